Background: an optimization exercise with open tools, aiming at small area and a short achievable clock period. Do not read the settings as production practice.
RTL that was checked went through simulation tests only; none was proved equivalent to the original.
Order is by start time. A run may have started before the one above it ended, and the first run may already hold edits.
Not every run is shown, and edits may drop behaviour that the tests do not exercise.
The RTL of run 4 was laid out without a check of its function.

==> flow/design.v <==
module macc_417
  #(parameter A_WIDTH = 32,
    parameter B_WIDTH = 32
  )
  (
    input clk,
    input rst,
    input [A_WIDTH-1:0] a,
    input [B_WIDTH-1:0] b,
    input accumulate_enable,
    output [A_WIDTH+B_WIDTH-1:0] result,
    output overflow
  );
  parameter R_WIDTH = A_WIDTH+B_WIDTH;
  wire [A_WIDTH-1:0]a_input = accumulate_enable?a:{A_WIDTH{1'b0}};
  wire [B_WIDTH-1:0]b_input = accumulate_enable?b:{B_WIDTH{1'b0}};  
  reg [R_WIDTH-1:0] accumulator;
  always@(posedge clk or posedge rst)begin
    if (rst) accumulator <= {R_WIDTH{1'b0}};
    else if (accumulate_enable) accumulator <= result;
  end
  wire [A_WIDTH:1][R_WIDTH:0] interconnects;
  generate
    genvar i;
    for (i = 1; i< A_WIDTH; i++) begin:mult
      wire [B_WIDTH-1+i:0] adder_a;
      if (i==1) assign adder_a =  a_input[A_WIDTH-1]?b:{B_WIDTH{1'b0}};
      else assign adder_a =  interconnects[i];
      ripple_adder #(B_WIDTH+i+1,B_WIDTH)ra1(
        {adder_a[B_WIDTH-1+i:0],1'b0},
        a_input[A_WIDTH-1-i]? b_input :{B_WIDTH{1'b0}},
        interconnects[i+1][B_WIDTH+i+1:0]);
    end
  endgenerate
  wire [R_WIDTH-1:0]multiply_result = interconnects[A_WIDTH][R_WIDTH-1:0];
  ripple_adder #(R_WIDTH,R_WIDTH) ra_final(multiply_result, accumulator, {overflow,result});
endmodule
module ripple_adder
  #(parameter A_WIDTH = 64,
    parameter B_WIDTH = 64,
    parameter RESULT_INCL_CARRY = 1
  )
  (
    input [A_WIDTH-1:0] a,
    input [B_WIDTH-1:0] b,
    output [A_WIDTH-1+RESULT_INCL_CARRY:0] result
  );
  wire [A_WIDTH:1] carry; 
  generate 
    genvar i;
    for (i = 0; i<A_WIDTH; i=i+1) begin:adder
      if (i == 0) begin
        half_adder ha0(
          a[i],
          b[i],
          result[i],
          carry[i+1]
        );
      end
      else if (i<B_WIDTH)begin
        full_adder fa1(
          a[i],
          b[i],
          carry[i],
          result[i],
          carry[i+1]
        );
      end else begin
        half_adder ha1(
          a[i],
          carry[i],
          result[i],
          carry[i+1]
        );
      end      
    end
  endgenerate
  if (RESULT_INCL_CARRY) assign result[A_WIDTH] = carry[A_WIDTH];
endmodule
module full_adder
(
  input a,
  input b,
  input carry_in,
  output sum,
  output carry
);
  wire partial_sum, carry_1, carry_2;
  half_adder ha1(a, b, partial_sum, carry_1);
  half_adder ha2(partial_sum, carry_in, sum, carry_2);
  assign carry = carry_1 | carry_2;
endmodule
module half_adder
(
  input a,
  input b,
  output sum,
  output carry
);
  assign sum = a ^ b;
  assign carry = a & b;
endmodule
==> flow/run.sh <==
#!/bin/bash
# synth_recipe.tcl (not shown) runs the flow's synth.tcl, then flattens the netlist and writes it again
# the make line also repeats each setting of config.mk as NAME=value (left out here)
make -C /OpenROAD-flow-scripts/flow DESIGN_CONFIG=/design/flow/config.mk WORK_HOME=/design/flow/orfs CLKGATE_MAP_FILE= SYNTH_SCRIPT=/design/flow/synth_recipe.tcl finish
==> flow/config.mk <==
export PLATFORM = sky130hd
export DESIGN_NAME = macc_417
export DESIGN_NICKNAME = macc_417
export VERILOG_FILES = /design/flow/design.v
export SDC_FILE = /design/flow/constraint.sdc
export NUM_CORES = 4
export LEC_CHECK = 0
export CAP_MARGIN = 20
export CORE_MARGIN = 2
export CORE_UTILIZATION = 40
export SLEW_MARGIN = 20
==> flow/constraint.sdc <==
create_clock -name core_clock -period 55.0 [get_ports {clk}]
set_input_delay 11.0000 -clock core_clock [delete_from_list [all_inputs] [get_ports {clk}]]
set_output_delay 11.0000 -clock core_clock [all_outputs]
set_load 0.01 [all_outputs]
==> results.yml, run 1 <==
run_status:
  outcome: "complete, no violations"
floorplan:
  design.die.area_sq_um: 97700
  chipHeight_um: 313
  die_width_um: 313
  floorplan.initialDensity: 0.402
  design.core.area_sq_um: 94700
  placement_rows: 113
  num_io_pins: 132
final_layout:
  max_ffs_per_register: 64
  design_area_sq_um: 40000
  layout_commonest_cell: "fa_1"
  drive_above_1_share: 0.0237
  most_frequent_cells_in_the_layout: "994 x fa_1, 904 x and3_1, 526 x ha_1"
  final_nets: 4878
  largest_registers: "accumulator (64)"
  largest_register: "accumulator"
  finished_core_util: 0.422
  final.fill_count: 9185
  syn_to_final_growth_pct: 5.03
synth:
  yosys-mux-area-fraction: 0.00348
  syn-cell-area_sq_um: 38100
  ys_top_cells_by_area: "fa_1 52%, ha_1 17%, and3_1 15%, dfrtp_1 4.2%, inv_1 3.4%"
  sequential_area_share_after_synthesis: 0.0420
  average_instance_area_after_synthesis_sq_um: 11.0
  synth_simple_gate_area_share: 0.168
  syn_inst: 3474
  synth_compound_gate_area_share: 0.00670
  yosys.area.top_type: "fa_1"
  yosys.area_share.xor_xnor: 0.00726
  post-synth-top-area-fraction: 0.522
  ys.warnings.count: 1
  synth.lib_cells_used.distinct: 20
  number_of_storage_elements_in_the_synthesis_netlist: 64
  synth_top_family_by_area: "adder cells"
  synth_adder_area_share: 0.695
global_route:
  grt_start_max_net_pins: 127
  grt_first_pass_wirelength_um: 142000
  antenna_found_initial: 2
  grt-ovfl-total: 0
  grt_pass1_vias: 26998
  gr-usage-all-layers: 0.175
drt:
  detailedRoute.firstPassIterationCount: 5
  postRouteWirelength_um: 80400
  detailedRoute.firstIterationViolations: 1266
  detailed_route_wire_length_per_cell_um: 17.6
  drc: 0
  detail_route.vias_per_cell: 5.31
  vias_after_detailed_routing: 24216
  detail-route-antenna-nets: 0
clock_tree:
  tritoncts: "done"
  cts.repair_timing.setup_buffer_count: 0
  numClockSinks: 64
  cts_made_buffers: 9
  ctsHtreeMaxLevel: 3
  worst_skew_pair.late_latency_ns: 0.36
  path_clk_slew_ns: 0.06
  ctsResizeCount: 0
  maximum_buffer_depth_of_the_clock_tree: 2
  post_cts_hold_buffer_count: 0
  clockRootBuffer: "clkbuf_16"
setup_path:
  required_ns: 44.00
  r2r_start: "accumulator[0]"
  timing.critical_path.fanout_max: 32
  cp_common_cell: "fa_1"
  worst_path_largest_cell_delay_ns: 1.00
  critPathKind: "in2out"
  timing.rr.end: "accumulator[63]"
  reg2reg_depth: 67
  cp-end-kind: "primary output"
  crit_arrival_ns: 42.17
  critPathSlowestCell: "clkdlybuf4s50_1"
  regToRegSetupSlack_ns: 26.72
  critPathLaunchType: "input port"
job:
  timing.max_cap.violations: 0
timing:
  timing.setup.tns_ns: 0
  report.final.hold_viol_count: 0
  fin_hold_ws_ns: 0.520
  final.period_utilization: 0.967
  report.final.slew_viol_count: 0
  setup_viol_count_final: 0
  max_slew_margin: 0.252
  tightest_slew_ns: 1.12
  max_freq_mhz: 18.8
  rsz_0062_raised_after_global_routing: "false"
  post_layout_min_period_ns: 53.17
  fin_worst_skew_ns: 0.00496
worst_hold_path:
  hold_path_end: "accumulator[0]"
  min_delay_path_depth: 1
  worst_hold_path_type: "reg2reg"
  worstHoldStart: "accumulator[0]"
place:
  port-buffer-count: 131
  finalWeightedCongestion: 0.797
  place_area_sq_um: 39700
  dpl.hpwl_um: 68700
[critical path, delay by kind of cell]
kind	cells	cell delay, ns
adder cells (fa/ha/maj)	64	28.89
AND/OR/NAND/NOR	1	0.46
buffers and inverters	6	1.76
[metal layers]
metal	global-route usage	share of wire	up-vias	wire [um]
li1	-	-	10914	-
met1	0.264	0.48	13014	38400
met2	0.286	0.49	269	39100
met3	0.0156	0.030	19	2440
met4	0.0156	0.0052	0	420
met5	0	0	-	0
[worst max-delay path by stage]
stage	from	endpoint	slack [ns]	cells after the start
finish	a[27]	result[63]	1.83	71
global route	b[1]	result[63]	0.74	71
CTS	b[1]	result[63]	1.53	71
detailed placement	b[1]	result[63]	1.67	71
global placement	b[1]	result[63]	1.74	71
floorplan	accumulate_enable	result[63]	3.93	74
[logic make-up (layout without fill, tap and decap cells)]
group | after synthesis | in the layout
AO/OA/AOI/OAI | 51 | 51
adder cells (fa/ha/maj) | 1520 | 1520
buffers and inverters | 722 | 544
flip-flops | 64 | 64
multiplexers | 13 | 13
other | 0 | 2
XOR/XNOR | 26 | 26
AND/OR/NAND/NOR | 1078 | 1078
[synth_stat cells]
library cell  count
mux2_2            2
and3_1          904
xnor2_2           1
fa_1            994
mux2i_1          11
a21oi_1          51
dfrtp_1          64
xor2_1            1
nor2_1           51
ha_1            526
clkbuf_1        299
xnor2_1          21
buf_1             8
and2_1            3
nand2_1          62
inv_1           346
buf_2             5
buf_4            64
nand3_1          58
xnor3_1           3
[cell type report]
| type | instances | area [sq um] | share of cell area |
|---|---|---|---|
| Multi-Input combinational cell | 2688 | 33500 | 0.838 |
| Timing Repair Buffer | 182 | 1680 | 0.0419 |
| Sequential cell | 64 | 1600 | 0.0400 |
| Tap cell | 1265 | 1580 | 0.0396 |
| Inverter | 346 | 1300 | 0.0325 |
| Clock buffer | 10 | 239 | 0.00597 |
| Clock inverter | 6 | 68.8 | 0.00172 |
| Antenna cell | 2 | 5.00 | 0.000125 |
[per-stage QoR]
| stage | setup WS [ns] | cells |
|---|---|---|
| 2_1_floorplan | 3.93 | 3474 |
| 3_3_place_gp | 1.74 | 4544 |
| 3_5_place_dp | 1.67 | 4544 |
| 4_1_cts | 1.53 | 4560 |
| 5_1_grt | 0.739 | 4563 |
| 6_report | 1.83 | 4563 |
Power of run 1 is not shown: default switching activity piles up to over one toggle a cycle in this logic, so the estimate is an artifact.
## Run 2: large edit since run 1, in outline
flow/design.v: 102 -> 1247 lines; modules unchanged: 0
  macc_417: edited, 37 -> 1207 lines, shown in part
  pp_row: new, 3 lines
  fa: new, 4 lines
  han: new, 4 lines
  xnor_g: new, 3 lines
  or_g: new, 3 lines
  final_adder: new, 23 lines
  removed: ripple_adder, full_adder, half_adder
==> module macc_417, changes in run 2, first 46 of 1220 lines <==
@@ -11,27 +11,1197 @@
     output [A_WIDTH+B_WIDTH-1:0] result,
     output overflow
   );
-  parameter R_WIDTH = A_WIDTH+B_WIDTH;
-  wire [A_WIDTH-1:0]a_input = accumulate_enable?a:{A_WIDTH{1'b0}};
-  wire [B_WIDTH-1:0]b_input = accumulate_enable?b:{B_WIDTH{1'b0}};  
-  reg [R_WIDTH-1:0] accumulator;
-  always@(posedge clk or posedge rst)begin
-    if (rst) accumulator <= {R_WIDTH{1'b0}};
-    else if (accumulate_enable) accumulator <= result;
+  reg [63:0] accumulator;
+  always @(posedge clk or posedge rst) begin
+    if (rst) accumulator <= 64'd0;
+    else accumulator <= result;
   end
-  wire [A_WIDTH:1][R_WIDTH:0] interconnects;
-  generate
-    genvar i;
-    for (i = 1; i< A_WIDTH; i++) begin:mult
-      wire [B_WIDTH-1+i:0] adder_a;
-      if (i==1) assign adder_a =  a_input[A_WIDTH-1]?b:{B_WIDTH{1'b0}};
-      else assign adder_a =  interconnects[i];
-      ripple_adder #(B_WIDTH+i+1,B_WIDTH)ra1(
-        {adder_a[B_WIDTH-1+i:0],1'b0},
-        a_input[A_WIDTH-1-i]? b_input :{B_WIDTH{1'b0}},
-        interconnects[i+1][B_WIDTH+i+1:0]);
-    end
-  endgenerate
-  wire [R_WIDTH-1:0]multiply_result = interconnects[A_WIDTH][R_WIDTH-1:0];
-  ripple_adder #(R_WIDTH,R_WIDTH) ra_final(multiply_result, accumulator, {overflow,result});
+  wire [31:0] ag = a & {32{accumulate_enable}};
+  wire [63:0] accn = ~accumulator;
+  wire [31:0] ppn0;
+  pp_row u_pp0 (.ai(ag[0]), .b(b), .ppn(ppn0));
+  wire [31:0] ppn1;
+  pp_row u_pp1 (.ai(ag[1]), .b(b), .ppn(ppn1));
+  wire [31:0] ppn2;
+  pp_row u_pp2 (.ai(ag[2]), .b(b), .ppn(ppn2));
+  wire [31:0] ppn3;
+  pp_row u_pp3 (.ai(ag[3]), .b(b), .ppn(ppn3));
+  wire [31:0] ppn4;
+  pp_row u_pp4 (.ai(ag[4]), .b(b), .ppn(ppn4));
+  wire [31:0] ppn5;
+  pp_row u_pp5 (.ai(ag[5]), .b(b), .ppn(ppn5));
+  wire [31:0] ppn6;
==> module pp_row as of run 2 <==
module pp_row (input ai, input [31:0] b, output [31:0] ppn);
  assign ppn = ~(b & {32{ai}});
endmodule
==> module fa as of run 2 <==
module fa (input a, input b, input ci, output s, output co);
  assign s = a ^ b ^ ci;
  assign co = (a & b) | (a & ci) | (b & ci);
endmodule
==> module han as of run 2 <==
module han (input a, input b, output s, output co);
  xnor_g u_s (.a(a), .b(b), .y(s));
  or_g u_c (.a(a), .b(b), .y(co));
endmodule
==> module xnor_g as of run 2 <==
module xnor_g (input a, input b, output y);
  assign y = ~(a ^ b);
endmodule
==> module or_g as of run 2 <==
module or_g (input a, input b, output y);
  assign y = a | b;
endmodule
==> module final_adder as of run 2 <==
module final_adder (input [64:0] xn, input [64:0] yn, output [64:0] s);
  wire [64:0] p0 = xn ^ yn;
  wire [64:0] g [0:7];
  wire [64:0] p [0:7];
  assign g[0] = {xn[64:1] & yn[64:1], xn[0] | yn[0]};
  assign p[0] = p0;
  genvar l, i;
  generate
    for (l = 0; l < 7; l = l + 1) begin : g_lvl
      for (i = 0; i < 65; i = i + 1) begin : g_bit
        if (((i >> l) & 1) && (i >= (1 << l))) begin : g_op
          localparam integer J = ((i >> l) << l) - 1;
          assign g[l+1][i] = g[l][i] | (p[l][i] & g[l][J]);
          assign p[l+1][i] = p[l][i] & p[l][J];
        end else begin : g_pass
          assign g[l+1][i] = g[l][i];
          assign p[l+1][i] = p[l][i];
        end
      end
    end
  endgenerate
  assign s = ~(p0 ^ {g[7][63:0], 1'b1});
endmodule
--- a/flow/config.mk
+++ b/flow/config.mk
@@ -9,3 +9,5 @@
 export CORE_MARGIN = 2
 export CORE_UTILIZATION = 40
 export SLEW_MARGIN = 20
+export SYNTH_HIERARCHICAL = 1
+export SYNTH_MINIMUM_KEEP_SIZE = 0
==> run 2 against run 1 <==
Against the previous run: clock skew grew 0.0083 ns; largest cell class unchanged; global-route usage up 11 points; fmax rose by 69%; utilization rose by 1.0 points; wire length is 29% higher.
==> results.yml, run 2 <==
global_route:
  grt-ovfl-total: 0
  grt_pass1_vias: 25340
  antenna_found_initial: 2
  grt_first_pass_wirelength_um: 156000
  grt_start_max_net_pins: 34
  gr-usage-all-layers: 0.284
timing:
  report.final.hold_viol_count: 0
  timing.setup.tns_ns: 0
  fin_worst_skew_ns: 0.0133
  report.final.slew_viol_count: 0
  post_layout_min_period_ns: 31.43
  final.period_utilization: 0.571
  setup_viol_count_final: 0
  max_freq_mhz: 31.8
  tightest_slew_ns: 0.962
  final.setup.worst_slack_ns: 23.57
  rsz_0062_raised_after_global_routing: "false"
  max_slew_margin: 0.358
synth:
  number_of_storage_elements_in_the_synthesis_netlist: 64
  syn-cell-area_sq_um: 29300
  synth.lib_cells_used.distinct: 48
  yosys.area.top_type: "fa_1"
  average_instance_area_after_synthesis_sq_um: 11.1
  post-synth-top-area-fraction: 0.659
  synth.cells.most_frequent: "1034 x nand2_1, 966 x fa_1, 96 x buf_6"
  synth_edf_count: 0
  sequential_area_share_after_synthesis: 0.0546
  syn_inst: 2636
  ys_top_cells_by_area: "fa_1 66%, nand2_1 13%, dfrtp_1 5.5%, buf_6 3.7%, ha_1 2.7%"
  ys.warnings.count: 8
  synthArstFlopShare: 1.00
  yosys.cell_count.top_type: "nand2_1"
  postSynth.topFlopCell: "dfrtp_1"
final_layout:
  largest_register: "accumulator"
  design_area_sq_um: 31500
  most_frequent_cells_in_the_layout: "1034 x nand2_1, 966 x fa_1, 131 x clkdlybuf4s50_1"
  drive_above_1_share: 0.0474
  final-instance-count-excl-fill: 3700
  layout_commonest_cell: "nand2_1"
  syn_to_final_growth_pct: 7.28
  final_nets: 3831
  max_ffs_per_register: 64
  largest_registers: "accumulator (64)"
floorplan:
  floorplan.initialDensity: 0.403
  design.die.area_sq_um: 75600
  chipHeight_um: 275
  design.core.area_sq_um: 72800
  placement_rows: 99
  num_io_pins: 132
  die_width_um: 275
clock_tree:
  worst_skew_pair.late_latency_ns: 0.40
  ctsResizeCount: 0
  tritoncts: "done"
  path_clk_slew_ns: 0.06
  post_cts_hold_buffer_count: 0
  ctsHtreeMaxLevel: 3
  maximum_buffer_depth_of_the_clock_tree: 2
  cts.repair_timing.setup_buffer_count: 0
  cts_made_buffers: 9
  clockRootBuffer: "clkbuf_16"
  numClockSinks: 64
setup_path:
  critPathLaunchType: "input port"
  critPathSlowestCell: "and2_2"
  timing.critical_path.fanout_max: 32
  reg2reg_depth: 20
  critPathKind: "in2out"
  regToRegSetupSlack_ns: 47.47
  required_ns: 44.00
  cp_common_cell: "fa_1"
  timing.rr.end: "accumulator[53]"
  worst_path_largest_cell_delay_ns: 0.58
  crit_arrival_ns: 20.43
  r2r_start: "accumulator[28]"
  cp-end-kind: "primary output"
drt:
  detailed_route_wire_length_per_cell_um: 28.0
  detailedRoute.firstIterationViolations: 2563
  vias_after_detailed_routing: 21930
  detail-route-antenna-nets: 0
  detail_route.vias_per_cell: 5.93
  drc: 0
  detailedRoute.firstPassIterationCount: 7
  postRouteWirelength_um: 104000
worst_hold_path:
  hold_path_end: "accumulator[0]"
  worst_hold_path_type: "reg2reg"
  worstHoldStart: "accumulator[0]"
  min_delay_path_depth: 3
place:
  numPlacedInstances: 3683
  finalWeightedCongestion: 0.922
  dpl.hpwl_um: 69800
  port-buffer-count: 131
  place_area_sq_um: 31200
  pre_cts_slack_ns: 23.66
run_status:
  outcome: "complete, no violations"
job:
  timing.max_cap.violations: 0
[run 2: cell count changes after synthesis, moves of 33 or more]
cell / before / now
and3_1: 904 / 4
buf_4: 64 / 1
nand3_1: 58 / 11
clkbuf_1: 299 / 0
ha_1: 526 / 63
inv_1: 346 / 84
nor2_1: 51 / 15
nand2_1: 62 / 1034
or2_1: 0 / 33
buf_6: 0 / 96
[run 2: Yosys stat by module, one instance, submodules excluded, a selection]
module / cells / flops+latches / times used / cell area, sq um
pp_row: 35 / 0 / 32 / 154
final_adder: 327 / 0 / 1 / 2620
xnor_g: 1 / 0 / 32 / 8.76
or_g: 1 / 0 / 32 / 6.26
macc_417: 165 / 64 / 1 / 2100
fa: 1 / 0 / 960 / 20.0
[run 2: worst max-delay path by stage]
stage | end | cells past startpoint | startpoint
after detailed placement | result[53] | 24 | accumulate_enable
after floorplan | result[53] | 23 | accumulate_enable
after global placement | result[53] | 25 | accumulate_enable
final | result[53] | 25 | accumulate_enable
after CTS | result[53] | 24 | accumulate_enable
after global routing | result[63] | 24 | accumulate_enable
[run 2: cells by family (layout without fill, tap and decap cells)]
group                      count (synthesis)  count (layout)  share of synthesized area
and+or+nand+nor                         1169            1169                      0.160
buffers and inverters                    185             288                     0.0485
AOI/OAI and AO/OA                        106             106                     0.0263
adders and majority gates               1029            1029                      0.686
other                                      1               3                   0.000128
DFF                                       64              64                     0.0546
xor gates and xnor gates                  82              82                     0.0245
[run 2: critical path, delay by kind of cell]
| family | cells | cell delay (ns) |
|---|---|---|
| and+or+nand+nor | 2 | 0.71 |
| xor gates and xnor gates | 1 | 0.24 |
| adders and majority gates | 10 | 4.51 |
| buffers and inverters | 4 | 1.76 |
| AOI/OAI and AO/OA | 8 | 2.20 |
[run 2: cell type report]
class / instances / area, sq um
antenna: 1 / 2.50
sequential: 64 / 1600
inverter: 85 / 320
tap: 959 / 1200
timing repair buffer: 187 / 1730
clock buffer: 13 / 260
fill: 6856 / 41300
multi-input combinational: 2388 / 26300
clock inverter: 3 / 40.0
[run 2: layer usage]
layer / vias to the layer above / global-route usage / wire length, um
li1: 8208 / - / -
met1: 11477 / 0.362 / 37800
met2: 1870 / 0.443 / 47700
met3: 375 / 0.0889 / 13000
met4: 0 / 0.134 / 5070
met5: - / 0 / 0
[run 2: per-stage QoR]
step            util  hold slack, ns
6_report       0.432           0.564
5_1_grt        0.432           0.630
4_1_cts        0.432           0.571
3_5_place_dp   0.428           0.553
3_3_place_gp   0.428           0.546
2_1_floorplan      -           0.621
Power of run 2 is left out for the same reason.
==> run 3: changes to the inputs <==
==> flow/design.v (replaced) <==
module macc_417
  #(parameter A_WIDTH = 32,
    parameter B_WIDTH = 32
  )
  (
    input clk,
    input rst,
    input [A_WIDTH-1:0] a,
    input [B_WIDTH-1:0] b,
    input accumulate_enable,
    output [A_WIDTH+B_WIDTH-1:0] result,
    output overflow
  );
  reg [63:0] accumulator;
  always @(posedge clk or posedge rst) begin
    if (rst) accumulator <= 64'd0;
    else accumulator <= result;
  end
  wire [32:0] bx = {b, 1'b0};
  wire [15:0] one, two, neg, negn;
  genvar gi;
  generate
    for (gi = 0; gi < 16; gi = gi + 1) begin : g_enc
      booth_enc u_enc (.en(accumulate_enable), .y(bx[2*gi+2:2*gi]),
                       .one(one[gi]), .two(two[gi]), .neg(neg[gi]), .negn(negn[gi]));
    end
  endgenerate
  wire [31:0] pl;
  last_row u_last (.en(accumulate_enable), .y(b[31]), .a(a), .pl(pl));
  wire [32:0] pp0;
  booth_row u_row0 (.one(one[0]), .two(two[0]), .neg(neg[0]), .a(a), .pp(pp0));
  wire [32:0] pp1;
  booth_row u_row1 (.one(one[1]), .two(two[1]), .neg(neg[1]), .a(a), .pp(pp1));
  wire [32:0] pp2;
  booth_row u_row2 (.one(one[2]), .two(two[2]), .neg(neg[2]), .a(a), .pp(pp2));
  wire [32:0] pp3;
  booth_row u_row3 (.one(one[3]), .two(two[3]), .neg(neg[3]), .a(a), .pp(pp3));
  wire [32:0] pp4;
  booth_row u_row4 (.one(one[4]), .two(two[4]), .neg(neg[4]), .a(a), .pp(pp4));
  wire [32:0] pp5;
  booth_row u_row5 (.one(one[5]), .two(two[5]), .neg(neg[5]), .a(a), .pp(pp5));
  wire [32:0] pp6;
  booth_row u_row6 (.one(one[6]), .two(two[6]), .neg(neg[6]), .a(a), .pp(pp6));
  wire [32:0] pp7;
  booth_row u_row7 (.one(one[7]), .two(two[7]), .neg(neg[7]), .a(a), .pp(pp7));
  wire [32:0] pp8;
  booth_row u_row8 (.one(one[8]), .two(two[8]), .neg(neg[8]), .a(a), .pp(pp8));
  wire [32:0] pp9;
  booth_row u_row9 (.one(one[9]), .two(two[9]), .neg(neg[9]), .a(a), .pp(pp9));
  wire [32:0] pp10;
  booth_row u_row10 (.one(one[10]), .two(two[10]), .neg(neg[10]), .a(a), .pp(pp10));
  wire [32:0] pp11;
  booth_row u_row11 (.one(one[11]), .two(two[11]), .neg(neg[11]), .a(a), .pp(pp11));
  wire [32:0] pp12;
  booth_row u_row12 (.one(one[12]), .two(two[12]), .neg(neg[12]), .a(a), .pp(pp12));
  wire [32:0] pp13;
  booth_row u_row13 (.one(one[13]), .two(two[13]), .neg(neg[13]), .a(a), .pp(pp13));
  wire [32:0] pp14;
  booth_row u_row14 (.one(one[14]), .two(two[14]), .neg(neg[14]), .a(a), .pp(pp14));
  wire [32:0] pp15;
  booth_row u_row15 (.one(one[15]), .two(two[15]), .neg(neg[15]), .a(a), .pp(pp15));
  wire s0, c0, s1, c1, s2, c2, s3, c3, s4, c4, s5, c5, s6, c6, s7, c7;
  wire s8, c8, s9, c9, s10, c10, s11, c11, s12, c12, s13, c13, s14, c14, s15, c15;
  wire s16, c16, s17, c17, s18, c18, s19, c19, s20, c20, s21, c21, s22, c22, s23, c23;
  wire s24, c24, s25, c25, s26, c26, s27, c27, s28, c28, s29, c29, s30, c30, s31, c31;
  wire s32, c32, s33, c33, s34, c34, s35, c35, s36, c36, s37, c37, s38, c38, s39, c39;
  wire s40, c40, s41, c41, s42, c42, s43, c43, s44, c44, s45, c45, s46, c46, s47, c47;
  wire s48, c48, s49, c49, s50, c50, s51, c51, s52, c52, s53, c53, s54, c54, s55, c55;
  wire s56, c56, s57, c57, s58, c58, s59, c59, s60, c60, s61, c61, s62, c62, s63, c63;
  wire s64, c64, s65, c65, s66, c66, s67, c67, s68, c68, s69, c69, s70, c70, s71, c71;
  wire s72, c72, s73, c73, s74, c74, s75, c75, s76, c76, s77, c77, s78, c78, s79, c79;
  wire s80, c80, s81, c81, s82, c82, s83, c83, s84, c84, s85, c85, s86, c86, s87, c87;
  wire s88, c88, s89, c89, s90, c90, s91, c91, s92, c92, s93, c93, s94, c94, s95, c95;
  wire s96, c96, s97, c97, s98, c98, s99, c99, s100, c100, s101, c101, s102, c102, s103, c103;
  wire s104, c104, s105, c105, s106, c106, s107, c107, s108, c108, s109, c109, s110, c110, s111, c111;
  wire s112, c112, s113, c113, s114, c114, s115, c115, s116, c116, s117, c117, s118, c118, s119, c119;
  wire s120, c120, s121, c121, s122, c122, s123, c123, s124, c124, s125, c125, s126, c126, s127, c127;
  wire s128, c128, s129, c129, s130, c130, s131, c131, s132, c132, s133, c133, s134, c134, s135, c135;
  wire s136, c136, s137, c137, s138, c138, s139, c139, s140, c140, s141, c141, s142, c142, s143, c143;
  wire s144, c144, s145, c145, s146, c146, s147, c147, s148, c148, s149, c149, s150, c150, s151, c151;
  wire s152, c152, s153, c153, s154, c154, s155, c155, s156, c156, s157, c157, s158, c158, s159, c159;
  wire s160, c160, s161, c161, s162, c162, s163, c163, s164, c164, s165, c165, s166, c166, s167, c167;
  wire s168, c168, s169, c169, s170, c170, s171, c171, s172, c172, s173, c173, s174, c174, s175, c175;
  wire s176, c176, s177, c177, s178, c178, s179, c179, s180, c180, s181, c181, s182, c182, s183, c183;
  wire s184, c184, s185, c185, s186, c186, s187, c187, s188, c188, s189, c189, s190, c190, s191, c191;
  wire s192, c192, s193, c193, s194, c194, s195, c195, s196, c196, s197, c197, s198, c198, s199, c199;
  wire s200, c200, s201, c201, s202, c202, s203, c203, s204, c204, s205, c205, s206, c206, s207, c207;
  wire s208, c208, s209, c209, s210, c210, s211, c211, s212, c212, s213, c213, s214, c214, s215, c215;
  wire s216, c216, s217, c217, s218, c218, s219, c219, s220, c220, s221, c221, s222, c222, s223, c223;
  wire s224, c224, s225, c225, s226, c226, s227, c227, s228, c228, s229, c229, s230, c230, s231, c231;
  wire s232, c232, s233, c233, s234, c234, s235, c235, s236, c236, s237, c237, s238, c238, s239, c239;
  wire s240, c240, s241, c241, s242, c242, s243, c243, s244, c244, s245, c245, s246, c246, s247, c247;
  wire s248, c248, s249, c249, s250, c250, s251, c251, s252, c252, s253, c253, s254, c254, s255, c255;
  wire s256, c256, s257, c257, s258, c258, s259, c259, s260, c260, s261, c261, s262, c262, s263, c263;
  wire s264, c264, s265, c265, s266, c266, s267, c267, s268, c268, s269, c269, s270, c270, s271, c271;
  wire s272, c272, s273, c273, s274, c274, s275, c275, s276, c276, s277, c277, s278, c278, s279, c279;
  wire s280, c280, s281, c281, s282, c282, s283, c283, s284, c284, s285, c285, s286, c286, s287, c287;
  wire s288, c288, s289, c289, s290, c290, s291, c291, s292, c292, s293, c293, s294, c294, s295, c295;
  wire s296, c296, s297, c297, s298, c298, s299, c299, s300, c300, s301, c301, s302, c302, s303, c303;
  wire s304, c304, s305, c305, s306, c306, s307, c307, s308, c308, s309, c309, s310, c310, s311, c311;
  wire s312, c312, s313, c313, s314, c314, s315, c315, s316, c316, s317, c317, s318, c318, s319, c319;
  wire s320, c320, s321, c321, s322, c322, s323, c323, s324, c324, s325, c325, s326, c326, s327, c327;
  wire s328, c328, s329, c329, s330, c330, s331, c331, s332, c332, s333, c333, s334, c334, s335, c335;
  wire s336, c336, s337, c337, s338, c338, s339, c339, s340, c340, s341, c341, s342, c342, s343, c343;
  wire s344, c344, s345, c345, s346, c346, s347, c347, s348, c348, s349, c349, s350, c350, s351, c351;
  wire s352, c352, s353, c353, s354, c354, s355, c355, s356, c356, s357, c357, s358, c358, s359, c359;
  wire s360, c360, s361, c361, s362, c362, s363, c363, s364, c364, s365, c365, s366, c366, s367, c367;
  wire s368, c368, s369, c369, s370, c370, s371, c371, s372, c372, s373, c373, s374, c374, s375, c375;
  wire s376, c376, s377, c377, s378, c378, s379, c379, s380, c380, s381, c381, s382, c382, s383, c383;
  wire s384, c384, s385, c385, s386, c386, s387, c387, s388, c388, s389, c389, s390, c390, s391, c391;
  wire s392, c392, s393, c393, s394, c394, s395, c395, s396, c396, s397, c397, s398, c398, s399, c399;
  wire s400, c400, s401, c401, s402, c402, s403, c403, s404, c404, s405, c405, s406, c406, s407, c407;
  wire s408, c408, s409, c409, s410, c410, s411, c411, s412, c412, s413, c413, s414, c414, s415, c415;
  wire s416, c416, s417, c417, s418, c418, s419, c419, s420, c420, s421, c421, s422, c422, s423, c423;
  wire s424, c424, s425, c425, s426, c426, s427, c427, s428, c428, s429, c429, s430, c430, s431, c431;
  wire s432, c432, s433, c433, s434, c434, s435, c435, s436, c436, s437, c437, s438, c438, s439, c439;
  wire s440, c440, s441, c441, s442, c442, s443, c443, s444, c444, s445, c445, s446, c446, s447, c447;
  wire s448, c448, s449, c449, s450, c450, s451, c451, s452, c452, s453, c453, s454, c454, s455, c455;
  wire s456, c456, s457, c457, s458, c458, s459, c459, s460, c460, s461, c461, s462, c462, s463, c463;
  wire s464, c464, s465, c465, s466, c466, s467, c467, s468, c468, s469, c469, s470, c470, s471, c471;
  wire s472, c472, s473, c473, s474, c474, s475, c475, s476, c476, s477, c477, s478, c478, s479, c479;
  wire s480, c480, s481, c481, s482, c482, s483, c483, s484, c484, s485, c485, s486, c486, s487, c487;
  wire s488, c488, s489, c489, s490, c490, s491, c491, s492, c492, s493, c493, s494, c494, s495, c495;
  wire s496, c496, s497, c497, s498, c498, s499, c499, s500, c500, s501, c501, s502, c502, s503, c503;
  wire s504, c504, s505, c505, s506, c506, s507, c507, s508, c508, s509, c509, s510, c510, s511, c511;
  wire s512, c512, s513, c513, s514, c514, s515, c515, s516, c516, s517, c517, s518, c518, s519, c519;
  wire s520, c520, s521, c521, s522, c522, s523, c523, s524, c524, s525, c525, s526, c526, s527, c527;
  wire s528, c528, s529, c529, s530, c530, s531, c531, s532, c532, s533, c533, s534, c534, s535, c535;
  wire s536, c536, s537, c537, s538, c538, s539, c539, s540, c540, s541, c541, s542, c542, s543, c543;
  wire s544, c544, s545, c545, s546, c546, s547, c547, s548, c548, s549, c549, s550, c550, s551, c551;
  wire s552, c552, s553, c553, s554, c554, s555, c555, s556, c556, s557, c557, s558, c558, s559, c559;
  wire s560, c560, s561, c561, s562, c562, s563, c563, s564, c564, s565, c565, s566, c566, s567, c567;
  wire s568, c568, s569, c569, s570, c570, s571, c571, s572, c572, s573, c573, s574, c574, s575, c575;
  wire s576, c576, s577, c577, s578, c578, s579, c579, s580, c580, s581, c581, s582, c582, s583, c583;
  wire s584, c584, s585, c585, s586, c586, s587, c587, s588, c588, s589, c589, s590;
  ha u_ha0 (.a(accumulator[0]), .b(neg[0]), .s(s0), .co(c0));
  ha u_ha1 (.a(accumulator[1]), .b(c0), .s(s1), .co(c1));
  fa u_fa2 (.a(accumulator[2]), .b(neg[1]), .ci(pp0[2]), .s(s2), .co(c2));
  ha u_ha3 (.a(pp1[0]), .b(c1), .s(s3), .co(c3));
  fa u_fa4 (.a(accumulator[3]), .b(pp0[3]), .ci(pp1[1]), .s(s4), .co(c4));
  ha u_ha5 (.a(c3), .b(c2), .s(s5), .co(c5));
  fa u_fa6 (.a(accumulator[4]), .b(neg[2]), .ci(pp0[4]), .s(s6), .co(c6));
  fa u_fa7 (.a(pp1[2]), .b(pp2[0]), .ci(c4), .s(s7), .co(c7));
  ha u_ha8 (.a(s6), .b(c5), .s(s8), .co(c8));
  fa u_fa9 (.a(accumulator[5]), .b(pp0[5]), .ci(pp1[3]), .s(s9), .co(c9));
  fa u_fa10 (.a(pp2[1]), .b(c6), .ci(s9), .s(s10), .co(c10));
  ha u_ha11 (.a(c7), .b(s10), .s(s11), .co(c11));
  fa u_fa12 (.a(accumulator[6]), .b(neg[3]), .ci(pp0[6]), .s(s12), .co(c12));
  fa u_fa13 (.a(pp1[4]), .b(pp2[2]), .ci(pp3[0]), .s(s13), .co(c13));
  fa u_fa14 (.a(c9), .b(s12), .ci(s13), .s(s14), .co(c14));
  ha u_ha15 (.a(c10), .b(s14), .s(s15), .co(c15));
  fa u_fa16 (.a(accumulator[7]), .b(pp0[7]), .ci(pp1[5]), .s(s16), .co(c16));
  fa u_fa17 (.a(pp2[3]), .b(pp3[1]), .ci(c12), .s(s17), .co(c17));
  fa u_fa18 (.a(c13), .b(s16), .ci(c14), .s(s18), .co(c18));
  ha u_ha19 (.a(s17), .b(c15), .s(s19), .co(c19));
  fa u_fa20 (.a(accumulator[8]), .b(neg[4]), .ci(pp0[8]), .s(s20), .co(c20));
  fa u_fa21 (.a(pp1[6]), .b(pp2[4]), .ci(pp3[2]), .s(s21), .co(c21));
  fa u_fa22 (.a(pp4[0]), .b(c16), .ci(s20), .s(s22), .co(c22));
  fa u_fa23 (.a(s21), .b(c17), .ci(s22), .s(s23), .co(c23));
  ha u_ha24 (.a(c18), .b(s23), .s(s24), .co(c24));
  fa u_fa25 (.a(accumulator[9]), .b(pp0[9]), .ci(pp1[7]), .s(s25), .co(c25));
  fa u_fa26 (.a(pp2[5]), .b(pp3[3]), .ci(pp4[1]), .s(s26), .co(c26));
  fa u_fa27 (.a(c20), .b(c21), .ci(s25), .s(s27), .co(c27));
  fa u_fa28 (.a(s26), .b(c22), .ci(s27), .s(s28), .co(c28));
  ha u_ha29 (.a(c23), .b(s28), .s(s29), .co(c29));
  fa u_fa30 (.a(accumulator[10]), .b(neg[5]), .ci(pp0[10]), .s(s30), .co(c30));
  fa u_fa31 (.a(pp1[8]), .b(pp2[6]), .ci(pp3[4]), .s(s31), .co(c31));
  fa u_fa32 (.a(pp4[2]), .b(pp5[0]), .ci(c25), .s(s32), .co(c32));
  fa u_fa33 (.a(c26), .b(s30), .ci(s31), .s(s33), .co(c33));
  fa u_fa34 (.a(c27), .b(s32), .ci(s33), .s(s34), .co(c34));
  ha u_ha35 (.a(c28), .b(s34), .s(s35), .co(c35));
  fa u_fa36 (.a(accumulator[11]), .b(pp0[11]), .ci(pp1[9]), .s(s36), .co(c36));
  fa u_fa37 (.a(pp2[7]), .b(pp3[5]), .ci(pp4[3]), .s(s37), .co(c37));
  fa u_fa38 (.a(pp5[1]), .b(c30), .ci(c31), .s(s38), .co(c38));
  fa u_fa39 (.a(s36), .b(s37), .ci(c32), .s(s39), .co(c39));
  fa u_fa40 (.a(c33), .b(s38), .ci(s39), .s(s40), .co(c40));
  ha u_ha41 (.a(c34), .b(c35), .s(s41), .co(c41));
  fa u_fa42 (.a(accumulator[12]), .b(neg[6]), .ci(pp0[12]), .s(s42), .co(c42));
  fa u_fa43 (.a(pp1[10]), .b(pp2[8]), .ci(pp3[6]), .s(s43), .co(c43));
  fa u_fa44 (.a(pp4[4]), .b(pp5[2]), .ci(pp6[0]), .s(s44), .co(c44));
  fa u_fa45 (.a(c36), .b(c37), .ci(s42), .s(s45), .co(c45));
  fa u_fa46 (.a(s43), .b(s44), .ci(c38), .s(s46), .co(c46));
  fa u_fa47 (.a(s45), .b(c39), .ci(s46), .s(s47), .co(c47));
  ha u_ha48 (.a(c40), .b(s47), .s(s48), .co(c48));
  fa u_fa49 (.a(accumulator[13]), .b(pp0[13]), .ci(pp1[11]), .s(s49), .co(c49));
  fa u_fa50 (.a(pp2[9]), .b(pp3[7]), .ci(pp4[5]), .s(s50), .co(c50));
  fa u_fa51 (.a(pp5[3]), .b(pp6[1]), .ci(c42), .s(s51), .co(c51));
  fa u_fa52 (.a(c43), .b(c44), .ci(s49), .s(s52), .co(c52));
  fa u_fa53 (.a(s50), .b(c45), .ci(s51), .s(s53), .co(c53));
  fa u_fa54 (.a(s52), .b(c46), .ci(s53), .s(s54), .co(c54));
  ha u_ha55 (.a(c47), .b(s54), .s(s55), .co(c55));
  fa u_fa56 (.a(accumulator[14]), .b(neg[7]), .ci(pp0[14]), .s(s56), .co(c56));
  fa u_fa57 (.a(pp1[12]), .b(pp2[10]), .ci(pp3[8]), .s(s57), .co(c57));
  fa u_fa58 (.a(pp4[6]), .b(pp5[4]), .ci(pp6[2]), .s(s58), .co(c58));
  fa u_fa59 (.a(pp7[0]), .b(c49), .ci(c50), .s(s59), .co(c59));
  fa u_fa60 (.a(s56), .b(s57), .ci(s58), .s(s60), .co(c60));
  fa u_fa61 (.a(c51), .b(c52), .ci(s59), .s(s61), .co(c61));
  fa u_fa62 (.a(s60), .b(c53), .ci(s61), .s(s62), .co(c62));
  ha u_ha63 (.a(c54), .b(s62), .s(s63), .co(c63));
  fa u_fa64 (.a(accumulator[15]), .b(pp0[15]), .ci(pp1[13]), .s(s64), .co(c64));
  fa u_fa65 (.a(pp2[11]), .b(pp3[9]), .ci(pp4[7]), .s(s65), .co(c65));
  fa u_fa66 (.a(pp5[5]), .b(pp6[3]), .ci(pp7[1]), .s(s66), .co(c66));
  fa u_fa67 (.a(c56), .b(c57), .ci(c58), .s(s67), .co(c67));
  fa u_fa68 (.a(s64), .b(s65), .ci(s66), .s(s68), .co(c68));
  fa u_fa69 (.a(c59), .b(c60), .ci(s67), .s(s69), .co(c69));
  fa u_fa70 (.a(s68), .b(c61), .ci(s69), .s(s70), .co(c70));
  ha u_ha71 (.a(c62), .b(s70), .s(s71), .co(c71));
  fa u_fa72 (.a(accumulator[16]), .b(neg[8]), .ci(pp0[16]), .s(s72), .co(c72));
  fa u_fa73 (.a(pp1[14]), .b(pp2[12]), .ci(pp3[10]), .s(s73), .co(c73));
  fa u_fa74 (.a(pp4[8]), .b(pp5[6]), .ci(pp6[4]), .s(s74), .co(c74));
  fa u_fa75 (.a(pp7[2]), .b(pp8[0]), .ci(c64), .s(s75), .co(c75));
  fa u_fa76 (.a(c65), .b(c66), .ci(s72), .s(s76), .co(c76));
  fa u_fa77 (.a(s73), .b(s74), .ci(c67), .s(s77), .co(c77));
  fa u_fa78 (.a(c68), .b(s75), .ci(s76), .s(s78), .co(c78));
  fa u_fa79 (.a(s77), .b(c69), .ci(s78), .s(s79), .co(c79));
  ha u_ha80 (.a(c70), .b(s79), .s(s80), .co(c80));
  fa u_fa81 (.a(accumulator[17]), .b(pp0[17]), .ci(pp1[15]), .s(s81), .co(c81));
  fa u_fa82 (.a(pp2[13]), .b(pp3[11]), .ci(pp4[9]), .s(s82), .co(c82));
  fa u_fa83 (.a(pp5[7]), .b(pp6[5]), .ci(pp7[3]), .s(s83), .co(c83));
  fa u_fa84 (.a(pp8[1]), .b(c72), .ci(c73), .s(s84), .co(c84));
  fa u_fa85 (.a(c74), .b(s81), .ci(s82), .s(s85), .co(c85));
  fa u_fa86 (.a(s83), .b(c75), .ci(c76), .s(s86), .co(c86));
  fa u_fa87 (.a(s84), .b(s85), .ci(c77), .s(s87), .co(c87));
  fa u_fa88 (.a(s86), .b(c78), .ci(s87), .s(s88), .co(c88));
  ha u_ha89 (.a(c79), .b(c80), .s(s89), .co(c89));
  fa u_fa90 (.a(accumulator[18]), .b(neg[9]), .ci(pp0[18]), .s(s90), .co(c90));
  fa u_fa91 (.a(pp1[16]), .b(pp2[14]), .ci(pp3[12]), .s(s91), .co(c91));
  fa u_fa92 (.a(pp4[10]), .b(pp5[8]), .ci(pp6[6]), .s(s92), .co(c92));
  fa u_fa93 (.a(pp7[4]), .b(pp8[2]), .ci(pp9[0]), .s(s93), .co(c93));
  fa u_fa94 (.a(c81), .b(c82), .ci(c83), .s(s94), .co(c94));
  fa u_fa95 (.a(s90), .b(s91), .ci(s92), .s(s95), .co(c95));
  fa u_fa96 (.a(s93), .b(c84), .ci(c85), .s(s96), .co(c96));
  fa u_fa97 (.a(s94), .b(s95), .ci(c86), .s(s97), .co(c97));
  fa u_fa98 (.a(s96), .b(c87), .ci(s97), .s(s98), .co(c98));
  ha u_ha99 (.a(c88), .b(s98), .s(s99), .co(c99));
  fa u_fa100 (.a(accumulator[19]), .b(pp0[19]), .ci(pp1[17]), .s(s100), .co(c100));
  fa u_fa101 (.a(pp2[15]), .b(pp3[13]), .ci(pp4[11]), .s(s101), .co(c101));
  fa u_fa102 (.a(pp5[9]), .b(pp6[7]), .ci(pp7[5]), .s(s102), .co(c102));
  fa u_fa103 (.a(pp8[3]), .b(pp9[1]), .ci(c90), .s(s103), .co(c103));
  fa u_fa104 (.a(c91), .b(c92), .ci(c93), .s(s104), .co(c104));
  fa u_fa105 (.a(s100), .b(s101), .ci(s102), .s(s105), .co(c105));
  fa u_fa106 (.a(c94), .b(c95), .ci(s103), .s(s106), .co(c106));
  fa u_fa107 (.a(s104), .b(s105), .ci(c96), .s(s107), .co(c107));
  fa u_fa108 (.a(s106), .b(c97), .ci(s107), .s(s108), .co(c108));
  ha u_ha109 (.a(c98), .b(s108), .s(s109), .co(c109));
  fa u_fa110 (.a(accumulator[20]), .b(neg[10]), .ci(pp0[20]), .s(s110), .co(c110));
  fa u_fa111 (.a(pp1[18]), .b(pp2[16]), .ci(pp3[14]), .s(s111), .co(c111));
  fa u_fa112 (.a(pp4[12]), .b(pp5[10]), .ci(pp6[8]), .s(s112), .co(c112));
  fa u_fa113 (.a(pp7[6]), .b(pp8[4]), .ci(pp9[2]), .s(s113), .co(c113));
  fa u_fa114 (.a(pp10[0]), .b(c100), .ci(c101), .s(s114), .co(c114));
  fa u_fa115 (.a(c102), .b(s110), .ci(s111), .s(s115), .co(c115));
  fa u_fa116 (.a(s112), .b(s113), .ci(c103), .s(s116), .co(c116));
  fa u_fa117 (.a(c104), .b(c105), .ci(s114), .s(s117), .co(c117));
  fa u_fa118 (.a(s115), .b(s116), .ci(c106), .s(s118), .co(c118));
  fa u_fa119 (.a(s117), .b(c107), .ci(s118), .s(s119), .co(c119));
  ha u_ha120 (.a(c108), .b(s119), .s(s120), .co(c120));
  fa u_fa121 (.a(accumulator[21]), .b(pp0[21]), .ci(pp1[19]), .s(s121), .co(c121));
  fa u_fa122 (.a(pp2[17]), .b(pp3[15]), .ci(pp4[13]), .s(s122), .co(c122));
  fa u_fa123 (.a(pp5[11]), .b(pp6[9]), .ci(pp7[7]), .s(s123), .co(c123));
  fa u_fa124 (.a(pp8[5]), .b(pp9[3]), .ci(pp10[1]), .s(s124), .co(c124));
  fa u_fa125 (.a(c110), .b(c111), .ci(c112), .s(s125), .co(c125));
  fa u_fa126 (.a(c113), .b(s121), .ci(s122), .s(s126), .co(c126));
  fa u_fa127 (.a(s123), .b(s124), .ci(c114), .s(s127), .co(c127));
  fa u_fa128 (.a(c115), .b(s125), .ci(s126), .s(s128), .co(c128));
  fa u_fa129 (.a(c116), .b(s127), .ci(c117), .s(s129), .co(c129));
  fa u_fa130 (.a(s128), .b(c118), .ci(s129), .s(s130), .co(c130));
  ha u_ha131 (.a(c119), .b(s130), .s(s131), .co(c131));
  fa u_fa132 (.a(accumulator[22]), .b(neg[11]), .ci(pp0[22]), .s(s132), .co(c132));
  fa u_fa133 (.a(pp1[20]), .b(pp2[18]), .ci(pp3[16]), .s(s133), .co(c133));
  fa u_fa134 (.a(pp4[14]), .b(pp5[12]), .ci(pp6[10]), .s(s134), .co(c134));
  fa u_fa135 (.a(pp7[8]), .b(pp8[6]), .ci(pp9[4]), .s(s135), .co(c135));
  fa u_fa136 (.a(pp10[2]), .b(pp11[0]), .ci(c121), .s(s136), .co(c136));
  fa u_fa137 (.a(c122), .b(c123), .ci(c124), .s(s137), .co(c137));
  fa u_fa138 (.a(s132), .b(s133), .ci(s134), .s(s138), .co(c138));
  fa u_fa139 (.a(s135), .b(c125), .ci(c126), .s(s139), .co(c139));
  fa u_fa140 (.a(s136), .b(s137), .ci(s138), .s(s140), .co(c140));
  fa u_fa141 (.a(c127), .b(s139), .ci(c128), .s(s141), .co(c141));
  fa u_fa142 (.a(s140), .b(c129), .ci(s141), .s(s142), .co(c142));
  ha u_ha143 (.a(c130), .b(s142), .s(s143), .co(c143));
  fa u_fa144 (.a(accumulator[23]), .b(pp0[23]), .ci(pp1[21]), .s(s144), .co(c144));
  fa u_fa145 (.a(pp2[19]), .b(pp3[17]), .ci(pp4[15]), .s(s145), .co(c145));
  fa u_fa146 (.a(pp5[13]), .b(pp6[11]), .ci(pp7[9]), .s(s146), .co(c146));
  fa u_fa147 (.a(pp8[7]), .b(pp9[5]), .ci(pp10[3]), .s(s147), .co(c147));
  fa u_fa148 (.a(pp11[1]), .b(c132), .ci(c133), .s(s148), .co(c148));
  fa u_fa149 (.a(c134), .b(c135), .ci(s144), .s(s149), .co(c149));
  fa u_fa150 (.a(s145), .b(s146), .ci(s147), .s(s150), .co(c150));
  fa u_fa151 (.a(c136), .b(c137), .ci(c138), .s(s151), .co(c151));
  fa u_fa152 (.a(s148), .b(s149), .ci(s150), .s(s152), .co(c152));
  fa u_fa153 (.a(c139), .b(s151), .ci(c140), .s(s153), .co(c153));
  fa u_fa154 (.a(s152), .b(c141), .ci(s153), .s(s154), .co(c154));
  ha u_ha155 (.a(c142), .b(s154), .s(s155), .co(c155));
  fa u_fa156 (.a(accumulator[24]), .b(neg[12]), .ci(pp0[24]), .s(s156), .co(c156));
  fa u_fa157 (.a(pp1[22]), .b(pp2[20]), .ci(pp3[18]), .s(s157), .co(c157));
  fa u_fa158 (.a(pp4[16]), .b(pp5[14]), .ci(pp6[12]), .s(s158), .co(c158));
  fa u_fa159 (.a(pp7[10]), .b(pp8[8]), .ci(pp9[6]), .s(s159), .co(c159));
  fa u_fa160 (.a(pp10[4]), .b(pp11[2]), .ci(pp12[0]), .s(s160), .co(c160));
  fa u_fa161 (.a(c144), .b(c145), .ci(c146), .s(s161), .co(c161));
  fa u_fa162 (.a(c147), .b(s156), .ci(s157), .s(s162), .co(c162));
  fa u_fa163 (.a(s158), .b(s159), .ci(s160), .s(s163), .co(c163));
  fa u_fa164 (.a(c148), .b(c149), .ci(c150), .s(s164), .co(c164));
  fa u_fa165 (.a(s161), .b(s162), .ci(s163), .s(s165), .co(c165));
  fa u_fa166 (.a(c151), .b(s164), .ci(c152), .s(s166), .co(c166));
  fa u_fa167 (.a(s165), .b(c153), .ci(s166), .s(s167), .co(c167));
  ha u_ha168 (.a(c154), .b(s167), .s(s168), .co(c168));
  fa u_fa169 (.a(accumulator[25]), .b(pp0[25]), .ci(pp1[23]), .s(s169), .co(c169));
  fa u_fa170 (.a(pp2[21]), .b(pp3[19]), .ci(pp4[17]), .s(s170), .co(c170));
  fa u_fa171 (.a(pp5[15]), .b(pp6[13]), .ci(pp7[11]), .s(s171), .co(c171));
  fa u_fa172 (.a(pp8[9]), .b(pp9[7]), .ci(pp10[5]), .s(s172), .co(c172));
  fa u_fa173 (.a(pp11[3]), .b(pp12[1]), .ci(c156), .s(s173), .co(c173));
  fa u_fa174 (.a(c157), .b(c158), .ci(c159), .s(s174), .co(c174));
  fa u_fa175 (.a(c160), .b(s169), .ci(s170), .s(s175), .co(c175));
  fa u_fa176 (.a(s171), .b(s172), .ci(c161), .s(s176), .co(c176));
  fa u_fa177 (.a(c162), .b(c163), .ci(s173), .s(s177), .co(c177));
  fa u_fa178 (.a(s174), .b(s175), .ci(c164), .s(s178), .co(c178));
  fa u_fa179 (.a(s176), .b(c165), .ci(s177), .s(s179), .co(c179));
  fa u_fa180 (.a(c166), .b(s178), .ci(s179), .s(s180), .co(c180));
  ha u_ha181 (.a(c167), .b(s180), .s(s181), .co(c181));
  fa u_fa182 (.a(accumulator[26]), .b(neg[13]), .ci(pp0[26]), .s(s182), .co(c182));
  fa u_fa183 (.a(pp1[24]), .b(pp2[22]), .ci(pp3[20]), .s(s183), .co(c183));
  fa u_fa184 (.a(pp4[18]), .b(pp5[16]), .ci(pp6[14]), .s(s184), .co(c184));
  fa u_fa185 (.a(pp7[12]), .b(pp8[10]), .ci(pp9[8]), .s(s185), .co(c185));
  fa u_fa186 (.a(pp10[6]), .b(pp11[4]), .ci(pp12[2]), .s(s186), .co(c186));
  fa u_fa187 (.a(pp13[0]), .b(c169), .ci(c170), .s(s187), .co(c187));
  fa u_fa188 (.a(c171), .b(c172), .ci(s182), .s(s188), .co(c188));
  fa u_fa189 (.a(s183), .b(s184), .ci(s185), .s(s189), .co(c189));
  fa u_fa190 (.a(s186), .b(c173), .ci(c174), .s(s190), .co(c190));
  fa u_fa191 (.a(c175), .b(s187), .ci(s188), .s(s191), .co(c191));
  fa u_fa192 (.a(s189), .b(c176), .ci(s190), .s(s192), .co(c192));
  fa u_fa193 (.a(c177), .b(s191), .ci(c178), .s(s193), .co(c193));
  fa u_fa194 (.a(c179), .b(s192), .ci(s193), .s(s194), .co(c194));
  ha u_ha195 (.a(c180), .b(c181), .s(s195), .co(c195));
  fa u_fa196 (.a(accumulator[27]), .b(pp0[27]), .ci(pp1[25]), .s(s196), .co(c196));
  fa u_fa197 (.a(pp2[23]), .b(pp3[21]), .ci(pp4[19]), .s(s197), .co(c197));
  fa u_fa198 (.a(pp5[17]), .b(pp6[15]), .ci(pp7[13]), .s(s198), .co(c198));
  fa u_fa199 (.a(pp8[11]), .b(pp9[9]), .ci(pp10[7]), .s(s199), .co(c199));
  fa u_fa200 (.a(pp11[5]), .b(pp12[3]), .ci(pp13[1]), .s(s200), .co(c200));
  fa u_fa201 (.a(c182), .b(c183), .ci(c184), .s(s201), .co(c201));
  fa u_fa202 (.a(c185), .b(c186), .ci(s196), .s(s202), .co(c202));
  fa u_fa203 (.a(s197), .b(s198), .ci(s199), .s(s203), .co(c203));
  fa u_fa204 (.a(s200), .b(c187), .ci(c188), .s(s204), .co(c204));
  fa u_fa205 (.a(c189), .b(s201), .ci(s202), .s(s205), .co(c205));
  fa u_fa206 (.a(s203), .b(c190), .ci(s204), .s(s206), .co(c206));
  fa u_fa207 (.a(c191), .b(s205), .ci(c192), .s(s207), .co(c207));
  fa u_fa208 (.a(s206), .b(c193), .ci(s207), .s(s208), .co(c208));
  ha u_ha209 (.a(c194), .b(s208), .s(s209), .co(c209));
  fa u_fa210 (.a(accumulator[28]), .b(neg[14]), .ci(pp0[28]), .s(s210), .co(c210));
  fa u_fa211 (.a(pp1[26]), .b(pp2[24]), .ci(pp3[22]), .s(s211), .co(c211));
  fa u_fa212 (.a(pp4[20]), .b(pp5[18]), .ci(pp6[16]), .s(s212), .co(c212));
  fa u_fa213 (.a(pp7[14]), .b(pp8[12]), .ci(pp9[10]), .s(s213), .co(c213));
  fa u_fa214 (.a(pp10[8]), .b(pp11[6]), .ci(pp12[4]), .s(s214), .co(c214));
  fa u_fa215 (.a(pp13[2]), .b(pp14[0]), .ci(c196), .s(s215), .co(c215));
  fa u_fa216 (.a(c197), .b(c198), .ci(c199), .s(s216), .co(c216));
  fa u_fa217 (.a(c200), .b(s210), .ci(s211), .s(s217), .co(c217));
  fa u_fa218 (.a(s212), .b(s213), .ci(s214), .s(s218), .co(c218));
  fa u_fa219 (.a(c201), .b(c202), .ci(c203), .s(s219), .co(c219));
  fa u_fa220 (.a(s215), .b(s216), .ci(s217), .s(s220), .co(c220));
  fa u_fa221 (.a(s218), .b(c204), .ci(s219), .s(s221), .co(c221));
  fa u_fa222 (.a(c205), .b(s220), .ci(c206), .s(s222), .co(c222));
  fa u_fa223 (.a(s221), .b(c207), .ci(s222), .s(s223), .co(c223));
  ha u_ha224 (.a(c208), .b(s223), .s(s224), .co(c224));
  fa u_fa225 (.a(accumulator[29]), .b(pp0[29]), .ci(pp1[27]), .s(s225), .co(c225));
  fa u_fa226 (.a(pp2[25]), .b(pp3[23]), .ci(pp4[21]), .s(s226), .co(c226));
  fa u_fa227 (.a(pp5[19]), .b(pp6[17]), .ci(pp7[15]), .s(s227), .co(c227));
  fa u_fa228 (.a(pp8[13]), .b(pp9[11]), .ci(pp10[9]), .s(s228), .co(c228));
  fa u_fa229 (.a(pp11[7]), .b(pp12[5]), .ci(pp13[3]), .s(s229), .co(c229));
  fa u_fa230 (.a(pp14[1]), .b(c210), .ci(c211), .s(s230), .co(c230));
  fa u_fa231 (.a(c212), .b(c213), .ci(c214), .s(s231), .co(c231));
  fa u_fa232 (.a(s225), .b(s226), .ci(s227), .s(s232), .co(c232));
  fa u_fa233 (.a(s228), .b(s229), .ci(c215), .s(s233), .co(c233));
  fa u_fa234 (.a(c216), .b(c217), .ci(c218), .s(s234), .co(c234));
  fa u_fa235 (.a(s230), .b(s231), .ci(s232), .s(s235), .co(c235));
  fa u_fa236 (.a(c219), .b(s233), .ci(s234), .s(s236), .co(c236));
  fa u_fa237 (.a(c220), .b(s235), .ci(c221), .s(s237), .co(c237));
  fa u_fa238 (.a(s236), .b(c222), .ci(s237), .s(s238), .co(c238));
  ha u_ha239 (.a(c223), .b(s238), .s(s239), .co(c239));
  fa u_fa240 (.a(accumulator[30]), .b(neg[15]), .ci(pp0[30]), .s(s240), .co(c240));
  fa u_fa241 (.a(pp1[28]), .b(pp2[26]), .ci(pp3[24]), .s(s241), .co(c241));
  fa u_fa242 (.a(pp4[22]), .b(pp5[20]), .ci(pp6[18]), .s(s242), .co(c242));
  fa u_fa243 (.a(pp7[16]), .b(pp8[14]), .ci(pp9[12]), .s(s243), .co(c243));
  fa u_fa244 (.a(pp10[10]), .b(pp11[8]), .ci(pp12[6]), .s(s244), .co(c244));
  fa u_fa245 (.a(pp13[4]), .b(pp14[2]), .ci(pp15[0]), .s(s245), .co(c245));
  fa u_fa246 (.a(c225), .b(c226), .ci(c227), .s(s246), .co(c246));
  fa u_fa247 (.a(c228), .b(c229), .ci(s240), .s(s247), .co(c247));
  fa u_fa248 (.a(s241), .b(s242), .ci(s243), .s(s248), .co(c248));
  fa u_fa249 (.a(s244), .b(s245), .ci(c230), .s(s249), .co(c249));
  fa u_fa250 (.a(c231), .b(c232), .ci(s246), .s(s250), .co(c250));
  fa u_fa251 (.a(s247), .b(s248), .ci(c233), .s(s251), .co(c251));
  fa u_fa252 (.a(c234), .b(s249), .ci(c235), .s(s252), .co(c252));
  fa u_fa253 (.a(s250), .b(s251), .ci(c236), .s(s253), .co(c253));
  fa u_fa254 (.a(s252), .b(c237), .ci(s253), .s(s254), .co(c254));
  ha u_ha255 (.a(c238), .b(s254), .s(s255), .co(c255));
  fa u_fa256 (.a(accumulator[31]), .b(pp0[31]), .ci(pp1[29]), .s(s256), .co(c256));
  fa u_fa257 (.a(pp2[27]), .b(pp3[25]), .ci(pp4[23]), .s(s257), .co(c257));
  fa u_fa258 (.a(pp5[21]), .b(pp6[19]), .ci(pp7[17]), .s(s258), .co(c258));
  fa u_fa259 (.a(pp8[15]), .b(pp9[13]), .ci(pp10[11]), .s(s259), .co(c259));
  fa u_fa260 (.a(pp11[9]), .b(pp12[7]), .ci(pp13[5]), .s(s260), .co(c260));
  fa u_fa261 (.a(pp14[3]), .b(pp15[1]), .ci(c240), .s(s261), .co(c261));
  fa u_fa262 (.a(c241), .b(c242), .ci(c243), .s(s262), .co(c262));
  fa u_fa263 (.a(c244), .b(c245), .ci(s256), .s(s263), .co(c263));
  fa u_fa264 (.a(s257), .b(s258), .ci(s259), .s(s264), .co(c264));
  fa u_fa265 (.a(s260), .b(c246), .ci(c247), .s(s265), .co(c265));
  fa u_fa266 (.a(c248), .b(s261), .ci(s262), .s(s266), .co(c266));
  fa u_fa267 (.a(s263), .b(s264), .ci(c249), .s(s267), .co(c267));
  fa u_fa268 (.a(c250), .b(s265), .ci(s266), .s(s268), .co(c268));
  fa u_fa269 (.a(c251), .b(s267), .ci(c252), .s(s269), .co(c269));
  fa u_fa270 (.a(s268), .b(c253), .ci(s269), .s(s270), .co(c270));
  ha u_ha271 (.a(c254), .b(s270), .s(s271), .co(c271));
  fa u_fa272 (.a(accumulator[32]), .b(pp0[32]), .ci(pp1[30]), .s(s272), .co(c272));
  fa u_fa273 (.a(pp2[28]), .b(pp3[26]), .ci(pp4[24]), .s(s273), .co(c273));
  fa u_fa274 (.a(pp5[22]), .b(pp6[20]), .ci(pp7[18]), .s(s274), .co(c274));
  fa u_fa275 (.a(pp8[16]), .b(pp9[14]), .ci(pp10[12]), .s(s275), .co(c275));
  fa u_fa276 (.a(pp11[10]), .b(pp12[8]), .ci(pp13[6]), .s(s276), .co(c276));
  fa u_fa277 (.a(pp14[4]), .b(pp15[2]), .ci(pl[0]), .s(s277), .co(c277));
  fa u_fa278 (.a(c256), .b(c257), .ci(c258), .s(s278), .co(c278));
  fa u_fa279 (.a(c259), .b(c260), .ci(s272), .s(s279), .co(c279));
  fa u_fa280 (.a(s273), .b(s274), .ci(s275), .s(s280), .co(c280));
  fa u_fa281 (.a(s276), .b(s277), .ci(c261), .s(s281), .co(c281));
  fa u_fa282 (.a(c262), .b(c263), .ci(c264), .s(s282), .co(c282));
  fa u_fa283 (.a(s278), .b(s279), .ci(s280), .s(s283), .co(c283));
  fa u_fa284 (.a(c265), .b(s281), .ci(c266), .s(s284), .co(c284));
  fa u_fa285 (.a(s282), .b(s283), .ci(c267), .s(s285), .co(c285));
  fa u_fa286 (.a(c268), .b(s284), .ci(s285), .s(s286), .co(c286));
  fa u_fa287 (.a(c269), .b(s286), .ci(c270), .s(s287), .co(c287));
  fa1 u_fa288 (.a(accumulator[33]), .b(negn[0]), .s(s288), .co(c288));
  fa u_fa289 (.a(pp1[31]), .b(pp2[29]), .ci(pp3[27]), .s(s289), .co(c289));
  fa u_fa290 (.a(pp4[25]), .b(pp5[23]), .ci(pp6[21]), .s(s290), .co(c290));
  fa u_fa291 (.a(pp7[19]), .b(pp8[17]), .ci(pp9[15]), .s(s291), .co(c291));
  fa u_fa292 (.a(pp10[13]), .b(pp11[11]), .ci(pp12[9]), .s(s292), .co(c292));
  fa u_fa293 (.a(pp13[7]), .b(pp14[5]), .ci(pp15[3]), .s(s293), .co(c293));
  fa u_fa294 (.a(pl[1]), .b(s288), .ci(c272), .s(s294), .co(c294));
  fa u_fa295 (.a(c273), .b(c274), .ci(c275), .s(s295), .co(c295));
  fa u_fa296 (.a(c276), .b(c277), .ci(s289), .s(s296), .co(c296));
  fa u_fa297 (.a(s290), .b(s291), .ci(s292), .s(s297), .co(c297));
  fa u_fa298 (.a(s293), .b(c278), .ci(c279), .s(s298), .co(c298));
  fa u_fa299 (.a(c280), .b(s294), .ci(s295), .s(s299), .co(c299));
  fa u_fa300 (.a(s296), .b(s297), .ci(c281), .s(s300), .co(c300));
  fa u_fa301 (.a(c282), .b(s298), .ci(c283), .s(s301), .co(c301));
  fa u_fa302 (.a(s299), .b(c284), .ci(s300), .s(s302), .co(c302));
  fa u_fa303 (.a(s301), .b(c285), .ci(s302), .s(s303), .co(c303));
  ha u_ha304 (.a(c286), .b(s303), .s(s304), .co(c304));
  fa1 u_fa305 (.a(accumulator[34]), .b(pp1[32]), .s(s305), .co(c305));
  fa u_fa306 (.a(pp2[30]), .b(pp3[28]), .ci(pp4[26]), .s(s306), .co(c306));
  fa u_fa307 (.a(pp5[24]), .b(pp6[22]), .ci(pp7[20]), .s(s307), .co(c307));
  fa u_fa308 (.a(pp8[18]), .b(pp9[16]), .ci(pp10[14]), .s(s308), .co(c308));
  fa u_fa309 (.a(pp11[12]), .b(pp12[10]), .ci(pp13[8]), .s(s309), .co(c309));
  fa u_fa310 (.a(pp14[6]), .b(pp15[4]), .ci(pl[2]), .s(s310), .co(c310));
  fa u_fa311 (.a(c288), .b(c289), .ci(c290), .s(s311), .co(c311));
  fa u_fa312 (.a(c291), .b(c292), .ci(c293), .s(s312), .co(c312));
  fa u_fa313 (.a(s305), .b(s306), .ci(s307), .s(s313), .co(c313));
  fa u_fa314 (.a(s308), .b(s309), .ci(s310), .s(s314), .co(c314));
  fa u_fa315 (.a(c294), .b(c295), .ci(c296), .s(s315), .co(c315));
  fa u_fa316 (.a(c297), .b(s311), .ci(s312), .s(s316), .co(c316));
  fa u_fa317 (.a(s313), .b(s314), .ci(c298), .s(s317), .co(c317));
  fa u_fa318 (.a(c299), .b(s315), .ci(s316), .s(s318), .co(c318));
  fa u_fa319 (.a(c300), .b(c301), .ci(s317), .s(s319), .co(c319));
  fa u_fa320 (.a(s318), .b(c302), .ci(s319), .s(s320), .co(c320));
  ha u_ha321 (.a(c303), .b(s320), .s(s321), .co(c321));
  fa u_fa322 (.a(accumulator[35]), .b(negn[1]), .ci(pp2[31]), .s(s322), .co(c322));
  fa u_fa323 (.a(pp3[29]), .b(pp4[27]), .ci(pp5[25]), .s(s323), .co(c323));
  fa u_fa324 (.a(pp6[23]), .b(pp7[21]), .ci(pp8[19]), .s(s324), .co(c324));
  fa u_fa325 (.a(pp9[17]), .b(pp10[15]), .ci(pp11[13]), .s(s325), .co(c325));
  fa u_fa326 (.a(pp12[11]), .b(pp13[9]), .ci(pp14[7]), .s(s326), .co(c326));
  fa u_fa327 (.a(pp15[5]), .b(pl[3]), .ci(c305), .s(s327), .co(c327));
  fa u_fa328 (.a(c306), .b(c307), .ci(c308), .s(s328), .co(c328));
  fa u_fa329 (.a(c309), .b(c310), .ci(s322), .s(s329), .co(c329));
  fa u_fa330 (.a(s323), .b(s324), .ci(s325), .s(s330), .co(c330));
  fa u_fa331 (.a(s326), .b(c311), .ci(c312), .s(s331), .co(c331));
  fa u_fa332 (.a(c313), .b(c314), .ci(s327), .s(s332), .co(c332));
  fa u_fa333 (.a(s328), .b(s329), .ci(s330), .s(s333), .co(c333));
  fa u_fa334 (.a(c315), .b(s331), .ci(c316), .s(s334), .co(c334));
  fa u_fa335 (.a(s332), .b(s333), .ci(c317), .s(s335), .co(c335));
  fa u_fa336 (.a(c318), .b(s334), .ci(c319), .s(s336), .co(c336));
  fa u_fa337 (.a(s335), .b(c320), .ci(s336), .s(s337), .co(c337));
  fa1 u_fa338 (.a(accumulator[36]), .b(pp2[32]), .s(s338), .co(c338));
  fa u_fa339 (.a(pp3[30]), .b(pp4[28]), .ci(pp5[26]), .s(s339), .co(c339));
  fa u_fa340 (.a(pp6[24]), .b(pp7[22]), .ci(pp8[20]), .s(s340), .co(c340));
  fa u_fa341 (.a(pp9[18]), .b(pp10[16]), .ci(pp11[14]), .s(s341), .co(c341));
  fa u_fa342 (.a(pp12[12]), .b(pp13[10]), .ci(pp14[8]), .s(s342), .co(c342));
  fa u_fa343 (.a(pp15[6]), .b(pl[4]), .ci(c322), .s(s343), .co(c343));
  fa u_fa344 (.a(c323), .b(c324), .ci(c325), .s(s344), .co(c344));
  fa u_fa345 (.a(c326), .b(s338), .ci(s339), .s(s345), .co(c345));
  fa u_fa346 (.a(s340), .b(s341), .ci(s342), .s(s346), .co(c346));
  fa u_fa347 (.a(c327), .b(c328), .ci(c329), .s(s347), .co(c347));
  fa u_fa348 (.a(c330), .b(s343), .ci(s344), .s(s348), .co(c348));
  fa u_fa349 (.a(s345), .b(s346), .ci(c331), .s(s349), .co(c349));
  fa u_fa350 (.a(c332), .b(s347), .ci(c333), .s(s350), .co(c350));
  fa u_fa351 (.a(s348), .b(c334), .ci(s349), .s(s351), .co(c351));
  fa u_fa352 (.a(s350), .b(c335), .ci(s351), .s(s352), .co(c352));
  ha u_ha353 (.a(c336), .b(s352), .s(s353), .co(c353));
  fa u_fa354 (.a(accumulator[37]), .b(negn[2]), .ci(pp3[31]), .s(s354), .co(c354));
  fa u_fa355 (.a(pp4[29]), .b(pp5[27]), .ci(pp6[25]), .s(s355), .co(c355));
  fa u_fa356 (.a(pp7[23]), .b(pp8[21]), .ci(pp9[19]), .s(s356), .co(c356));
  fa u_fa357 (.a(pp10[17]), .b(pp11[15]), .ci(pp12[13]), .s(s357), .co(c357));
  fa u_fa358 (.a(pp13[11]), .b(pp14[9]), .ci(pp15[7]), .s(s358), .co(c358));
  fa u_fa359 (.a(pl[5]), .b(c338), .ci(c339), .s(s359), .co(c359));
  fa u_fa360 (.a(c340), .b(c341), .ci(c342), .s(s360), .co(c360));
  fa u_fa361 (.a(s354), .b(s355), .ci(s356), .s(s361), .co(c361));
  fa u_fa362 (.a(s357), .b(s358), .ci(c343), .s(s362), .co(c362));
  fa u_fa363 (.a(c344), .b(c345), .ci(c346), .s(s363), .co(c363));
  fa u_fa364 (.a(s359), .b(s360), .ci(s361), .s(s364), .co(c364));
  fa u_fa365 (.a(c347), .b(s362), .ci(c348), .s(s365), .co(c365));
  fa u_fa366 (.a(s363), .b(s364), .ci(c349), .s(s366), .co(c366));
  fa u_fa367 (.a(c350), .b(s365), .ci(c351), .s(s367), .co(c367));
  fa u_fa368 (.a(s366), .b(c352), .ci(s367), .s(s368), .co(c368));
  fa1 u_fa369 (.a(accumulator[38]), .b(pp3[32]), .s(s369), .co(c369));
  fa u_fa370 (.a(pp4[30]), .b(pp5[28]), .ci(pp6[26]), .s(s370), .co(c370));
  fa u_fa371 (.a(pp7[24]), .b(pp8[22]), .ci(pp9[20]), .s(s371), .co(c371));
  fa u_fa372 (.a(pp10[18]), .b(pp11[16]), .ci(pp12[14]), .s(s372), .co(c372));
  fa u_fa373 (.a(pp13[12]), .b(pp14[10]), .ci(pp15[8]), .s(s373), .co(c373));
  fa u_fa374 (.a(pl[6]), .b(c354), .ci(c355), .s(s374), .co(c374));
  fa u_fa375 (.a(c356), .b(c357), .ci(c358), .s(s375), .co(c375));
  fa u_fa376 (.a(s369), .b(s370), .ci(s371), .s(s376), .co(c376));
  fa u_fa377 (.a(s372), .b(s373), .ci(c359), .s(s377), .co(c377));
  fa u_fa378 (.a(c360), .b(c361), .ci(s374), .s(s378), .co(c378));
  fa u_fa379 (.a(s375), .b(s376), .ci(c362), .s(s379), .co(c379));
  fa u_fa380 (.a(c363), .b(s377), .ci(c364), .s(s380), .co(c380));
  fa u_fa381 (.a(s378), .b(c365), .ci(s379), .s(s381), .co(c381));
  fa u_fa382 (.a(s380), .b(c366), .ci(s381), .s(s382), .co(c382));
  ha u_ha383 (.a(c367), .b(s382), .s(s383), .co(c383));
  fa u_fa384 (.a(accumulator[39]), .b(negn[3]), .ci(pp4[31]), .s(s384), .co(c384));
  fa u_fa385 (.a(pp5[29]), .b(pp6[27]), .ci(pp7[25]), .s(s385), .co(c385));
  fa u_fa386 (.a(pp8[23]), .b(pp9[21]), .ci(pp10[19]), .s(s386), .co(c386));
  fa u_fa387 (.a(pp11[17]), .b(pp12[15]), .ci(pp13[13]), .s(s387), .co(c387));
  fa u_fa388 (.a(pp14[11]), .b(pp15[9]), .ci(pl[7]), .s(s388), .co(c388));
  fa u_fa389 (.a(c369), .b(c370), .ci(c371), .s(s389), .co(c389));
  fa u_fa390 (.a(c372), .b(c373), .ci(s384), .s(s390), .co(c390));
  fa u_fa391 (.a(s385), .b(s386), .ci(s387), .s(s391), .co(c391));
  fa u_fa392 (.a(s388), .b(c374), .ci(c375), .s(s392), .co(c392));
  fa u_fa393 (.a(c376), .b(s389), .ci(s390), .s(s393), .co(c393));
  fa u_fa394 (.a(s391), .b(c377), .ci(s392), .s(s394), .co(c394));
  fa u_fa395 (.a(c378), .b(s393), .ci(c379), .s(s395), .co(c395));
  fa u_fa396 (.a(c380), .b(s394), .ci(c381), .s(s396), .co(c396));
  fa u_fa397 (.a(s395), .b(c382), .ci(s396), .s(s397), .co(c397));
  fa1 u_fa398 (.a(accumulator[40]), .b(pp4[32]), .s(s398), .co(c398));
  fa u_fa399 (.a(pp5[30]), .b(pp6[28]), .ci(pp7[26]), .s(s399), .co(c399));
  fa u_fa400 (.a(pp8[24]), .b(pp9[22]), .ci(pp10[20]), .s(s400), .co(c400));
  fa u_fa401 (.a(pp11[18]), .b(pp12[16]), .ci(pp13[14]), .s(s401), .co(c401));
  fa u_fa402 (.a(pp14[12]), .b(pp15[10]), .ci(pl[8]), .s(s402), .co(c402));
  fa u_fa403 (.a(c384), .b(c385), .ci(c386), .s(s403), .co(c403));
  fa u_fa404 (.a(c387), .b(c388), .ci(s398), .s(s404), .co(c404));
  fa u_fa405 (.a(s399), .b(s400), .ci(s401), .s(s405), .co(c405));
  fa u_fa406 (.a(s402), .b(c389), .ci(c390), .s(s406), .co(c406));
  fa u_fa407 (.a(c391), .b(s403), .ci(s404), .s(s407), .co(c407));
  fa u_fa408 (.a(s405), .b(c392), .ci(s406), .s(s408), .co(c408));
  fa u_fa409 (.a(c393), .b(s407), .ci(c394), .s(s409), .co(c409));
  fa u_fa410 (.a(s408), .b(c395), .ci(s409), .s(s410), .co(c410));
  ha u_ha411 (.a(c396), .b(s410), .s(s411), .co(c411));
  fa u_fa412 (.a(accumulator[41]), .b(negn[4]), .ci(pp5[31]), .s(s412), .co(c412));
  fa u_fa413 (.a(pp6[29]), .b(pp7[27]), .ci(pp8[25]), .s(s413), .co(c413));
  fa u_fa414 (.a(pp9[23]), .b(pp10[21]), .ci(pp11[19]), .s(s414), .co(c414));
  fa u_fa415 (.a(pp12[17]), .b(pp13[15]), .ci(pp14[13]), .s(s415), .co(c415));
  fa u_fa416 (.a(pp15[11]), .b(pl[9]), .ci(c398), .s(s416), .co(c416));
  fa u_fa417 (.a(c399), .b(c400), .ci(c401), .s(s417), .co(c417));
  fa u_fa418 (.a(c402), .b(s412), .ci(s413), .s(s418), .co(c418));
  fa u_fa419 (.a(s414), .b(s415), .ci(c403), .s(s419), .co(c419));
  fa u_fa420 (.a(c404), .b(c405), .ci(s416), .s(s420), .co(c420));
  fa u_fa421 (.a(s417), .b(s418), .ci(c406), .s(s421), .co(c421));
  fa u_fa422 (.a(s419), .b(c407), .ci(s420), .s(s422), .co(c422));
  fa u_fa423 (.a(c408), .b(s421), .ci(s422), .s(s423), .co(c423));
  fa u_fa424 (.a(c409), .b(s423), .ci(c410), .s(s424), .co(c424));
  fa1 u_fa425 (.a(accumulator[42]), .b(pp5[32]), .s(s425), .co(c425));
  fa u_fa426 (.a(pp6[30]), .b(pp7[28]), .ci(pp8[26]), .s(s426), .co(c426));
  fa u_fa427 (.a(pp9[24]), .b(pp10[22]), .ci(pp11[20]), .s(s427), .co(c427));
  fa u_fa428 (.a(pp12[18]), .b(pp13[16]), .ci(pp14[14]), .s(s428), .co(c428));
  fa u_fa429 (.a(pp15[12]), .b(pl[10]), .ci(c412), .s(s429), .co(c429));
  fa u_fa430 (.a(c413), .b(c414), .ci(c415), .s(s430), .co(c430));
  fa u_fa431 (.a(s425), .b(s426), .ci(s427), .s(s431), .co(c431));
  fa u_fa432 (.a(s428), .b(c416), .ci(c417), .s(s432), .co(c432));
  fa u_fa433 (.a(c418), .b(s429), .ci(s430), .s(s433), .co(c433));
  fa u_fa434 (.a(s431), .b(c419), .ci(s432), .s(s434), .co(c434));
  fa u_fa435 (.a(c420), .b(s433), .ci(c421), .s(s435), .co(c435));
  fa u_fa436 (.a(c422), .b(s434), .ci(s435), .s(s436), .co(c436));
  ha u_ha437 (.a(c423), .b(s436), .s(s437), .co(c437));
  fa u_fa438 (.a(accumulator[43]), .b(negn[5]), .ci(pp6[31]), .s(s438), .co(c438));
  fa u_fa439 (.a(pp7[29]), .b(pp8[27]), .ci(pp9[25]), .s(s439), .co(c439));
  fa u_fa440 (.a(pp10[23]), .b(pp11[21]), .ci(pp12[19]), .s(s440), .co(c440));
  fa u_fa441 (.a(pp13[17]), .b(pp14[15]), .ci(pp15[13]), .s(s441), .co(c441));
  fa u_fa442 (.a(pl[11]), .b(c425), .ci(c426), .s(s442), .co(c442));
  fa u_fa443 (.a(c427), .b(c428), .ci(s438), .s(s443), .co(c443));
  fa u_fa444 (.a(s439), .b(s440), .ci(s441), .s(s444), .co(c444));
  fa u_fa445 (.a(c429), .b(c430), .ci(c431), .s(s445), .co(c445));
  fa u_fa446 (.a(s442), .b(s443), .ci(s444), .s(s446), .co(c446));
  fa u_fa447 (.a(c432), .b(c433), .ci(s445), .s(s447), .co(c447));
  fa u_fa448 (.a(s446), .b(c434), .ci(s447), .s(s448), .co(c448));
  fa u_fa449 (.a(c435), .b(s448), .ci(c436), .s(s449), .co(c449));
  fa1 u_fa450 (.a(accumulator[44]), .b(pp6[32]), .s(s450), .co(c450));
  fa u_fa451 (.a(pp7[30]), .b(pp8[28]), .ci(pp9[26]), .s(s451), .co(c451));
  fa u_fa452 (.a(pp10[24]), .b(pp11[22]), .ci(pp12[20]), .s(s452), .co(c452));
  fa u_fa453 (.a(pp13[18]), .b(pp14[16]), .ci(pp15[14]), .s(s453), .co(c453));
  fa u_fa454 (.a(pl[12]), .b(c438), .ci(c439), .s(s454), .co(c454));
  fa u_fa455 (.a(c440), .b(c441), .ci(s450), .s(s455), .co(c455));
  fa u_fa456 (.a(s451), .b(s452), .ci(s453), .s(s456), .co(c456));
  fa u_fa457 (.a(c442), .b(c443), .ci(c444), .s(s457), .co(c457));
  fa u_fa458 (.a(s454), .b(s455), .ci(s456), .s(s458), .co(c458));
  fa u_fa459 (.a(c445), .b(s457), .ci(c446), .s(s459), .co(c459));
  fa u_fa460 (.a(s458), .b(c447), .ci(s459), .s(s460), .co(c460));
  ha u_ha461 (.a(c448), .b(s460), .s(s461), .co(c461));
  fa u_fa462 (.a(accumulator[45]), .b(negn[6]), .ci(pp7[31]), .s(s462), .co(c462));
  fa u_fa463 (.a(pp8[29]), .b(pp9[27]), .ci(pp10[25]), .s(s463), .co(c463));
  fa u_fa464 (.a(pp11[23]), .b(pp12[21]), .ci(pp13[19]), .s(s464), .co(c464));
  fa u_fa465 (.a(pp14[17]), .b(pp15[15]), .ci(pl[13]), .s(s465), .co(c465));
  fa u_fa466 (.a(c450), .b(c451), .ci(c452), .s(s466), .co(c466));
  fa u_fa467 (.a(c453), .b(s462), .ci(s463), .s(s467), .co(c467));
  fa u_fa468 (.a(s464), .b(s465), .ci(c454), .s(s468), .co(c468));
  fa u_fa469 (.a(c455), .b(c456), .ci(s466), .s(s469), .co(c469));
  fa u_fa470 (.a(s467), .b(c457), .ci(s468), .s(s470), .co(c470));
  fa u_fa471 (.a(c458), .b(s469), .ci(c459), .s(s471), .co(c471));
  fa u_fa472 (.a(s470), .b(c460), .ci(s471), .s(s472), .co(c472));
  fa1 u_fa473 (.a(accumulator[46]), .b(pp7[32]), .s(s473), .co(c473));
  fa u_fa474 (.a(pp8[30]), .b(pp9[28]), .ci(pp10[26]), .s(s474), .co(c474));
  fa u_fa475 (.a(pp11[24]), .b(pp12[22]), .ci(pp13[20]), .s(s475), .co(c475));
  fa u_fa476 (.a(pp14[18]), .b(pp15[16]), .ci(pl[14]), .s(s476), .co(c476));
  fa u_fa477 (.a(c462), .b(c463), .ci(c464), .s(s477), .co(c477));
  fa u_fa478 (.a(c465), .b(s473), .ci(s474), .s(s478), .co(c478));
  fa u_fa479 (.a(s475), .b(s476), .ci(c466), .s(s479), .co(c479));
  fa u_fa480 (.a(c467), .b(s477), .ci(s478), .s(s480), .co(c480));
  fa u_fa481 (.a(c468), .b(s479), .ci(c469), .s(s481), .co(c481));
  fa u_fa482 (.a(s480), .b(c470), .ci(s481), .s(s482), .co(c482));
  ha u_ha483 (.a(c471), .b(s482), .s(s483), .co(c483));
  fa u_fa484 (.a(accumulator[47]), .b(negn[7]), .ci(pp8[31]), .s(s484), .co(c484));
  fa u_fa485 (.a(pp9[29]), .b(pp10[27]), .ci(pp11[25]), .s(s485), .co(c485));
  fa u_fa486 (.a(pp12[23]), .b(pp13[21]), .ci(pp14[19]), .s(s486), .co(c486));
  fa u_fa487 (.a(pp15[17]), .b(pl[15]), .ci(c473), .s(s487), .co(c487));
  fa u_fa488 (.a(c474), .b(c475), .ci(c476), .s(s488), .co(c488));
  fa u_fa489 (.a(s484), .b(s485), .ci(s486), .s(s489), .co(c489));
  fa u_fa490 (.a(c477), .b(c478), .ci(s487), .s(s490), .co(c490));
  fa u_fa491 (.a(s488), .b(s489), .ci(c479), .s(s491), .co(c491));
  fa u_fa492 (.a(c480), .b(s490), .ci(c481), .s(s492), .co(c492));
  fa u_fa493 (.a(s491), .b(c482), .ci(s492), .s(s493), .co(c493));
  fa1 u_fa494 (.a(accumulator[48]), .b(pp8[32]), .s(s494), .co(c494));
  fa u_fa495 (.a(pp9[30]), .b(pp10[28]), .ci(pp11[26]), .s(s495), .co(c495));
  fa u_fa496 (.a(pp12[24]), .b(pp13[22]), .ci(pp14[20]), .s(s496), .co(c496));
  fa u_fa497 (.a(pp15[18]), .b(pl[16]), .ci(c484), .s(s497), .co(c497));
  fa u_fa498 (.a(c485), .b(c486), .ci(s494), .s(s498), .co(c498));
  fa u_fa499 (.a(s495), .b(s496), .ci(c487), .s(s499), .co(c499));
  fa u_fa500 (.a(c488), .b(c489), .ci(s497), .s(s500), .co(c500));
  fa u_fa501 (.a(s498), .b(s499), .ci(c490), .s(s501), .co(c501));
  fa u_fa502 (.a(s500), .b(c491), .ci(s501), .s(s502), .co(c502));
  ha u_ha503 (.a(c492), .b(s502), .s(s503), .co(c503));
  fa u_fa504 (.a(accumulator[49]), .b(negn[8]), .ci(pp9[31]), .s(s504), .co(c504));
  fa u_fa505 (.a(pp10[29]), .b(pp11[27]), .ci(pp12[25]), .s(s505), .co(c505));
  fa u_fa506 (.a(pp13[23]), .b(pp14[21]), .ci(pp15[19]), .s(s506), .co(c506));
  fa u_fa507 (.a(pl[17]), .b(c494), .ci(c495), .s(s507), .co(c507));
  fa u_fa508 (.a(c496), .b(s504), .ci(s505), .s(s508), .co(c508));
  fa u_fa509 (.a(s506), .b(c497), .ci(c498), .s(s509), .co(c509));
  fa u_fa510 (.a(s507), .b(s508), .ci(c499), .s(s510), .co(c510));
  fa u_fa511 (.a(c500), .b(s509), .ci(c501), .s(s511), .co(c511));
  fa u_fa512 (.a(s510), .b(c502), .ci(s511), .s(s512), .co(c512));
  fa1 u_fa513 (.a(accumulator[50]), .b(pp9[32]), .s(s513), .co(c513));
  fa u_fa514 (.a(pp10[30]), .b(pp11[28]), .ci(pp12[26]), .s(s514), .co(c514));
  fa u_fa515 (.a(pp13[24]), .b(pp14[22]), .ci(pp15[20]), .s(s515), .co(c515));
  fa u_fa516 (.a(pl[18]), .b(c504), .ci(c505), .s(s516), .co(c516));
  fa u_fa517 (.a(c506), .b(s513), .ci(s514), .s(s517), .co(c517));
  fa u_fa518 (.a(s515), .b(c507), .ci(c508), .s(s518), .co(c518));
  fa u_fa519 (.a(s516), .b(s517), .ci(c509), .s(s519), .co(c519));
  fa u_fa520 (.a(s518), .b(c510), .ci(s519), .s(s520), .co(c520));
  ha u_ha521 (.a(c511), .b(s520), .s(s521), .co(c521));
  fa u_fa522 (.a(accumulator[51]), .b(negn[9]), .ci(pp10[31]), .s(s522), .co(c522));
  fa u_fa523 (.a(pp11[29]), .b(pp12[27]), .ci(pp13[25]), .s(s523), .co(c523));
  fa u_fa524 (.a(pp14[23]), .b(pp15[21]), .ci(pl[19]), .s(s524), .co(c524));
  fa u_fa525 (.a(c513), .b(c514), .ci(c515), .s(s525), .co(c525));
  fa u_fa526 (.a(s522), .b(s523), .ci(s524), .s(s526), .co(c526));
  fa u_fa527 (.a(c516), .b(c517), .ci(s525), .s(s527), .co(c527));
  fa u_fa528 (.a(s526), .b(c518), .ci(s527), .s(s528), .co(c528));
  fa u_fa529 (.a(c519), .b(s528), .ci(c520), .s(s529), .co(c529));
  fa1 u_fa530 (.a(accumulator[52]), .b(pp10[32]), .s(s530), .co(c530));
  fa u_fa531 (.a(pp11[30]), .b(pp12[28]), .ci(pp13[26]), .s(s531), .co(c531));
  fa u_fa532 (.a(pp14[24]), .b(pp15[22]), .ci(pl[20]), .s(s532), .co(c532));
  fa u_fa533 (.a(c522), .b(c523), .ci(c524), .s(s533), .co(c533));
  fa u_fa534 (.a(s530), .b(s531), .ci(s532), .s(s534), .co(c534));
  fa u_fa535 (.a(c525), .b(c526), .ci(s533), .s(s535), .co(c535));
  fa u_fa536 (.a(s534), .b(c527), .ci(s535), .s(s536), .co(c536));
  ha u_ha537 (.a(c528), .b(s536), .s(s537), .co(c537));
  fa u_fa538 (.a(accumulator[53]), .b(negn[10]), .ci(pp11[31]), .s(s538), .co(c538));
  fa u_fa539 (.a(pp12[29]), .b(pp13[27]), .ci(pp14[25]), .s(s539), .co(c539));
  fa u_fa540 (.a(pp15[23]), .b(pl[21]), .ci(c530), .s(s540), .co(c540));
  fa u_fa541 (.a(c531), .b(c532), .ci(s538), .s(s541), .co(c541));
  fa u_fa542 (.a(s539), .b(c533), .ci(c534), .s(s542), .co(c542));
  fa u_fa543 (.a(s540), .b(s541), .ci(c535), .s(s543), .co(c543));
  fa u_fa544 (.a(s542), .b(c536), .ci(s543), .s(s544), .co(c544));
  fa1 u_fa545 (.a(accumulator[54]), .b(pp11[32]), .s(s545), .co(c545));
  fa u_fa546 (.a(pp12[30]), .b(pp13[28]), .ci(pp14[26]), .s(s546), .co(c546));
  fa u_fa547 (.a(pp15[24]), .b(pl[22]), .ci(c538), .s(s547), .co(c547));
  fa u_fa548 (.a(c539), .b(s545), .ci(s546), .s(s548), .co(c548));
  fa u_fa549 (.a(c540), .b(c541), .ci(s547), .s(s549), .co(c549));
  fa u_fa550 (.a(s548), .b(c542), .ci(s549), .s(s550), .co(c550));
  ha u_ha551 (.a(c543), .b(s550), .s(s551), .co(c551));
  fa u_fa552 (.a(accumulator[55]), .b(negn[11]), .ci(pp12[31]), .s(s552), .co(c552));
  fa u_fa553 (.a(pp13[29]), .b(pp14[27]), .ci(pp15[25]), .s(s553), .co(c553));
  fa u_fa554 (.a(pl[23]), .b(c545), .ci(c546), .s(s554), .co(c554));
  fa u_fa555 (.a(s552), .b(s553), .ci(c547), .s(s555), .co(c555));
  fa u_fa556 (.a(c548), .b(s554), .ci(s555), .s(s556), .co(c556));
  fa u_fa557 (.a(c549), .b(c550), .ci(s556), .s(s557), .co(c557));
  fa1 u_fa558 (.a(accumulator[56]), .b(pp12[32]), .s(s558), .co(c558));
  fa u_fa559 (.a(pp13[30]), .b(pp14[28]), .ci(pp15[26]), .s(s559), .co(c559));
  fa u_fa560 (.a(pl[24]), .b(c552), .ci(c553), .s(s560), .co(c560));
  fa u_fa561 (.a(s558), .b(s559), .ci(c554), .s(s561), .co(c561));
  fa u_fa562 (.a(s560), .b(c555), .ci(s561), .s(s562), .co(c562));
  ha u_ha563 (.a(c556), .b(s562), .s(s563), .co(c563));
  fa u_fa564 (.a(accumulator[57]), .b(negn[12]), .ci(pp13[31]), .s(s564), .co(c564));
  fa u_fa565 (.a(pp14[29]), .b(pp15[27]), .ci(pl[25]), .s(s565), .co(c565));
  fa u_fa566 (.a(c558), .b(c559), .ci(s564), .s(s566), .co(c566));
  fa u_fa567 (.a(s565), .b(c560), .ci(s566), .s(s567), .co(c567));
  fa u_fa568 (.a(c561), .b(s567), .ci(c562), .s(s568), .co(c568));
  fa1 u_fa569 (.a(accumulator[58]), .b(pp13[32]), .s(s569), .co(c569));
  fa u_fa570 (.a(pp14[30]), .b(pp15[28]), .ci(pl[26]), .s(s570), .co(c570));
  fa u_fa571 (.a(c564), .b(c565), .ci(s569), .s(s571), .co(c571));
  fa u_fa572 (.a(s570), .b(c566), .ci(s571), .s(s572), .co(c572));
  ha u_ha573 (.a(c567), .b(s572), .s(s573), .co(c573));
  fa u_fa574 (.a(accumulator[59]), .b(negn[13]), .ci(pp14[31]), .s(s574), .co(c574));
  fa u_fa575 (.a(pp15[29]), .b(pl[27]), .ci(c569), .s(s575), .co(c575));
  fa u_fa576 (.a(c570), .b(s574), .ci(c571), .s(s576), .co(c576));
  fa u_fa577 (.a(s575), .b(s576), .ci(c572), .s(s577), .co(c577));
  fa1 u_fa578 (.a(accumulator[60]), .b(pp14[32]), .s(s578), .co(c578));
  fa u_fa579 (.a(pp15[30]), .b(pl[28]), .ci(c574), .s(s579), .co(c579));
  fa u_fa580 (.a(s578), .b(c575), .ci(s579), .s(s580), .co(c580));
  ha u_ha581 (.a(c576), .b(s580), .s(s581), .co(c581));
  fa u_fa582 (.a(accumulator[61]), .b(negn[14]), .ci(pp15[31]), .s(s582), .co(c582));
  fa u_fa583 (.a(pl[29]), .b(c578), .ci(s582), .s(s583), .co(c583));
  fa u_fa584 (.a(c579), .b(s583), .ci(c580), .s(s584), .co(c584));
  fa1 u_fa585 (.a(accumulator[62]), .b(pp15[32]), .s(s585), .co(c585));
  fa u_fa586 (.a(pl[30]), .b(c582), .ci(s585), .s(s586), .co(c586));
  ha u_ha587 (.a(c583), .b(s586), .s(s587), .co(c587));
  fa u_fa588 (.a(accumulator[63]), .b(negn[15]), .ci(pl[31]), .s(s588), .co(c588));
  fa u_fa589 (.a(c585), .b(s588), .ci(c586), .s(s589), .co(c589));
  assign s590 = ~c588;
  wire [64:0] x = {c589, c587, c584, c581, c577, c573, c568, c563, c557, c551, c544, c537, c529, c521, c512, c503, c493, c483, c472, c461, c449, c437, c424, c411, c397, c383, c368, c353, c337, c321, c304, c287, c271, c255, c239, c224, c209, c195, s194, c168, c155, c143, c131, c120, c109, c99, c89, s88, c71, c63, c55, c48, c41, s40, c29, c24, c19, s18, c11, c8, s7, s4, s2, pp0[1], pp0[0]};
  wire [64:0] y = {s590, s589, s587, s584, s581, s577, s573, s568, s563, s557, s551, s544, s537, s529, s521, s512, s503, s493, s483, s472, s461, s449, s437, s424, s411, s397, s383, s368, s353, s337, s321, s304, s287, s271, s255, s239, s224, s209, s195, s181, s168, s155, s143, s131, s120, s109, s99, s89, s80, s71, s63, s55, s48, s41, s35, s29, s24, s19, s15, s11, s8, s5, s3, s1, s0};
  wire [64:0] sum;
  final_adder u_add (.x(x), .y(y), .s(sum));
  assign result = sum[63:0];
  assign overflow = sum[64];
endmodule
module booth_enc (input en, input [2:0] y, output one, output two, output neg, output negn);
  assign one = en & (y[1] ^ y[0]);
  assign two = en & ((y[2] & ~y[1] & ~y[0]) | (~y[2] & y[1] & y[0]));
  assign neg = en & y[2];
  assign negn = ~neg;
endmodule
module booth_row (input one, input two, input neg, input [31:0] a, output [32:0] pp);
  wire [32:0] a0 = {1'b0, a};
  wire [32:0] a1 = {a, 1'b0};
  assign pp = ((a0 & {33{one}}) | (a1 & {33{two}})) ^ {33{neg}};
endmodule
module last_row (input en, input y, input [31:0] a, output [31:0] pl);
  wire e = en & y;
  assign pl = a & {32{e}};
endmodule
module fa (input a, input b, input ci, output s, output co);
  assign s = a ^ b ^ ci;
  assign co = (a & b) | (a & ci) | (b & ci);
endmodule
module ha (input a, input b, output s, output co);
  assign s = a ^ b;
  assign co = a & b;
endmodule
module fa1 (input a, input b, output s, output co);
  xnor_g u_s (.a(a), .b(b), .y(s));
  or_g u_c (.a(a), .b(b), .y(co));
endmodule
module xnor_g (input a, input b, output y);
  assign y = ~(a ^ b);
endmodule
module or_g (input a, input b, output y);
  assign y = a | b;
endmodule
module final_adder (input [64:0] x, input [64:0] y, output [64:0] s);
  wire [64:0] p0 = x ^ y;
  wire [64:0] g [0:7];
  wire [64:0] p [0:7];
  assign g[0] = x & y;
  assign p[0] = p0;
  genvar l, i;
  generate
    for (l = 0; l < 7; l = l + 1) begin : g_lvl
      for (i = 0; i < 65; i = i + 1) begin : g_bit
        if (((i >> l) & 1) && (i >= (1 << l))) begin : g_op
          localparam integer J = ((i >> l) << l) - 1;
          assign g[l+1][i] = g[l][i] | (p[l][i] & g[l][J]);
          assign p[l+1][i] = p[l][i] & p[l][J];
        end else begin : g_pass
          assign g[l+1][i] = g[l][i];
          assign p[l+1][i] = p[l][i];
        end
      end
    end
  endgenerate
  assign s = p0 ^ {g[7][63:0], 1'b0};
endmodule
==> run 3 against run 2 <==
Against the previous run: critical path type unchanged; sequential share of layout area is 0.55 points higher; clock skew is 0.00054 ns higher; wire length is 7.6% lower; highest routed layer unchanged; cell area is 9.8% lower; utilization is 0.73 points higher; critical path depth is 1 higher; final cell count is 12% lower; global-route usage is 0.59 points higher; hold slack better by 0.088 ns; fmax is 0.57% lower; still clean; die area is 11% lower.
==> results.yml, run 3 <==
timing:
  report.final.hold_viol_count: 0
  final.period_utilization: 0.575
  max_freq_mhz: 31.6
  tightest_slew_ns: 1.17
  post_layout_min_period_ns: 31.61
  rsz_0062_raised_after_global_routing: "false"
  max_slew_margin: 0.209
  fin_hold_ws_ns: 0.653
  fin_worst_skew_ns: 0.0138
  setup_viol_count_final: 0
  timing.setup.tns_ns: 0
  final.setup.worst_slack_ns: 23.39
  report.final.slew_viol_count: 0
setup_path:
  cp-end-kind: "primary output"
  timing.critical_path.fanout_max: 57
  required_ns: 44.00
  critPathKind: "in2out"
  crit_arrival_ns: 20.61
  critPathLaunchType: "input port"
synth:
  syn_inst: 2351
  ys_top_cells_by_area: "fa_1 41%, xnor2_1 19%, a22oi_1 14%, dfrtp_1 6.1%, ha_1 5.3%"
  synth.cells.most_frequent: "576 x xnor2_1, 532 x fa_1, 496 x a22oi_1"
  synthArstFlopShare: 1.00
  yosys.area.top_type: "fa_1"
  yosys.cell_count.top_type: "xnor2_1"
  synth.lib_cells_used.distinct: 57
  synth_edf_count: 0
  post-synth-top-area-fraction: 0.407
  syn-cell-area_sq_um: 26200
  average_instance_area_after_synthesis_sq_um: 11.1
  number_of_storage_elements_in_the_synthesis_netlist: 64
  synth_compound_gate_area_share: 0.174
  ys.warnings.count: 8
  postSynth.topFlopCell: "dfrtp_1"
  yosys.area_share.xor_xnor: 0.205
  synth_adder_area_share: 0.460
  yosys-mux-area-fraction: 0
  sequential_area_share_after_synthesis: 0.0612
  synth_top_family_by_area: "adder cells"
  synth_simple_gate_area_share: 0.0461
floorplan:
  design.die.area_sq_um: 67500
  num_io_pins: 132
  design.core.area_sq_um: 64600
  chipHeight_um: 260
  floorplan.initialDensity: 0.405
  placement_rows: 93
  die_width_um: 260
final_layout:
  syn_to_final_growth_pct: 8.51
  largest_register: "accumulator"
  layout_commonest_cell: "xnor2_1"
  drive_above_1_share: 0.0749
  most_frequent_cells_in_the_layout: "576 x xnor2_1, 532 x fa_1, 496 x a22oi_1"
  final_nets: 3109
  max_ffs_per_register: 64
  design_area_sq_um: 28400
  largest_registers: "accumulator (64)"
drt:
  vias_after_detailed_routing: 20958
  drc: 0
  detail-route-antenna-nets: 0
  detailedRoute.firstIterationViolations: 2669
  detailedRoute.firstPassIterationCount: 10
  detailed_route_wire_length_per_cell_um: 29.4
  postRouteWirelength_um: 95800
  detail_route.vias_per_cell: 6.43
global_route:
  grt_start_max_net_pins: 58
  antenna_found_initial: 1
  grt_pass1_vias: 23134
  grt_first_pass_wirelength_um: 146000
  gr-usage-all-layers: 0.290
  grt-ovfl-total: 0
clock_tree:
  clockRootBuffer: "clkbuf_16"
  path_clk_slew_ns: 0.07
  cts.repair_timing.setup_buffer_count: 0
  worst_skew_pair.late_latency_ns: 0.41
  ctsHtreeMaxLevel: 3
  numClockSinks: 64
  cts_made_buffers: 9
  ctsResizeCount: 0
  post_cts_hold_buffer_count: 0
  maximum_buffer_depth_of_the_clock_tree: 2
  tritoncts: "done"
place:
  finalWeightedCongestion: 0.915
  pre_cts_slack_ns: 23.57
  dpl.hpwl_um: 63500
  place_area_sq_um: 28000
  port-buffer-count: 131
worst_hold_path:
  worst_hold_path_type: "reg2reg"
job:
  timing.max_cap.violations: 0
run_status:
  outcome: "complete, no violations"
## run 3: changes by cell type after synthesis, sizes merged, moves of 21 or more
cell,previous run,this run
a22oi,0,496
nand2,1034,64
and3,4,35
fa,966,532
or2,40,19
buf,97,148
xnor2,53,576
inv,85,33
ha,63,111
## run 3: logic make-up (layout without fill, tap and decap cells)
family / after synthesis / count (layout)
buf+inv: 200 / 251
xor+xnor: 612 / 612
simple gates: 215 / 215
other cells: 1 / 4
flops: 64 / 64
fa+ha+maj: 643 / 643
compound gates: 616 / 616
## run 3: final timing paths
kind                                   start               to  slack (ns)  depth (start not counted)
max                        accumulate_enable       result[59]       23.39                         26
min                           accumulator[0]   accumulator[0]        0.65                          2
max reg2reg                  accumulator[31]  accumulator[59]       48.05                         18
min reg2reg                   accumulator[0]   accumulator[0]        0.65                          2
max in group asynchronous                rst  accumulator[52]       43.00                          3
min in group asynchronous                rst   accumulator[5]       10.96                          2
## run 3: per-module statistics from Yosys (local to each module, per instance), excerpt
module	cells inside	flip-flops and latches	area (sq um)	times used
or_g	1	0	6.26	16
booth_row	76	0	607	16
fa	1	0	20.0	526
xnor_g	1	0	8.76	16
final_adder	328	0	2560	1
macc_417	67	64	1610	1
booth_enc	6	0	40.0	16
## run 3: worst max-delay path, stage by stage
cell	delay (ns)
buf_2	0.48
buf_4	0.65
nand2_1	0.30
o31ai_4	0.23
buf_4	0.48
a22oi_1	0.19
xnor2_1	0.22
fa_1	0.50
fa_1	0.48
fa_1	0.46
fa_1	0.48
fa_1	0.50
fa_1	0.42
fa_1	0.48
ha_1	0.37
a21oi_1	0.14
o21ai_1	0.19
a21oi_1	0.27
o21ai_1	0.25
o211a_1	0.32
a221o_1	0.30
a31oi_1	0.57
nor2b_1	0.23
a31oi_1	0.26
xnor2_1	0.18
clkdlybuf4s50_1	0.58
## run 3: cell type report
cell class | instances | area (sq um)
Clock buffer | 9 | 225
Tap cell | 855 | 1070
Multi-Input combinational cell | 2089 | 23400
Sequential cell | 64 | 1600
Inverter | 33 | 125
Timing Repair Buffer | 202 | 1830
Fill cell | 6056 | 36200
Clock inverter | 7 | 144
Antenna cell | 1 | 2.50
## run 3: stage by stage
| step | instances | util |
|---|---|---|
| after detailed placement | 3243 | 0.434 |
| after global placement | 3243 | 0.434 |
| final | 3260 | 0.440 |
| after floorplan | 2353 | - |
| after global routing | 3259 | 0.440 |
| after CTS | 3259 | 0.440 |
## run 3: metal layers
layer / up-vias / routed length, um / track usage
met5: - / 0 / 0
met4: 0 / 4300 / 0.130
met3: 331 / 10800 / 0.0780
met2: 1509 / 44100 / 0.458
met1: 10754 / 36500 / 0.372
li1: 8364 / - / -
Power of run 3 is left out for the same reason.
==> run 4: changes to the inputs <==
--- a/flow/design.v
+++ b/flow/design.v
@@ -138,24 +138,24 @@
   fa u_fa2 (.a(accumulator[2]), .b(neg[1]), .ci(pp0[2]), .s(s2), .co(c2));
   ha u_ha3 (.a(pp1[0]), .b(c1), .s(s3), .co(c3));
   fa u_fa4 (.a(accumulator[3]), .b(pp0[3]), .ci(pp1[1]), .s(s4), .co(c4));
-  ha u_ha5 (.a(c3), .b(c2), .s(s5), .co(c5));
+  ha u_ha5 (.a(c2), .b(s4), .s(s5), .co(c5));
   fa u_fa6 (.a(accumulator[4]), .b(neg[2]), .ci(pp0[4]), .s(s6), .co(c6));
-  fa u_fa7 (.a(pp1[2]), .b(pp2[0]), .ci(c4), .s(s7), .co(c7));
-  ha u_ha8 (.a(s6), .b(c5), .s(s8), .co(c8));
+  fa u_fa7 (.a(pp1[2]), .b(pp2[0]), .ci(s6), .s(s7), .co(c7));
+  ha u_ha8 (.a(c4), .b(c5), .s(s8), .co(c8));
   fa u_fa9 (.a(accumulator[5]), .b(pp0[5]), .ci(pp1[3]), .s(s9), .co(c9));
   fa u_fa10 (.a(pp2[1]), .b(c6), .ci(s9), .s(s10), .co(c10));
   ha u_ha11 (.a(c7), .b(s10), .s(s11), .co(c11));
   fa u_fa12 (.a(accumulator[6]), .b(neg[3]), .ci(pp0[6]), .s(s12), .co(c12));
   fa u_fa13 (.a(pp1[4]), .b(pp2[2]), .ci(pp3[0]), .s(s13), .co(c13));
-  fa u_fa14 (.a(c9), .b(s12), .ci(s13), .s(s14), .co(c14));
+  fa u_fa14 (.a(s12), .b(c9), .ci(s13), .s(s14), .co(c14));
   ha u_ha15 (.a(c10), .b(s14), .s(s15), .co(c15));
   fa u_fa16 (.a(accumulator[7]), .b(pp0[7]), .ci(pp1[5]), .s(s16), .co(c16));
   fa u_fa17 (.a(pp2[3]), .b(pp3[1]), .ci(c12), .s(s17), .co(c17));
-  fa u_fa18 (.a(c13), .b(s16), .ci(c14), .s(s18), .co(c18));
-  ha u_ha19 (.a(s17), .b(c15), .s(s19), .co(c19));
+  fa u_fa18 (.a(c13), .b(s16), .ci(s17), .s(s18), .co(c18));
+  ha u_ha19 (.a(c14), .b(s18), .s(s19), .co(c19));
   fa u_fa20 (.a(accumulator[8]), .b(neg[4]), .ci(pp0[8]), .s(s20), .co(c20));
   fa u_fa21 (.a(pp1[6]), .b(pp2[4]), .ci(pp3[2]), .s(s21), .co(c21));
-  fa u_fa22 (.a(pp4[0]), .b(c16), .ci(s20), .s(s22), .co(c22));
+  fa u_fa22 (.a(pp4[0]), .b(s20), .ci(c16), .s(s22), .co(c22));
   fa u_fa23 (.a(s21), .b(c17), .ci(s22), .s(s23), .co(c23));
   ha u_ha24 (.a(c18), .b(s23), .s(s24), .co(c24));
   fa u_fa25 (.a(accumulator[9]), .b(pp0[9]), .ci(pp1[7]), .s(s25), .co(c25));
@@ -165,20 +165,20 @@
   ha u_ha29 (.a(c23), .b(s28), .s(s29), .co(c29));
   fa u_fa30 (.a(accumulator[10]), .b(neg[5]), .ci(pp0[10]), .s(s30), .co(c30));
   fa u_fa31 (.a(pp1[8]), .b(pp2[6]), .ci(pp3[4]), .s(s31), .co(c31));
-  fa u_fa32 (.a(pp4[2]), .b(pp5[0]), .ci(c25), .s(s32), .co(c32));
-  fa u_fa33 (.a(c26), .b(s30), .ci(s31), .s(s33), .co(c33));
-  fa u_fa34 (.a(c27), .b(s32), .ci(s33), .s(s34), .co(c34));
+  fa u_fa32 (.a(pp4[2]), .b(pp5[0]), .ci(s30), .s(s32), .co(c32));
+  fa u_fa33 (.a(c25), .b(c26), .ci(s31), .s(s33), .co(c33));
+  fa u_fa34 (.a(s32), .b(c27), .ci(s33), .s(s34), .co(c34));
   ha u_ha35 (.a(c28), .b(s34), .s(s35), .co(c35));
   fa u_fa36 (.a(accumulator[11]), .b(pp0[11]), .ci(pp1[9]), .s(s36), .co(c36));
   fa u_fa37 (.a(pp2[7]), .b(pp3[5]), .ci(pp4[3]), .s(s37), .co(c37));
   fa u_fa38 (.a(pp5[1]), .b(c30), .ci(c31), .s(s38), .co(c38));
   fa u_fa39 (.a(s36), .b(s37), .ci(c32), .s(s39), .co(c39));
-  fa u_fa40 (.a(c33), .b(s38), .ci(s39), .s(s40), .co(c40));
-  ha u_ha41 (.a(c34), .b(c35), .s(s41), .co(c41));
+  fa u_fa40 (.a(s38), .b(c33), .ci(s39), .s(s40), .co(c40));
+  ha u_ha41 (.a(c34), .b(s40), .s(s41), .co(c41));
   fa u_fa42 (.a(accumulator[12]), .b(neg[6]), .ci(pp0[12]), .s(s42), .co(c42));
   fa u_fa43 (.a(pp1[10]), .b(pp2[8]), .ci(pp3[6]), .s(s43), .co(c43));
   fa u_fa44 (.a(pp4[4]), .b(pp5[2]), .ci(pp6[0]), .s(s44), .co(c44));
-  fa u_fa45 (.a(c36), .b(c37), .ci(s42), .s(s45), .co(c45));
+  fa u_fa45 (.a(s42), .b(c36), .ci(c37), .s(s45), .co(c45));
   fa u_fa46 (.a(s43), .b(s44), .ci(c38), .s(s46), .co(c46));
   fa u_fa47 (.a(s45), .b(c39), .ci(s46), .s(s47), .co(c47));
   ha u_ha48 (.a(c40), .b(s47), .s(s48), .co(c48));
@@ -186,15 +186,15 @@
   fa u_fa50 (.a(pp2[9]), .b(pp3[7]), .ci(pp4[5]), .s(s50), .co(c50));
   fa u_fa51 (.a(pp5[3]), .b(pp6[1]), .ci(c42), .s(s51), .co(c51));
   fa u_fa52 (.a(c43), .b(c44), .ci(s49), .s(s52), .co(c52));
-  fa u_fa53 (.a(s50), .b(c45), .ci(s51), .s(s53), .co(c53));
+  fa u_fa53 (.a(s50), .b(s51), .ci(c45), .s(s53), .co(c53));
   fa u_fa54 (.a(s52), .b(c46), .ci(s53), .s(s54), .co(c54));
   ha u_ha55 (.a(c47), .b(s54), .s(s55), .co(c55));
   fa u_fa56 (.a(accumulator[14]), .b(neg[7]), .ci(pp0[14]), .s(s56), .co(c56));
   fa u_fa57 (.a(pp1[12]), .b(pp2[10]), .ci(pp3[8]), .s(s57), .co(c57));
   fa u_fa58 (.a(pp4[6]), .b(pp5[4]), .ci(pp6[2]), .s(s58), .co(c58));
-  fa u_fa59 (.a(pp7[0]), .b(c49), .ci(c50), .s(s59), .co(c59));
-  fa u_fa60 (.a(s56), .b(s57), .ci(s58), .s(s60), .co(c60));
-  fa u_fa61 (.a(c51), .b(c52), .ci(s59), .s(s61), .co(c61));
+  fa u_fa59 (.a(pp7[0]), .b(s56), .ci(c49), .s(s59), .co(c59));
+  fa u_fa60 (.a(c50), .b(s57), .ci(s58), .s(s60), .co(c60));
+  fa u_fa61 (.a(c51), .b(s59), .ci(c52), .s(s61), .co(c61));
   fa u_fa62 (.a(s60), .b(c53), .ci(s61), .s(s62), .co(c62));
   ha u_ha63 (.a(c54), .b(s62), .s(s63), .co(c63));
   fa u_fa64 (.a(accumulator[15]), .b(pp0[15]), .ci(pp1[13]), .s(s64), .co(c64));
@@ -208,10 +208,10 @@
   fa u_fa72 (.a(accumulator[16]), .b(neg[8]), .ci(pp0[16]), .s(s72), .co(c72));
   fa u_fa73 (.a(pp1[14]), .b(pp2[12]), .ci(pp3[10]), .s(s73), .co(c73));
   fa u_fa74 (.a(pp4[8]), .b(pp5[6]), .ci(pp6[4]), .s(s74), .co(c74));
-  fa u_fa75 (.a(pp7[2]), .b(pp8[0]), .ci(c64), .s(s75), .co(c75));
-  fa u_fa76 (.a(c65), .b(c66), .ci(s72), .s(s76), .co(c76));
-  fa u_fa77 (.a(s73), .b(s74), .ci(c67), .s(s77), .co(c77));
-  fa u_fa78 (.a(c68), .b(s75), .ci(s76), .s(s78), .co(c78));
+  fa u_fa75 (.a(pp7[2]), .b(pp8[0]), .ci(s72), .s(s75), .co(c75));
+  fa u_fa76 (.a(c64), .b(c65), .ci(c66), .s(s76), .co(c76));
+  fa u_fa77 (.a(s73), .b(s74), .ci(s75), .s(s77), .co(c77));
+  fa u_fa78 (.a(c67), .b(c68), .ci(s76), .s(s78), .co(c78));
   fa u_fa79 (.a(s77), .b(c69), .ci(s78), .s(s79), .co(c79));
   ha u_ha80 (.a(c70), .b(s79), .s(s80), .co(c80));
   fa u_fa81 (.a(accumulator[17]), .b(pp0[17]), .ci(pp1[15]), .s(s81), .co(c81));
@@ -219,16 +219,16 @@
   fa u_fa83 (.a(pp5[7]), .b(pp6[5]), .ci(pp7[3]), .s(s83), .co(c83));
   fa u_fa84 (.a(pp8[1]), .b(c72), .ci(c73), .s(s84), .co(c84));
   fa u_fa85 (.a(c74), .b(s81), .ci(s82), .s(s85), .co(c85));
-  fa u_fa86 (.a(s83), .b(c75), .ci(c76), .s(s86), .co(c86));
-  fa u_fa87 (.a(s84), .b(s85), .ci(c77), .s(s87), .co(c87));
+  fa u_fa86 (.a(s83), .b(c75), .ci(s84), .s(s86), .co(c86));
+  fa u_fa87 (.a(c76), .b(s85), .ci(c77), .s(s87), .co(c87));
   fa u_fa88 (.a(s86), .b(c78), .ci(s87), .s(s88), .co(c88));
-  ha u_ha89 (.a(c79), .b(c80), .s(s89), .co(c89));
+  ha u_ha89 (.a(c79), .b(s88), .s(s89), .co(c89));
   fa u_fa90 (.a(accumulator[18]), .b(neg[9]), .ci(pp0[18]), .s(s90), .co(c90));
   fa u_fa91 (.a(pp1[16]), .b(pp2[14]), .ci(pp3[12]), .s(s91), .co(c91));
   fa u_fa92 (.a(pp4[10]), .b(pp5[8]), .ci(pp6[6]), .s(s92), .co(c92));
   fa u_fa93 (.a(pp7[4]), .b(pp8[2]), .ci(pp9[0]), .s(s93), .co(c93));
-  fa u_fa94 (.a(c81), .b(c82), .ci(c83), .s(s94), .co(c94));
-  fa u_fa95 (.a(s90), .b(s91), .ci(s92), .s(s95), .co(c95));
+  fa u_fa94 (.a(s90), .b(c81), .ci(c82), .s(s94), .co(c94));
+  fa u_fa95 (.a(c83), .b(s91), .ci(s92), .s(s95), .co(c95));
   fa u_fa96 (.a(s93), .b(c84), .ci(c85), .s(s96), .co(c96));
   fa u_fa97 (.a(s94), .b(s95), .ci(c86), .s(s97), .co(c97));
   fa u_fa98 (.a(s96), .b(c87), .ci(s97), .s(s98), .co(c98));
@@ -239,7 +239,7 @@
   fa u_fa103 (.a(pp8[3]), .b(pp9[1]), .ci(c90), .s(s103), .co(c103));
   fa u_fa104 (.a(c91), .b(c92), .ci(c93), .s(s104), .co(c104));
   fa u_fa105 (.a(s100), .b(s101), .ci(s102), .s(s105), .co(c105));
-  fa u_fa106 (.a(c94), .b(c95), .ci(s103), .s(s106), .co(c106));
+  fa u_fa106 (.a(s103), .b(c94), .ci(c95), .s(s106), .co(c106));
   fa u_fa107 (.a(s104), .b(s105), .ci(c96), .s(s107), .co(c107));
   fa u_fa108 (.a(s106), .b(c97), .ci(s107), .s(s108), .co(c108));
   ha u_ha109 (.a(c98), .b(s108), .s(s109), .co(c109));
@@ -247,10 +247,10 @@
   fa u_fa111 (.a(pp1[18]), .b(pp2[16]), .ci(pp3[14]), .s(s111), .co(c111));
   fa u_fa112 (.a(pp4[12]), .b(pp5[10]), .ci(pp6[8]), .s(s112), .co(c112));
   fa u_fa113 (.a(pp7[6]), .b(pp8[4]), .ci(pp9[2]), .s(s113), .co(c113));
-  fa u_fa114 (.a(pp10[0]), .b(c100), .ci(c101), .s(s114), .co(c114));
-  fa u_fa115 (.a(c102), .b(s110), .ci(s111), .s(s115), .co(c115));
+  fa u_fa114 (.a(pp10[0]), .b(s110), .ci(c100), .s(s114), .co(c114));
+  fa u_fa115 (.a(c101), .b(c102), .ci(s111), .s(s115), .co(c115));
   fa u_fa116 (.a(s112), .b(s113), .ci(c103), .s(s116), .co(c116));
-  fa u_fa117 (.a(c104), .b(c105), .ci(s114), .s(s117), .co(c117));
+  fa u_fa117 (.a(s114), .b(c104), .ci(c105), .s(s117), .co(c117));
   fa u_fa118 (.a(s115), .b(s116), .ci(c106), .s(s118), .co(c118));
   fa u_fa119 (.a(s117), .b(c107), .ci(s118), .s(s119), .co(c119));
   ha u_ha120 (.a(c108), .b(s119), .s(s120), .co(c120));
@@ -269,11 +269,11 @@
   fa u_fa133 (.a(pp1[20]), .b(pp2[18]), .ci(pp3[16]), .s(s133), .co(c133));
   fa u_fa134 (.a(pp4[14]), .b(pp5[12]), .ci(pp6[10]), .s(s134), .co(c134));
   fa u_fa135 (.a(pp7[8]), .b(pp8[6]), .ci(pp9[4]), .s(s135), .co(c135));
-  fa u_fa136 (.a(pp10[2]), .b(pp11[0]), .ci(c121), .s(s136), .co(c136));
-  fa u_fa137 (.a(c122), .b(c123), .ci(c124), .s(s137), .co(c137));
-  fa u_fa138 (.a(s132), .b(s133), .ci(s134), .s(s138), .co(c138));
-  fa u_fa139 (.a(s135), .b(c125), .ci(c126), .s(s139), .co(c139));
-  fa u_fa140 (.a(s136), .b(s137), .ci(s138), .s(s140), .co(c140));
+  fa u_fa136 (.a(pp10[2]), .b(pp11[0]), .ci(s132), .s(s136), .co(c136));
+  fa u_fa137 (.a(c121), .b(c122), .ci(c123), .s(s137), .co(c137));
+  fa u_fa138 (.a(c124), .b(s133), .ci(s134), .s(s138), .co(c138));
+  fa u_fa139 (.a(s135), .b(s136), .ci(c125), .s(s139), .co(c139));
+  fa u_fa140 (.a(c126), .b(s137), .ci(s138), .s(s140), .co(c140));
   fa u_fa141 (.a(c127), .b(s139), .ci(c128), .s(s141), .co(c141));
   fa u_fa142 (.a(s140), .b(c129), .ci(s141), .s(s142), .co(c142));
   ha u_ha143 (.a(c130), .b(s142), .s(s143), .co(c143));
@@ -284,8 +284,8 @@
   fa u_fa148 (.a(pp11[1]), .b(c132), .ci(c133), .s(s148), .co(c148));
   fa u_fa149 (.a(c134), .b(c135), .ci(s144), .s(s149), .co(c149));
   fa u_fa150 (.a(s145), .b(s146), .ci(s147), .s(s150), .co(c150));
-  fa u_fa151 (.a(c136), .b(c137), .ci(c138), .s(s151), .co(c151));
-  fa u_fa152 (.a(s148), .b(s149), .ci(s150), .s(s152), .co(c152));
+  fa u_fa151 (.a(c136), .b(s148), .ci(c137), .s(s151), .co(c151));
+  fa u_fa152 (.a(c138), .b(s149), .ci(s150), .s(s152), .co(c152));
   fa u_fa153 (.a(c139), .b(s151), .ci(c140), .s(s153), .co(c153));
   fa u_fa154 (.a(s152), .b(c141), .ci(s153), .s(s154), .co(c154));
   ha u_ha155 (.a(c142), .b(s154), .s(s155), .co(c155));
@@ -294,12 +294,12 @@
   fa u_fa158 (.a(pp4[16]), .b(pp5[14]), .ci(pp6[12]), .s(s158), .co(c158));
   fa u_fa159 (.a(pp7[10]), .b(pp8[8]), .ci(pp9[6]), .s(s159), .co(c159));
   fa u_fa160 (.a(pp10[4]), .b(pp11[2]), .ci(pp12[0]), .s(s160), .co(c160));
-  fa u_fa161 (.a(c144), .b(c145), .ci(c146), .s(s161), .co(c161));
-  fa u_fa162 (.a(c147), .b(s156), .ci(s157), .s(s162), .co(c162));
+  fa u_fa161 (.a(s156), .b(c144), .ci(c145), .s(s161), .co(c161));
+  fa u_fa162 (.a(c146), .b(c147), .ci(s157), .s(s162), .co(c162));
   fa u_fa163 (.a(s158), .b(s159), .ci(s160), .s(s163), .co(c163));
   fa u_fa164 (.a(c148), .b(c149), .ci(c150), .s(s164), .co(c164));
   fa u_fa165 (.a(s161), .b(s162), .ci(s163), .s(s165), .co(c165));
-  fa u_fa166 (.a(c151), .b(s164), .ci(c152), .s(s166), .co(c166));
+  fa u_fa166 (.a(c151), .b(c152), .ci(s164), .s(s166), .co(c166));
   fa u_fa167 (.a(s165), .b(c153), .ci(s166), .s(s167), .co(c167));
   ha u_ha168 (.a(c154), .b(s167), .s(s168), .co(c168));
   fa u_fa169 (.a(accumulator[25]), .b(pp0[25]), .ci(pp1[23]), .s(s169), .co(c169));
@@ -309,26 +309,26 @@
   fa u_fa173 (.a(pp11[3]), .b(pp12[1]), .ci(c156), .s(s173), .co(c173));
   fa u_fa174 (.a(c157), .b(c158), .ci(c159), .s(s174), .co(c174));
   fa u_fa175 (.a(c160), .b(s169), .ci(s170), .s(s175), .co(c175));
-  fa u_fa176 (.a(s171), .b(s172), .ci(c161), .s(s176), .co(c176));
-  fa u_fa177 (.a(c162), .b(c163), .ci(s173), .s(s177), .co(c177));
-  fa u_fa178 (.a(s174), .b(s175), .ci(c164), .s(s178), .co(c178));
-  fa u_fa179 (.a(s176), .b(c165), .ci(s177), .s(s179), .co(c179));
-  fa u_fa180 (.a(c166), .b(s178), .ci(s179), .s(s180), .co(c180));
+  fa u_fa176 (.a(s171), .b(s172), .ci(s173), .s(s176), .co(c176));
+  fa u_fa177 (.a(c161), .b(c162), .ci(c163), .s(s177), .co(c177));
+  fa u_fa178 (.a(s174), .b(s175), .ci(s176), .s(s178), .co(c178));
+  fa u_fa179 (.a(c164), .b(c165), .ci(s177), .s(s179), .co(c179));
+  fa u_fa180 (.a(s178), .b(c166), .ci(s179), .s(s180), .co(c180));
   ha u_ha181 (.a(c167), .b(s180), .s(s181), .co(c181));
   fa u_fa182 (.a(accumulator[26]), .b(neg[13]), .ci(pp0[26]), .s(s182), .co(c182));
   fa u_fa183 (.a(pp1[24]), .b(pp2[22]), .ci(pp3[20]), .s(s183), .co(c183));
   fa u_fa184 (.a(pp4[18]), .b(pp5[16]), .ci(pp6[14]), .s(s184), .co(c184));
   fa u_fa185 (.a(pp7[12]), .b(pp8[10]), .ci(pp9[8]), .s(s185), .co(c185));
   fa u_fa186 (.a(pp10[6]), .b(pp11[4]), .ci(pp12[2]), .s(s186), .co(c186));
-  fa u_fa187 (.a(pp13[0]), .b(c169), .ci(c170), .s(s187), .co(c187));
-  fa u_fa188 (.a(c171), .b(c172), .ci(s182), .s(s188), .co(c188));
+  fa u_fa187 (.a(pp13[0]), .b(s182), .ci(c169), .s(s187), .co(c187));
+  fa u_fa188 (.a(c170), .b(c171), .ci(c172), .s(s188), .co(c188));
   fa u_fa189 (.a(s183), .b(s184), .ci(s185), .s(s189), .co(c189));
-  fa u_fa190 (.a(s186), .b(c173), .ci(c174), .s(s190), .co(c190));
-  fa u_fa191 (.a(c175), .b(s187), .ci(s188), .s(s191), .co(c191));
+  fa u_fa190 (.a(s186), .b(c173), .ci(s187), .s(s190), .co(c190));
+  fa u_fa191 (.a(c174), .b(c175), .ci(s188), .s(s191), .co(c191));
   fa u_fa192 (.a(s189), .b(c176), .ci(s190), .s(s192), .co(c192));
   fa u_fa193 (.a(c177), .b(s191), .ci(c178), .s(s193), .co(c193));
-  fa u_fa194 (.a(c179), .b(s192), .ci(s193), .s(s194), .co(c194));
-  ha u_ha195 (.a(c180), .b(c181), .s(s195), .co(c195));
+  fa u_fa194 (.a(s192), .b(c179), .ci(s193), .s(s194), .co(c194));
+  ha u_ha195 (.a(c180), .b(s194), .s(s195), .co(c195));
   fa u_fa196 (.a(accumulator[27]), .b(pp0[27]), .ci(pp1[25]), .s(s196), .co(c196));
   fa u_fa197 (.a(pp2[23]), .b(pp3[21]), .ci(pp4[19]), .s(s197), .co(c197));
   fa u_fa198 (.a(pp5[17]), .b(pp6[15]), .ci(pp7[13]), .s(s198), .co(c198));
@@ -348,14 +348,14 @@
   fa u_fa212 (.a(pp4[20]), .b(pp5[18]), .ci(pp6[16]), .s(s212), .co(c212));
   fa u_fa213 (.a(pp7[14]), .b(pp8[12]), .ci(pp9[10]), .s(s213), .co(c213));
   fa u_fa214 (.a(pp10[8]), .b(pp11[6]), .ci(pp12[4]), .s(s214), .co(c214));
-  fa u_fa215 (.a(pp13[2]), .b(pp14[0]), .ci(c196), .s(s215), .co(c215));
-  fa u_fa216 (.a(c197), .b(c198), .ci(c199), .s(s216), .co(c216));
-  fa u_fa217 (.a(c200), .b(s210), .ci(s211), .s(s217), .co(c217));
+  fa u_fa215 (.a(pp13[2]), .b(pp14[0]), .ci(s210), .s(s215), .co(c215));
+  fa u_fa216 (.a(c196), .b(c197), .ci(c198), .s(s216), .co(c216));
+  fa u_fa217 (.a(c199), .b(c200), .ci(s211), .s(s217), .co(c217));
   fa u_fa218 (.a(s212), .b(s213), .ci(s214), .s(s218), .co(c218));
-  fa u_fa219 (.a(c201), .b(c202), .ci(c203), .s(s219), .co(c219));
-  fa u_fa220 (.a(s215), .b(s216), .ci(s217), .s(s220), .co(c220));
-  fa u_fa221 (.a(s218), .b(c204), .ci(s219), .s(s221), .co(c221));
-  fa u_fa222 (.a(c205), .b(s220), .ci(c206), .s(s222), .co(c222));
+  fa u_fa219 (.a(s215), .b(c201), .ci(c202), .s(s219), .co(c219));
+  fa u_fa220 (.a(c203), .b(s216), .ci(s217), .s(s220), .co(c220));
+  fa u_fa221 (.a(s218), .b(c204), .ci(c205), .s(s221), .co(c221));
+  fa u_fa222 (.a(s219), .b(s220), .ci(c206), .s(s222), .co(c222));
   fa u_fa223 (.a(s221), .b(c207), .ci(s222), .s(s223), .co(c223));
   ha u_ha224 (.a(c208), .b(s223), .s(s224), .co(c224));
   fa u_fa225 (.a(accumulator[29]), .b(pp0[29]), .ci(pp1[27]), .s(s225), .co(c225));
@@ -367,10 +367,10 @@
   fa u_fa231 (.a(c212), .b(c213), .ci(c214), .s(s231), .co(c231));
   fa u_fa232 (.a(s225), .b(s226), .ci(s227), .s(s232), .co(c232));
   fa u_fa233 (.a(s228), .b(s229), .ci(c215), .s(s233), .co(c233));
-  fa u_fa234 (.a(c216), .b(c217), .ci(c218), .s(s234), .co(c234));
-  fa u_fa235 (.a(s230), .b(s231), .ci(s232), .s(s235), .co(c235));
-  fa u_fa236 (.a(c219), .b(s233), .ci(s234), .s(s236), .co(c236));
-  fa u_fa237 (.a(c220), .b(s235), .ci(c221), .s(s237), .co(c237));
+  fa u_fa234 (.a(s230), .b(c216), .ci(c217), .s(s234), .co(c234));
+  fa u_fa235 (.a(c218), .b(s231), .ci(s232), .s(s235), .co(c235));
+  fa u_fa236 (.a(s233), .b(c219), .ci(c220), .s(s236), .co(c236));
+  fa u_fa237 (.a(s234), .b(s235), .ci(c221), .s(s237), .co(c237));
   fa u_fa238 (.a(s236), .b(c222), .ci(s237), .s(s238), .co(c238));
   ha u_ha239 (.a(c223), .b(s238), .s(s239), .co(c239));
   fa u_fa240 (.a(accumulator[30]), .b(neg[15]), .ci(pp0[30]), .s(s240), .co(c240));
@@ -379,13 +379,13 @@
   fa u_fa243 (.a(pp7[16]), .b(pp8[14]), .ci(pp9[12]), .s(s243), .co(c243));
   fa u_fa244 (.a(pp10[10]), .b(pp11[8]), .ci(pp12[6]), .s(s244), .co(c244));
   fa u_fa245 (.a(pp13[4]), .b(pp14[2]), .ci(pp15[0]), .s(s245), .co(c245));
-  fa u_fa246 (.a(c225), .b(c226), .ci(c227), .s(s246), .co(c246));
-  fa u_fa247 (.a(c228), .b(c229), .ci(s240), .s(s247), .co(c247));
+  fa u_fa246 (.a(s240), .b(c225), .ci(c226), .s(s246), .co(c246));
+  fa u_fa247 (.a(c227), .b(c228), .ci(c229), .s(s247), .co(c247));
   fa u_fa248 (.a(s241), .b(s242), .ci(s243), .s(s248), .co(c248));
   fa u_fa249 (.a(s244), .b(s245), .ci(c230), .s(s249), .co(c249));
   fa u_fa250 (.a(c231), .b(c232), .ci(s246), .s(s250), .co(c250));
   fa u_fa251 (.a(s247), .b(s248), .ci(c233), .s(s251), .co(c251));
-  fa u_fa252 (.a(c234), .b(s249), .ci(c235), .s(s252), .co(c252));
+  fa u_fa252 (.a(s249), .b(c234), .ci(c235), .s(s252), .co(c252));
   fa u_fa253 (.a(s250), .b(s251), .ci(c236), .s(s253), .co(c253));
   fa u_fa254 (.a(s252), .b(c237), .ci(s253), .s(s254), .co(c254));
   ha u_ha255 (.a(c238), .b(s254), .s(s255), .co(c255));
@@ -398,10 +398,10 @@
   fa u_fa262 (.a(c241), .b(c242), .ci(c243), .s(s262), .co(c262));
   fa u_fa263 (.a(c244), .b(c245), .ci(s256), .s(s263), .co(c263));
   fa u_fa264 (.a(s257), .b(s258), .ci(s259), .s(s264), .co(c264));
-  fa u_fa265 (.a(s260), .b(c246), .ci(c247), .s(s265), .co(c265));
-  fa u_fa266 (.a(c248), .b(s261), .ci(s262), .s(s266), .co(c266));
+  fa u_fa265 (.a(s260), .b(s261), .ci(c246), .s(s265), .co(c265));
+  fa u_fa266 (.a(c247), .b(c248), .ci(s262), .s(s266), .co(c266));
   fa u_fa267 (.a(s263), .b(s264), .ci(c249), .s(s267), .co(c267));
-  fa u_fa268 (.a(c250), .b(s265), .ci(s266), .s(s268), .co(c268));
+  fa u_fa268 (.a(s265), .b(c250), .ci(s266), .s(s268), .co(c268));
   fa u_fa269 (.a(c251), .b(s267), .ci(c252), .s(s269), .co(c269));
   fa u_fa270 (.a(s268), .b(c253), .ci(s269), .s(s270), .co(c270));
   ha u_ha271 (.a(c254), .b(s270), .s(s271), .co(c271));
@@ -417,9 +417,9 @@
   fa u_fa281 (.a(s276), .b(s277), .ci(c261), .s(s281), .co(c281));
   fa u_fa282 (.a(c262), .b(c263), .ci(c264), .s(s282), .co(c282));
   fa u_fa283 (.a(s278), .b(s279), .ci(s280), .s(s283), .co(c283));
-  fa u_fa284 (.a(c265), .b(s281), .ci(c266), .s(s284), .co(c284));
+  fa u_fa284 (.a(s281), .b(c265), .ci(c266), .s(s284), .co(c284));
   fa u_fa285 (.a(s282), .b(s283), .ci(c267), .s(s285), .co(c285));
-  fa u_fa286 (.a(c268), .b(s284), .ci(s285), .s(s286), .co(c286));
+  fa u_fa286 (.a(s284), .b(c268), .ci(s285), .s(s286), .co(c286));
   fa u_fa287 (.a(c269), .b(s286), .ci(c270), .s(s287), .co(c287));
   fa1 u_fa288 (.a(accumulator[33]), .b(negn[0]), .s(s288), .co(c288));
   fa u_fa289 (.a(pp1[31]), .b(pp2[29]), .ci(pp3[27]), .s(s289), .co(c289));
@@ -431,11 +431,11 @@
   fa u_fa295 (.a(c273), .b(c274), .ci(c275), .s(s295), .co(c295));
   fa u_fa296 (.a(c276), .b(c277), .ci(s289), .s(s296), .co(c296));
   fa u_fa297 (.a(s290), .b(s291), .ci(s292), .s(s297), .co(c297));
-  fa u_fa298 (.a(s293), .b(c278), .ci(c279), .s(s298), .co(c298));
-  fa u_fa299 (.a(c280), .b(s294), .ci(s295), .s(s299), .co(c299));
+  fa u_fa298 (.a(s293), .b(s294), .ci(c278), .s(s298), .co(c298));
+  fa u_fa299 (.a(c279), .b(c280), .ci(s295), .s(s299), .co(c299));
   fa u_fa300 (.a(s296), .b(s297), .ci(c281), .s(s300), .co(c300));
-  fa u_fa301 (.a(c282), .b(s298), .ci(c283), .s(s301), .co(c301));
-  fa u_fa302 (.a(s299), .b(c284), .ci(s300), .s(s302), .co(c302));
+  fa u_fa301 (.a(s298), .b(c282), .ci(c283), .s(s301), .co(c301));
+  fa u_fa302 (.a(s299), .b(s300), .ci(c284), .s(s302), .co(c302));
   fa u_fa303 (.a(s301), .b(c285), .ci(s302), .s(s303), .co(c303));
   ha u_ha304 (.a(c286), .b(s303), .s(s304), .co(c304));
   fa1 u_fa305 (.a(accumulator[34]), .b(pp1[32]), .s(s305), .co(c305));
@@ -444,15 +444,15 @@
   fa u_fa308 (.a(pp8[18]), .b(pp9[16]), .ci(pp10[14]), .s(s308), .co(c308));
   fa u_fa309 (.a(pp11[12]), .b(pp12[10]), .ci(pp13[8]), .s(s309), .co(c309));
   fa u_fa310 (.a(pp14[6]), .b(pp15[4]), .ci(pl[2]), .s(s310), .co(c310));
-  fa u_fa311 (.a(c288), .b(c289), .ci(c290), .s(s311), .co(c311));
-  fa u_fa312 (.a(c291), .b(c292), .ci(c293), .s(s312), .co(c312));
-  fa u_fa313 (.a(s305), .b(s306), .ci(s307), .s(s313), .co(c313));
+  fa u_fa311 (.a(c288), .b(s305), .ci(c289), .s(s311), .co(c311));
+  fa u_fa312 (.a(c290), .b(c291), .ci(c292), .s(s312), .co(c312));
+  fa u_fa313 (.a(c293), .b(s306), .ci(s307), .s(s313), .co(c313));
   fa u_fa314 (.a(s308), .b(s309), .ci(s310), .s(s314), .co(c314));
-  fa u_fa315 (.a(c294), .b(c295), .ci(c296), .s(s315), .co(c315));
-  fa u_fa316 (.a(c297), .b(s311), .ci(s312), .s(s316), .co(c316));
+  fa u_fa315 (.a(c294), .b(s311), .ci(c295), .s(s315), .co(c315));
+  fa u_fa316 (.a(c296), .b(c297), .ci(s312), .s(s316), .co(c316));
   fa u_fa317 (.a(s313), .b(s314), .ci(c298), .s(s317), .co(c317));
-  fa u_fa318 (.a(c299), .b(s315), .ci(s316), .s(s318), .co(c318));
-  fa u_fa319 (.a(c300), .b(c301), .ci(s317), .s(s319), .co(c319));
+  fa u_fa318 (.a(s315), .b(c299), .ci(s316), .s(s318), .co(c318));
+  fa u_fa319 (.a(c300), .b(s317), .ci(c301), .s(s319), .co(c319));
   fa u_fa320 (.a(s318), .b(c302), .ci(s319), .s(s320), .co(c320));
   ha u_ha321 (.a(c303), .b(s320), .s(s321), .co(c321));
   fa u_fa322 (.a(accumulator[35]), .b(negn[1]), .ci(pp2[31]), .s(s322), .co(c322));
@@ -461,30 +461,30 @@
   fa u_fa325 (.a(pp9[17]), .b(pp10[15]), .ci(pp11[13]), .s(s325), .co(c325));
   fa u_fa326 (.a(pp12[11]), .b(pp13[9]), .ci(pp14[7]), .s(s326), .co(c326));
   fa u_fa327 (.a(pp15[5]), .b(pl[3]), .ci(c305), .s(s327), .co(c327));
-  fa u_fa328 (.a(c306), .b(c307), .ci(c308), .s(s328), .co(c328));
-  fa u_fa329 (.a(c309), .b(c310), .ci(s322), .s(s329), .co(c329));
+  fa u_fa328 (.a(s322), .b(c306), .ci(c307), .s(s328), .co(c328));
+  fa u_fa329 (.a(c308), .b(c309), .ci(c310), .s(s329), .co(c329));
   fa u_fa330 (.a(s323), .b(s324), .ci(s325), .s(s330), .co(c330));
-  fa u_fa331 (.a(s326), .b(c311), .ci(c312), .s(s331), .co(c331));
-  fa u_fa332 (.a(c313), .b(c314), .ci(s327), .s(s332), .co(c332));
+  fa u_fa331 (.a(s326), .b(s327), .ci(c311), .s(s331), .co(c331));
+  fa u_fa332 (.a(c312), .b(c313), .ci(c314), .s(s332), .co(c332));
   fa u_fa333 (.a(s328), .b(s329), .ci(s330), .s(s333), .co(c333));
-  fa u_fa334 (.a(c315), .b(s331), .ci(c316), .s(s334), .co(c334));
+  fa u_fa334 (.a(s331), .b(c315), .ci(c316), .s(s334), .co(c334));
   fa u_fa335 (.a(s332), .b(s333), .ci(c317), .s(s335), .co(c335));
-  fa u_fa336 (.a(c318), .b(s334), .ci(c319), .s(s336), .co(c336));
-  fa u_fa337 (.a(s335), .b(c320), .ci(s336), .s(s337), .co(c337));
+  fa u_fa336 (.a(s334), .b(c318), .ci(s335), .s(s336), .co(c336));
+  fa u_fa337 (.a(c319), .b(s336), .ci(c320), .s(s337), .co(c337));
   fa1 u_fa338 (.a(accumulator[36]), .b(pp2[32]), .s(s338), .co(c338));
   fa u_fa339 (.a(pp3[30]), .b(pp4[28]), .ci(pp5[26]), .s(s339), .co(c339));
   fa u_fa340 (.a(pp6[24]), .b(pp7[22]), .ci(pp8[20]), .s(s340), .co(c340));
   fa u_fa341 (.a(pp9[18]), .b(pp10[16]), .ci(pp11[14]), .s(s341), .co(c341));
   fa u_fa342 (.a(pp12[12]), .b(pp13[10]), .ci(pp14[8]), .s(s342), .co(c342));
   fa u_fa343 (.a(pp15[6]), .b(pl[4]), .ci(c322), .s(s343), .co(c343));
-  fa u_fa344 (.a(c323), .b(c324), .ci(c325), .s(s344), .co(c344));
-  fa u_fa345 (.a(c326), .b(s338), .ci(s339), .s(s345), .co(c345));
+  fa u_fa344 (.a(s338), .b(c323), .ci(c324), .s(s344), .co(c344));
+  fa u_fa345 (.a(c325), .b(c326), .ci(s339), .s(s345), .co(c345));
   fa u_fa346 (.a(s340), .b(s341), .ci(s342), .s(s346), .co(c346));
-  fa u_fa347 (.a(c327), .b(c328), .ci(c329), .s(s347), .co(c347));
-  fa u_fa348 (.a(c330), .b(s343), .ci(s344), .s(s348), .co(c348));
+  fa u_fa347 (.a(c327), .b(s343), .ci(c328), .s(s347), .co(c347));
+  fa u_fa348 (.a(c329), .b(c330), .ci(s344), .s(s348), .co(c348));
   fa u_fa349 (.a(s345), .b(s346), .ci(c331), .s(s349), .co(c349));
-  fa u_fa350 (.a(c332), .b(s347), .ci(c333), .s(s350), .co(c350));
-  fa u_fa351 (.a(s348), .b(c334), .ci(s349), .s(s351), .co(c351));
+  fa u_fa350 (.a(s347), .b(c332), .ci(c333), .s(s350), .co(c350));
+  fa u_fa351 (.a(s348), .b(s349), .ci(c334), .s(s351), .co(c351));
   fa u_fa352 (.a(s350), .b(c335), .ci(s351), .s(s352), .co(c352));
   ha u_ha353 (.a(c336), .b(s352), .s(s353), .co(c353));
   fa u_fa354 (.a(accumulator[37]), .b(negn[2]), .ci(pp3[31]), .s(s354), .co(c354));
@@ -492,29 +492,29 @@
   fa u_fa356 (.a(pp7[23]), .b(pp8[21]), .ci(pp9[19]), .s(s356), .co(c356));
   fa u_fa357 (.a(pp10[17]), .b(pp11[15]), .ci(pp12[13]), .s(s357), .co(c357));
   fa u_fa358 (.a(pp13[11]), .b(pp14[9]), .ci(pp15[7]), .s(s358), .co(c358));
-  fa u_fa359 (.a(pl[5]), .b(c338), .ci(c339), .s(s359), .co(c359));
-  fa u_fa360 (.a(c340), .b(c341), .ci(c342), .s(s360), .co(c360));
-  fa u_fa361 (.a(s354), .b(s355), .ci(s356), .s(s361), .co(c361));
+  fa u_fa359 (.a(pl[5]), .b(c338), .ci(s354), .s(s359), .co(c359));
+  fa u_fa360 (.a(c339), .b(c340), .ci(c341), .s(s360), .co(c360));
+  fa u_fa361 (.a(c342), .b(s355), .ci(s356), .s(s361), .co(c361));
   fa u_fa362 (.a(s357), .b(s358), .ci(c343), .s(s362), .co(c362));
-  fa u_fa363 (.a(c344), .b(c345), .ci(c346), .s(s363), .co(c363));
-  fa u_fa364 (.a(s359), .b(s360), .ci(s361), .s(s364), .co(c364));
-  fa u_fa365 (.a(c347), .b(s362), .ci(c348), .s(s365), .co(c365));
+  fa u_fa363 (.a(s359), .b(c344), .ci(c345), .s(s363), .co(c363));
+  fa u_fa364 (.a(c346), .b(s360), .ci(s361), .s(s364), .co(c364));
+  fa u_fa365 (.a(s362), .b(c347), .ci(c348), .s(s365), .co(c365));
   fa u_fa366 (.a(s363), .b(s364), .ci(c349), .s(s366), .co(c366));
-  fa u_fa367 (.a(c350), .b(s365), .ci(c351), .s(s367), .co(c367));
-  fa u_fa368 (.a(s366), .b(c352), .ci(s367), .s(s368), .co(c368));
+  fa u_fa367 (.a(s365), .b(c350), .ci(s366), .s(s367), .co(c367));
+  fa u_fa368 (.a(c351), .b(s367), .ci(c352), .s(s368), .co(c368));
   fa1 u_fa369 (.a(accumulator[38]), .b(pp3[32]), .s(s369), .co(c369));
   fa u_fa370 (.a(pp4[30]), .b(pp5[28]), .ci(pp6[26]), .s(s370), .co(c370));
   fa u_fa371 (.a(pp7[24]), .b(pp8[22]), .ci(pp9[20]), .s(s371), .co(c371));
   fa u_fa372 (.a(pp10[18]), .b(pp11[16]), .ci(pp12[14]), .s(s372), .co(c372));
   fa u_fa373 (.a(pp13[12]), .b(pp14[10]), .ci(pp15[8]), .s(s373), .co(c373));
-  fa u_fa374 (.a(pl[6]), .b(c354), .ci(c355), .s(s374), .co(c374));
-  fa u_fa375 (.a(c356), .b(c357), .ci(c358), .s(s375), .co(c375));
-  fa u_fa376 (.a(s369), .b(s370), .ci(s371), .s(s376), .co(c376));
+  fa u_fa374 (.a(pl[6]), .b(c354), .ci(s369), .s(s374), .co(c374));
+  fa u_fa375 (.a(c355), .b(c356), .ci(c357), .s(s375), .co(c375));
+  fa u_fa376 (.a(c358), .b(s370), .ci(s371), .s(s376), .co(c376));
   fa u_fa377 (.a(s372), .b(s373), .ci(c359), .s(s377), .co(c377));
-  fa u_fa378 (.a(c360), .b(c361), .ci(s374), .s(s378), .co(c378));
+  fa u_fa378 (.a(s374), .b(c360), .ci(c361), .s(s378), .co(c378));
   fa u_fa379 (.a(s375), .b(s376), .ci(c362), .s(s379), .co(c379));
-  fa u_fa380 (.a(c363), .b(s377), .ci(c364), .s(s380), .co(c380));
-  fa u_fa381 (.a(s378), .b(c365), .ci(s379), .s(s381), .co(c381));
+  fa u_fa380 (.a(s377), .b(c363), .ci(c364), .s(s380), .co(c380));
+  fa u_fa381 (.a(s378), .b(s379), .ci(c365), .s(s381), .co(c381));
   fa u_fa382 (.a(s380), .b(c366), .ci(s381), .s(s382), .co(c382));
   ha u_ha383 (.a(c367), .b(s382), .s(s383), .co(c383));
   fa u_fa384 (.a(accumulator[39]), .b(negn[3]), .ci(pp4[31]), .s(s384), .co(c384));
@@ -522,25 +522,25 @@
   fa u_fa386 (.a(pp8[23]), .b(pp9[21]), .ci(pp10[19]), .s(s386), .co(c386));
   fa u_fa387 (.a(pp11[17]), .b(pp12[15]), .ci(pp13[13]), .s(s387), .co(c387));
   fa u_fa388 (.a(pp14[11]), .b(pp15[9]), .ci(pl[7]), .s(s388), .co(c388));
-  fa u_fa389 (.a(c369), .b(c370), .ci(c371), .s(s389), .co(c389));
-  fa u_fa390 (.a(c372), .b(c373), .ci(s384), .s(s390), .co(c390));
+  fa u_fa389 (.a(c369), .b(s384), .ci(c370), .s(s389), .co(c389));
+  fa u_fa390 (.a(c371), .b(c372), .ci(c373), .s(s390), .co(c390));
   fa u_fa391 (.a(s385), .b(s386), .ci(s387), .s(s391), .co(c391));
-  fa u_fa392 (.a(s388), .b(c374), .ci(c375), .s(s392), .co(c392));
-  fa u_fa393 (.a(c376), .b(s389), .ci(s390), .s(s393), .co(c393));
+  fa u_fa392 (.a(s388), .b(c374), .ci(s389), .s(s392), .co(c392));
+  fa u_fa393 (.a(c375), .b(c376), .ci(s390), .s(s393), .co(c393));
   fa u_fa394 (.a(s391), .b(c377), .ci(s392), .s(s394), .co(c394));
   fa u_fa395 (.a(c378), .b(s393), .ci(c379), .s(s395), .co(c395));
-  fa u_fa396 (.a(c380), .b(s394), .ci(c381), .s(s396), .co(c396));
-  fa u_fa397 (.a(s395), .b(c382), .ci(s396), .s(s397), .co(c397));
+  fa u_fa396 (.a(s394), .b(c380), .ci(s395), .s(s396), .co(c396));
+  fa u_fa397 (.a(c381), .b(s396), .ci(c382), .s(s397), .co(c397));
   fa1 u_fa398 (.a(accumulator[40]), .b(pp4[32]), .s(s398), .co(c398));
   fa u_fa399 (.a(pp5[30]), .b(pp6[28]), .ci(pp7[26]), .s(s399), .co(c399));
   fa u_fa400 (.a(pp8[24]), .b(pp9[22]), .ci(pp10[20]), .s(s400), .co(c400));
   fa u_fa401 (.a(pp11[18]), .b(pp12[16]), .ci(pp13[14]), .s(s401), .co(c401));
   fa u_fa402 (.a(pp14[12]), .b(pp15[10]), .ci(pl[8]), .s(s402), .co(c402));
-  fa u_fa403 (.a(c384), .b(c385), .ci(c386), .s(s403), .co(c403));
-  fa u_fa404 (.a(c387), .b(c388), .ci(s398), .s(s404), .co(c404));
+  fa u_fa403 (.a(c384), .b(s398), .ci(c385), .s(s403), .co(c403));
+  fa u_fa404 (.a(c386), .b(c387), .ci(c388), .s(s404), .co(c404));
   fa u_fa405 (.a(s399), .b(s400), .ci(s401), .s(s405), .co(c405));
-  fa u_fa406 (.a(s402), .b(c389), .ci(c390), .s(s406), .co(c406));
-  fa u_fa407 (.a(c391), .b(s403), .ci(s404), .s(s407), .co(c407));
+  fa u_fa406 (.a(s402), .b(c389), .ci(s403), .s(s406), .co(c406));
+  fa u_fa407 (.a(c390), .b(c391), .ci(s404), .s(s407), .co(c407));
   fa u_fa408 (.a(s405), .b(c392), .ci(s406), .s(s408), .co(c408));
   fa u_fa409 (.a(c393), .b(s407), .ci(c394), .s(s409), .co(c409));
   fa u_fa410 (.a(s408), .b(c395), .ci(s409), .s(s410), .co(c410));
@@ -550,48 +550,48 @@
   fa u_fa414 (.a(pp9[23]), .b(pp10[21]), .ci(pp11[19]), .s(s414), .co(c414));
   fa u_fa415 (.a(pp12[17]), .b(pp13[15]), .ci(pp14[13]), .s(s415), .co(c415));
   fa u_fa416 (.a(pp15[11]), .b(pl[9]), .ci(c398), .s(s416), .co(c416));
-  fa u_fa417 (.a(c399), .b(c400), .ci(c401), .s(s417), .co(c417));
-  fa u_fa418 (.a(c402), .b(s412), .ci(s413), .s(s418), .co(c418));
-  fa u_fa419 (.a(s414), .b(s415), .ci(c403), .s(s419), .co(c419));
-  fa u_fa420 (.a(c404), .b(c405), .ci(s416), .s(s420), .co(c420));
-  fa u_fa421 (.a(s417), .b(s418), .ci(c406), .s(s421), .co(c421));
-  fa u_fa422 (.a(s419), .b(c407), .ci(s420), .s(s422), .co(c422));
-  fa u_fa423 (.a(c408), .b(s421), .ci(s422), .s(s423), .co(c423));
+  fa u_fa417 (.a(s412), .b(c399), .ci(c400), .s(s417), .co(c417));
+  fa u_fa418 (.a(c401), .b(c402), .ci(s413), .s(s418), .co(c418));
+  fa u_fa419 (.a(s414), .b(s415), .ci(s416), .s(s419), .co(c419));
+  fa u_fa420 (.a(c403), .b(c404), .ci(c405), .s(s420), .co(c420));
+  fa u_fa421 (.a(s417), .b(s418), .ci(s419), .s(s421), .co(c421));
+  fa u_fa422 (.a(c406), .b(c407), .ci(s420), .s(s422), .co(c422));
+  fa u_fa423 (.a(s421), .b(c408), .ci(s422), .s(s423), .co(c423));
   fa u_fa424 (.a(c409), .b(s423), .ci(c410), .s(s424), .co(c424));
   fa1 u_fa425 (.a(accumulator[42]), .b(pp5[32]), .s(s425), .co(c425));
   fa u_fa426 (.a(pp6[30]), .b(pp7[28]), .ci(pp8[26]), .s(s426), .co(c426));
   fa u_fa427 (.a(pp9[24]), .b(pp10[22]), .ci(pp11[20]), .s(s427), .co(c427));
   fa u_fa428 (.a(pp12[18]), .b(pp13[16]), .ci(pp14[14]), .s(s428), .co(c428));
   fa u_fa429 (.a(pp15[12]), .b(pl[10]), .ci(c412), .s(s429), .co(c429));
-  fa u_fa430 (.a(c413), .b(c414), .ci(c415), .s(s430), .co(c430));
-  fa u_fa431 (.a(s425), .b(s426), .ci(s427), .s(s431), .co(c431));
-  fa u_fa432 (.a(s428), .b(c416), .ci(c417), .s(s432), .co(c432));
-  fa u_fa433 (.a(c418), .b(s429), .ci(s430), .s(s433), .co(c433));
+  fa u_fa430 (.a(s425), .b(c413), .ci(c414), .s(s430), .co(c430));
+  fa u_fa431 (.a(c415), .b(s426), .ci(s427), .s(s431), .co(c431));
+  fa u_fa432 (.a(s428), .b(c416), .ci(s429), .s(s432), .co(c432));
+  fa u_fa433 (.a(c417), .b(c418), .ci(s430), .s(s433), .co(c433));
   fa u_fa434 (.a(s431), .b(c419), .ci(s432), .s(s434), .co(c434));
   fa u_fa435 (.a(c420), .b(s433), .ci(c421), .s(s435), .co(c435));
-  fa u_fa436 (.a(c422), .b(s434), .ci(s435), .s(s436), .co(c436));
+  fa u_fa436 (.a(s434), .b(c422), .ci(s435), .s(s436), .co(c436));
   ha u_ha437 (.a(c423), .b(s436), .s(s437), .co(c437));
   fa u_fa438 (.a(accumulator[43]), .b(negn[5]), .ci(pp6[31]), .s(s438), .co(c438));
   fa u_fa439 (.a(pp7[29]), .b(pp8[27]), .ci(pp9[25]), .s(s439), .co(c439));
   fa u_fa440 (.a(pp10[23]), .b(pp11[21]), .ci(pp12[19]), .s(s440), .co(c440));
   fa u_fa441 (.a(pp13[17]), .b(pp14[15]), .ci(pp15[13]), .s(s441), .co(c441));
-  fa u_fa442 (.a(pl[11]), .b(c425), .ci(c426), .s(s442), .co(c442));
-  fa u_fa443 (.a(c427), .b(c428), .ci(s438), .s(s443), .co(c443));
+  fa u_fa442 (.a(pl[11]), .b(c425), .ci(s438), .s(s442), .co(c442));
+  fa u_fa443 (.a(c426), .b(c427), .ci(c428), .s(s443), .co(c443));
   fa u_fa444 (.a(s439), .b(s440), .ci(s441), .s(s444), .co(c444));
-  fa u_fa445 (.a(c429), .b(c430), .ci(c431), .s(s445), .co(c445));
-  fa u_fa446 (.a(s442), .b(s443), .ci(s444), .s(s446), .co(c446));
-  fa u_fa447 (.a(c432), .b(c433), .ci(s445), .s(s447), .co(c447));
+  fa u_fa445 (.a(c429), .b(s442), .ci(c430), .s(s445), .co(c445));
+  fa u_fa446 (.a(c431), .b(s443), .ci(s444), .s(s446), .co(c446));
+  fa u_fa447 (.a(c432), .b(s445), .ci(c433), .s(s447), .co(c447));
   fa u_fa448 (.a(s446), .b(c434), .ci(s447), .s(s448), .co(c448));
   fa u_fa449 (.a(c435), .b(s448), .ci(c436), .s(s449), .co(c449));
   fa1 u_fa450 (.a(accumulator[44]), .b(pp6[32]), .s(s450), .co(c450));
   fa u_fa451 (.a(pp7[30]), .b(pp8[28]), .ci(pp9[26]), .s(s451), .co(c451));
   fa u_fa452 (.a(pp10[24]), .b(pp11[22]), .ci(pp12[20]), .s(s452), .co(c452));
   fa u_fa453 (.a(pp13[18]), .b(pp14[16]), .ci(pp15[14]), .s(s453), .co(c453));
-  fa u_fa454 (.a(pl[12]), .b(c438), .ci(c439), .s(s454), .co(c454));
-  fa u_fa455 (.a(c440), .b(c441), .ci(s450), .s(s455), .co(c455));
+  fa u_fa454 (.a(pl[12]), .b(c438), .ci(s450), .s(s454), .co(c454));
+  fa u_fa455 (.a(c439), .b(c440), .ci(c441), .s(s455), .co(c455));
   fa u_fa456 (.a(s451), .b(s452), .ci(s453), .s(s456), .co(c456));
-  fa u_fa457 (.a(c442), .b(c443), .ci(c444), .s(s457), .co(c457));
-  fa u_fa458 (.a(s454), .b(s455), .ci(s456), .s(s458), .co(c458));
+  fa u_fa457 (.a(c442), .b(s454), .ci(c443), .s(s457), .co(c457));
+  fa u_fa458 (.a(c444), .b(s455), .ci(s456), .s(s458), .co(c458));
   fa u_fa459 (.a(c445), .b(s457), .ci(c446), .s(s459), .co(c459));
   fa u_fa460 (.a(s458), .b(c447), .ci(s459), .s(s460), .co(c460));
   ha u_ha461 (.a(c448), .b(s460), .s(s461), .co(c461));
@@ -599,21 +599,21 @@
   fa u_fa463 (.a(pp8[29]), .b(pp9[27]), .ci(pp10[25]), .s(s463), .co(c463));
   fa u_fa464 (.a(pp11[23]), .b(pp12[21]), .ci(pp13[19]), .s(s464), .co(c464));
   fa u_fa465 (.a(pp14[17]), .b(pp15[15]), .ci(pl[13]), .s(s465), .co(c465));
-  fa u_fa466 (.a(c450), .b(c451), .ci(c452), .s(s466), .co(c466));
-  fa u_fa467 (.a(c453), .b(s462), .ci(s463), .s(s467), .co(c467));
+  fa u_fa466 (.a(c450), .b(s462), .ci(c451), .s(s466), .co(c466));
+  fa u_fa467 (.a(c452), .b(c453), .ci(s463), .s(s467), .co(c467));
   fa u_fa468 (.a(s464), .b(s465), .ci(c454), .s(s468), .co(c468));
-  fa u_fa469 (.a(c455), .b(c456), .ci(s466), .s(s469), .co(c469));
-  fa u_fa470 (.a(s467), .b(c457), .ci(s468), .s(s470), .co(c470));
-  fa u_fa471 (.a(c458), .b(s469), .ci(c459), .s(s471), .co(c471));
-  fa u_fa472 (.a(s470), .b(c460), .ci(s471), .s(s472), .co(c472));
+  fa u_fa469 (.a(s466), .b(c455), .ci(c456), .s(s469), .co(c469));
+  fa u_fa470 (.a(s467), .b(s468), .ci(c457), .s(s470), .co(c470));
+  fa u_fa471 (.a(c458), .b(s469), .ci(s470), .s(s471), .co(c471));
+  fa u_fa472 (.a(c459), .b(s471), .ci(c460), .s(s472), .co(c472));
   fa1 u_fa473 (.a(accumulator[46]), .b(pp7[32]), .s(s473), .co(c473));
   fa u_fa474 (.a(pp8[30]), .b(pp9[28]), .ci(pp10[26]), .s(s474), .co(c474));
   fa u_fa475 (.a(pp11[24]), .b(pp12[22]), .ci(pp13[20]), .s(s475), .co(c475));
   fa u_fa476 (.a(pp14[18]), .b(pp15[16]), .ci(pl[14]), .s(s476), .co(c476));
-  fa u_fa477 (.a(c462), .b(c463), .ci(c464), .s(s477), .co(c477));
-  fa u_fa478 (.a(c465), .b(s473), .ci(s474), .s(s478), .co(c478));
+  fa u_fa477 (.a(c462), .b(s473), .ci(c463), .s(s477), .co(c477));
+  fa u_fa478 (.a(c464), .b(c465), .ci(s474), .s(s478), .co(c478));
   fa u_fa479 (.a(s475), .b(s476), .ci(c466), .s(s479), .co(c479));
-  fa u_fa480 (.a(c467), .b(s477), .ci(s478), .s(s480), .co(c480));
+  fa u_fa480 (.a(s477), .b(c467), .ci(s478), .s(s480), .co(c480));
   fa u_fa481 (.a(c468), .b(s479), .ci(c469), .s(s481), .co(c481));
   fa u_fa482 (.a(s480), .b(c470), .ci(s481), .s(s482), .co(c482));
   ha u_ha483 (.a(c471), .b(s482), .s(s483), .co(c483));
@@ -621,96 +621,96 @@
   fa u_fa485 (.a(pp9[29]), .b(pp10[27]), .ci(pp11[25]), .s(s485), .co(c485));
   fa u_fa486 (.a(pp12[23]), .b(pp13[21]), .ci(pp14[19]), .s(s486), .co(c486));
   fa u_fa487 (.a(pp15[17]), .b(pl[15]), .ci(c473), .s(s487), .co(c487));
-  fa u_fa488 (.a(c474), .b(c475), .ci(c476), .s(s488), .co(c488));
-  fa u_fa489 (.a(s484), .b(s485), .ci(s486), .s(s489), .co(c489));
-  fa u_fa490 (.a(c477), .b(c478), .ci(s487), .s(s490), .co(c490));
+  fa u_fa488 (.a(s484), .b(c474), .ci(c475), .s(s488), .co(c488));
+  fa u_fa489 (.a(c476), .b(s485), .ci(s486), .s(s489), .co(c489));
+  fa u_fa490 (.a(s487), .b(c477), .ci(c478), .s(s490), .co(c490));
   fa u_fa491 (.a(s488), .b(s489), .ci(c479), .s(s491), .co(c491));
-  fa u_fa492 (.a(c480), .b(s490), .ci(c481), .s(s492), .co(c492));
-  fa u_fa493 (.a(s491), .b(c482), .ci(s492), .s(s493), .co(c493));
+  fa u_fa492 (.a(s490), .b(c480), .ci(s491), .s(s492), .co(c492));
+  fa u_fa493 (.a(c481), .b(s492), .ci(c482), .s(s493), .co(c493));
   fa1 u_fa494 (.a(accumulator[48]), .b(pp8[32]), .s(s494), .co(c494));
   fa u_fa495 (.a(pp9[30]), .b(pp10[28]), .ci(pp11[26]), .s(s495), .co(c495));
   fa u_fa496 (.a(pp12[24]), .b(pp13[22]), .ci(pp14[20]), .s(s496), .co(c496));
   fa u_fa497 (.a(pp15[18]), .b(pl[16]), .ci(c484), .s(s497), .co(c497));
-  fa u_fa498 (.a(c485), .b(c486), .ci(s494), .s(s498), .co(c498));
+  fa u_fa498 (.a(s494), .b(c485), .ci(c486), .s(s498), .co(c498));
   fa u_fa499 (.a(s495), .b(s496), .ci(c487), .s(s499), .co(c499));
-  fa u_fa500 (.a(c488), .b(c489), .ci(s497), .s(s500), .co(c500));
+  fa u_fa500 (.a(s497), .b(c488), .ci(c489), .s(s500), .co(c500));
   fa u_fa501 (.a(s498), .b(s499), .ci(c490), .s(s501), .co(c501));
   fa u_fa502 (.a(s500), .b(c491), .ci(s501), .s(s502), .co(c502));
   ha u_ha503 (.a(c492), .b(s502), .s(s503), .co(c503));
   fa u_fa504 (.a(accumulator[49]), .b(negn[8]), .ci(pp9[31]), .s(s504), .co(c504));
   fa u_fa505 (.a(pp10[29]), .b(pp11[27]), .ci(pp12[25]), .s(s505), .co(c505));
   fa u_fa506 (.a(pp13[23]), .b(pp14[21]), .ci(pp15[19]), .s(s506), .co(c506));
-  fa u_fa507 (.a(pl[17]), .b(c494), .ci(c495), .s(s507), .co(c507));
-  fa u_fa508 (.a(c496), .b(s504), .ci(s505), .s(s508), .co(c508));
-  fa u_fa509 (.a(s506), .b(c497), .ci(c498), .s(s509), .co(c509));
-  fa u_fa510 (.a(s507), .b(s508), .ci(c499), .s(s510), .co(c510));
-  fa u_fa511 (.a(c500), .b(s509), .ci(c501), .s(s511), .co(c511));
-  fa u_fa512 (.a(s510), .b(c502), .ci(s511), .s(s512), .co(c512));
+  fa u_fa507 (.a(pl[17]), .b(c494), .ci(s504), .s(s507), .co(c507));
+  fa u_fa508 (.a(c495), .b(c496), .ci(s505), .s(s508), .co(c508));
+  fa u_fa509 (.a(s506), .b(c497), .ci(s507), .s(s509), .co(c509));
+  fa u_fa510 (.a(c498), .b(s508), .ci(c499), .s(s510), .co(c510));
+  fa u_fa511 (.a(s509), .b(c500), .ci(s510), .s(s511), .co(c511));
+  fa u_fa512 (.a(c501), .b(s511), .ci(c502), .s(s512), .co(c512));
   fa1 u_fa513 (.a(accumulator[50]), .b(pp9[32]), .s(s513), .co(c513));
   fa u_fa514 (.a(pp10[30]), .b(pp11[28]), .ci(pp12[26]), .s(s514), .co(c514));
   fa u_fa515 (.a(pp13[24]), .b(pp14[22]), .ci(pp15[20]), .s(s515), .co(c515));
-  fa u_fa516 (.a(pl[18]), .b(c504), .ci(c505), .s(s516), .co(c516));
-  fa u_fa517 (.a(c506), .b(s513), .ci(s514), .s(s517), .co(c517));
-  fa u_fa518 (.a(s515), .b(c507), .ci(c508), .s(s518), .co(c518));
-  fa u_fa519 (.a(s516), .b(s517), .ci(c509), .s(s519), .co(c519));
+  fa u_fa516 (.a(pl[18]), .b(c504), .ci(s513), .s(s516), .co(c516));
+  fa u_fa517 (.a(c505), .b(c506), .ci(s514), .s(s517), .co(c517));
+  fa u_fa518 (.a(s515), .b(c507), .ci(s516), .s(s518), .co(c518));
+  fa u_fa519 (.a(c508), .b(s517), .ci(c509), .s(s519), .co(c519));
   fa u_fa520 (.a(s518), .b(c510), .ci(s519), .s(s520), .co(c520));
   ha u_ha521 (.a(c511), .b(s520), .s(s521), .co(c521));
   fa u_fa522 (.a(accumulator[51]), .b(negn[9]), .ci(pp10[31]), .s(s522), .co(c522));
   fa u_fa523 (.a(pp11[29]), .b(pp12[27]), .ci(pp13[25]), .s(s523), .co(c523));
   fa u_fa524 (.a(pp14[23]), .b(pp15[21]), .ci(pl[19]), .s(s524), .co(c524));
-  fa u_fa525 (.a(c513), .b(c514), .ci(c515), .s(s525), .co(c525));
-  fa u_fa526 (.a(s522), .b(s523), .ci(s524), .s(s526), .co(c526));
-  fa u_fa527 (.a(c516), .b(c517), .ci(s525), .s(s527), .co(c527));
+  fa u_fa525 (.a(c513), .b(s522), .ci(c514), .s(s525), .co(c525));
+  fa u_fa526 (.a(c515), .b(s523), .ci(s524), .s(s526), .co(c526));
+  fa u_fa527 (.a(c516), .b(s525), .ci(c517), .s(s527), .co(c527));
   fa u_fa528 (.a(s526), .b(c518), .ci(s527), .s(s528), .co(c528));
   fa u_fa529 (.a(c519), .b(s528), .ci(c520), .s(s529), .co(c529));
   fa1 u_fa530 (.a(accumulator[52]), .b(pp10[32]), .s(s530), .co(c530));
   fa u_fa531 (.a(pp11[30]), .b(pp12[28]), .ci(pp13[26]), .s(s531), .co(c531));
   fa u_fa532 (.a(pp14[24]), .b(pp15[22]), .ci(pl[20]), .s(s532), .co(c532));
-  fa u_fa533 (.a(c522), .b(c523), .ci(c524), .s(s533), .co(c533));
-  fa u_fa534 (.a(s530), .b(s531), .ci(s532), .s(s534), .co(c534));
-  fa u_fa535 (.a(c525), .b(c526), .ci(s533), .s(s535), .co(c535));
+  fa u_fa533 (.a(c522), .b(s530), .ci(c523), .s(s533), .co(c533));
+  fa u_fa534 (.a(c524), .b(s531), .ci(s532), .s(s534), .co(c534));
+  fa u_fa535 (.a(c525), .b(s533), .ci(c526), .s(s535), .co(c535));
   fa u_fa536 (.a(s534), .b(c527), .ci(s535), .s(s536), .co(c536));
   ha u_ha537 (.a(c528), .b(s536), .s(s537), .co(c537));
   fa u_fa538 (.a(accumulator[53]), .b(negn[10]), .ci(pp11[31]), .s(s538), .co(c538));
   fa u_fa539 (.a(pp12[29]), .b(pp13[27]), .ci(pp14[25]), .s(s539), .co(c539));
   fa u_fa540 (.a(pp15[23]), .b(pl[21]), .ci(c530), .s(s540), .co(c540));
-  fa u_fa541 (.a(c531), .b(c532), .ci(s538), .s(s541), .co(c541));
-  fa u_fa542 (.a(s539), .b(c533), .ci(c534), .s(s542), .co(c542));
-  fa u_fa543 (.a(s540), .b(s541), .ci(c535), .s(s543), .co(c543));
-  fa u_fa544 (.a(s542), .b(c536), .ci(s543), .s(s544), .co(c544));
+  fa u_fa541 (.a(s538), .b(c531), .ci(c532), .s(s541), .co(c541));
+  fa u_fa542 (.a(s539), .b(s540), .ci(c533), .s(s542), .co(c542));
+  fa u_fa543 (.a(c534), .b(s541), .ci(s542), .s(s543), .co(c543));
+  fa u_fa544 (.a(c535), .b(s543), .ci(c536), .s(s544), .co(c544));
   fa1 u_fa545 (.a(accumulator[54]), .b(pp11[32]), .s(s545), .co(c545));
   fa u_fa546 (.a(pp12[30]), .b(pp13[28]), .ci(pp14[26]), .s(s546), .co(c546));
   fa u_fa547 (.a(pp15[24]), .b(pl[22]), .ci(c538), .s(s547), .co(c547));
-  fa u_fa548 (.a(c539), .b(s545), .ci(s546), .s(s548), .co(c548));
-  fa u_fa549 (.a(c540), .b(c541), .ci(s547), .s(s549), .co(c549));
+  fa u_fa548 (.a(s545), .b(c539), .ci(s546), .s(s548), .co(c548));
+  fa u_fa549 (.a(c540), .b(s547), .ci(c541), .s(s549), .co(c549));
   fa u_fa550 (.a(s548), .b(c542), .ci(s549), .s(s550), .co(c550));
   ha u_ha551 (.a(c543), .b(s550), .s(s551), .co(c551));
   fa u_fa552 (.a(accumulator[55]), .b(negn[11]), .ci(pp12[31]), .s(s552), .co(c552));
   fa u_fa553 (.a(pp13[29]), .b(pp14[27]), .ci(pp15[25]), .s(s553), .co(c553));
-  fa u_fa554 (.a(pl[23]), .b(c545), .ci(c546), .s(s554), .co(c554));
-  fa u_fa555 (.a(s552), .b(s553), .ci(c547), .s(s555), .co(c555));
-  fa u_fa556 (.a(c548), .b(s554), .ci(s555), .s(s556), .co(c556));
-  fa u_fa557 (.a(c549), .b(c550), .ci(s556), .s(s557), .co(c557));
+  fa u_fa554 (.a(pl[23]), .b(c545), .ci(s552), .s(s554), .co(c554));
+  fa u_fa555 (.a(c546), .b(s553), .ci(c547), .s(s555), .co(c555));
+  fa u_fa556 (.a(s554), .b(c548), .ci(s555), .s(s556), .co(c556));
+  fa u_fa557 (.a(c549), .b(s556), .ci(c550), .s(s557), .co(c557));
   fa1 u_fa558 (.a(accumulator[56]), .b(pp12[32]), .s(s558), .co(c558));
   fa u_fa559 (.a(pp13[30]), .b(pp14[28]), .ci(pp15[26]), .s(s559), .co(c559));
-  fa u_fa560 (.a(pl[24]), .b(c552), .ci(c553), .s(s560), .co(c560));
-  fa u_fa561 (.a(s558), .b(s559), .ci(c554), .s(s561), .co(c561));
+  fa u_fa560 (.a(pl[24]), .b(c552), .ci(s558), .s(s560), .co(c560));
+  fa u_fa561 (.a(c553), .b(s559), .ci(c554), .s(s561), .co(c561));
   fa u_fa562 (.a(s560), .b(c555), .ci(s561), .s(s562), .co(c562));
   ha u_ha563 (.a(c556), .b(s562), .s(s563), .co(c563));
   fa u_fa564 (.a(accumulator[57]), .b(negn[12]), .ci(pp13[31]), .s(s564), .co(c564));
   fa u_fa565 (.a(pp14[29]), .b(pp15[27]), .ci(pl[25]), .s(s565), .co(c565));
-  fa u_fa566 (.a(c558), .b(c559), .ci(s564), .s(s566), .co(c566));
+  fa u_fa566 (.a(c558), .b(s564), .ci(c559), .s(s566), .co(c566));
   fa u_fa567 (.a(s565), .b(c560), .ci(s566), .s(s567), .co(c567));
   fa u_fa568 (.a(c561), .b(s567), .ci(c562), .s(s568), .co(c568));
   fa1 u_fa569 (.a(accumulator[58]), .b(pp13[32]), .s(s569), .co(c569));
   fa u_fa570 (.a(pp14[30]), .b(pp15[28]), .ci(pl[26]), .s(s570), .co(c570));
-  fa u_fa571 (.a(c564), .b(c565), .ci(s569), .s(s571), .co(c571));
+  fa u_fa571 (.a(c564), .b(s569), .ci(c565), .s(s571), .co(c571));
   fa u_fa572 (.a(s570), .b(c566), .ci(s571), .s(s572), .co(c572));
   ha u_ha573 (.a(c567), .b(s572), .s(s573), .co(c573));
   fa u_fa574 (.a(accumulator[59]), .b(negn[13]), .ci(pp14[31]), .s(s574), .co(c574));
   fa u_fa575 (.a(pp15[29]), .b(pl[27]), .ci(c569), .s(s575), .co(c575));
-  fa u_fa576 (.a(c570), .b(s574), .ci(c571), .s(s576), .co(c576));
-  fa u_fa577 (.a(s575), .b(s576), .ci(c572), .s(s577), .co(c577));
+  fa u_fa576 (.a(s574), .b(c570), .ci(s575), .s(s576), .co(c576));
+  fa u_fa577 (.a(c571), .b(s576), .ci(c572), .s(s577), .co(c577));
   fa1 u_fa578 (.a(accumulator[60]), .b(pp14[32]), .s(s578), .co(c578));
   fa u_fa579 (.a(pp15[30]), .b(pl[28]), .ci(c574), .s(s579), .co(c579));
   fa u_fa580 (.a(s578), .b(c575), .ci(s579), .s(s580), .co(c580));
@@ -724,7 +724,7 @@
   fa u_fa588 (.a(accumulator[63]), .b(negn[15]), .ci(pl[31]), .s(s588), .co(c588));
   fa u_fa589 (.a(c585), .b(s588), .ci(c586), .s(s589), .co(c589));
   assign s590 = ~c588;
-  wire [64:0] x = {c589, c587, c584, c581, c577, c573, c568, c563, c557, c551, c544, c537, c529, c521, c512, c503, c493, c483, c472, c461, c449, c437, c424, c411, c397, c383, c368, c353, c337, c321, c304, c287, c271, c255, c239, c224, c209, c195, s194, c168, c155, c143, c131, c120, c109, c99, c89, s88, c71, c63, c55, c48, c41, s40, c29, c24, c19, s18, c11, c8, s7, s4, s2, pp0[1], pp0[0]};
+  wire [64:0] x = {c589, c587, c584, c581, c577, c573, c568, c563, c557, c551, c544, c537, c529, c521, c512, c503, c493, c483, c472, c461, c449, c437, c424, c411, c397, c383, c368, c353, c337, c321, c304, c287, c271, c255, c239, c224, c209, c195, c181, c168, c155, c143, c131, c120, c109, c99, c89, c80, c71, c63, c55, c48, c41, c35, c29, c24, c19, c15, c11, c8, s7, c3, s2, pp0[1], pp0[0]};
   wire [64:0] y = {s590, s589, s587, s584, s581, s577, s573, s568, s563, s557, s551, s544, s537, s529, s521, s512, s503, s493, s483, s472, s461, s449, s437, s424, s411, s397, s383, s368, s353, s337, s321, s304, s287, s271, s255, s239, s224, s209, s195, s181, s168, s155, s143, s131, s120, s109, s99, s89, s80, s71, s63, s55, s48, s41, s35, s29, s24, s19, s15, s11, s8, s5, s3, s1, s0};
   wire [64:0] sum;
   final_adder u_add (.x(x), .y(y), .s(sum));
@@ -765,25 +765,622 @@
   assign y = a | b;
 endmodule
 module final_adder (input [64:0] x, input [64:0] y, output [64:0] s);
-  wire [64:0] p0 = x ^ y;
-  wire [64:0] g [0:7];
-  wire [64:0] p [0:7];
-  assign g[0] = x & y;
-  assign p[0] = p0;
-  genvar l, i;
-  generate
-    for (l = 0; l < 7; l = l + 1) begin : g_lvl
-      for (i = 0; i < 65; i = i + 1) begin : g_bit
-        if (((i >> l) & 1) && (i >= (1 << l))) begin : g_op
-          localparam integer J = ((i >> l) << l) - 1;
-          assign g[l+1][i] = g[l][i] | (p[l][i] & g[l][J]);
-          assign p[l+1][i] = p[l][i] & p[l][J];
-        end else begin : g_pass
-          assign g[l+1][i] = g[l][i];
-          assign p[l+1][i] = p[l][i];
-        end
-      end
-    end
-  endgenerate
-  assign s = p0 ^ {g[7][63:0], 1'b0};
+  wire [64:0] p0;
+  wire w1;
+  ha u_h0 (.a(x[0]), .b(y[0]), .s(p0[0]), .co(w1));
+  wire w2;
+  ha u_h1 (.a(x[1]), .b(y[1]), .s(p0[1]), .co(w2));
+  wire w3;
+  ha u_h2 (.a(x[2]), .b(y[2]), .s(p0[2]), .co(w3));
+  wire w4;
+  ha u_h3 (.a(x[3]), .b(y[3]), .s(p0[3]), .co(w4));
+  wire w5;
+  ha u_h4 (.a(x[4]), .b(y[4]), .s(p0[4]), .co(w5));
+  wire w6;
+  ha u_h5 (.a(x[5]), .b(y[5]), .s(p0[5]), .co(w6));
+  wire w7;
+  ha u_h6 (.a(x[6]), .b(y[6]), .s(p0[6]), .co(w7));
+  wire w8;
+  ha u_h7 (.a(x[7]), .b(y[7]), .s(p0[7]), .co(w8));
+  wire w9;
+  ha u_h8 (.a(x[8]), .b(y[8]), .s(p0[8]), .co(w9));
+  wire w10;
+  ha u_h9 (.a(x[9]), .b(y[9]), .s(p0[9]), .co(w10));
+  wire w11;
+  ha u_h10 (.a(x[10]), .b(y[10]), .s(p0[10]), .co(w11));
+  wire w12;
+  ha u_h11 (.a(x[11]), .b(y[11]), .s(p0[11]), .co(w12));
+  wire w13;
+  ha u_h12 (.a(x[12]), .b(y[12]), .s(p0[12]), .co(w13));
+  wire w14;
+  ha u_h13 (.a(x[13]), .b(y[13]), .s(p0[13]), .co(w14));
+  wire w15;
+  ha u_h14 (.a(x[14]), .b(y[14]), .s(p0[14]), .co(w15));
+  wire w16;
+  ha u_h15 (.a(x[15]), .b(y[15]), .s(p0[15]), .co(w16));
+  wire w17;
+  ha u_h16 (.a(x[16]), .b(y[16]), .s(p0[16]), .co(w17));
+  wire w18;
+  ha u_h17 (.a(x[17]), .b(y[17]), .s(p0[17]), .co(w18));
+  wire w19;
+  ha u_h18 (.a(x[18]), .b(y[18]), .s(p0[18]), .co(w19));
+  wire w20;
+  ha u_h19 (.a(x[19]), .b(y[19]), .s(p0[19]), .co(w20));
+  wire w21;
+  ha u_h20 (.a(x[20]), .b(y[20]), .s(p0[20]), .co(w21));
+  wire w22;
+  ha u_h21 (.a(x[21]), .b(y[21]), .s(p0[21]), .co(w22));
+  wire w23;
+  ha u_h22 (.a(x[22]), .b(y[22]), .s(p0[22]), .co(w23));
+  wire w24;
+  ha u_h23 (.a(x[23]), .b(y[23]), .s(p0[23]), .co(w24));
+  wire w25;
+  ha u_h24 (.a(x[24]), .b(y[24]), .s(p0[24]), .co(w25));
+  wire w26;
+  ha u_h25 (.a(x[25]), .b(y[25]), .s(p0[25]), .co(w26));
+  wire w27;
+  ha u_h26 (.a(x[26]), .b(y[26]), .s(p0[26]), .co(w27));
+  wire w28;
+  ha u_h27 (.a(x[27]), .b(y[27]), .s(p0[27]), .co(w28));
+  wire w29;
+  ha u_h28 (.a(x[28]), .b(y[28]), .s(p0[28]), .co(w29));
+  wire w30;
+  ha u_h29 (.a(x[29]), .b(y[29]), .s(p0[29]), .co(w30));
+  wire w31;
+  ha u_h30 (.a(x[30]), .b(y[30]), .s(p0[30]), .co(w31));
+  wire w32;
+  ha u_h31 (.a(x[31]), .b(y[31]), .s(p0[31]), .co(w32));
+  wire w33;
+  ha u_h32 (.a(x[32]), .b(y[32]), .s(p0[32]), .co(w33));
+  wire w34;
+  ha u_h33 (.a(x[33]), .b(y[33]), .s(p0[33]), .co(w34));
+  wire w35;
+  ha u_h34 (.a(x[34]), .b(y[34]), .s(p0[34]), .co(w35));
+  wire w36;
+  ha u_h35 (.a(x[35]), .b(y[35]), .s(p0[35]), .co(w36));
+  wire w37;
+  ha u_h36 (.a(x[36]), .b(y[36]), .s(p0[36]), .co(w37));
+  wire w38;
+  ha u_h37 (.a(x[37]), .b(y[37]), .s(p0[37]), .co(w38));
+  wire w39;
+  ha u_h38 (.a(x[38]), .b(y[38]), .s(p0[38]), .co(w39));
+  wire w40;
+  ha u_h39 (.a(x[39]), .b(y[39]), .s(p0[39]), .co(w40));
+  wire w41;
+  ha u_h40 (.a(x[40]), .b(y[40]), .s(p0[40]), .co(w41));
+  wire w42;
+  ha u_h41 (.a(x[41]), .b(y[41]), .s(p0[41]), .co(w42));
+  wire w43;
+  ha u_h42 (.a(x[42]), .b(y[42]), .s(p0[42]), .co(w43));
+  wire w44;
+  ha u_h43 (.a(x[43]), .b(y[43]), .s(p0[43]), .co(w44));
+  wire w45;
+  ha u_h44 (.a(x[44]), .b(y[44]), .s(p0[44]), .co(w45));
+  wire w46;
+  ha u_h45 (.a(x[45]), .b(y[45]), .s(p0[45]), .co(w46));
+  wire w47;
+  ha u_h46 (.a(x[46]), .b(y[46]), .s(p0[46]), .co(w47));
+  wire w48;
+  ha u_h47 (.a(x[47]), .b(y[47]), .s(p0[47]), .co(w48));
+  wire w49;
+  ha u_h48 (.a(x[48]), .b(y[48]), .s(p0[48]), .co(w49));
+  wire w50;
+  ha u_h49 (.a(x[49]), .b(y[49]), .s(p0[49]), .co(w50));
+  wire w51;
+  ha u_h50 (.a(x[50]), .b(y[50]), .s(p0[50]), .co(w51));
+  wire w52;
+  ha u_h51 (.a(x[51]), .b(y[51]), .s(p0[51]), .co(w52));
+  wire w53;
+  ha u_h52 (.a(x[52]), .b(y[52]), .s(p0[52]), .co(w53));
+  wire w54;
+  ha u_h53 (.a(x[53]), .b(y[53]), .s(p0[53]), .co(w54));
+  wire w55;
+  ha u_h54 (.a(x[54]), .b(y[54]), .s(p0[54]), .co(w55));
+  wire w56;
+  ha u_h55 (.a(x[55]), .b(y[55]), .s(p0[55]), .co(w56));
+  wire w57;
+  ha u_h56 (.a(x[56]), .b(y[56]), .s(p0[56]), .co(w57));
+  wire w58;
+  ha u_h57 (.a(x[57]), .b(y[57]), .s(p0[57]), .co(w58));
+  wire w59;
+  ha u_h58 (.a(x[58]), .b(y[58]), .s(p0[58]), .co(w59));
+  wire w60;
+  ha u_h59 (.a(x[59]), .b(y[59]), .s(p0[59]), .co(w60));
+  wire w61;
+  ha u_h60 (.a(x[60]), .b(y[60]), .s(p0[60]), .co(w61));
+  wire w62;
+  ha u_h61 (.a(x[61]), .b(y[61]), .s(p0[61]), .co(w62));
+  wire w63;
+  ha u_h62 (.a(x[62]), .b(y[62]), .s(p0[62]), .co(w63));
+  wire w64;
+  ha u_h63 (.a(x[63]), .b(y[63]), .s(p0[63]), .co(w64));
+  wire w65;
+  ha u_h64 (.a(x[64]), .b(y[64]), .s(p0[64]), .co(w65));
+  wire w66;
+  g_aoi21 u_n66 (.a1(p0[1]), .a2(w1), .b(w2), .y(w66));
+  wire w67;
+  g_aoi21 u_n67 (.a1(p0[3]), .a2(w3), .b(w4), .y(w67));
+  wire w68;
+  g_nand u_q68 (.a(p0[3]), .b(p0[2]), .y(w68));
+  wire w69;
+  g_aoi21 u_n69 (.a1(p0[5]), .a2(w5), .b(w6), .y(w69));
+  wire w70;
+  g_nand u_q70 (.a(p0[5]), .b(p0[4]), .y(w70));
+  wire w71;
+  g_aoi21 u_n71 (.a1(p0[7]), .a2(w7), .b(w8), .y(w71));
+  wire w72;
+  g_nand u_q72 (.a(p0[7]), .b(p0[6]), .y(w72));
+  wire w73;
+  g_aoi21 u_n73 (.a1(p0[9]), .a2(w9), .b(w10), .y(w73));
+  wire w74;
+  g_nand u_q74 (.a(p0[9]), .b(p0[8]), .y(w74));
+  wire w75;
+  g_aoi21 u_n75 (.a1(p0[11]), .a2(w11), .b(w12), .y(w75));
+  wire w76;
+  g_nand u_q76 (.a(p0[11]), .b(p0[10]), .y(w76));
+  wire w77;
+  g_aoi21 u_n77 (.a1(p0[13]), .a2(w13), .b(w14), .y(w77));
+  wire w78;
+  g_nand u_q78 (.a(p0[13]), .b(p0[12]), .y(w78));
+  wire w79;
+  g_aoi21 u_n79 (.a1(p0[15]), .a2(w15), .b(w16), .y(w79));
+  wire w80;
+  g_nand u_q80 (.a(p0[15]), .b(p0[14]), .y(w80));
+  wire w81;
+  g_aoi21 u_n81 (.a1(p0[17]), .a2(w17), .b(w18), .y(w81));
+  wire w82;
+  g_nand u_q82 (.a(p0[17]), .b(p0[16]), .y(w82));
+  wire w83;
+  g_aoi21 u_n83 (.a1(p0[19]), .a2(w19), .b(w20), .y(w83));
+  wire w84;
+  g_nand u_q84 (.a(p0[19]), .b(p0[18]), .y(w84));
+  wire w85;
+  g_aoi21 u_n85 (.a1(p0[21]), .a2(w21), .b(w22), .y(w85));
+  wire w86;
+  g_nand u_q86 (.a(p0[21]), .b(p0[20]), .y(w86));
+  wire w87;
+  g_aoi21 u_n87 (.a1(p0[23]), .a2(w23), .b(w24), .y(w87));
+  wire w88;
+  g_nand u_q88 (.a(p0[23]), .b(p0[22]), .y(w88));
+  wire w89;
+  g_aoi21 u_n89 (.a1(p0[25]), .a2(w25), .b(w26), .y(w89));
+  wire w90;
+  g_nand u_q90 (.a(p0[25]), .b(p0[24]), .y(w90));
+  wire w91;
+  g_aoi21 u_n91 (.a1(p0[27]), .a2(w27), .b(w28), .y(w91));
+  wire w92;
+  g_nand u_q92 (.a(p0[27]), .b(p0[26]), .y(w92));
+  wire w93;
+  g_aoi21 u_n93 (.a1(p0[29]), .a2(w29), .b(w30), .y(w93));
+  wire w94;
+  g_nand u_q94 (.a(p0[29]), .b(p0[28]), .y(w94));
+  wire w95;
+  g_aoi21 u_n95 (.a1(p0[31]), .a2(w31), .b(w32), .y(w95));
+  wire w96;
+  g_nand u_q96 (.a(p0[31]), .b(p0[30]), .y(w96));
+  wire w97;
+  g_aoi21 u_n97 (.a1(p0[33]), .a2(w33), .b(w34), .y(w97));
+  wire w98;
+  g_nand u_q98 (.a(p0[33]), .b(p0[32]), .y(w98));
+  wire w99;
+  g_aoi21 u_n99 (.a1(p0[35]), .a2(w35), .b(w36), .y(w99));
+  wire w100;
+  g_nand u_q100 (.a(p0[35]), .b(p0[34]), .y(w100));
+  wire w101;
+  g_aoi21 u_n101 (.a1(p0[37]), .a2(w37), .b(w38), .y(w101));
+  wire w102;
+  g_nand u_q102 (.a(p0[37]), .b(p0[36]), .y(w102));
+  wire w103;
+  g_aoi21 u_n103 (.a1(p0[39]), .a2(w39), .b(w40), .y(w103));
+  wire w104;
+  g_nand u_q104 (.a(p0[39]), .b(p0[38]), .y(w104));
+  wire w105;
+  g_aoi21 u_n105 (.a1(p0[41]), .a2(w41), .b(w42), .y(w105));
+  wire w106;
+  g_nand u_q106 (.a(p0[41]), .b(p0[40]), .y(w106));
+  wire w107;
+  g_aoi21 u_n107 (.a1(p0[43]), .a2(w43), .b(w44), .y(w107));
+  wire w108;
+  g_nand u_q108 (.a(p0[43]), .b(p0[42]), .y(w108));
+  wire w109;
+  g_aoi21 u_n109 (.a1(p0[45]), .a2(w45), .b(w46), .y(w109));
+  wire w110;
+  g_nand u_q110 (.a(p0[45]), .b(p0[44]), .y(w110));
+  wire w111;
+  g_aoi21 u_n111 (.a1(p0[47]), .a2(w47), .b(w48), .y(w111));
+  wire w112;
+  g_nand u_q112 (.a(p0[47]), .b(p0[46]), .y(w112));
+  wire w113;
+  g_aoi21 u_n113 (.a1(p0[49]), .a2(w49), .b(w50), .y(w113));
+  wire w114;
+  g_nand u_q114 (.a(p0[49]), .b(p0[48]), .y(w114));
+  wire w115;
+  g_aoi21 u_n115 (.a1(p0[51]), .a2(w51), .b(w52), .y(w115));
+  wire w116;
+  g_nand u_q116 (.a(p0[51]), .b(p0[50]), .y(w116));
+  wire w117;
+  g_aoi21 u_n117 (.a1(p0[53]), .a2(w53), .b(w54), .y(w117));
+  wire w118;
+  g_nand u_q118 (.a(p0[53]), .b(p0[52]), .y(w118));
+  wire w119;
+  g_aoi21 u_n119 (.a1(p0[55]), .a2(w55), .b(w56), .y(w119));
+  wire w120;
+  g_nand u_q120 (.a(p0[55]), .b(p0[54]), .y(w120));
+  wire w121;
+  g_aoi21 u_n121 (.a1(p0[57]), .a2(w57), .b(w58), .y(w121));
+  wire w122;
+  g_nand u_q122 (.a(p0[57]), .b(p0[56]), .y(w122));
+  wire w123;
+  g_aoi21 u_n123 (.a1(p0[59]), .a2(w59), .b(w60), .y(w123));
+  wire w124;
+  g_nand u_q124 (.a(p0[59]), .b(p0[58]), .y(w124));
+  wire w125;
+  g_aoi21 u_n125 (.a1(p0[61]), .a2(w61), .b(w62), .y(w125));
+  wire w126;
+  g_nand u_q126 (.a(p0[61]), .b(p0[60]), .y(w126));
+  wire w127;
+  g_aoi21 u_n127 (.a1(p0[63]), .a2(w63), .b(w64), .y(w127));
+  wire w128;
+  g_nand u_q128 (.a(p0[63]), .b(p0[62]), .y(w128));
+  wire w129;
+  g_oai21 u_n129 (.a1(w68), .a2(w66), .b(w67), .y(w129));
+  wire w130;
+  g_oai21 u_n130 (.a1(w72), .a2(w69), .b(w71), .y(w130));
+  wire w131;
+  g_nor u_q131 (.a(w72), .b(w70), .y(w131));
+  wire w132;
+  g_oai21 u_n132 (.a1(w76), .a2(w73), .b(w75), .y(w132));
+  wire w133;
+  g_nor u_q133 (.a(w76), .b(w74), .y(w133));
+  wire w134;
+  g_oai21 u_n134 (.a1(w80), .a2(w77), .b(w79), .y(w134));
+  wire w135;
+  g_nor u_q135 (.a(w80), .b(w78), .y(w135));
+  wire w136;
+  g_oai21 u_n136 (.a1(w84), .a2(w81), .b(w83), .y(w136));
+  wire w137;
+  g_nor u_q137 (.a(w84), .b(w82), .y(w137));
+  wire w138;
+  g_oai21 u_n138 (.a1(w88), .a2(w85), .b(w87), .y(w138));
+  wire w139;
+  g_nor u_q139 (.a(w88), .b(w86), .y(w139));
+  wire w140;
+  g_oai21 u_n140 (.a1(w92), .a2(w89), .b(w91), .y(w140));
+  wire w141;
+  g_nor u_q141 (.a(w92), .b(w90), .y(w141));
+  wire w142;
+  g_oai21 u_n142 (.a1(w96), .a2(w93), .b(w95), .y(w142));
+  wire w143;
+  g_nor u_q143 (.a(w96), .b(w94), .y(w143));
+  wire w144;
+  g_oai21 u_n144 (.a1(w100), .a2(w97), .b(w99), .y(w144));
+  wire w145;
+  g_nor u_q145 (.a(w100), .b(w98), .y(w145));
+  wire w146;
+  g_oai21 u_n146 (.a1(w104), .a2(w101), .b(w103), .y(w146));
+  wire w147;
+  g_nor u_q147 (.a(w104), .b(w102), .y(w147));
+  wire w148;
+  g_oai21 u_n148 (.a1(w108), .a2(w105), .b(w107), .y(w148));
+  wire w149;
+  g_nor u_q149 (.a(w108), .b(w106), .y(w149));
+  wire w150;
+  g_oai21 u_n150 (.a1(w112), .a2(w109), .b(w111), .y(w150));
+  wire w151;
+  g_nor u_q151 (.a(w112), .b(w110), .y(w151));
+  wire w152;
+  g_oai21 u_n152 (.a1(w116), .a2(w113), .b(w115), .y(w152));
+  wire w153;
+  g_nor u_q153 (.a(w116), .b(w114), .y(w153));
+  wire w154;
+  g_oai21 u_n154 (.a1(w120), .a2(w117), .b(w119), .y(w154));
+  wire w155;
+  g_nor u_q155 (.a(w120), .b(w118), .y(w155));
+  wire w156;
+  g_oai21 u_n156 (.a1(w124), .a2(w121), .b(w123), .y(w156));
+  wire w157;
+  g_nor u_q157 (.a(w124), .b(w122), .y(w157));
+  wire w158;
+  g_oai21 u_n158 (.a1(w128), .a2(w125), .b(w127), .y(w158));
+  wire w159;
+  g_nor u_q159 (.a(w128), .b(w126), .y(w159));
+  wire w160;
+  g_aoi21 u_n160 (.a1(w131), .a2(w129), .b(w130), .y(w160));
+  wire w161;
+  g_aoi21 u_n161 (.a1(w135), .a2(w132), .b(w134), .y(w161));
+  wire w162;
+  g_nand u_q162 (.a(w135), .b(w133), .y(w162));
+  wire w163;
+  g_aoi21 u_n163 (.a1(w139), .a2(w136), .b(w138), .y(w163));
+  wire w164;
+  g_nand u_q164 (.a(w139), .b(w137), .y(w164));
+  wire w165;
+  g_aoi21 u_n165 (.a1(w143), .a2(w140), .b(w142), .y(w165));
+  wire w166;
+  g_nand u_q166 (.a(w143), .b(w141), .y(w166));
+  wire w167;
+  g_aoi21 u_n167 (.a1(w147), .a2(w144), .b(w146), .y(w167));
+  wire w168;
+  g_nand u_q168 (.a(w147), .b(w145), .y(w168));
+  wire w169;
+  g_aoi21 u_n169 (.a1(w151), .a2(w148), .b(w150), .y(w169));
+  wire w170;
+  g_nand u_q170 (.a(w151), .b(w149), .y(w170));
+  wire w171;
+  g_aoi21 u_n171 (.a1(w155), .a2(w152), .b(w154), .y(w171));
+  wire w172;
+  g_nand u_q172 (.a(w155), .b(w153), .y(w172));
+  wire w173;
+  g_aoi21 u_n173 (.a1(w159), .a2(w156), .b(w158), .y(w173));
+  wire w174;
+  g_nand u_q174 (.a(w159), .b(w157), .y(w174));
+  wire w175;
+  g_oai21 u_n175 (.a1(w162), .a2(w160), .b(w161), .y(w175));
+  wire w176;
+  g_oai21 u_n176 (.a1(w166), .a2(w163), .b(w165), .y(w176));
+  wire w177;
+  g_nor u_q177 (.a(w166), .b(w164), .y(w177));
+  wire w178;
+  g_oai21 u_n178 (.a1(w170), .a2(w167), .b(w169), .y(w178));
+  wire w179;
+  g_nor u_q179 (.a(w170), .b(w168), .y(w179));
+  wire w180;
+  g_oai21 u_n180 (.a1(w174), .a2(w171), .b(w173), .y(w180));
+  wire w181;
+  g_nor u_q181 (.a(w174), .b(w172), .y(w181));
+  wire w182;
+  g_aoi21 u_n182 (.a1(w177), .a2(w175), .b(w176), .y(w182));
+  wire w183;
+  g_aoi21 u_n183 (.a1(w181), .a2(w178), .b(w180), .y(w183));
+  wire w184;
+  g_nand u_q184 (.a(w181), .b(w179), .y(w184));
+  wire w185;
+  g_oai21 u_n185 (.a1(w184), .a2(w182), .b(w183), .y(w185));
+  wire w186;
+  g_inv u_i186 (.a(w182), .y(w186));
+  wire w187;
+  g_aoi21 u_n187 (.a1(w179), .a2(w186), .b(w178), .y(w187));
+  wire w188;
+  g_inv u_i188 (.a(w175), .y(w188));
+  wire w189;
+  g_oai21 u_n189 (.a1(w164), .a2(w188), .b(w163), .y(w189));
+  wire w190;
+  g_oai21 u_n190 (.a1(w168), .a2(w182), .b(w167), .y(w190));
+  wire w191;
+  g_oai21 u_n191 (.a1(w172), .a2(w187), .b(w171), .y(w191));
+  wire w192;
+  g_inv u_i192 (.a(w160), .y(w192));
+  wire w193;
+  g_aoi21 u_n193 (.a1(w133), .a2(w192), .b(w132), .y(w193));
+  wire w194;
+  g_aoi21 u_n194 (.a1(w137), .a2(w175), .b(w136), .y(w194));
+  wire w195;
+  g_aoi21 u_n195 (.a1(w141), .a2(w189), .b(w140), .y(w195));
+  wire w196;
+  g_inv u_i196 (.a(w182), .y(w196));
+  wire w197;
+  g_aoi21 u_n197 (.a1(w145), .a2(w196), .b(w144), .y(w197));
+  wire w198;
+  g_aoi21 u_n198 (.a1(w149), .a2(w190), .b(w148), .y(w198));
+  wire w199;
+  g_inv u_i199 (.a(w187), .y(w199));
+  wire w200;
+  g_aoi21 u_n200 (.a1(w153), .a2(w199), .b(w152), .y(w200));
+  wire w201;
+  g_aoi21 u_n201 (.a1(w157), .a2(w191), .b(w156), .y(w201));
+  wire w202;
+  g_inv u_i202 (.a(w129), .y(w202));
+  wire w203;
+  g_oai21 u_n203 (.a1(w70), .a2(w202), .b(w69), .y(w203));
+  wire w204;
+  g_oai21 u_n204 (.a1(w74), .a2(w160), .b(w73), .y(w204));
+  wire w205;
+  g_oai21 u_n205 (.a1(w78), .a2(w193), .b(w77), .y(w205));
+  wire w206;
+  g_inv u_i206 (.a(w175), .y(w206));
+  wire w207;
+  g_oai21 u_n207 (.a1(w82), .a2(w206), .b(w81), .y(w207));
+  wire w208;
+  g_oai21 u_n208 (.a1(w86), .a2(w194), .b(w85), .y(w208));
+  wire w209;
+  g_inv u_i209 (.a(w189), .y(w209));
+  wire w210;
+  g_oai21 u_n210 (.a1(w90), .a2(w209), .b(w89), .y(w210));
+  wire w211;
+  g_oai21 u_n211 (.a1(w94), .a2(w195), .b(w93), .y(w211));
+  wire w212;
+  g_oai21 u_n212 (.a1(w98), .a2(w182), .b(w97), .y(w212));
+  wire w213;
+  g_oai21 u_n213 (.a1(w102), .a2(w197), .b(w101), .y(w213));
+  wire w214;
+  g_inv u_i214 (.a(w190), .y(w214));
+  wire w215;
+  g_oai21 u_n215 (.a1(w106), .a2(w214), .b(w105), .y(w215));
+  wire w216;
+  g_oai21 u_n216 (.a1(w110), .a2(w198), .b(w109), .y(w216));
+  wire w217;
+  g_oai21 u_n217 (.a1(w114), .a2(w187), .b(w113), .y(w217));
+  wire w218;
+  g_oai21 u_n218 (.a1(w118), .a2(w200), .b(w117), .y(w218));
+  wire w219;
+  g_inv u_i219 (.a(w191), .y(w219));
+  wire w220;
+  g_oai21 u_n220 (.a1(w122), .a2(w219), .b(w121), .y(w220));
+  wire w221;
+  g_oai21 u_n221 (.a1(w126), .a2(w201), .b(w125), .y(w221));
+  wire w222;
+  g_inv u_i222 (.a(w66), .y(w222));
+  wire w223;
+  g_aoi21 u_n223 (.a1(p0[2]), .a2(w222), .b(w3), .y(w223));
+  wire w224;
+  g_aoi21 u_n224 (.a1(p0[4]), .a2(w129), .b(w5), .y(w224));
+  wire w225;
+  g_aoi21 u_n225 (.a1(p0[6]), .a2(w203), .b(w7), .y(w225));
+  wire w226;
+  g_inv u_i226 (.a(w160), .y(w226));
+  wire w227;
+  g_aoi21 u_n227 (.a1(p0[8]), .a2(w226), .b(w9), .y(w227));
+  wire w228;
+  g_aoi21 u_n228 (.a1(p0[10]), .a2(w204), .b(w11), .y(w228));
+  wire w229;
+  g_inv u_i229 (.a(w193), .y(w229));
+  wire w230;
+  g_aoi21 u_n230 (.a1(p0[12]), .a2(w229), .b(w13), .y(w230));
+  wire w231;
+  g_aoi21 u_n231 (.a1(p0[14]), .a2(w205), .b(w15), .y(w231));
+  wire w232;
+  g_aoi21 u_n232 (.a1(p0[16]), .a2(w175), .b(w17), .y(w232));
+  wire w233;
+  g_aoi21 u_n233 (.a1(p0[18]), .a2(w207), .b(w19), .y(w233));
+  wire w234;
+  g_inv u_i234 (.a(w194), .y(w234));
+  wire w235;
+  g_aoi21 u_n235 (.a1(p0[20]), .a2(w234), .b(w21), .y(w235));
+  wire w236;
+  g_aoi21 u_n236 (.a1(p0[22]), .a2(w208), .b(w23), .y(w236));
+  wire w237;
+  g_aoi21 u_n237 (.a1(p0[24]), .a2(w189), .b(w25), .y(w237));
+  wire w238;
+  g_aoi21 u_n238 (.a1(p0[26]), .a2(w210), .b(w27), .y(w238));
+  wire w239;
+  g_inv u_i239 (.a(w195), .y(w239));
+  wire w240;
+  g_aoi21 u_n240 (.a1(p0[28]), .a2(w239), .b(w29), .y(w240));
+  wire w241;
+  g_aoi21 u_n241 (.a1(p0[30]), .a2(w211), .b(w31), .y(w241));
+  wire w242;
+  g_inv u_i242 (.a(w182), .y(w242));
+  wire w243;
+  g_aoi21 u_n243 (.a1(p0[32]), .a2(w242), .b(w33), .y(w243));
+  wire w244;
+  g_aoi21 u_n244 (.a1(p0[34]), .a2(w212), .b(w35), .y(w244));
+  wire w245;
+  g_inv u_i245 (.a(w197), .y(w245));
+  wire w246;
+  g_aoi21 u_n246 (.a1(p0[36]), .a2(w245), .b(w37), .y(w246));
+  wire w247;
+  g_aoi21 u_n247 (.a1(p0[38]), .a2(w213), .b(w39), .y(w247));
+  wire w248;
+  g_aoi21 u_n248 (.a1(p0[40]), .a2(w190), .b(w41), .y(w248));
+  wire w249;
+  g_aoi21 u_n249 (.a1(p0[42]), .a2(w215), .b(w43), .y(w249));
+  wire w250;
+  g_inv u_i250 (.a(w198), .y(w250));
+  wire w251;
+  g_aoi21 u_n251 (.a1(p0[44]), .a2(w250), .b(w45), .y(w251));
+  wire w252;
+  g_aoi21 u_n252 (.a1(p0[46]), .a2(w216), .b(w47), .y(w252));
+  wire w253;
+  g_inv u_i253 (.a(w187), .y(w253));
+  wire w254;
+  g_aoi21 u_n254 (.a1(p0[48]), .a2(w253), .b(w49), .y(w254));
+  wire w255;
+  g_aoi21 u_n255 (.a1(p0[50]), .a2(w217), .b(w51), .y(w255));
+  wire w256;
+  g_inv u_i256 (.a(w200), .y(w256));
+  wire w257;
+  g_aoi21 u_n257 (.a1(p0[52]), .a2(w256), .b(w53), .y(w257));
+  wire w258;
+  g_aoi21 u_n258 (.a1(p0[54]), .a2(w218), .b(w55), .y(w258));
+  wire w259;
+  g_aoi21 u_n259 (.a1(p0[56]), .a2(w191), .b(w57), .y(w259));
+  wire w260;
+  g_aoi21 u_n260 (.a1(p0[58]), .a2(w220), .b(w59), .y(w260));
+  wire w261;
+  g_inv u_i261 (.a(w201), .y(w261));
+  wire w262;
+  g_aoi21 u_n262 (.a1(p0[60]), .a2(w261), .b(w61), .y(w262));
+  wire w263;
+  g_aoi21 u_n263 (.a1(p0[62]), .a2(w221), .b(w63), .y(w263));
+  wire w264;
+  g_aoi21 u_n264 (.a1(p0[64]), .a2(w185), .b(w65), .y(w264));
+  assign s[0] = p0[0];
+  g_xor u_s1 (.a(p0[1]), .b(w1), .y(s[1]));
+  g_xnor u_s2 (.a(p0[2]), .b(w66), .y(s[2]));
+  g_xnor u_s3 (.a(p0[3]), .b(w223), .y(s[3]));
+  g_xor u_s4 (.a(p0[4]), .b(w129), .y(s[4]));
+  g_xnor u_s5 (.a(p0[5]), .b(w224), .y(s[5]));
+  g_xor u_s6 (.a(p0[6]), .b(w203), .y(s[6]));
+  g_xnor u_s7 (.a(p0[7]), .b(w225), .y(s[7]));
+  g_xnor u_s8 (.a(p0[8]), .b(w160), .y(s[8]));
+  g_xnor u_s9 (.a(p0[9]), .b(w227), .y(s[9]));
+  g_xor u_s10 (.a(p0[10]), .b(w204), .y(s[10]));
+  g_xnor u_s11 (.a(p0[11]), .b(w228), .y(s[11]));
+  g_xnor u_s12 (.a(p0[12]), .b(w193), .y(s[12]));
+  g_xnor u_s13 (.a(p0[13]), .b(w230), .y(s[13]));
+  g_xor u_s14 (.a(p0[14]), .b(w205), .y(s[14]));
+  g_xnor u_s15 (.a(p0[15]), .b(w231), .y(s[15]));
+  g_xor u_s16 (.a(p0[16]), .b(w175), .y(s[16]));
+  g_xnor u_s17 (.a(p0[17]), .b(w232), .y(s[17]));
+  g_xor u_s18 (.a(p0[18]), .b(w207), .y(s[18]));
+  g_xnor u_s19 (.a(p0[19]), .b(w233), .y(s[19]));
+  g_xnor u_s20 (.a(p0[20]), .b(w194), .y(s[20]));
+  g_xnor u_s21 (.a(p0[21]), .b(w235), .y(s[21]));
+  g_xor u_s22 (.a(p0[22]), .b(w208), .y(s[22]));
+  g_xnor u_s23 (.a(p0[23]), .b(w236), .y(s[23]));
+  g_xor u_s24 (.a(p0[24]), .b(w189), .y(s[24]));
+  g_xnor u_s25 (.a(p0[25]), .b(w237), .y(s[25]));
+  g_xor u_s26 (.a(p0[26]), .b(w210), .y(s[26]));
+  g_xnor u_s27 (.a(p0[27]), .b(w238), .y(s[27]));
+  g_xnor u_s28 (.a(p0[28]), .b(w195), .y(s[28]));
+  g_xnor u_s29 (.a(p0[29]), .b(w240), .y(s[29]));
+  g_xor u_s30 (.a(p0[30]), .b(w211), .y(s[30]));
+  g_xnor u_s31 (.a(p0[31]), .b(w241), .y(s[31]));
+  g_xnor u_s32 (.a(p0[32]), .b(w182), .y(s[32]));
+  g_xnor u_s33 (.a(p0[33]), .b(w243), .y(s[33]));
+  g_xor u_s34 (.a(p0[34]), .b(w212), .y(s[34]));
+  g_xnor u_s35 (.a(p0[35]), .b(w244), .y(s[35]));
+  g_xnor u_s36 (.a(p0[36]), .b(w197), .y(s[36]));
+  g_xnor u_s37 (.a(p0[37]), .b(w246), .y(s[37]));
+  g_xor u_s38 (.a(p0[38]), .b(w213), .y(s[38]));
+  g_xnor u_s39 (.a(p0[39]), .b(w247), .y(s[39]));
+  g_xor u_s40 (.a(p0[40]), .b(w190), .y(s[40]));
+  g_xnor u_s41 (.a(p0[41]), .b(w248), .y(s[41]));
+  g_xor u_s42 (.a(p0[42]), .b(w215), .y(s[42]));
+  g_xnor u_s43 (.a(p0[43]), .b(w249), .y(s[43]));
+  g_xnor u_s44 (.a(p0[44]), .b(w198), .y(s[44]));
+  g_xnor u_s45 (.a(p0[45]), .b(w251), .y(s[45]));
+  g_xor u_s46 (.a(p0[46]), .b(w216), .y(s[46]));
+  g_xnor u_s47 (.a(p0[47]), .b(w252), .y(s[47]));
+  g_xnor u_s48 (.a(p0[48]), .b(w187), .y(s[48]));
+  g_xnor u_s49 (.a(p0[49]), .b(w254), .y(s[49]));
+  g_xor u_s50 (.a(p0[50]), .b(w217), .y(s[50]));
+  g_xnor u_s51 (.a(p0[51]), .b(w255), .y(s[51]));
+  g_xnor u_s52 (.a(p0[52]), .b(w200), .y(s[52]));
+  g_xnor u_s53 (.a(p0[53]), .b(w257), .y(s[53]));
+  g_xor u_s54 (.a(p0[54]), .b(w218), .y(s[54]));
+  g_xnor u_s55 (.a(p0[55]), .b(w258), .y(s[55]));
+  g_xor u_s56 (.a(p0[56]), .b(w191), .y(s[56]));
+  g_xnor u_s57 (.a(p0[57]), .b(w259), .y(s[57]));
+  g_xor u_s58 (.a(p0[58]), .b(w220), .y(s[58]));
+  g_xnor u_s59 (.a(p0[59]), .b(w260), .y(s[59]));
+  g_xnor u_s60 (.a(p0[60]), .b(w201), .y(s[60]));
+  g_xnor u_s61 (.a(p0[61]), .b(w262), .y(s[61]));
+  g_xor u_s62 (.a(p0[62]), .b(w221), .y(s[62]));
+  g_xnor u_s63 (.a(p0[63]), .b(w263), .y(s[63]));
+  g_xor u_s64 (.a(p0[64]), .b(w185), .y(s[64]));
+endmodule
+module g_inv (input a, output y);
+  assign y = ~a;
+endmodule
+module g_nand (input a, input b, output y);
+  assign y = ~(a & b);
+endmodule
+module g_or (input a, input b, output y);
+  assign y = a | b;
+endmodule
+module g_nor (input a, input b, output y);
+  assign y = ~(a | b);
+endmodule
+module g_xor (input a, input b, output y);
+  assign y = a ^ b;
+endmodule
+module g_xnor (input a, input b, output y);
+  assign y = ~(a ^ b);
+endmodule
+module g_aoi21 (input a1, input a2, input b, output y);
+  assign y = ~((a1 & a2) | b);
+endmodule
+module g_oai21 (input a1, input a2, input b, output y);
+  assign y = ~((a1 | a2) & b);
 endmodule
==> flow/flow/run.sh (new file) <==
#!/bin/bash
# The standard layout (standard.sh: standard synthesis, then ORFS to
# finish), with one change: the buffers placed on the input and output ports
# are sky130_fd_sc_hd__buf_2 cells instead of the ones buffer_ports picks.
set -euo pipefail
export BUFFER_PORTS_ARGS="-buffer_cell sky130_fd_sc_hd__buf_2"
bash standard.sh > standard_flow.log 2>&1
==> flow/standard.sh (new file) <==
#!/bin/bash
# synth_recipe.tcl (not shown) runs the flow's synth.tcl, then flattens the netlist and writes it again
# the make line also repeats each setting of config.mk as NAME=value (left out here)
make -C /OpenROAD-flow-scripts/flow DESIGN_CONFIG=/design/flow/config.mk WORK_HOME=/design/flow/orfs CLKGATE_MAP_FILE= SYNTH_SCRIPT=/design/flow/synth_recipe.tcl "${@:-finish}"
removed: flow/run.sh
==> run 4 against run 3 <==
Against the previous run: synthesized area about the same; setup slack better by 0.87 ns; clock-buffer cell count up 2; hold slack barely moved; flip-flop and latch count is the same; register-to-register slack improved by 0.35 ns; highest routed layer is now met5.
==> results.yml, run 4 <==
run_status:
  outcome: "complete, no violations"
global_route:
  grt-ovfl-total: 0
  grt_start_max_net_pins: 65
  gr-usage-all-layers: 0.283
  antenna_found_initial: 2
  grt_pass1_vias: 22666
  grt_first_pass_wirelength_um: 143000
drt:
  postRouteWirelength_um: 94700
  detail_route.vias_per_cell: 6.44
  detailedRoute.firstIterationViolations: 2621
  detailed_route_wire_length_per_cell_um: 29.2
  drc: 0
  vias_after_detailed_routing: 20836
  detail-route-antenna-nets: 0
  detailedRoute.firstPassIterationCount: 6
synth:
  ys_top_cells_by_area: "fa_1 40%, xnor2_1 20%, a22oi_1 14%, dfrtp_1 6.1%, ha_1 5.4%"
  number_of_storage_elements_in_the_synthesis_netlist: 64
  ys.warnings.count: 7
  average_instance_area_after_synthesis_sq_um: 11.1
  sequential_area_share_after_synthesis: 0.0612
  synthArstFlopShare: 1.00
  syn-cell-area_sq_um: 26200
  yosys.area.top_type: "fa_1"
  postSynth.topFlopCell: "dfrtp_1"
  synth.lib_cells_used.distinct: 22
  synth_edf_count: 0
  post-synth-top-area-fraction: 0.402
  syn_inst: 2351
  yosys.cell_count.top_type: "xnor2_1"
  synth.cells.most_frequent: "586 x xnor2_1, 526 x fa_1, 496 x a22oi_1"
final_layout:
  largest_registers: "accumulator (64)"
  layout_commonest_cell: "xnor2_1"
  multiInputGateArea_sq_um: 23400
  final_nets: 3083
  syn_to_final_growth_pct: 5.10
  drive_above_1_share: 0.149
  largest_register: "accumulator"
  layout.area.seq_sq_um: 1600
  most_frequent_cells_in_the_layout: "586 x xnor2_1, 526 x fa_1, 496 x a22oi_1"
  num_antenna_cells: 0
  max_ffs_per_register: 64
  final.fill_count: 6081
clock_tree:
  worst_skew_pair.late_latency_ns: 0.40
  path_clk_slew_ns: 0.07
  cts_made_buffers: 9
  ctsResizeCount: 0
  maximum_buffer_depth_of_the_clock_tree: 2
  clockRootBuffer: "clkbuf_16"
  tritoncts: "done"
  ctsHtreeMaxLevel: 3
  cts.repair_timing.setup_buffer_count: 0
  numClockSinks: 64
  post_cts_hold_buffer_count: 0
floorplan:
  chipHeight_um: 260
  placement_rows: 93
  floorplan.initialDensity: 0.405
  die_width_um: 260
  num_io_pins: 132
  design.core.area_sq_um: 64600
  design.die.area_sq_um: 67500
timing:
  max_freq_mhz: 32.5
  setup_viol_count_final: 0
  final.period_utilization: 0.559
  report.final.slew_viol_count: 0
  report.final.hold_viol_count: 0
  timing.setup.tns_ns: 0
  max_slew_margin: 0.212
  tightest_slew_ns: 1.18
  rsz_0062_raised_after_global_routing: "false"
  fin_worst_skew_ns: 0.0179
  post_layout_min_period_ns: 30.74
setup_path:
  reg2reg_depth: 18
  cp-end-kind: "primary output"
  required_ns: 44.00
  critPathLaunchType: "input port"
  timing.critical_path.fanout_max: 61
  crit_arrival_ns: 19.74
  r2r_start: "accumulator[31]"
  regToRegSetupSlack_ns: 48.40
  critPathKind: "in2out"
  timing.rr.end: "accumulator[59]"
worst_hold_path:
  worst_hold_path_type: "reg2reg"
  min_delay_path_depth: 2
  hold_path_end: "accumulator[0]"
  worstHoldStart: "accumulator[0]"
place:
  dpl.hpwl_um: 61600
  port-buffer-count: 131
  finalWeightedCongestion: 0.902
job:
  timing.max_cap.violations: 0
## run 4: area by class of cell
type	count	area share
Timing Repair Buffer	180	0.0373
Sequential cell	64	0.0582
Multi-Input combinational cell	2083	0.850
Inverter	39	0.00541
Clock buffer	11	0.00882
Clock inverter	5	0.00150
Tap cell	855	0.0389
## run 4: per-layer routing
layer	wire length [um]	up-vias	GRT usage
li1	-	8241	-
met1	36800	10784	0.372
met2	43000	1525	0.435
met3	11100	284	0.0781
met4	3780	2	0.121
met5	8	-	0
## run 4: cell families after synthesis
logic type / after synthesis / share of synthesized area
AO/OA/AOI/OAI: 632 / 0.181
flip-flops: 64 / 0.0612
other: 1 / 0.000143
AND/OR/NAND/NOR: 185 / 0.0380
XOR/XNOR: 624 / 0.209
adder cells (fa/ha/maj): 639 / 0.456
buffers and inverters: 206 / 0.0544
## run 4: per-module statistics from Yosys (local to each module, per instance), a selection
module,area (sq um),flops+latches
g_nor,3.75,0
fa,20.0,0
final_adder,7.51,0
g_oai21,5.00,0
g_aoi21,8.76,0
g_xor,8.76,0
ha,12.5,0
booth_enc,40.0,0
booth_row,607,0
macc_417,1610,64
last_row,270,0
g_inv,3.75,0
g_nand,3.75,0
or_g,6.26,0
xnor_g,8.76,0
## run 4: stage by stage
stage	hold WS (ns)	setup slack, ns	util	instances	cell area (sq um)
floorplan	0.683	27.00	-	2353	26200
global placement	0.659	24.73	0.422	3221	27200
CTS	0.667	24.57	0.426	3237	27500
detailed placement	0.650	24.57	0.422	3221	27200
global route	0.670	24.11	0.426	3237	27500
finish	0.653	24.26	0.426	3237	27500
## run 4: worst max-delay path by stage
stage                            end  cells after the start         startpoint  slack (ns)
final                     result[59]                     24  accumulate_enable       24.26
after global placement    result[59]                     26  accumulate_enable       24.73
after global routing      result[59]                     24  accumulate_enable       24.11
after detailed placement  result[59]                     24  accumulate_enable       24.57
after CTS                 result[59]                     24  accumulate_enable       24.57
after floorplan           result[63]                     25  accumulate_enable       27.00
## run 4: worst max-delay path, stage by stage
cell     delay (ns)
buf_2          0.30
buf_4          0.62
nand2_1        0.32
inv_2          0.93
xnor2_1        0.26
fa_1           0.50
fa_1           0.50
fa_1           0.45
fa_1           0.44
fa_1           0.42
fa_1           0.42
fa_1           0.44
ha_1           0.38
nand2_1        0.09
nor2_1         0.39
nand2_1        0.23
nor2_1         0.30
a21oi_2        0.17
o21ai_1        0.54
inv_1          0.10
o21ai_1        0.25
a21oi_2        0.09
xnor2_1        0.28
buf_2          0.19
Power of run 4 is left out for the same reason.
==> run 5: changes to the inputs <==
--- a/flow/design.v
+++ b/flow/design.v
@@ -16,49 +16,50 @@
     if (rst) accumulator <= 64'd0;
     else accumulator <= result;
   end
+  wire [31:0] ag = a & {32{accumulate_enable}};
   wire [32:0] bx = {b, 1'b0};
   wire [15:0] one, two, neg, negn;
   genvar gi;
   generate
     for (gi = 0; gi < 16; gi = gi + 1) begin : g_enc
-      booth_enc u_enc (.en(accumulate_enable), .y(bx[2*gi+2:2*gi]),
+      booth_enc u_enc (.y(bx[2*gi+2:2*gi]),
                        .one(one[gi]), .two(two[gi]), .neg(neg[gi]), .negn(negn[gi]));
     end
   endgenerate
   wire [31:0] pl;
-  last_row u_last (.en(accumulate_enable), .y(b[31]), .a(a), .pl(pl));
+  last_row u_last (.y(b[31]), .a(ag), .pl(pl));
   wire [32:0] pp0;
-  booth_row u_row0 (.one(one[0]), .two(two[0]), .neg(neg[0]), .a(a), .pp(pp0));
+  booth_row u_row0 (.one(one[0]), .two(two[0]), .neg(neg[0]), .a(ag), .pp(pp0));
   wire [32:0] pp1;
-  booth_row u_row1 (.one(one[1]), .two(two[1]), .neg(neg[1]), .a(a), .pp(pp1));
+  booth_row u_row1 (.one(one[1]), .two(two[1]), .neg(neg[1]), .a(ag), .pp(pp1));
   wire [32:0] pp2;
-  booth_row u_row2 (.one(one[2]), .two(two[2]), .neg(neg[2]), .a(a), .pp(pp2));
+  booth_row u_row2 (.one(one[2]), .two(two[2]), .neg(neg[2]), .a(ag), .pp(pp2));
   wire [32:0] pp3;
-  booth_row u_row3 (.one(one[3]), .two(two[3]), .neg(neg[3]), .a(a), .pp(pp3));
+  booth_row u_row3 (.one(one[3]), .two(two[3]), .neg(neg[3]), .a(ag), .pp(pp3));
   wire [32:0] pp4;
-  booth_row u_row4 (.one(one[4]), .two(two[4]), .neg(neg[4]), .a(a), .pp(pp4));
+  booth_row u_row4 (.one(one[4]), .two(two[4]), .neg(neg[4]), .a(ag), .pp(pp4));
   wire [32:0] pp5;
-  booth_row u_row5 (.one(one[5]), .two(two[5]), .neg(neg[5]), .a(a), .pp(pp5));
+  booth_row u_row5 (.one(one[5]), .two(two[5]), .neg(neg[5]), .a(ag), .pp(pp5));
   wire [32:0] pp6;
-  booth_row u_row6 (.one(one[6]), .two(two[6]), .neg(neg[6]), .a(a), .pp(pp6));
+  booth_row u_row6 (.one(one[6]), .two(two[6]), .neg(neg[6]), .a(ag), .pp(pp6));
   wire [32:0] pp7;
-  booth_row u_row7 (.one(one[7]), .two(two[7]), .neg(neg[7]), .a(a), .pp(pp7));
+  booth_row u_row7 (.one(one[7]), .two(two[7]), .neg(neg[7]), .a(ag), .pp(pp7));
   wire [32:0] pp8;
-  booth_row u_row8 (.one(one[8]), .two(two[8]), .neg(neg[8]), .a(a), .pp(pp8));
+  booth_row u_row8 (.one(one[8]), .two(two[8]), .neg(neg[8]), .a(ag), .pp(pp8));
   wire [32:0] pp9;
-  booth_row u_row9 (.one(one[9]), .two(two[9]), .neg(neg[9]), .a(a), .pp(pp9));
+  booth_row u_row9 (.one(one[9]), .two(two[9]), .neg(neg[9]), .a(ag), .pp(pp9));
   wire [32:0] pp10;
-  booth_row u_row10 (.one(one[10]), .two(two[10]), .neg(neg[10]), .a(a), .pp(pp10));
+  booth_row u_row10 (.one(one[10]), .two(two[10]), .neg(neg[10]), .a(ag), .pp(pp10));
   wire [32:0] pp11;
-  booth_row u_row11 (.one(one[11]), .two(two[11]), .neg(neg[11]), .a(a), .pp(pp11));
+  booth_row u_row11 (.one(one[11]), .two(two[11]), .neg(neg[11]), .a(ag), .pp(pp11));
   wire [32:0] pp12;
-  booth_row u_row12 (.one(one[12]), .two(two[12]), .neg(neg[12]), .a(a), .pp(pp12));
+  booth_row u_row12 (.one(one[12]), .two(two[12]), .neg(neg[12]), .a(ag), .pp(pp12));
   wire [32:0] pp13;
-  booth_row u_row13 (.one(one[13]), .two(two[13]), .neg(neg[13]), .a(a), .pp(pp13));
+  booth_row u_row13 (.one(one[13]), .two(two[13]), .neg(neg[13]), .a(ag), .pp(pp13));
   wire [32:0] pp14;
-  booth_row u_row14 (.one(one[14]), .two(two[14]), .neg(neg[14]), .a(a), .pp(pp14));
+  booth_row u_row14 (.one(one[14]), .two(two[14]), .neg(neg[14]), .a(ag), .pp(pp14));
   wire [32:0] pp15;
-  booth_row u_row15 (.one(one[15]), .two(two[15]), .neg(neg[15]), .a(a), .pp(pp15));
+  booth_row u_row15 (.one(one[15]), .two(two[15]), .neg(neg[15]), .a(ag), .pp(pp15));
   wire s0, c0, s1, c1, s2, c2, s3, c3, s4, c4, s5, c5, s6, c6, s7, c7;
   wire s8, c8, s9, c9, s10, c10, s11, c11, s12, c12, s13, c13, s14, c14, s15, c15;
   wire s16, c16, s17, c17, s18, c18, s19, c19, s20, c20, s21, c21, s22, c22, s23, c23;
@@ -731,10 +732,10 @@
   assign result = sum[63:0];
   assign overflow = sum[64];
 endmodule
-module booth_enc (input en, input [2:0] y, output one, output two, output neg, output negn);
-  assign one = en & (y[1] ^ y[0]);
-  assign two = en & ((y[2] & ~y[1] & ~y[0]) | (~y[2] & y[1] & y[0]));
-  assign neg = en & y[2];
+module booth_enc (input [2:0] y, output one, output two, output neg, output negn);
+  assign one = y[1] ^ y[0];
+  assign two = (y[2] & ~y[1] & ~y[0]) | (~y[2] & y[1] & y[0]);
+  assign neg = y[2];
   assign negn = ~neg;
 endmodule
 module booth_row (input one, input two, input neg, input [31:0] a, output [32:0] pp);
@@ -742,9 +743,8 @@
   wire [32:0] a1 = {a, 1'b0};
   assign pp = ((a0 & {33{one}}) | (a1 & {33{two}})) ^ {33{neg}};
 endmodule
-module last_row (input en, input y, input [31:0] a, output [31:0] pl);
-  wire e = en & y;
-  assign pl = a & {32{e}};
+module last_row (input y, input [31:0] a, output [31:0] pl);
+  assign pl = a & {32{y}};
 endmodule
 module fa (input a, input b, input ci, output s, output co);
   assign s = a ^ b ^ ci;
==> flow/run.sh (new file) <==
#!/bin/bash
# synth_recipe.tcl (not shown) runs the flow's synth.tcl, then flattens the netlist and writes it again
# the make line also repeats each setting of config.mk as NAME=value (left out here)
make -C /OpenROAD-flow-scripts/flow DESIGN_CONFIG=/design/flow/config.mk WORK_HOME=/design/flow/orfs CLKGATE_MAP_FILE= SYNTH_SCRIPT=/design/flow/synth_recipe.tcl finish
removed: flow/flow/run.sh
removed: flow/standard.sh
==> run 5 against run 4 <==
Against the previous run: still clean on timing, DRC and antenna; wire length decreased by 2.5%; clock-buffer cell count is 1 higher; via count down 2.4%; first-iteration DRC count fell by 10%; die area rose by 1.1%; utilization grew 0.37 points; hold slack got worse by 0.0074 ns; clock skew is 0.0025 ns lower; cell area increased by 2.5%; critical path type unchanged.
==> results.yml, run 5 <==
place:
  dpl.hpwl_um: 61500
  pre_cts_slack_ns: 23.56
  port-buffer-count: 131
  place_area_sq_um: 27900
  finalWeightedCongestion: 0.911
setup_path:
  r2r_start: "accumulator[26]"
  timing.rr.end: "accumulator[63]"
  required_ns: 44.00
  reg2reg_depth: 20
  worstPathBufferInverterCount: 5
  timing.critical_path.fanout_max: 40
  source_of_the_critical_timing_path: "b[9]"
  cp-end-kind: "primary output"
  regToRegSetupSlack_ns: 48.22
  cp_top_family: "adder cells"
  critPathLaunchType: "input port"
  crit_cells: 28
  critPathSlowestCell: "buf_4"
  critPathKind: "in2out"
  crit_arrival_ns: 19.76
  worst_path_largest_cell_delay_ns: 0.66
floorplan:
  placement_rows: 94
  design.core.area_sq_um: 65600
  chipHeight_um: 261
  design.die.area_sq_um: 68200
  num_io_pins: 132
  floorplan.initialDensity: 0.403
  die_width_um: 261
worst_hold_path:
  min_delay_path_depth: 2
  worstHoldStart: "accumulator[0]"
  worst_hold_path_type: "reg2reg"
  hold_path_end: "accumulator[0]"
timing:
  final.setup.worst_slack_ns: 24.24
  post_layout_min_period_ns: 30.76
  setup_viol_count_final: 0
  fin_worst_skew_ns: 0.0154
  final.period_utilization: 0.559
  report.final.hold_viol_count: 0
  max_freq_mhz: 32.5
  report.final.slew_viol_count: 0
  tightest_slew_ns: 0.944
  max_slew_margin: 0.371
  rsz_0062_raised_after_global_routing: "false"
  timing.setup.tns_ns: 0
final_layout:
  finished_core_util: 0.430
  multiInputGateArea_sq_um: 23400
  final_nets: 3107
  largest_register: "accumulator"
  most_frequent_cells_in_the_layout: "586 x xnor2_1, 526 x fa_1, 496 x a22oi_1"
  largest_registers: "accumulator (64)"
  layout.area.seq_sq_um: 1600
  design_area_sq_um: 28200
  syn_to_final_growth_pct: 6.59
  drive_above_1_share: 0.111
  max_ffs_per_register: 64
  num_antenna_cells: 0
  final.fill_count: 6267
  layout_commonest_cell: "xnor2_1"
drt:
  detailedRoute.firstPassIterationCount: 7
  detail-route-antenna-nets: 0
  drc: 0
  detailedRoute.firstIterationViolations: 2354
  detailed_route_wire_length_per_cell_um: 28.2
  detail_route.vias_per_cell: 6.22
  vias_after_detailed_routing: 20334
  postRouteWirelength_um: 92300
synth:
  number_of_storage_elements_in_the_synthesis_netlist: 64
  post-synth-top-area-fraction: 0.398
  average_instance_area_after_synthesis_sq_um: 11.1
  ys_top_cells_by_area: "fa_1 40%, xnor2_1 19%, a22oi_1 14%, dfrtp_1 6.1%, ha_1 5.3%"
  synth.cells.most_frequent: "586 x xnor2_1, 526 x fa_1, 496 x a22oi_1"
  yosys.cell_count.top_type: "xnor2_1"
  syn_inst: 2383
  synthArstFlopShare: 1.00
  sequential_area_share_after_synthesis: 0.0605
  syn-cell-area_sq_um: 26500
  postSynth.topFlopCell: "dfrtp_1"
  yosys.area.top_type: "fa_1"
  ys.warnings.count: 7
  synth.lib_cells_used.distinct: 21
  synth_edf_count: 0
global_route:
  gr-usage-all-layers: 0.277
  grt_start_max_net_pins: 65
  grt_pass1_vias: 22463
  grt-ovfl-total: 0
  grt_first_pass_wirelength_um: 142000
  antenna_found_initial: 0
clock_tree:
  worst_skew_pair.late_latency_ns: 0.41
  ctsHtreeMaxLevel: 3
  tritoncts: "done"
  maximum_buffer_depth_of_the_clock_tree: 2
  cts_made_buffers: 9
  ctsResizeCount: 0
  path_clk_slew_ns: 0.07
  cts.repair_timing.setup_buffer_count: 0
  post_cts_hold_buffer_count: 0
  numClockSinks: 64
  clockRootBuffer: "clkbuf_16"
run_status:
  outcome: "complete, no violations"
job:
  timing.max_cap.violations: 0
run 5: changes by cell type in the layout (fill, tap and decap cells not counted), moves of 32 or more:
cell	before	now
and3_2	32	0
clkdlybuf4s50_1	0	114
buf_2	131	17
and2_2	16	64
run 5: worst max path at each step:
stage                     slack [ns]         end
final                          24.24  result[63]
after global routing           23.94  result[63]
after CTS                      23.54  result[63]
after global placement         23.77  result[63]
after detailed placement       23.56  result[63]
after floorplan                27.06  result[63]
run 5: modules after synthesis (local to each module, per instance), excerpt:
module,cells,area (sq um),flops+latches,copies in the design
booth_enc,6,42.5,0,16
booth_row,76,607,0,16
fa,1,20.0,0,526
final_adder,1,7.51,0,1
g_aoi21,1,8.76,0,81
g_inv,1,3.75,0,21
g_nand,1,3.75,0,39
g_nor,1,3.75,0,18
g_oai21,1,5.00,0,39
g_xnor,1,8.76,0,42
g_xor,1,8.76,0,22
ha,1,12.5,0,113
last_row,35,255,0,1
macc_417,102,1870,64,1
or_g,1,6.26,0,16
xnor_g,1,8.76,0,16
run 5: cell families (layout without fill, tap and decap cells):
kind of cell,count (synthesis),in the layout,share of synthesized area
other cells,1,3,0.000142
compound gates,632,632,0.182
fa+ha+maj,639,639,0.451
buf+inv,222,242,0.0584
xor+xnor,624,624,0.207
simple gates,201,201,0.0406
flops,64,64,0.0605
run 5: cell type report:
cell class | instances | area share
Sequential cell | 64 | 0.0568
Clock buffer | 12 | 0.00909
Timing Repair Buffer | 188 | 0.0588
Tap cell | 864 | 0.0383
Clock inverter | 3 | 0.000621
Multi-Input combinational cell | 2099 | 0.831
Inverter | 39 | 0.00523
run 5: worst register-to-register path: stages (launching register included):
cell and delay [ns]:
dfrtp_1 0.40, fa_1 0.52, fa_1 0.55, fa_1 0.43
fa_1 0.39, fa_1 0.50, fa_1 0.41, ha_1 0.30
ha_1 0.33, a21oi_2 0.14, o21ai_1 0.15, a21oi_2 0.15
o21ai_1 0.08, a21oi_2 0.51, inv_1 0.14, a21oi_2 0.58
o21ai_1 0.37, a21oi_2 0.28, o21ai_1 0.15, a21oi_2 0.16
xnor2_1 0.15
run 5: per-stage QoR:
step / cells / hold WS (ns)
final: 3269 / 0.645
after global routing: 3269 / 0.691
after CTS: 3269 / 0.665
after detailed placement: 3254 / 0.649
after global placement: 3254 / 0.618
after floorplan: 2385 / 0.683
run 5: routing by layer:
layer | GRT usage | vias to the layer above | wire (um)
met2 | 0.440 | 1267 | 43300
met1 | 0.363 | 10565 | 36200
met4 | 0.125 | 0 | 4320
met5 | 0 | - | 0
met3 | 0.0610 | 276 | 8450
li1 | - | 8226 | -
Power of run 5 is left out for the same reason.
==> run 6: changes to the inputs <==
==> flow/flow/run.sh (new file) <==
#!/bin/bash
# The standard layout (standard.sh: standard synthesis, then ORFS to
# finish), with one change: the buffers placed on the input and output ports
# are sky130_fd_sc_hd__buf_2 cells instead of the ones buffer_ports picks.
set -euo pipefail
export BUFFER_PORTS_ARGS="-buffer_cell sky130_fd_sc_hd__buf_2"
bash standard.sh > standard_flow.log 2>&1
==> flow/standard.sh (new file) <==
#!/bin/bash
# synth_recipe.tcl (not shown) runs the flow's synth.tcl, then flattens the netlist and writes it again
# the make line also repeats each setting of config.mk as NAME=value (left out here)
make -C /OpenROAD-flow-scripts/flow DESIGN_CONFIG=/design/flow/config.mk WORK_HOME=/design/flow/orfs CLKGATE_MAP_FILE= SYNTH_SCRIPT=/design/flow/synth_recipe.tcl "${@:-finish}"
removed: flow/run.sh
==> run 6 against run 5 <==
Against the previous run: still clean; utilization down 0.86 points; first-iteration DRC count down 0.42%; hold slack worse by 0.028 ns; critical path depth unchanged; global-route usage down 0.88 points; die area unchanged; via count about the same; final cell count about the same; synthesized cell count unchanged; wire length down 3.2%; flip-flop and latch count unchanged; critical endpoint unchanged.
==> results.yml, run 6 <==
timing:
  rsz_0062_raised_after_global_routing: "false"
  max_slew_margin: 0.305
  final.period_utilization: 0.551
  fin_worst_skew_ns: 0.0190
  setup_viol_count_final: 0
  tightest_slew_ns: 1.04
  timing.setup.tns_ns: 0
  report.final.slew_viol_count: 0
  post_layout_min_period_ns: 30.28
  max_freq_mhz: 33.0
  report.final.hold_viol_count: 0
global_route:
  gr-usage-all-layers: 0.268
  antenna_found_initial: 0
  grt_start_max_net_pins: 65
  grt-ovfl-total: 0
  grt_first_pass_wirelength_um: 138000
  grt_pass1_vias: 22329
setup_path:
  required_ns: 44.00
  cp-end-kind: "primary output"
  crit_arrival_ns: 19.28
  source_of_the_critical_timing_path: "b[13]"
  critPathKind: "in2out"
  timing.critical_path.fanout_max: 40
  critPathLaunchType: "input port"
  r2r_start: "accumulator[26]"
clock_tree:
  post_cts_hold_buffer_count: 0
  worst_skew_pair.late_latency_ns: 0.41
  tritoncts: "done"
  clockRootBuffer: "clkbuf_16"
  path_clk_slew_ns: 0.06
  cts_made_buffers: 9
  ctsHtreeMaxLevel: 3
  numClockSinks: 64
  cts.repair_timing.setup_buffer_count: 0
  maximum_buffer_depth_of_the_clock_tree: 2
  ctsResizeCount: 0
drt:
  detailedRoute.firstPassIterationCount: 6
  drc: 0
  postRouteWirelength_um: 89400
  detailedRoute.firstIterationViolations: 2344
  detail-route-antenna-nets: 0
  detail_route.vias_per_cell: 6.22
  detailed_route_wire_length_per_cell_um: 27.3
  vias_after_detailed_routing: 20328
final_layout:
  largest_register: "accumulator"
  syn_to_final_growth_pct: 4.45
  layout.area.seq_sq_um: 1600
  most_frequent_cells_in_the_layout: "586 x xnor2_1, 526 x fa_1, 496 x a22oi_1"
  final-instance-count-excl-fill: 3268
  num_antenna_cells: 0
  multiInputGateArea_sq_um: 23400
  max_ffs_per_register: 64
  drive_above_1_share: 0.158
  design_area_sq_um: 27600
  final_nets: 3106
  layout_commonest_cell: "xnor2_1"
  largest_registers: "accumulator (64)"
  final.fill_count: 6310
job:
  timing.max_cap.violations: 0
synth:
  ys_top_cells_by_area: "fa_1 40%, xnor2_1 19%, a22oi_1 14%, dfrtp_1 6.1%, ha_1 5.3%"
  yosys.area.top_type: "fa_1"
  synth.lib_cells_used.distinct: 21
  sequential_area_share_after_synthesis: 0.0605
  postSynth.topFlopCell: "dfrtp_1"
  synthArstFlopShare: 1.00
  post-synth-top-area-fraction: 0.398
  ys.warnings.count: 7
  yosys.cell_count.top_type: "xnor2_1"
  number_of_storage_elements_in_the_synthesis_netlist: 64
  synth_edf_count: 0
  syn-cell-area_sq_um: 26500
  average_instance_area_after_synthesis_sq_um: 11.1
  syn_inst: 2383
  synth.cells.most_frequent: "586 x xnor2_1, 526 x fa_1, 496 x a22oi_1"
place:
  port-buffer-count: 131
  numPlacedInstances: 3253
  dpl.hpwl_um: 60400
  place_area_sq_um: 27400
  finalWeightedCongestion: 0.894
worst_hold_path:
  worst_hold_path_type: "reg2reg"
  worstHoldStart: "accumulator[0]"
floorplan:
  placement_rows: 94
  design.core.area_sq_um: 65600
  die_width_um: 261
  design.die.area_sq_um: 68200
  floorplan.initialDensity: 0.403
  chipHeight_um: 261
  num_io_pins: 132
run_status:
  outcome: "complete, no violations"
run 6: final cells by class:
cell class | instances | area share
clock buffer | 11 | 0.00878
clock inverter | 4 | 0.00163
inverter | 39 | 0.00534
multi-input combinational | 2099 | 0.848
tap | 864 | 0.0391
timing repair buffer | 187 | 0.0391
sequential | 64 | 0.0579
run 6: final timing paths:
kind | endpoint | slack, ns | cells past startpoint
hold / removal | accumulator[0] | 0.62 | 2
max in group asynchronous | accumulator[37] | 43.70 | 3
hold reg to reg | accumulator[0] | 0.62 | 2
min in group asynchronous | accumulator[62] | 10.77 | 3
setup reg to reg | accumulator[63] | 48.42 | 20
setup / recovery | result[63] | 24.72 | 28
run 6: logic make-up (layout without fill, tap and decap cells):
logic type,Yosys count,after routing,share of synthesized area
AO/OA/AOI/OAI,632,632,0.182
XOR/XNOR,624,624,0.207
adder cells (fa/ha/maj),639,639,0.451
buffers and inverters,222,241,0.0584
flip-flops,64,64,0.0605
other,1,3,0.000142
AND/OR/NAND/NOR,201,201,0.0406
run 6: per-layer routing:
metal	vias up	share of wire	routed length (um)	global-route usage
met5	-	0	0	0
met4	0	0.042	3730	0.122
met3	246	0.096	8570	0.0587
met2	1271	0.47	42200	0.427
met1	10590	0.39	34900	0.350
li1	8221	-	-	-
run 6: worst max-delay path, stage by stage:
cell and delay [ns]:
buf_2 0.07, buf_4 0.59, nand2_1 0.14, o22ai_2 0.63, buf_4 0.37, a22oi_1 0.12, xnor2_1 0.21, fa_1 0.53
fa_1 0.43, fa_1 0.46, fa_1 0.40, fa_1 0.52, fa_1 0.43, ha_1 0.29, ha_1 0.33, a21oi_2 0.15
o21ai_1 0.08, a21oi_2 0.10, o21ai_1 0.08, a21oi_2 0.38, inv_1 0.11, a21oi_2 0.52, o21ai_1 0.32, a21oi_2 0.26
o21ai_1 0.15, a21oi_2 0.16, xnor2_1 0.17, buf_2 0.19
run 6: modules after synthesis, one instance, submodules excluded, a selection:
module / cells inside / flops+latches / cell area [sq um] / copies in the design
last_row: 35 / 0 / 255 / 1
booth_row: 76 / 0 / 607 / 16
g_xnor: 1 / 0 / 8.76 / 42
ha: 1 / 0 / 12.5 / 113
booth_enc: 6 / 0 / 42.5 / 16
g_nand: 1 / 0 / 3.75 / 39
fa: 1 / 0 / 20.0 / 526
g_nor: 1 / 0 / 3.75 / 18
or_g: 1 / 0 / 6.26 / 16
g_aoi21: 1 / 0 / 8.76 / 81
macc_417: 102 / 64 / 1870 / 1
g_oai21: 1 / 0 / 5.00 / 39
final_adder: 1 / 0 / 7.51 / 1
g_xor: 1 / 0 / 8.76 / 22
run 6: metrics by stage:
| step | worst slack (ns) | utilization | hold slack [ns] |
|---|---|---|---|
| floorplan | 27.06 | - | 0.683 |
| global placement | 25.02 | 0.417 | 0.606 |
| detailed placement | 24.83 | 0.417 | 0.613 |
| CTS | 24.81 | 0.421 | 0.630 |
| global route | 24.37 | 0.421 | 0.667 |
| finish | 24.72 | 0.421 | 0.618 |
Power of run 6 is left out for the same reason.
==> run 7: changes to the inputs <==
--- a/flow/design.v
+++ b/flow/design.v
@@ -22,7 +22,7 @@
   genvar gi;
   generate
     for (gi = 0; gi < 16; gi = gi + 1) begin : g_enc
-      booth_enc u_enc (.y(bx[2*gi+2:2*gi]),
+      booth_enc u_enc (.en(accumulate_enable), .y(bx[2*gi+2:2*gi]),
                        .one(one[gi]), .two(two[gi]), .neg(neg[gi]), .negn(negn[gi]));
     end
   endgenerate
@@ -732,10 +732,10 @@
   assign result = sum[63:0];
   assign overflow = sum[64];
 endmodule
-module booth_enc (input [2:0] y, output one, output two, output neg, output negn);
+module booth_enc (input en, input [2:0] y, output one, output two, output neg, output negn);
   assign one = y[1] ^ y[0];
   assign two = (y[2] & ~y[1] & ~y[0]) | (~y[2] & y[1] & y[0]);
-  assign neg = y[2];
+  assign neg = en & y[2];
   assign negn = ~neg;
 endmodule
 module booth_row (input one, input two, input neg, input [31:0] a, output [32:0] pp);
==> run 7 against run 6 <==
Against the previous run: utilization is 0.19 points higher; setup slack worse by 0.19 ns; final cell count up 0.64%; global-route usage up 1.4 points; critical path depth down 3; clock-buffer cell count down 2; die area fell by 0.22%.
==> results.yml, run 7 <==
run_status:
  outcome: "complete, no violations"
timing:
  report.final.slew_viol_count: 0
  timing.setup.tns_ns: 0
  fin_hold_ws_ns: 0.634
  fin_worst_skew_ns: 0.0126
  tightest_slew_ns: 1.06
  report.final.hold_viol_count: 0
  final.period_utilization: 0.554
  max_slew_margin: 0.295
  setup_viol_count_final: 0
  post_layout_min_period_ns: 30.47
  max_freq_mhz: 32.8
  rsz_0062_raised_after_global_routing: "false"
final_layout:
  most_frequent_cells_in_the_layout: "586 x xnor2_1, 526 x fa_1, 496 x a22oi_1"
  syn_to_final_growth_pct: 4.98
  layout.area.seq_sq_um: 1600
  multiInputGateArea_sq_um: 23500
  largest_register: "accumulator"
  num_antenna_cells: 0
  final_nets: 3129
  largest_registers: "accumulator (64)"
  drive_above_1_share: 0.162
  max_ffs_per_register: 64
  layout_commonest_cell: "xnor2_1"
  design_area_sq_um: 27700
  final.fill_count: 6287
floorplan:
  design.die.area_sq_um: 68100
  die_width_um: 261
  floorplan.initialDensity: 0.403
  num_io_pins: 132
  placement_rows: 94
  chipHeight_um: 261
  design.core.area_sq_um: 65500
synth:
  syn-cell-area_sq_um: 26400
  post-synth-top-area-fraction: 0.399
  synth.lib_cells_used.distinct: 21
  syn_inst: 2383
  number_of_storage_elements_in_the_synthesis_netlist: 64
  sequential_area_share_after_synthesis: 0.0607
  ys.warnings.count: 7
  synth.cells.most_frequent: "586 x xnor2_1, 526 x fa_1, 496 x a22oi_1"
  synth_edf_count: 0
  average_instance_area_after_synthesis_sq_um: 11.1
  synthArstFlopShare: 1.00
  yosys.area.top_type: "fa_1"
  yosys.cell_count.top_type: "xnor2_1"
  ys_top_cells_by_area: "fa_1 40%, xnor2_1 19%, a22oi_1 14%, dfrtp_1 6.1%, ha_1 5.4%"
  postSynth.topFlopCell: "dfrtp_1"
setup_path:
  cp-end-kind: "primary output"
  timing.critical_path.fanout_max: 48
  critPathLaunchType: "input port"
  critPathKind: "in2out"
  crit_arrival_ns: 19.47
  required_ns: 44.00
clock_tree:
  numClockSinks: 64
  cts_made_buffers: 9
  maximum_buffer_depth_of_the_clock_tree: 2
  clockRootBuffer: "clkbuf_16"
  post_cts_hold_buffer_count: 0
  ctsHtreeMaxLevel: 3
  tritoncts: "done"
  path_clk_slew_ns: 0.07
  cts.repair_timing.setup_buffer_count: 0
  worst_skew_pair.late_latency_ns: 0.41
  ctsResizeCount: 0
drt:
  postRouteWirelength_um: 93700
  detail-route-antenna-nets: 0
  drc: 0
  detailed_route_wire_length_per_cell_um: 28.5
  detailedRoute.firstPassIterationCount: 6
  detailedRoute.firstIterationViolations: 2405
  wl_met3_um: 9290
  vias_after_detailed_routing: 20764
  m1WireLength_um: 36400
  detail_route.vias_per_cell: 6.31
  met2_layer_wire_length_in_the_routed_design_um: 43500
  dr.max_layer_used: "met4"
global_route:
  gr-usage-all-layers: 0.282
  grt_first_pass_wirelength_um: 144000
  grt_start_max_net_pins: 65
  grt-ovfl-total: 0
  grt_pass1_vias: 22843
  antenna_found_initial: 0
worst_hold_path:
  worst_hold_path_type: "reg2reg"
place:
  finalWeightedCongestion: 0.905
  port-buffer-count: 131
  place_area_sq_um: 27500
  dpl.hpwl_um: 61300
job:
  timing.max_cap.violations: 0
run 7: cell count changes after synthesis, sizes merged:
cell	change
nand2	+16
buf	-16
run 7: metrics by stage:
step / setup WS (ns) / utilization / cells
global route: 24.25 / 0.423 / 3289
global placement: 24.88 / 0.419 / 3276
detailed placement: 24.69 / 0.419 / 3276
finish: 24.53 / 0.423 / 3289
CTS: 24.66 / 0.423 / 3289
floorplan: 27.06 / - / 2385
run 7: kinds of logic (layout without fill, tap and decap cells):
group / after synthesis / in the layout / share of synthesized area
other cells: 1 / 3 / 0.000142
compound gates: 632 / 632 / 0.183
flops: 64 / 64 / 0.0607
xor+xnor: 624 / 624 / 0.207
buf+inv: 206 / 246 / 0.0540
fa+ha+maj: 639 / 639 / 0.452
simple gates: 217 / 217 / 0.0430
run 7: area by class of cell:
class                      instances  area share
clock inverter                     4    0.000903
sequential                        64      0.0578
tap                              864      0.0390
multi-input combinational       2115       0.848
inverter                          39     0.00537
clock buffer                       9     0.00813
timing repair buffer             194      0.0409
run 7: path summary, 6_finish.rpt:
path / startpoint / endpoint / slack (ns) / cells past startpoint
min in group asynchronous: rst / accumulator[63] / 10.76 / 3
max in group asynchronous: rst / accumulator[35] / 43.70 / 3
min: accumulator[0] / accumulator[0] / 0.63 / 2
min reg2reg: accumulator[0] / accumulator[0] / 0.63 / 2
max reg2reg: accumulator[26] / accumulator[63] / 48.41 / 20
max: accumulate_enable / result[63] / 24.53 / 25
run 7: modules after synthesis (local to each module, per instance), a selection:
module | cells inside | copies in the design | area [sq um] | flops+latches
g_xnor | 1 | 42 | 8.76 | 0
g_xor | 1 | 22 | 8.76 | 0
g_inv | 1 | 21 | 3.75 | 0
g_oai21 | 1 | 39 | 5.00 | 0
g_nor | 1 | 18 | 3.75 | 0
g_nand | 1 | 39 | 3.75 | 0
or_g | 1 | 16 | 6.26 | 0
run 7: metal layers:
layer | global-route usage | vias to the layer above
li1 | - | 8284
met1 | 0.365 | 10799
met2 | 0.444 | 1381
met3 | 0.0659 | 300
met4 | 0.139 | 0
met5 | 0.00139 | -
run 7: critical path: stages:
cell	delay [ns]
buf_2	0.74
and2_2	0.94
a22oi_1	0.24
xnor2_1	0.25
fa_1	0.47
fa_1	0.56
fa_1	0.43
fa_1	0.40
fa_1	0.51
fa_1	0.42
ha_1	0.32
ha_1	0.34
a21oi_2	0.16
o21ai_1	0.19
a21oi_2	0.17
o21ai_1	0.09
a21oi_2	0.41
inv_1	0.12
a21oi_2	0.45
o21ai_1	0.32
a21oi_2	0.27
o21ai_1	0.15
a21oi_2	0.15
xnor2_1	0.16
buf_2	0.17
Power of run 7 is left out for the same reason.
==> run 8: changes to the inputs <==
--- a/flow/config.mk
+++ b/flow/config.mk
@@ -7,7 +7,8 @@
 export LEC_CHECK = 0
 export CAP_MARGIN = 20
 export CORE_MARGIN = 2
-export CORE_UTILIZATION = 40
+export CORE_UTILIZATION = 55
+export PLACE_DENSITY = 0.72
 export SLEW_MARGIN = 20
 export SYNTH_HIERARCHICAL = 1
 export SYNTH_MINIMUM_KEEP_SIZE = 0
==> run 8 against run 7 <==
Against the previous run: hold slack improved by 0.016 ns; non-clock buffer count decreased by 3; via count increased by 2.1%; largest cell class unchanged; wire length decreased by 5.5%; setup slack improved by 0.20 ns; clock skew increased by 0.0013 ns; critical path depth increased by 1.
==> results.yml, run 8 <==
run_status:
  outcome: "complete, no violations"
drt:
  drc: 0
  postRouteWirelength_um: 88500
  detailed_route_wire_length_per_cell_um: 29.1
  detail-route-antenna-nets: 0
  vias_after_detailed_routing: 21195
  detailedRoute.firstIterationViolations: 2918
  detail_route.vias_per_cell: 6.97
  detailedRoute.firstPassIterationCount: 8
place:
  numPlacedInstances: 3024
  port-buffer-count: 131
  finalWeightedCongestion: 0.950
  dpl.hpwl_um: 58200
synth:
  ys_top_cells_by_area: "fa_1 40%, xnor2_1 19%, a22oi_1 14%, dfrtp_1 6.1%, ha_1 5.4%"
  postSynth.topFlopCell: "dfrtp_1"
  sequential_area_share_after_synthesis: 0.0607
  average_instance_area_after_synthesis_sq_um: 11.1
  yosys.area.top_type: "fa_1"
  synth.lib_cells_used.distinct: 21
  synth.cells.most_frequent: "586 x xnor2_1, 526 x fa_1, 496 x a22oi_1"
  syn-cell-area_sq_um: 26400
  number_of_storage_elements_in_the_synthesis_netlist: 64
  post-synth-top-area-fraction: 0.399
  syn_inst: 2383
  yosys.cell_count.top_type: "xnor2_1"
  synth_edf_count: 0
  ys.warnings.count: 7
  synthArstFlopShare: 1.00
timing:
  setup_viol_count_final: 0
  report.final.hold_viol_count: 0
  report.final.slew_viol_count: 0
  fin_worst_skew_ns: 0.0139
  post_layout_min_period_ns: 30.28
  max_slew_margin: 0.316
  max_freq_mhz: 33.0
  rsz_0062_raised_after_global_routing: "false"
  timing.setup.tns_ns: 0
  final.period_utilization: 0.550
  tightest_slew_ns: 1.03
final_layout:
  layout_commonest_cell: "xnor2_1"
  final.fill_count: 3944
  largest_registers: "accumulator (64)"
  syn_to_final_growth_pct: 4.01
  largest_register: "accumulator"
  max_ffs_per_register: 64
  final-instance-count-excl-fill: 3040
  most_frequent_cells_in_the_layout: "586 x xnor2_1, 526 x fa_1, 496 x a22oi_1"
  final_nets: 3126
  finished_core_util: 0.578
  drive_above_1_share: 0.159
  num_antenna_cells: 0
clock_tree:
  clockRootBuffer: "clkbuf_16"
  worst_skew_pair.late_latency_ns: 0.42
  maximum_buffer_depth_of_the_clock_tree: 2
  tritoncts: "done"
  path_clk_slew_ns: 0.07
  ctsResizeCount: 0
  cts_made_buffers: 9
  numClockSinks: 64
  cts.repair_timing.setup_buffer_count: 0
  ctsHtreeMaxLevel: 3
  post_cts_hold_buffer_count: 0
floorplan:
  floorplan.initialDensity: 0.555
  design.core.area_sq_um: 47500
  placement_rows: 80
  chipHeight_um: 223
  die_width_um: 223
  num_io_pins: 132
  design.die.area_sq_um: 49800
setup_path:
  critPathKind: "in2out"
  timing.rr.end: "accumulator[63]"
  r2r_start: "accumulator[26]"
  regToRegSetupSlack_ns: 48.33
  critPathLaunchType: "input port"
  cp-end-kind: "primary output"
  reg2reg_depth: 20
  required_ns: 44.00
  timing.critical_path.fanout_max: 48
  crit_arrival_ns: 19.28
global_route:
  gr-usage-all-layers: 0.365
  grt_first_pass_wirelength_um: 137000
  grt_pass1_vias: 23214
  grt_start_max_net_pins: 65
  antenna_found_initial: 0
  grt-ovfl-total: 0
worst_hold_path:
  hold_path_end: "accumulator[0]"
  min_delay_path_depth: 2
  worst_hold_path_type: "reg2reg"
  worstHoldStart: "accumulator[0]"
job:
  timing.max_cap.violations: 0
==> run 8: cell counts after synthesis <==
No cell type changed its count.
==> run 8: worst max path at each step <==
stage | start | to | depth (start not counted)
after global routing | accumulate_enable | result[63] | 26
after global placement | accumulate_enable | result[63] | 26
after detailed placement | accumulate_enable | result[63] | 26
final | accumulate_enable | result[63] | 26
after CTS | accumulate_enable | result[63] | 26
after floorplan | accumulate_enable | result[63] | 24
==> run 8: worst max-delay path: stages <==
cell and delay [ns]:
buf_2 0.08, buf_4 0.44, and2_2 0.89, a22oi_1 0.23, xnor2_1 0.26, fa_1 0.48, fa_1 0.54, fa_1 0.43
fa_1 0.40, fa_1 0.51, fa_1 0.42, ha_1 0.30, ha_1 0.33, a21oi_2 0.15, o21ai_1 0.17, a21oi_2 0.23
o21ai_1 0.11, a21oi_2 0.41, inv_1 0.11, a21oi_2 0.55, o21ai_1 0.31, a21oi_2 0.27, o21ai_1 0.14, a21oi_2 0.15
xnor2_1 0.15, buf_2 0.17
==> run 8: area by class of cell <==
class / count / area (sq um) / area share
Clock inverter: 6 / 91.3 / 0.00333
Multi-Input combinational cell: 2115 / 23500 / 0.856
Timing Repair Buffer: 191 / 1110 / 0.0404
Tap cell: 615 / 769 / 0.0280
Clock buffer: 10 / 239 / 0.00870
Sequential cell: 64 / 1600 / 0.0583
Inverter: 39 / 146 / 0.00533
==> run 8: per-module statistics from Yosys, one instance, submodules excluded, excerpt <==
module,flip-flops and latches,area (sq um),times used
g_nand,0,3.75,39
booth_row,0,607,16
or_g,0,6.26,16
g_xor,0,8.76,22
g_aoi21,0,8.76,81
g_xnor,0,8.76,42
==> run 8: kinds of logic after synthesis <==
group / after synthesis / synth area share
other cells: 1 / 0.000142
simple gates: 217 / 0.0430
xor+xnor: 624 / 0.207
compound gates: 632 / 0.183
flops: 64 / 0.0607
buf+inv: 206 / 0.0540
fa+ha+maj: 639 / 0.452
==> run 8: layer usage <==
layer / vias to the layer above / wire length [um] / track usage
met5: - / 0 / 0.00293
met1: 10650 / 31400 / 0.456
li1: 8286 / - / -
met3: 489 / 11100 / 0.113
met4: 0 / 5880 / 0.207
met2: 1770 / 40100 / 0.565
==> run 8: through the flow <==
| step | worst slack, ns | hold slack, ns | cell area [sq um] |
|---|---|---|---|
| 3_5_place_dp | 24.97 | 0.650 | 27100 |
| 5_1_grt | 24.57 | 0.696 | 27500 |
| 3_3_place_gp | 25.04 | 0.634 | 27100 |
| 2_1_floorplan | 27.06 | 0.683 | 26400 |
| 6_report | 24.72 | 0.649 | 27500 |
| 4_1_cts | 24.95 | 0.667 | 27500 |
Power of run 8 is left out for the same reason.
==> run 9: changes to the inputs <==
--- a/flow/design.v
+++ b/flow/design.v
@@ -16,50 +16,50 @@
     if (rst) accumulator <= 64'd0;
     else accumulator <= result;
   end
-  wire [31:0] ag = a & {32{accumulate_enable}};
-  wire [32:0] bx = {b, 1'b0};
+  wire [31:0] bg = b & {32{accumulate_enable}};
+  wire [32:0] bx = {bg, 1'b0};
   wire [15:0] one, two, neg, negn;
   genvar gi;
   generate
     for (gi = 0; gi < 16; gi = gi + 1) begin : g_enc
-      booth_enc u_enc (.en(accumulate_enable), .y(bx[2*gi+2:2*gi]),
+      booth_enc u_enc (.y(bx[2*gi+2:2*gi]),
                        .one(one[gi]), .two(two[gi]), .neg(neg[gi]), .negn(negn[gi]));
     end
   endgenerate
   wire [31:0] pl;
-  last_row u_last (.y(b[31]), .a(ag), .pl(pl));
+  last_row u_last (.y(bg[31]), .a(a), .pl(pl));
   wire [32:0] pp0;
-  booth_row u_row0 (.one(one[0]), .two(two[0]), .neg(neg[0]), .a(ag), .pp(pp0));
+  booth_row u_row0 (.one(one[0]), .two(two[0]), .neg(neg[0]), .a(a), .pp(pp0));
   wire [32:0] pp1;
-  booth_row u_row1 (.one(one[1]), .two(two[1]), .neg(neg[1]), .a(ag), .pp(pp1));
+  booth_row u_row1 (.one(one[1]), .two(two[1]), .neg(neg[1]), .a(a), .pp(pp1));
   wire [32:0] pp2;
-  booth_row u_row2 (.one(one[2]), .two(two[2]), .neg(neg[2]), .a(ag), .pp(pp2));
+  booth_row u_row2 (.one(one[2]), .two(two[2]), .neg(neg[2]), .a(a), .pp(pp2));
   wire [32:0] pp3;
-  booth_row u_row3 (.one(one[3]), .two(two[3]), .neg(neg[3]), .a(ag), .pp(pp3));
+  booth_row u_row3 (.one(one[3]), .two(two[3]), .neg(neg[3]), .a(a), .pp(pp3));
   wire [32:0] pp4;
-  booth_row u_row4 (.one(one[4]), .two(two[4]), .neg(neg[4]), .a(ag), .pp(pp4));
+  booth_row u_row4 (.one(one[4]), .two(two[4]), .neg(neg[4]), .a(a), .pp(pp4));
   wire [32:0] pp5;
-  booth_row u_row5 (.one(one[5]), .two(two[5]), .neg(neg[5]), .a(ag), .pp(pp5));
+  booth_row u_row5 (.one(one[5]), .two(two[5]), .neg(neg[5]), .a(a), .pp(pp5));
   wire [32:0] pp6;
-  booth_row u_row6 (.one(one[6]), .two(two[6]), .neg(neg[6]), .a(ag), .pp(pp6));
+  booth_row u_row6 (.one(one[6]), .two(two[6]), .neg(neg[6]), .a(a), .pp(pp6));
   wire [32:0] pp7;
-  booth_row u_row7 (.one(one[7]), .two(two[7]), .neg(neg[7]), .a(ag), .pp(pp7));
+  booth_row u_row7 (.one(one[7]), .two(two[7]), .neg(neg[7]), .a(a), .pp(pp7));
   wire [32:0] pp8;
-  booth_row u_row8 (.one(one[8]), .two(two[8]), .neg(neg[8]), .a(ag), .pp(pp8));
+  booth_row u_row8 (.one(one[8]), .two(two[8]), .neg(neg[8]), .a(a), .pp(pp8));
   wire [32:0] pp9;
-  booth_row u_row9 (.one(one[9]), .two(two[9]), .neg(neg[9]), .a(ag), .pp(pp9));
+  booth_row u_row9 (.one(one[9]), .two(two[9]), .neg(neg[9]), .a(a), .pp(pp9));
   wire [32:0] pp10;
-  booth_row u_row10 (.one(one[10]), .two(two[10]), .neg(neg[10]), .a(ag), .pp(pp10));
+  booth_row u_row10 (.one(one[10]), .two(two[10]), .neg(neg[10]), .a(a), .pp(pp10));
   wire [32:0] pp11;
-  booth_row u_row11 (.one(one[11]), .two(two[11]), .neg(neg[11]), .a(ag), .pp(pp11));
+  booth_row u_row11 (.one(one[11]), .two(two[11]), .neg(neg[11]), .a(a), .pp(pp11));
   wire [32:0] pp12;
-  booth_row u_row12 (.one(one[12]), .two(two[12]), .neg(neg[12]), .a(ag), .pp(pp12));
+  booth_row u_row12 (.one(one[12]), .two(two[12]), .neg(neg[12]), .a(a), .pp(pp12));
   wire [32:0] pp13;
-  booth_row u_row13 (.one(one[13]), .two(two[13]), .neg(neg[13]), .a(ag), .pp(pp13));
+  booth_row u_row13 (.one(one[13]), .two(two[13]), .neg(neg[13]), .a(a), .pp(pp13));
   wire [32:0] pp14;
-  booth_row u_row14 (.one(one[14]), .two(two[14]), .neg(neg[14]), .a(ag), .pp(pp14));
+  booth_row u_row14 (.one(one[14]), .two(two[14]), .neg(neg[14]), .a(a), .pp(pp14));
   wire [32:0] pp15;
-  booth_row u_row15 (.one(one[15]), .two(two[15]), .neg(neg[15]), .a(ag), .pp(pp15));
+  booth_row u_row15 (.one(one[15]), .two(two[15]), .neg(neg[15]), .a(a), .pp(pp15));
   wire s0, c0, s1, c1, s2, c2, s3, c3, s4, c4, s5, c5, s6, c6, s7, c7;
   wire s8, c8, s9, c9, s10, c10, s11, c11, s12, c12, s13, c13, s14, c14, s15, c15;
   wire s16, c16, s17, c17, s18, c18, s19, c19, s20, c20, s21, c21, s22, c22, s23, c23;
@@ -732,10 +732,10 @@
   assign result = sum[63:0];
   assign overflow = sum[64];
 endmodule
-module booth_enc (input en, input [2:0] y, output one, output two, output neg, output negn);
+module booth_enc (input [2:0] y, output one, output two, output neg, output negn);
   assign one = y[1] ^ y[0];
   assign two = (y[2] & ~y[1] & ~y[0]) | (~y[2] & y[1] & y[0]);
-  assign neg = en & y[2];
+  assign neg = y[2];
   assign negn = ~neg;
 endmodule
 module booth_row (input one, input two, input neg, input [31:0] a, output [32:0] pp);
==> run 9 against run 8 <==
Against the previous run: synthesized cell count did not move; global-route usage fell by 0.26 points; critical path type unchanged; critical path depth rose by 3.
==> results.yml, run 9 <==
run_status:
  outcome: "complete, no violations"
final_layout:
  design_area_sq_um: 27400
  layout.area.seq_sq_um: 1600
  layout_commonest_cell: "xnor2_1"
  final.fill_count: 4080
  syn_to_final_growth_pct: 3.57
  largest_registers: "accumulator (64)"
  multiInputGateArea_sq_um: 23500
  final_nets: 3108
  drive_above_1_share: 0.159
  largest_register: "accumulator"
  most_frequent_cells_in_the_layout: "586 x xnor2_1, 526 x fa_1, 496 x a22oi_1"
  max_ffs_per_register: 64
  finished_core_util: 0.575
timing:
  tightest_slew_ns: 1.12
  final.period_utilization: 0.561
  timing.setup.tns_ns: 0
  fin_hold_ws_ns: 0.634
  report.final.hold_viol_count: 0
  max_freq_mhz: 32.4
  report.final.slew_viol_count: 0
  max_slew_margin: 0.254
  rsz_0062_raised_after_global_routing: "false"
  post_layout_min_period_ns: 30.87
  fin_worst_skew_ns: 0.0179
  setup_viol_count_final: 0
clock_tree:
  ctsHtreeMaxLevel: 3
  cts_made_buffers: 9
  post_cts_hold_buffer_count: 0
  path_clk_slew_ns: 0.07
  maximum_buffer_depth_of_the_clock_tree: 2
  worst_skew_pair.late_latency_ns: 0.40
  tritoncts: "done"
  numClockSinks: 64
  clockRootBuffer: "clkbuf_16"
  cts.repair_timing.setup_buffer_count: 0
  ctsResizeCount: 0
synth:
  syn_inst: 2383
  sequential_area_share_after_synthesis: 0.0605
  synth.lib_cells_used.distinct: 21
  postSynth.topFlopCell: "dfrtp_1"
  average_instance_area_after_synthesis_sq_um: 11.1
  synth.cells.most_frequent: "586 x xnor2_1, 526 x fa_1, 496 x a22oi_1"
  ys_top_cells_by_area: "fa_1 40%, xnor2_1 19%, a22oi_1 14%, dfrtp_1 6.1%, ha_1 5.3%"
  syn-cell-area_sq_um: 26500
  post-synth-top-area-fraction: 0.398
  number_of_storage_elements_in_the_synthesis_netlist: 64
  synthArstFlopShare: 1.00
  yosys.cell_count.top_type: "xnor2_1"
  synth_edf_count: 0
  yosys.area.top_type: "fa_1"
  ys.warnings.count: 7
setup_path:
  cp_top_family: "adder cells"
  reg2reg_depth: 20
  source_of_the_critical_timing_path: "accumulate_enable"
  crit_arrival_ns: 19.87
  worst_path_largest_cell_delay_ns: 0.54
  r2r_start: "accumulator[26]"
  critical_path.endpoint: "result[63]"
  cp-end-kind: "primary output"
  critPathSlowestCell: "buf_4"
  crit_cells: 29
  regToRegSetupSlack_ns: 48.42
  required_ns: 44.00
  timing.critical_path.fanout_max: 32
  worstPathBufferInverterCount: 5
  critPathKind: "in2out"
  critPathLaunchType: "input port"
  timing.rr.end: "accumulator[63]"
drt:
  detail_route.vias_per_cell: 6.99
  drc: 0
  postRouteWirelength_um: 88300
  vias_after_detailed_routing: 21151
  detailedRoute.firstIterationViolations: 2662
  detailed_route_wire_length_per_cell_um: 29.2
  detail-route-antenna-nets: 0
  detailedRoute.firstPassIterationCount: 7
floorplan:
  die_width_um: 223
  design.core.area_sq_um: 47600
  floorplan.initialDensity: 0.555
  chipHeight_um: 223
  design.die.area_sq_um: 49900
  placement_rows: 80
  num_io_pins: 132
job:
  timing.max_cap.violations: 0
worst_hold_path:
  worst_hold_path_type: "reg2reg"
global_route:
  grt_first_pass_wirelength_um: 136000
  grt_pass1_vias: 23162
  antenna_found_initial: 2
  grt-ovfl-total: 0
  gr-usage-all-layers: 0.363
  grt_start_max_net_pins: 65
place:
  port-buffer-count: 131
  place_area_sq_um: 27100
  dpl.hpwl_um: 57400
  finalWeightedCongestion: 0.943
[run 9: per-stage QoR]
| stage | instances | worst slack (ns) |
|---|---|---|
| final | 3026 | 24.13 |
| after global placement | 3006 | 24.40 |
| after global routing | 3022 | 23.77 |
| after detailed placement | 3006 | 24.21 |
| after CTS | 3022 | 24.20 |
| after floorplan | 2385 | 26.81 |
[run 9: layer usage]
layer  GRT usage  vias to the layer above  part of all wire
li1            -                     8239                 -
met1       0.448                    10708              0.36
met2       0.562                     1776              0.45
met3       0.117                      428              0.13
met4       0.205                        0             0.061
met5           0                        -                 0
[run 9: worst min path at each step]
stage	endpoint	slack [ns]	startpoint	cells past startpoint
after floorplan	accumulator[0]	0.68	accumulator[0]	3
after global placement	accumulator[0]	0.60	accumulator[0]	2
after detailed placement	accumulator[0]	0.62	accumulator[0]	2
after CTS	accumulator[0]	0.64	accumulator[0]	2
after global routing	accumulator[0]	0.68	accumulator[0]	2
final	accumulator[0]	0.63	accumulator[0]	2
[run 9: worst min-delay path: stages (launching register included)]
cell and delay (ns):
dfrtp_1 0.34, ha_1 0.13, ha_1 0.13
[run 9: final cells by class]
type	count	share of cell area
repair buffers	189	0.0398
well taps	615	0.0281
clock inverters	5	0.00288
flip-flops and latches	64	0.0584
inverters	39	0.00539
multi-input cells	2099	0.856
clock buffers	11	0.00922
diodes	4	0.000365
[run 9: per-module statistics from Yosys (local to each module, per instance), a selection]
module / flops+latches / cell area (sq um)
final_adder: 0 / 7.51
booth_row: 0 / 607
g_xor: 0 / 8.76
g_inv: 0 / 3.75
last_row: 0 / 255
or_g: 0 / 6.26
g_nand: 0 / 3.75
g_nor: 0 / 3.75
[run 9: kinds of logic after synthesis]
family,after synthesis,synth area share
XOR/XNOR,624,0.207
other,1,0.000142
AND/OR/NAND/NOR,201,0.0406
AO/OA/AOI/OAI,632,0.182
buffers and inverters,222,0.0584
flip-flops,64,0.0605
adder cells (fa/ha/maj),639,0.451
Power of run 9 is left out for the same reason.
==> run 10: changes to the inputs <==
==> flow/design.v: back to that of run 7 <==
--- a/flow/config.mk
+++ b/flow/config.mk
@@ -7,8 +7,8 @@
 export LEC_CHECK = 0
 export CAP_MARGIN = 20
 export CORE_MARGIN = 2
-export CORE_UTILIZATION = 55
-export PLACE_DENSITY = 0.72
+export CORE_UTILIZATION = 65
+export PLACE_DENSITY = 0.8
 export SLEW_MARGIN = 20
 export SYNTH_HIERARCHICAL = 1
 export SYNTH_MINIMUM_KEEP_SIZE = 0
==> run 10 against run 9 <==
Against the previous run: synthesized cell count unchanged; setup slack better by 0.46 ns; flip-flop and latch count unchanged; register-to-register slack worse by 0.23 ns; utilization up 11 points; non-clock buffer count down 5; critical path depth down 3; fmax up 1.5%; sequential share of layout area about the same.
==> results.yml, run 10 <==
run_status:
  outcome: "complete, no violations"
timing:
  rsz_0062_raised_after_global_routing: "false"
  max_slew_margin: 0.272
  setup_viol_count_final: 0
  post_layout_min_period_ns: 30.41
  final.period_utilization: 0.553
  fin_worst_skew_ns: 0.0110
  max_freq_mhz: 32.9
  timing.setup.tns_ns: 0
  tightest_slew_ns: 1.09
  report.final.hold_viol_count: 0
  report.final.slew_viol_count: 0
drt:
  detail_route.vias_per_cell: 7.46
  vias_after_detailed_routing: 21944
  detail-route-antenna-nets: 0
  detailed_route_wire_length_per_cell_um: 30.6
  drc: 0
  detailedRoute.firstPassIterationCount: 10
  detailedRoute.firstIterationViolations: 3635
  postRouteWirelength_um: 90100
setup_path:
  critPathLaunchType: "input port"
  crit_arrival_ns: 19.41
  required_ns: 44.00
  critPathKind: "in2out"
  regToRegSetupSlack_ns: 48.19
  timing.critical_path.fanout_max: 48
  reg2reg_depth: 20
  r2r_start: "accumulator[29]"
  timing.rr.end: "accumulator[63]"
  cp-end-kind: "primary output"
worst_hold_path:
  worstHoldStart: "accumulator[0]"
  min_delay_path_depth: 2
  worst_hold_path_type: "reg2reg"
  hold_path_end: "accumulator[0]"
place:
  dpl.hpwl_um: 57400
  finalWeightedCongestion: 0.931
  port-buffer-count: 131
clock_tree:
  maximum_buffer_depth_of_the_clock_tree: 2
  path_clk_slew_ns: 0.06
  worst_skew_pair.late_latency_ns: 0.40
  numClockSinks: 64
  cts_made_buffers: 9
  ctsHtreeMaxLevel: 3
  clockRootBuffer: "clkbuf_16"
  post_cts_hold_buffer_count: 0
  cts.repair_timing.setup_buffer_count: 0
  tritoncts: "done"
  ctsResizeCount: 0
floorplan:
  die_width_um: 206
  design.core.area_sq_um: 39900
  chipHeight_um: 206
  design.die.area_sq_um: 42200
  floorplan.initialDensity: 0.661
  placement_rows: 73
  num_io_pins: 132
final_layout:
  largest_registers: "accumulator (64)"
  finished_core_util: 0.684
  max_ffs_per_register: 64
  layout_commonest_cell: "xnor2_1"
  final_nets: 3119
  num_antenna_cells: 0
  most_frequent_cells_in_the_layout: "586 x xnor2_1, 526 x fa_1, 496 x a22oi_1"
  syn_to_final_growth_pct: 3.45
  largest_register: "accumulator"
  drive_above_1_share: 0.156
synth:
  ys.warnings.count: 7
  yosys.area.top_type: "fa_1"
  yosys.cell_count.top_type: "xnor2_1"
  syn-cell-area_sq_um: 26400
  ys_top_cells_by_area: "fa_1 40%, xnor2_1 19%, a22oi_1 14%, dfrtp_1 6.1%, ha_1 5.4%"
  synth_edf_count: 0
  postSynth.topFlopCell: "dfrtp_1"
  synth.cells.most_frequent: "586 x xnor2_1, 526 x fa_1, 496 x a22oi_1"
  number_of_storage_elements_in_the_synthesis_netlist: 64
  average_instance_area_after_synthesis_sq_um: 11.1
  synth.lib_cells_used.distinct: 21
  post-synth-top-area-fraction: 0.399
  sequential_area_share_after_synthesis: 0.0607
  syn_inst: 2383
  synthArstFlopShare: 1.00
global_route:
  grt_start_max_net_pins: 65
  antenna_found_initial: 0
  grt_pass1_vias: 24152
  gr-usage-all-layers: 0.441
  grt_first_pass_wirelength_um: 139000
  grt-ovfl-total: 0
job:
  timing.max_cap.violations: 0
[run 10: cell types whose count changed in the layout (fill, tap and decap cells not counted)]
cell	change
inv_1	-16
clkinvlp_4	+1
clkbuf_1	+1
nand2_1	+16
inv_2	+2
clkinv_1	+15
diode_2	-4
buf_16	+1
xor2_4	-1
clkinv_2	-3
buf_4	-6
xor2_2	+1
[run 10: area by class of cell]
cell class                      instances  area (sq um)
Clock buffer                           12           256
Clock inverter                          4          76.3
Fill cell                            3010         12600
Inverter                               39           146
Multi-Input combinational cell       2115         23500
Sequential cell                        64          1600
Tap cell                              525           657
Timing Repair Buffer                  184          1070
[run 10: worst max-delay path, cell delays in order]
cell and delay, ns:
buf_2 0.08, buf_4 0.41, and2_2 0.95, a22oi_1 0.23, xnor2_1 0.33, fa_1 0.48, fa_1 0.49, fa_1 0.46
fa_1 0.40, fa_1 0.51, fa_1 0.42, ha_1 0.34, ha_1 0.35, a21oi_2 0.14, o21ai_1 0.14, a21oi_2 0.25
o21ai_1 0.12, a21oi_2 0.56, inv_1 0.13, a21oi_2 0.38, o21ai_1 0.30, a21oi_2 0.30, o21ai_1 0.15, a21oi_2 0.15
xnor2_1 0.14, buf_2 0.16
[run 10: through the flow]
stage | std cells | hold slack, ns | setup WS (ns) | instance area (sq um)
floorplan | 2385 | 0.683 | 27.06 | 26400
global placement | 2926 | 0.619 | 24.96 | 27000
detailed placement | 2926 | 0.644 | 24.87 | 27000
CTS | 2942 | 0.660 | 24.85 | 27300
global route | 2943 | 0.682 | 24.39 | 27300
finish | 2943 | 0.666 | 24.59 | 27300
[run 10: worst max-delay path by stage]
stage / start / end / slack (ns) / depth (start not counted)
global route: accumulate_enable / result[63] / 24.39 / 26
finish: accumulate_enable / result[63] / 24.59 / 26
CTS: accumulate_enable / result[63] / 24.85 / 26
detailed placement: accumulate_enable / result[63] / 24.87 / 26
floorplan: accumulate_enable / result[63] / 27.06 / 24
global placement: accumulate_enable / result[63] / 24.96 / 26
[run 10: cell families (layout without fill, tap and decap cells)]
logic type               after synthesis  count (layout)  share of synthesized area
AND/OR/NAND/NOR                      217             217                     0.0430
buffers and inverters                206             239                     0.0540
XOR/XNOR                             624             624                      0.207
other                                  1               3                   0.000142
AO/OA/AOI/OAI                        632             632                      0.183
adder cells (fa/ha/maj)              639             639                      0.452
flip-flops                            64              64                     0.0607
[run 10: routing by layer]
| layer | vias to the layer above | part of all wire | track usage |
|---|---|---|---|
| met2 | 2220 | 0.45 | 0.673 |
| met1 | 10785 | 0.33 | 0.539 |
| li1 | 8267 | - | - |
| met3 | 672 | 0.15 | 0.149 |
| met5 | - | 0 | 0.00119 |
| met4 | 0 | 0.073 | 0.282 |
[run 10: Yosys stat by module, one instance, submodules excluded, excerpt]
module / flip-flops and latches / cell area [sq um] / cells / times used
booth_enc: 0 / 38.8 / 6 / 16
booth_row: 0 / 607 / 76 / 16
fa: 0 / 20.0 / 1 / 526
final_adder: 0 / 7.51 / 1 / 1
g_aoi21: 0 / 8.76 / 1 / 81
g_nand: 0 / 3.75 / 1 / 39
g_nor: 0 / 3.75 / 1 / 18
g_oai21: 0 / 5.00 / 1 / 39
g_xnor: 0 / 8.76 / 1 / 42
g_xor: 0 / 8.76 / 1 / 22
last_row: 0 / 255 / 35 / 1
macc_417: 64 / 1870 / 102 / 1
or_g: 0 / 6.26 / 1 / 16
xnor_g: 0 / 8.76 / 1 / 16
Power of run 10 is left out for the same reason.

port drivers added, routing unchanged:
The results above use ideal ports. As a check the final layouts listed here were re-extracted and re-timed, cells and wires unchanged. Step 1, drivers: a clkbuf_16 drives clk and a buf_2 each remaining input, both assumed. Step 2 adds t to the input delays and takes it off the output delays; t is the mean of the earliest and latest rising clock arrival at the registers after step 1. Input paths then give back, and output paths get back, about the clock's delay inside the block. Slacks: ideal / step 1 / step 2; pairs: ideal / step 1.
run | shift t [ns] | setup slack, ns | worst setup path after step 2 | clock arrival spread, ns | worst slew at a driven data input, ns
run 1 | 0.404 | 1.825 / 1.800 / 1.800 | input to output | 0.005 / 0.005 | 0.13
run 2 | 0.455 | 23.568 / 23.544 / 23.544 | input to output | 0.014 / 0.013 | 0.04
run 3 | 0.461 | 23.387 / 23.347 / 23.347 | input to output | 0.014 / 0.014 | 0.08
run 4 | 0.452 | 24.260 / 24.200 / 24.200 | input to output | 0.018 / 0.018 | 0.09
run 5 | 0.465 | 24.241 / 24.218 / 24.218 | input to output | 0.015 / 0.015 | 0.06
run 6 | 0.462 | 24.717 / 24.696 / 24.696 | input to output | 0.019 / 0.019 | 0.05
run 7 | 0.470 | 24.527 / 24.498 / 24.498 | input to output | 0.012 / 0.012 | 0.05
run 8 | 0.473 | 24.724 / 24.695 / 24.695 | input to output | 0.014 / 0.014 | 0.04
run 9 | 0.451 | 24.133 / 24.111 / 24.111 | input to output | 0.017 / 0.018 | 0.05
run 10 | 0.447 | 24.591 / 24.565 / 24.565 | input to output | 0.011 / 0.011 | 0.05
After both steps every run listed still meets setup and hold. The setup slack of run 4, which loses most, moves by -0.060 ns with the drivers and by -0.060 ns with both steps.
